This design comes from an exercise in tuning for small area on the open sky130 flow, not from production work.
Where RTL was checked, it was by simulation tests only, not by an equivalence proof against the original.
The runs stand in the order in which they began. Some may have run side by side, so a run need not build on the results above it, and the first need not be the original design.
Not every run is shown, and edits may drop behaviour that the tests do not exercise.
The RTL of runs 3 to 6 was laid out without a check of its function.

<file path="flow/design.v">
module syncfifo_axis 
    #(
    parameter DATA_WIDTH      = 32,
	parameter FIFO_DEPTH      = 8                
    )(
	input  logic                            s_aclk,
	input  logic                            s_aresetn,
	input  logic [DATA_WIDTH-1:0]           s_axis_tdata,
	input  logic                            s_axis_tvalid,
	output logic                            s_axis_tready,
	output logic [DATA_WIDTH-1:0]           m_axis_tdata,
	output logic                            m_axis_tvalid,
	input  logic                            m_axis_tready
    );
    localparam int ADDR_WIDTH   = $clog2(FIFO_DEPTH);
    typedef logic [ADDR_WIDTH-1:0] addr_t;
    addr_t wraddr, rdaddr;
    addr_t nxtread, dblnext;
    logic write, read;
    logic pre_tvalid;
    logic [DATA_WIDTH-1:0] bram [FIFO_DEPTH];
    assign write = s_axis_tvalid & s_axis_tready;
    assign read  = pre_tvalid & (~m_axis_tvalid | m_axis_tready);
    assign dblnext = wraddr + 2'd2;
	assign nxtread = rdaddr + 1'd1;
    always_ff @(posedge s_aclk) begin
        if (~s_aresetn) begin
            s_axis_tready   <= '1;
            m_axis_tdata    <= '0;
            pre_tvalid      <= '0;
            m_axis_tvalid   <= '0;
            wraddr          <= '0;
            rdaddr          <= '0;
        end else begin
            if (!write && read) begin             
                s_axis_tready   <= '1;
                pre_tvalid      <= (nxtread != wraddr);
            end else if (write && !read) begin    
                s_axis_tready   <= (dblnext != rdaddr);
                pre_tvalid      <= '1;
            end else begin                        
                s_axis_tready   <= s_axis_tready;
                pre_tvalid      <= pre_tvalid;
            end
            if (write) begin
                wraddr          <= (wraddr + 1'b1);
                bram[wraddr]    <= s_axis_tdata;
            end
            if (read) begin
                rdaddr          <= (rdaddr + 1'b1);
                m_axis_tdata    <= bram[rdaddr];
            end
            m_axis_tvalid       <= pre_tvalid | (m_axis_tvalid & ~m_axis_tready);
        end
    end
endmodule
module uart #(
    parameter SYS_CLK     = 100,       
    parameter BAUDRATE    = 115200,    
    parameter FIFO_DEPTH  = 16,        
    parameter DBITS       = 8,         
    parameter PARITY    = "Odd",       
    parameter N_STOP_BITS = 1          
)(
    input   logic                               clk,
    input   logic                               rst_n,
    input   logic                               rx,
    output  logic                               tx,
    output  logic [DBITS-1:0]                   rx_axis_tdata,
    output  logic                               rx_axis_tvalid,
    input   logic                               rx_axis_tready,
    input   logic [DBITS-1:0]                   tx_axis_tdata,
    input   logic                               tx_axis_tvalid,
    output  logic                               tx_axis_tready,
    output  logic                               irq,
    output  logic [DBITS-1:0]                   debug_rx
);
    typedef logic [DBITS-1:0] data_t;
    localparam int BAUDRATE_SCALE_VALUE = (SYS_CLK * 1000000 + BAUDRATE - 1) / BAUDRATE;
    logic [$clog2(BAUDRATE_SCALE_VALUE)-1:0] rx_baud_scaler, tx_baud_scaler;
    logic rx_baud_scaler_rst, rx_baud_period_start, rx_baud_period_end;
    logic tx_baud_scaler_rst, tx_baud_period_start, tx_baud_period_end;
    localparam RX_IN_FILTER_SIZE = 32;
    logic [RX_IN_FILTER_SIZE-1:0] rx_in_filter;
    logic [$clog2(DBITS)-1:0] rx_dbits_cnt, tx_dbits_cnt;
    data_t rx_shift_rg, tx_shift_rg;
    logic [$clog2(N_STOP_BITS):0] rx_sbits_cnt, tx_sbits_cnt;
    logic rx_parity_ok;
    logic tx_parity_bit;
    data_t axis_rx_fifo_tdata, axis_tx_fifo_tdata;
    logic  axis_rx_fifo_tvalid, axis_rx_fifo_tready;
    logic  axis_tx_fifo_tvalid, axis_tx_fifo_tready;
    typedef enum {
        RS_IDLE,
        RS_START,
        RS_DATA,
        RS_PARITY,
        RS_STOP
    } rx_state_t;
    rx_state_t rx_state;
    typedef enum {
        TS_IDLE,
        TS_START,
        TS_DATA,
        TS_PARITY,
        TS_STOP
    } tx_state_t;
    tx_state_t tx_state;
    assign rx_baud_period_start    = (rx_baud_scaler == '0);
    assign rx_baud_period_end      = (rx_baud_scaler == BAUDRATE_SCALE_VALUE);
    assign rx_baud_scaler_rst      = (rx_state == RS_IDLE) & (rx_in_filter == '0);
    always_ff @(posedge clk) begin : rx_baudrate_generator
        if(!rst_n)
            rx_baud_scaler <= '0;
        else begin
            if(rx_baud_period_end || rx_baud_scaler_rst)
                rx_baud_scaler <= '0;
            else
                rx_baud_scaler <= rx_baud_scaler + 1'b1;
        end
    end
    assign tx_baud_period_start    = (tx_baud_scaler == '0);
    assign tx_baud_period_end      = (tx_baud_scaler == BAUDRATE_SCALE_VALUE);
    assign tx_baud_scaler_rst      = (tx_state == TS_IDLE) & (axis_tx_fifo_tvalid & axis_tx_fifo_tready);
    always_ff @(posedge clk) begin : tx_baudrate_generator
        if(!rst_n)
            tx_baud_scaler <= '0;
        else begin
            if(tx_baud_period_end || tx_baud_scaler_rst)
                tx_baud_scaler <= '0;
            else
                tx_baud_scaler <= tx_baud_scaler + 1'b1;
        end
    end
    always_ff @(posedge clk)
        rx_in_filter <= {rx_in_filter[RX_IN_FILTER_SIZE-2:0], rx};
    generate
        if(PARITY == "Odd") begin
            always_ff @(posedge clk) begin
                if(rx_baud_period_start && (rx_state == RS_PARITY))
                    rx_parity_ok <= (rx_in_filter == '0) ? ^rx_shift_rg : ~^rx_shift_rg;
            end
        end else if(PARITY == "Even") begin
            always_ff @(posedge clk) begin
                if(rx_baud_period_start && (rx_state == RS_PARITY))
                    rx_parity_ok <= (rx_in_filter == '0) ? ~^rx_shift_rg : ^rx_shift_rg;
            end
        end else begin
            assign rx_parity_ok = '0;
        end
    endgenerate
    always_ff @(posedge clk)
        if(!rst_n) begin
            rx_state        <= RS_IDLE;
            rx_dbits_cnt    <= '0;
            rx_sbits_cnt    <= '0;
        end else if (rx_baud_period_start)
            case(rx_state)
                RS_IDLE: begin
                    rx_dbits_cnt <= '0;
                    rx_sbits_cnt <= '0;
                    if(rx_in_filter == '0)  
                        rx_state <= RS_START;
                end
                RS_START: begin
                    rx_state <= RS_DATA;
                end
                RS_DATA: begin
                    rx_shift_rg     <= (rx_in_filter == '0) ? {1'b0, rx_shift_rg[DBITS-1:1]} : {1'b1, rx_shift_rg[DBITS-1:1]};
                    rx_dbits_cnt    <= rx_dbits_cnt + 1'b1;
                    if(rx_dbits_cnt == (DBITS - 1))
                        rx_state <= RS_PARITY;
                end
                RS_PARITY: begin
                    rx_state <= RS_STOP;
                end
                RS_STOP: begin
                    rx_sbits_cnt <= rx_sbits_cnt + 1'b1;
                    if(rx_sbits_cnt == (N_STOP_BITS - 1))
                        rx_state <= RS_IDLE;
                end
            endcase
    assign axis_rx_fifo_tdata  = rx_shift_rg;
    assign axis_rx_fifo_tvalid = rx_baud_period_start & (rx_state == RS_STOP) & (rx_sbits_cnt == (N_STOP_BITS - 1));
    syncfifo_axis #(.DATA_WIDTH(DBITS), .FIFO_DEPTH(FIFO_DEPTH))
        rx_fifo (.s_aclk(clk),           .s_aresetn(rst_n),
                 .s_axis_tdata(axis_rx_fifo_tdata), .s_axis_tvalid(axis_rx_fifo_tvalid), .s_axis_tready(axis_rx_fifo_tready),
                 .m_axis_tdata(rx_axis_tdata),      .m_axis_tvalid(rx_axis_tvalid),      .m_axis_tready(rx_axis_tready));
    generate
        if(PARITY == "Odd") begin
            always_ff @(posedge clk) begin
                if(tx_baud_period_start && (tx_state == TS_START))
                    tx_parity_bit <= ~^tx_shift_rg;
            end
        end else if(PARITY == "Even") begin
            always_ff @(posedge clk) begin
                if(tx_baud_period_start && (tx_state == TS_START))
                    tx_parity_bit <= ^tx_shift_rg;
            end
        end else begin
            assign tx_parity_bit = '0;
        end
    endgenerate
    always_ff @(posedge clk)
        if(!rst_n) begin
            tx_state            <= TS_IDLE;
            tx_dbits_cnt        <= '0;
            tx_sbits_cnt        <= '0;
            axis_tx_fifo_tready <= '0;
            tx                  <= '1;
        end else
            case(tx_state)
                TS_IDLE: begin
                    tx_dbits_cnt        <= '0;
                    tx_sbits_cnt        <= '0;
                    axis_tx_fifo_tready <= '1;
                    if(axis_tx_fifo_tready && axis_tx_fifo_tvalid) begin
                        tx_state            <= TS_START;
                        axis_tx_fifo_tready <= '0;
                        tx_shift_rg         <= axis_tx_fifo_tdata;
                    end
                end
                TS_START: begin
                    if(tx_baud_period_start) begin
                        tx_state    <= TS_DATA;
                        tx          <= '0;
                    end
                end
                TS_DATA: begin
                    if(tx_baud_period_start) begin
                        tx_shift_rg <= tx_shift_rg >> 1;
                        tx          <= tx_shift_rg[0];
                        tx_dbits_cnt <= tx_dbits_cnt + 1'b1;
                        if(tx_dbits_cnt == (DBITS - 1))
                            tx_state <= TS_PARITY;
                    end
                end
                TS_PARITY: begin
                    if(tx_baud_period_start) begin
                        tx_state    <= TS_STOP;
                        tx          <= tx_parity_bit;
                    end
                end
                TS_STOP: begin
                    if(tx_baud_period_start) begin
                        tx <= '1;
                        tx_sbits_cnt <= tx_sbits_cnt + 1'b1;
                        if(tx_sbits_cnt == (N_STOP_BITS))
                            tx_state <= TS_IDLE;
                    end
                end
            endcase
    syncfifo_axis #(.DATA_WIDTH(DBITS), .FIFO_DEPTH(FIFO_DEPTH))
        tx_fifo (.s_aclk(clk),      .s_aresetn(rst_n),
                 .s_axis_tdata(tx_axis_tdata),      .s_axis_tvalid(tx_axis_tvalid),      .s_axis_tready(tx_axis_tready),
                 .m_axis_tdata(axis_tx_fifo_tdata), .m_axis_tvalid(axis_tx_fifo_tvalid), .m_axis_tready(axis_tx_fifo_tready));
    assign irq  = tx_baud_period_start & (tx_state == TS_STOP) & (tx_sbits_cnt == (N_STOP_BITS));
    assign debug_rx = rx_shift_rg;
endmodule
</file>
<file path="flow/run.sh">
#!/bin/bash
# synth_recipe.tcl (not shown) runs the flow's synth.tcl, then flattens the netlist and writes it again
# the make line also repeats each setting of config.mk as NAME=value (left out here)
make -C /OpenROAD-flow-scripts/flow DESIGN_CONFIG=/design/flow/config.mk WORK_HOME=/design/flow/orfs CLKGATE_MAP_FILE= SYNTH_SCRIPT=/design/flow/synth_recipe.tcl finish
</file>
<file path="flow/config.mk">
export PLATFORM = sky130hd
export DESIGN_NAME = uart
export DESIGN_NICKNAME = uart
export VERILOG_FILES = /design/flow/design.v
export SDC_FILE = /design/flow/constraint.sdc
export NUM_CORES = 4
export LEC_CHECK = 0
export CAP_MARGIN = 20
export CORE_MARGIN = 2
export CORE_UTILIZATION = 40
export SLEW_MARGIN = 20
</file>
<file path="flow/constraint.sdc">
create_clock -name core_clock -period 10.0 [get_ports {clk}]
set_input_delay 2.0000 -clock core_clock [delete_from_list [all_inputs] [get_ports {clk}]]
set_output_delay 2.0000 -clock core_clock [all_outputs]
set_load 0.01 [all_outputs]
</file>
==> Flow_metrics.wiki, run 1 <==
{| class="wikitable"
! Metric !! Value
|-
| Routed Antenna Nets || 0
|-
| Worst min path class || register to register
|-
| Clock latency of the later-clocked register in the worst-skew pair || 550 ps
|-
| Setup repair after global routing missed its margin || no
|-
| Gate count after technology mapping || 915
|-
| Post-layout net count || 998
|-
| Via count of the first global-routing pass || 7,748
|-
| Number of placed instances, taps included || 1,384
|-
| Post-route clock period utilization || 0.462
|-
| Number of cells traversed by the worst hold path || 0
|-
| WP data arrival || 2620 ps
|-
| Setup TNS || 0 ps
|-
| Starting DRT DRC Count || 548
|-
| Total vias in the final route || 7,742
|-
| Data required time at the worst endpoint || 8000 ps
|-
| CTS tree || built
|-
| Core area || 0.0366 mm2
|-
| Post-layout utilization of the core || 0.466
|-
| Post-Synthesis Net Count || 954
|-
| Depth of the most critical reg-to-reg path || 6
|-
| Distinct cell type count of the synthesized netlist || 60
|-
| Die Y-Extent || 197 um
|-
| Worst reg2reg path startpoint || rx_baud_scaler[0]
|-
| Non-filler instance count after layout || 1,459
|-
| Flop-to-flop setup slack || 7280 ps
|-
| Slew headroom || 0.323
|-
| Global-route usage over all layers || 0.154
|-
| Pre-antenna DRT Iters || 5
|-
| Count of pins over their slew limit || 0
|-
| Post-detailed-routing wire length || 28,900 um
|-
| Register area share after synthesis || 0.693
|-
| Asr flop ratio synth || 0
|-
| Effective utilization at floorplan || 0.407
|-
| Worst-case clock buffer depth || 3
|-
| Fraction of final layout cells sized beyond drive strength 1 || 0.171
|-
| CTS Root Buffer Type || sky130_fd_sc_hd__clkbuf_16
|-
| Area of the mapped netlist || 0.0149 mm2
|-
| Final worst clock skew || 22.1 ps
|-
| Worst Tran Pin Value || 1010 ps
|-
| Die Width || 197 um
|-
| Number of I/O pins || 33
|-
| Total DRC errors in the routed layout || 0
|-
| First-pass GRT wire length || 45,100 um
|-
| Crit path setup slack, layout || 5380 ps
|-
| Number of max-capacitance violations reported || 0
|-
| Antenna violations before repair || 0
|-
| Gpl congestion || 0.753
|-
| Largest net degree at the start of global routing || 41
|-
| Post-Place Setup Slack || 5890 ps
|-
| Number of gates resized after CTS || 0
|-
| Setup repair bufs after CTS || 0
|-
| Count of buffers from port buffering || 32
|-
| Total of hold buffers inserted after clock tree synthesis || 0
|-
| Final Setup Violations || 0
|-
| Final HPWL DP || 18,400 um
|-
| Per-instance average area after synthesis || 16.3 um2
|-
| Path type of the worst setup path || register to output pin
|-
| Vias per std cell || 5.31
|-
| Post-DR wirelength/cell || 19.8 um
|-
| Total die area || 0.0388 mm2
|-
| Number of buffers created by CTS || 41
|-
| Fmax || 0.217 GHz
|-
| Number of synthesized register bits || 379
|-
| Synth-to-Final Area Change || 14.6%
|-
| Number of flops mapped to enable cells by yosys || 273
|-
| Global-route congestion overflow total || 0
|-
| Worst hold endpoint || rx_in_filter[8]
|-
| Outcome || no timing/DRC/antenna violations
|-
| Biggest fanout along the worst timing path || 6
|-
| Kind of start point of the critical path || register
|-
| Row count || 70
|-
| Crit. End Element || output pin
|-
| Total count of hold-check failures in the final report || 0
|-
| Ant. Diodes || 0
|-
| Most frequently used flop master after synthesis || sky130_fd_sc_hd__edfxtp_1
|-
| Clock Pin Slew Worst Setup and Hold Paths || 60 ps
|-
| Number of synthesis warnings || 2
|-
| Hold wc startpoint || rx_in_filter[7]
|-
| Clock sink count || 379
|-
| Clock period minus final worst setup slack || 4620 ps
|-
| H-tree levels || 2
|-
| Reg-to-Reg End || rx_fifo.bram[14][2]
|}
==> final cells by class <==
type                       instances  area (um2)
fill                            3167       19600
sequential                       379       10300
multi-input combinational        469        4280
clock buffer                      53        1100
tap                              468         586
timing repair buffer              43         398
clock inverter                    22         273
inverter                          25        93.8
==> per-stage QoR <==
stage	instance area (um2)	hold WS [ps]
global route	17100	345
floorplan	14900	331
finish	17100	335
global placement	15700	333
CTS	17100	339
detailed placement	15700	338
==> state kept, by name, indices dropped and copies added, names as in the netlist, 3 cells and up <==
signal                flops
rx_in_filter             32
rx_dbits_cnt              3
tx_state                  3
rx_baud_scaler           10
tx_fifo.m_axis_tdata      8
rx_fifo.rdaddr            4
rx_state                  3
tx_baud_scaler           10
tx_fifo.rdaddr            4
rx_fifo.m_axis_tdata      8
tx_shift_rg               8
rx_fifo.bram            128
tx_fifo.wraddr            4
rx_shift_rg               8
rx_fifo.wraddr            4
tx_dbits_cnt              3
tx_fifo.bram            128
==> worst max-delay path by stage <==
stage / startpoint / to
global route: tx_baud_scaler[8] / irq
CTS: tx_baud_scaler[8] / irq
floorplan: rst_n / tx_fifo.bram[12][0]
global placement: rst_n / rx_shift_rg[0]
detailed placement: rst_n / rx_fifo.bram[15][3]
finish: tx_baud_scaler[8] / irq
==> cells in the mapped netlist, types with 3 or more instances <==
| cell | n | area, um2 |
|---|---|---|
| sky130_fd_sc_hd__buf_2 | 16 | 80.1 |
| sky130_fd_sc_hd__nand4_1 | 14 | 87.6 |
| sky130_fd_sc_hd__mux2i_1 | 34 | 340 |
| sky130_fd_sc_hd__dfxtp_1 | 106 | 2120 |
| sky130_fd_sc_hd__mux2_2 | 7 | 78.8 |
| sky130_fd_sc_hd__buf_4 | 3 | 22.5 |
| sky130_fd_sc_hd__o21ai_0 | 7 | 35.0 |
| sky130_fd_sc_hd__xnor2_1 | 37 | 324 |
| sky130_fd_sc_hd__o21ai_1 | 3 | 15.0 |
| sky130_fd_sc_hd__buf_1 | 7 | 26.3 |
| sky130_fd_sc_hd__nor4_1 | 12 | 75.1 |
| sky130_fd_sc_hd__o22ai_1 | 4 | 25.0 |
| sky130_fd_sc_hd__a21oi_1 | 18 | 90.1 |
| sky130_fd_sc_hd__inv_1 | 24 | 90.1 |
| sky130_fd_sc_hd__clkbuf_1 | 15 | 56.3 |
| sky130_fd_sc_hd__nand2_1 | 32 | 120 |
| sky130_fd_sc_hd__ha_1 | 26 | 325 |
| sky130_fd_sc_hd__nand3b_1 | 6 | 45.0 |
| sky130_fd_sc_hd__xor2_1 | 14 | 123 |
| sky130_fd_sc_hd__mux4_2 | 64 | 1440 |
| sky130_fd_sc_hd__nor3_1 | 21 | 105 |
| sky130_fd_sc_hd__nor2_1 | 50 | 188 |
| sky130_fd_sc_hd__edfxtp_1 | 273 | 8200 |
| sky130_fd_sc_hd__o221ai_1 | 17 | 149 |
| sky130_fd_sc_hd__and3_1 | 14 | 87.6 |
| sky130_fd_sc_hd__nand2b_1 | 5 | 31.3 |
| sky130_fd_sc_hd__nand3_1 | 38 | 190 |
| sky130_fd_sc_hd__or3_1 | 7 | 43.8 |
==> critical path: stages (launching register included) <==
cell and delay, ps:
sky130_fd_sc_hd__dfxtp_1 350, sky130_fd_sc_hd__or4_4 560, sky130_fd_sc_hd__nor3_2 320, sky130_fd_sc_hd__nand2_1 100, sky130_fd_sc_hd__nor3_1 180, sky130_fd_sc_hd__clkdlybuf4s50_1 570
==> logic make-up after synthesis <==
logic type      synth area share
flops                      0.693
simple gates              0.0794
mux                        0.125
fa+ha+maj                 0.0218
buf+inv                   0.0195
xor+xnor                  0.0300
compound gates            0.0312
==> layer usage <==
layer	global-route usage	vias to the layer above	part of all wire
li1	-	3636	-
met1	0.216	3899	0.46
met2	0.241	167	0.47
met3	0.0354	40	0.049
met4	0.0412	0	0.019
met5	0	-	0
==> layout by cell type (no fill, tap or decap), drive strengths merged, types with 2 or more instances in the layout <==
cell type      synthesis  final
edfxtp               273    273
dfxtp                106    106
mux4                  64     64
clkbuf                15     53
nor2                  51     51
nand3                 39     39
xnor2                 37     37
mux2i                 34     34
nand2                 32     32
clkdlybuf4s50          0     31
inv                   24     27
ha                    26     26
nor3                  24     24
a21oi                 18     18
o221ai                17     17
and3                  15     15
nand4                 14     14
xor2                  14     14
nor4                  13     13
clkinv                 1     13
buf                   27     12
o21ai                 10     10
or3                    8      8
mux2                   7      7
nand3b                 6      6
bufinv                 0      6
nand2b                 5      5
o22ai                  4      4
o31ai                  4      4
or2                    2      2
a31oi                  2      2
a211oi                 2      2
or3b                   2      2
and2                   2      2
nor2b                  2      2
or4                    2      2
o31a                   2      2
Power of run 1 is not shown: the default activity estimate is doubtful for this run.
==> run 2: changes to the inputs <==
==> flow/design.v (replaced) <==
module syncfifo_axis
    #(
    parameter DATA_WIDTH      = 32,
    parameter FIFO_DEPTH      = 8                
    )(
    input  logic                            s_aclk,
    input  logic                            s_aresetn,
    input  logic [DATA_WIDTH-1:0]           s_axis_tdata,
    input  logic                            s_axis_tvalid,
    output logic                            s_axis_tready,
    output logic [DATA_WIDTH-1:0]           m_axis_tdata,
    output logic                            m_axis_tvalid,
    input  logic                            m_axis_tready
    );
    localparam int ADDR_WIDTH   = $clog2(FIFO_DEPTH);
    typedef logic [ADDR_WIDTH-1:0] addr_t;
    addr_t wraddr, hdaddr, hdnext;
    logic write, read, pending;
    logic [DATA_WIDTH-1:0] bram [FIFO_DEPTH];
    assign hdnext        = hdaddr + 1'b1;
    assign pending       = (wraddr != hdnext);
    assign s_axis_tready = (wraddr != hdaddr);
    assign write = s_axis_tvalid & s_axis_tready;
    assign read  = pending & (~m_axis_tvalid | m_axis_tready);
    assign m_axis_tdata = bram[hdaddr];
    always_ff @(posedge s_aclk)
        if (write)
            bram[wraddr] <= s_axis_tdata;
    always_ff @(posedge s_aclk) begin
        if (~s_aresetn) begin
            m_axis_tvalid   <= '0;
            wraddr          <= '0;
            hdaddr          <= '1;
        end else begin
            if (write)
                wraddr      <= wraddr + 1'b1;
            if (read)
                hdaddr      <= hdnext;
            m_axis_tvalid   <= pending | (m_axis_tvalid & ~m_axis_tready);
        end
    end
endmodule
module uart #(
    parameter SYS_CLK     = 100,       
    parameter BAUDRATE    = 115200,    
    parameter FIFO_DEPTH  = 16,        
    parameter DBITS       = 8,         
    parameter PARITY    = "Odd",       
    parameter N_STOP_BITS = 1          
)(
    input   logic                               clk,
    input   logic                               rst_n,
    input   logic                               rx,
    output  logic                               tx,
    output  logic [DBITS-1:0]                   rx_axis_tdata,
    output  logic                               rx_axis_tvalid,
    input   logic                               rx_axis_tready,
    input   logic [DBITS-1:0]                   tx_axis_tdata,
    input   logic                               tx_axis_tvalid,
    output  logic                               tx_axis_tready,
    output  logic                               irq,
    output  logic [DBITS-1:0]                   debug_rx
);
    localparam int BAUDRATE_SCALE_VALUE = (SYS_CLK * 1000000 + BAUDRATE - 1) / BAUDRATE;
    localparam int SW = $clog2(BAUDRATE_SCALE_VALUE);
    logic [4:0] rx_run;
    logic       rx_low;
    always_ff @(posedge clk) begin
        rx_run <= rx ? 5'd0 : rx_run + 1'b1;
        rx_low <= ~rx & (rx_low | (&rx_run));
    end
    logic [SW-1:0] rx_baud;
    logic [3:0]    rx_ph;
    logic [DBITS-1:0] rx_shift_rg;
    logic rx_start, rx_end, rx_idle, rx_wr, rx_fifo_ready;
    assign rx_start = (rx_baud == '0);
    assign rx_end   = (rx_baud == BAUDRATE_SCALE_VALUE);
    assign rx_idle  = (rx_ph == 4'd6);
    always_ff @(posedge clk)
        if (!rst_n || rx_end || (rx_idle && rx_low))
            rx_baud <= '0;
        else
            rx_baud <= rx_baud + 1'b1;
    always_ff @(posedge clk)
        if (!rst_n || (rx_start && rx_ph == 4'd1))
            rx_ph <= 4'd6;
        else if (rx_start && (!rx_idle || rx_low))
            rx_ph <= rx_ph + 1'b1;
    always_ff @(posedge clk)
        if (rx_start && rx_ph[3])
            rx_shift_rg <= {~rx_low, rx_shift_rg[DBITS-1:1]};
    assign rx_wr = rx_start & (rx_ph == 4'd1);
    syncfifo_axis #(.DATA_WIDTH(DBITS), .FIFO_DEPTH(FIFO_DEPTH))
        rx_fifo (.s_aclk(clk),           .s_aresetn(rst_n),
                 .s_axis_tdata(rx_shift_rg),   .s_axis_tvalid(rx_wr),          .s_axis_tready(rx_fifo_ready),
                 .m_axis_tdata(rx_axis_tdata), .m_axis_tvalid(rx_axis_tvalid), .m_axis_tready(rx_axis_tready));
    assign debug_rx = rx_shift_rg;
    logic [SW-1:0] tx_baud;
    logic [3:0]    tx_ph;
    logic [DBITS-1:0] tx_byte, tx_fifo_tdata;
    logic tx_fifo_tvalid, tx_fifo_tready, tx_par;
    logic tx_start, tx_end, tx_idle, tx_hs;
    assign tx_start       = (tx_baud == '0);
    assign tx_end         = (tx_baud == BAUDRATE_SCALE_VALUE);
    assign tx_idle        = (tx_ph[3:1] == 3'b010);
    assign tx_fifo_tready = (tx_ph == 4'd5);
    assign tx_hs          = tx_fifo_tready & tx_fifo_tvalid;
    always_ff @(posedge clk)
        if (!rst_n || tx_end || tx_idle)
            tx_baud <= '0;
        else
            tx_baud <= tx_baud + 1'b1;
    always_ff @(posedge clk)
        if (!rst_n || (tx_start && tx_ph == 4'd1))
            tx_ph <= 4'd4;
        else if (tx_idle ? (!tx_ph[0] || tx_fifo_tvalid) : tx_start)
            tx_ph <= tx_ph + 1'b1;
    always_ff @(posedge clk)
        if (tx_hs)
            tx_byte <= tx_fifo_tdata;
    always_ff @(posedge clk)
        if (tx_idle)
            tx_par <= 1'b1;
        else if (tx_start && tx_ph[3])
            tx_par <= tx_par ^ tx_byte[tx_ph[2:0]];
    always_comb
        if (tx_ph[3])              tx = tx_byte[tx_ph[2:0]];
        else if (tx_ph == 4'd0)    tx = tx_par;
        else                       tx = (tx_ph != 4'd7);
    assign irq = tx_start & (tx_ph == 4'd1);
    syncfifo_axis #(.DATA_WIDTH(DBITS), .FIFO_DEPTH(FIFO_DEPTH))
        tx_fifo (.s_aclk(clk),      .s_aresetn(rst_n),
                 .s_axis_tdata(tx_axis_tdata), .s_axis_tvalid(tx_axis_tvalid), .s_axis_tready(tx_axis_tready),
                 .m_axis_tdata(tx_fifo_tdata), .m_axis_tvalid(tx_fifo_tvalid), .m_axis_tready(tx_fifo_tready));
endmodule
==> run 2 against run 1 <==
Synthesized area down 8.2%. Non-clock buffer count down 1. Sequential share of layout area down 0.42 points. Global-route usage down 0.72 points. Utilization down 0.51 points. Critical endpoint is now rx_axis_tdata[2].
==> Flow_metrics.wiki, run 2 <==
{| class="wikitable"
! Metric !! Value
|-
| Outcome || no timing/DRC/antenna violations
|-
| Count of pins over their slew limit || 0
|-
| Global-route usage over all layers || 0.146
|-
| Leading post-synthesis cells by instance count || sky130_fd_sc_hd__edfxtp_1, sky130_fd_sc_hd__dfxtp_1, sky130_fd_sc_hd__nor2_1, sky130_fd_sc_hd__mux4_2, sky130_fd_sc_hd__mux4_1
|-
| Worst Tran Pin Value || 1060 ps
|-
| Clock Pin Slew Worst Setup and Hold Paths || 60 ps
|-
| Register area share after synthesis || 0.681
|-
| Die Width || 189 um
|-
| Fill cell count || 2,842
|-
| Setup TNS || 0 ps
|-
| Fmax || 0.203 GHz
|-
| Ant. Diodes || 0
|-
| Core area || 0.0336 mm2
|-
| Final Setup Violations || 0
|-
| Synth-to-Final Area Change || 13.4%
|-
| Number of flops mapped to enable cells by yosys || 272
|-
| Most used cells in the layout excluding fill and tap cells || sky130_fd_sc_hd__edfxtp_1, sky130_fd_sc_hd__nor2_1, sky130_fd_sc_hd__dfxtp_1
|-
| Slew headroom || 0.294
|-
| Fraction of final layout cells sized beyond drive strength 1 || 0.137
|-
| Reg-to-Reg End || tx_fifo.bram[7][5]
|-
| Post-Synthesis Net Count || 822
|-
| Starting DRT DRC Count || 512
|-
| Post-layout utilization of the core || 0.461
|-
| Post-Place Setup Slack || 5530 ps
|-
| Die Y-Extent || 189 um
|-
| End of the critical path || rx_axis_tdata[2]
|-
| Most frequently used flop master after synthesis || sky130_fd_sc_hd__edfxtp_1
|-
| Total die area || 0.0356 mm2
|-
| Largest area contributor in the synthesized netlist || sky130_fd_sc_hd__edfxtp_1
|-
| Kind of start point of the critical path || register
|-
| Total vias in the final route || 6,832
|-
| Area of the mapped netlist || 0.0137 mm2
|-
| Sequential standard cell area || 0.00931 mm2
|-
| Count leader, synth || sky130_fd_sc_hd__edfxtp_1
|-
| Final worst clock skew || 18.0 ps
|-
| Asr flop ratio synth || 0
|-
| Number of buffers created by CTS || 36
|-
| Number of I/O pins || 33
|-
| Worst reg2reg path startpoint || tx_fifo.hdaddr[3]
|-
| Worst-case clock buffer depth || 3
|-
| Post-layout net count || 865
|-
| Clock sink count || 329
|-
| H-tree levels || 2
|-
| Biggest fanout along the worst timing path || 32
|-
| Number of synthesis warnings || 2
|-
| Setup repair bufs after CTS || 0
|-
| Number of max-capacitance violations reported || 0
|-
| Gpl congestion || 0.729
|-
| Multi-input gate area in the final layout || 0.00407 mm2
|-
| Total DRC errors in the routed layout || 0
|-
| Antenna violations before repair || 0
|-
| Routed Antenna Nets || 0
|-
| Crit. End Element || output pin
|-
| Per-instance average area after synthesis || 17.4 um2
|-
| First-pass GRT wire length || 40,100 um
|-
| Final HPWL DP || 15,600 um
|-
| Count of buffers from port buffering || 32
|-
| Data required time at the worst endpoint || 8000 ps
|-
| Path type of the worst setup path || register to output pin
|-
| Total count of hold-check failures in the final report || 0
|-
| Row count || 67
|-
| Flop-to-flop setup slack || 7180 ps
|-
| Clock latency of the later-clocked register in the worst-skew pair || 510 ps
|-
| Total of hold buffers inserted after clock tree synthesis || 0
|-
| Global-route congestion overflow total || 0
|-
| CTS tree || built
|-
| Number of gates resized after CTS || 0
|-
| Setup repair after global routing missed its margin || no
|-
| Number of synthesized register bits || 329
|-
| Crit path setup slack, layout || 5070 ps
|-
| Registers with the highest flip-flop counts || rx_fifo.bram (128), tx_fifo.bram (128)
|-
| Pre-antenna DRT Iters || 4
|-
| Post-route clock period utilization || 0.493
|-
| Clock period minus final worst setup slack || 4930 ps
|-
| Via count of the first global-routing pass || 6,811
|-
| Post-detailed-routing wire length || 25,800 um
|-
| Yosys top cell area share || 0.598
|-
| Largest net degree at the start of global routing || 39
|-
| Effective utilization at floorplan || 0.406
|-
| Gate count after technology mapping || 785
|-
| Hold_ws || 459 ps
|-
| Post-DR wirelength/cell || 19.8 um
|-
| Depth of the most critical reg-to-reg path || 4
|-
| Vias per std cell || 5.25
|-
| Distinct cell type count of the synthesized netlist || 52
|-
| WP data arrival || 2930 ps
|-
| Worst min path class || register to register
|-
| Most common cell after layout, fill and taps aside || sky130_fd_sc_hd__edfxtp_1
|-
| Area contributors post-synth || sky130_fd_sc_hd__edfxtp_1, sky130_fd_sc_hd__mux4_2, sky130_fd_sc_hd__dfxtp_1, sky130_fd_sc_hd__mux4_1, sky130_fd_sc_hd__ha_1
|-
| CTS Root Buffer Type || sky130_fd_sc_hd__clkbuf_16
|}
[run 2: cell count changes after synthesis, moves of 13 or more]
cell                       change
sky130_fd_sc_hd__o221ai_1     -17
sky130_fd_sc_hd__mux2i_1      -27
sky130_fd_sc_hd__mux4_1       +27
sky130_fd_sc_hd__nand3_1      -14
sky130_fd_sc_hd__xnor2_1      -13
sky130_fd_sc_hd__dfxtp_1      -49
[run 2: worst min-delay path by stage]
stage / end / cells past startpoint / slack (ps) / startpoint
2_1_floorplan: rx_run[0] / 1 / 420 / rx_run[0]
3_3_place_gp: rx_run[0] / 1 / 430 / rx_run[0]
3_5_place_dp: rx_run[0] / 1 / 450 / rx_run[0]
4_1_cts: rx_run[0] / 1 / 460 / rx_run[0]
5_1_grt: rx_run[0] / 1 / 460 / rx_run[0]
6_report: rx_run[0] / 1 / 460 / rx_run[0]
[run 2: cell type report]
cell class,count,area share
sequential,329,0.601
timing repair buffer,42,0.0255
multi-input combinational,397,0.263
clock buffer,48,0.0624
tap,448,0.0362
inverter,22,0.00533
clock inverter,15,0.00703
[run 2: cells by family (layout without fill, tap and decap cells)]
kind of cell | count (synthesis) | count (layout) | share of synthesized area
AO/OA/AOI/OAI | 53 | 53 | 0.0268
XOR/XNOR | 38 | 38 | 0.0254
adder cells (fa/ha/maj) | 24 | 24 | 0.0220
buffers and inverters | 59 | 127 | 0.0209
flip-flops | 329 | 329 | 0.681
multiplexers | 89 | 89 | 0.147
AND/OR/NAND/NOR | 193 | 193 | 0.0767
[run 2: through the flow]
step,cells,instance area [um2]
after detailed placement,1238,14400
after CTS,1301,15500
after floorplan,785,13700
after global placement,1238,14400
final,1301,15500
after global routing,1301,15500
[run 2: layer usage]
metal  track usage  up-vias  share of wire
li1              -     3205              -
met1         0.211     3454           0.46
met2         0.229      133           0.47
met3        0.0291       40          0.049
met4        0.0364        0          0.018
met5             0        -              0
[run 2: worst max-delay path, stage by stage, from the launching register on]
cell                              delay, ps
sky130_fd_sc_hd__dfxtp_2                310
sky130_fd_sc_hd__buf_4                  510
sky130_fd_sc_hd__mux4_2                 580
sky130_fd_sc_hd__mux4_2                 510
sky130_fd_sc_hd__clkdlybuf4s50_1        510
Power of run 2 is not shown: the default activity estimate is doubtful for this run.
==> run 3: changes to the inputs <==
--- a/flow/design.v
+++ b/flow/design.v
@@ -13,29 +13,39 @@
     input  logic                            m_axis_tready
     );
     localparam int ADDR_WIDTH   = $clog2(FIFO_DEPTH);
-    typedef logic [ADDR_WIDTH-1:0] addr_t;
-    addr_t wraddr, hdaddr, hdnext;
+    logic [ADDR_WIDTH-1:0] cnt;
     logic write, read, pending;
     logic [DATA_WIDTH-1:0] bram [FIFO_DEPTH];
-    assign hdnext        = hdaddr + 1'b1;
-    assign pending       = (wraddr != hdnext);
-    assign s_axis_tready = (wraddr != hdaddr);
+    assign pending       = (cnt != '0);
+    assign s_axis_tready = (cnt != '1);
     assign write = s_axis_tvalid & s_axis_tready;
     assign read  = pending & (~m_axis_tvalid | m_axis_tready);
-    assign m_axis_tdata = bram[hdaddr];
+    logic [DATA_WIDTH-1:0] rdtree [ADDR_WIDTH+1][FIFO_DEPTH];
+    for (genvar k = 0; k <= ADDR_WIDTH; k++) begin : g_lvl
+        for (genvar j = 0; j < (FIFO_DEPTH >> k); j++) begin : g_node
+            if (k == 0) begin : g_leaf
+                assign rdtree[k][j] = bram[j];
+            end else begin : g_mux
+                assign rdtree[k][j] = cnt[k-1] ? rdtree[k-1][2*j+1] : rdtree[k-1][2*j];
+            end
+        end
+    end
+    assign m_axis_tdata = rdtree[ADDR_WIDTH][0];
     always_ff @(posedge s_aclk)
-        if (write)
-            bram[wraddr] <= s_axis_tdata;
+        if (write) begin
+            bram[0] <= s_axis_tdata;
+            for (int i = 1; i < FIFO_DEPTH; i++)
+                bram[i] <= bram[i-1];
+        end
     always_ff @(posedge s_aclk) begin
         if (~s_aresetn) begin
             m_axis_tvalid   <= '0;
-            wraddr          <= '0;
-            hdaddr          <= '1;
+            cnt             <= '0;
         end else begin
-            if (write)
-                wraddr      <= wraddr + 1'b1;
-            if (read)
-                hdaddr      <= hdnext;
+            if (write && !read)
+                cnt         <= cnt + 1'b1;
+            else if (read && !write)
+                cnt         <= cnt - 1'b1;
             m_axis_tvalid   <= pending | (m_axis_tvalid & ~m_axis_tready);
         end
     end
@@ -63,6 +73,7 @@
 );
     localparam int BAUDRATE_SCALE_VALUE = (SYS_CLK * 1000000 + BAUDRATE - 1) / BAUDRATE;
     localparam int SW = $clog2(BAUDRATE_SCALE_VALUE);
+    localparam logic [SW-1:0] BAUD_LAST = 10'b0110011001;
     logic [4:0] rx_run;
     logic       rx_low;
     always_ff @(posedge clk) begin
@@ -74,13 +85,13 @@
     logic [DBITS-1:0] rx_shift_rg;
     logic rx_start, rx_end, rx_idle, rx_wr, rx_fifo_ready;
     assign rx_start = (rx_baud == '0);
-    assign rx_end   = (rx_baud == BAUDRATE_SCALE_VALUE);
+    assign rx_end   = (rx_baud == BAUD_LAST);
     assign rx_idle  = (rx_ph == 4'd6);
     always_ff @(posedge clk)
         if (!rst_n || rx_end || (rx_idle && rx_low))
             rx_baud <= '0;
         else
-            rx_baud <= rx_baud + 1'b1;
+            rx_baud <= {rx_baud[SW-2:0], ~(rx_baud[9] ^ rx_baud[6])};
     always_ff @(posedge clk)
         if (!rst_n || (rx_start && rx_ph == 4'd1))
             rx_ph <= 4'd6;
@@ -101,7 +112,7 @@
     logic tx_fifo_tvalid, tx_fifo_tready, tx_par;
     logic tx_start, tx_end, tx_idle, tx_hs;
     assign tx_start       = (tx_baud == '0);
-    assign tx_end         = (tx_baud == BAUDRATE_SCALE_VALUE);
+    assign tx_end         = (tx_baud == BAUD_LAST);
     assign tx_idle        = (tx_ph[3:1] == 3'b010);
     assign tx_fifo_tready = (tx_ph == 4'd5);
     assign tx_hs          = tx_fifo_tready & tx_fifo_tvalid;
@@ -109,7 +120,7 @@
         if (!rst_n || tx_end || tx_idle)
             tx_baud <= '0;
         else
-            tx_baud <= tx_baud + 1'b1;
+            tx_baud <= {tx_baud[SW-2:0], ~(tx_baud[9] ^ tx_baud[6])};
     always_ff @(posedge clk)
         if (!rst_n || (tx_start && tx_ph == 4'd1))
             tx_ph <= 4'd4;
--- a/flow/config.mk
+++ b/flow/config.mk
@@ -8,4 +8,5 @@
 export CAP_MARGIN = 20
 export CORE_MARGIN = 2
 export CORE_UTILIZATION = 40
+export CTS_BUF_LIST = sky130_fd_sc_hd__clkbuf_4
 export SLEW_MARGIN = 20
==> run 3 against run 2 <==
Still clean on timing, DRC and antenna. Via count fell by 12%. Count of clock-buffer cells in the layout rose by 74. Wire length fell by 18%. Hold slack got worse by 37 ps. Die area fell by 9.9%. Non-clock buffer count fell by 2. Worst setup slack got worse by 290 ps. Utilization rose by 0.11 points. Register-to-register slack got worse by 900 ps. Synthesized cell count fell by 20%. Fmax fell by 5.6%. Largest cell class unchanged.
==> Flow_metrics.wiki, run 3 <==
{| class="wikitable"
! Metric !! Value
|-
| Non-filler instance count after layout || 1,173
|-
| Setup TNS || 0 ps
|-
| Dominant combinational cell family by area after synthesis || multiplexers
|-
| Most used cells in the layout excluding fill and tap cells || sky130_fd_sc_hd__edfxtp_1, sky130_fd_sc_hd__clkbuf_4, sky130_fd_sc_hd__mux4_2
|-
| Compound-cell area share of the yosys netlist || 0.0246
|-
| Area of the mapped netlist || 0.0123 mm2
|-
| Most frequently used flop master after synthesis || sky130_fd_sc_hd__edfxtp_1
|-
| Total count of hold-check failures in the final report || 0
|-
| Registers with the highest flip-flop counts || rx_fifo.bram (128), tx_fifo.bram (128)
|-
| Fmax || 0.192 GHz
|-
| CTS Root Buffer Type || sky130_fd_sc_hd__clkbuf_4
|-
| Clock Pin Slew Worst Setup and Hold Paths || 70 ps
|-
| Synth-to-Final Area Change || 14.5%
|-
| Via count of the first global-routing pass || 6,587
|-
| Global-route usage over all layers || 0.138
|-
| Fill cell count || 2,603
|-
| Post-layout utilization of the core || 0.462
|-
| Worst min path class || register to register
|-
| Slew headroom || 0.354
|-
| Final Setup Violations || 0
|-
| Yosys top cell area share || 0.665
|-
| Fraction of final layout cells sized beyond drive strength 1 || 0.286
|-
| Kind of start point of the critical path || register
|-
| Number of synthesized register bits || 317
|-
| Effective utilization at floorplan || 0.404
|-
| Post-route clock period utilization || 0.522
|-
| Row count || 64
|-
| Share of synthesized area spent on multiplexers || 0.148
|-
| Met3 layer wire length in the routed design || 910 um
|-
| Crit. End Element || output pin
|-
| Total of hold buffers inserted after clock tree synthesis || 0
|-
| Register area share after synthesis || 0.739
|-
| Number of placed instances, taps included || 1,032
|-
| Count of pins over their slew limit || 0
|-
| Worst-case clock buffer depth || 3
|-
| Leading post-synthesis cells by instance count || sky130_fd_sc_hd__edfxtp_1, sky130_fd_sc_hd__mux4_2, sky130_fd_sc_hd__dfxtp_1, sky130_fd_sc_hd__and2_1, sky130_fd_sc_hd__clkbuf_1
|-
| Total vias in the final route || 6,027
|-
| Total die area || 0.0321 mm2
|-
| Path type of the worst setup path || register to output pin
|-
| Reg-to-Reg End || rx_fifo.cnt[3]
|-
| Data required time at the worst endpoint || 8000 ps
|-
| Count leader, synth || sky130_fd_sc_hd__edfxtp_1
|-
| Share of the synthesized netlist area taken by xor and xnor gates || 0.00571
|-
| Area contributors post-synth || sky130_fd_sc_hd__edfxtp_1, sky130_fd_sc_hd__mux4_2, sky130_fd_sc_hd__dfxtp_1, sky130_fd_sc_hd__ha_1, sky130_fd_sc_hd__mux2i_1
|-
| Largest area contributor in the synthesized netlist || sky130_fd_sc_hd__edfxtp_1
|-
| DRT met1 WL || 9220 um
|-
| Worst reg2reg path startpoint || rx_baud[2]
|-
| Final worst clock skew || 30.2 ps
|-
| End of the critical path || rx_axis_tdata[1]
|-
| Depth of the most critical reg-to-reg path || 10
|-
| Worst Tran Pin Value || 969 ps
|-
| Number of I/O pins || 33
|-
| Core area || 0.0304 mm2
|-
| Clock period minus final worst setup slack || 5220 ps
|-
| Critical Path Start || rx_fifo.cnt[0]
|-
| Number of synthesis warnings || 4
|-
| Antenna violations before repair || 1
|-
| Post-Synthesis Net Count || 655
|-
| Count of buffers from port buffering || 32
|-
| Number of flops mapped to enable cells by yosys || 272
|-
| Per-instance average area after synthesis || 19.6 um2
|-
| Asr flop ratio synth || 0
|-
| WP data arrival || 3220 ps
|-
| H-tree levels || 3
|-
| Clock sink count || 317
|-
| CTS tree || built
|-
| Distinct cell type count of the synthesized netlist || 46
|-
| Vias per std cell || 5.14
|-
| Flop-to-flop setup slack || 6280 ps
|-
| Number of buffers created by CTS || 81
|-
| Setup repair bufs after CTS || 0
|-
| Starting DRT DRC Count || 479
|-
| Pre-antenna DRT Iters || 4
|-
| Total DRC errors in the routed layout || 0
|-
| Setup repair after global routing missed its margin || no
|-
| Die Width || 179 um
|-
| First-pass GRT wire length || 34,200 um
|-
| Post-detailed-routing wire length || 21,100 um
|-
| Synthesized-area fraction occupied by and/or/nand/nor cells || 0.0520
|-
| Final HPWL DP || 12,200 um
|-
| Adder-cell area share of the yosys netlist || 0.0175
|-
| Number of max-capacitance violations reported || 0
|-
| Number of gates resized after CTS || 0
|-
| Post-layout net count || 748
|-
| Gate count after technology mapping || 626
|-
| Biggest fanout along the worst timing path || 32
|-
| Most common cell after layout, fill and taps aside || sky130_fd_sc_hd__edfxtp_1
|-
| Gpl congestion || 0.753
|-
| Post-DR wirelength/cell || 18.0 um
|-
| Global-route congestion overflow total || 0
|-
| Routed Antenna Nets || 0
|-
| Highest metal layer with signal wires || met4
|-
| Largest net degree at the start of global routing || 95
|-
| Clock latency of the later-clocked register in the worst-skew pair || 690 ps
|-
| Outcome || no timing/DRC/antenna violations
|-
| Die Y-Extent || 179 um
|-
| Amount of wire on met2 after detailed routing || 10,400 um
|}
[run 3: cell types whose count changed after synthesis, sizes merged, moves of 14 or more]
cell | previous run | this run
xnor2 | 24 | 5
nor2 | 56 | 16
nand3 | 25 | 6
and3 | 17 | 3
and2 | 6 | 23
[run 3: layer usage]
layer  track usage  vias to the layer above
met1         0.174                     3087
li1              -                     2756
met5             0                        -
met4        0.0665                        0
met2         0.222                      134
met3        0.0367                       50
[run 3: cell families (layout without fill, tap and decap cells)]
kind of cell	count (synthesis)	count (layout)
XOR/XNOR	8	8
AND/OR/NAND/NOR	107	107
other	0	1
multiplexers	90	90
AO/OA/AOI/OAI	47	47
buffers and inverters	41	191
adder cells (fa/ha/maj)	16	16
flip-flops	317	317
[run 3: cell type report]
cell class / count / area [um2] / area share
Antenna cell: 1 / 2.50 / 0.000178
Clock inverter: 18 / 101 / 0.00721
Sequential cell: 317 / 9070 / 0.645
Inverter: 11 / 41.3 / 0.00294
Timing Repair Buffer: 40 / 384 / 0.0273
Clock buffer: 122 / 916 / 0.0651
Multi-Input combinational cell: 268 / 3050 / 0.217
Tap cell: 396 / 495 / 0.0352
[run 3: how the worst min path moves through the flow]
stage / depth (start not counted) / to / startpoint
final: 0 / rx_fifo.bram[2][6] / rx_fifo.bram[1][6]
after global routing: 0 / tx_fifo.bram[9][5] / tx_fifo.bram[8][5]
after CTS: 0 / rx_fifo.bram[2][6] / rx_fifo.bram[1][6]
after detailed placement: 0 / rx_fifo.bram[7][0] / rx_fifo.bram[6][0]
after global placement: 1 / rx_run[0] / rx_run[0]
after floorplan: 1 / rx_run[0] / rx_run[0]
[run 3: stage by stage]
step                      setup slack (ps)  instance area [um2]  hold WS [ps]
final                                 4780                14100           422
after global routing                  4530                14100           440
after CTS                             4650                14100           410
after detailed placement              5330                13000           431
after global placement                5440                13000           426
after floorplan                       3300                12300           416
[run 3: worst max-delay path, cell delays in order, from the launching register on]
cell and delay (ps):
sky130_fd_sc_hd__dfxtp_2 420, sky130_fd_sc_hd__buf_4 540, sky130_fd_sc_hd__mux4_2 570, sky130_fd_sc_hd__nor2b_1 140, sky130_fd_sc_hd__a211oi_1 250, sky130_fd_sc_hd__a21oi_1 80, sky130_fd_sc_hd__clkdlybuf4s50_1 530
Power of run 3 is not shown: the default activity estimate is doubtful for this run.
==> run 4: changes to the inputs <==
--- a/flow/config.mk
+++ b/flow/config.mk
@@ -7,6 +7,6 @@
 export LEC_CHECK = 0
 export CAP_MARGIN = 20
 export CORE_MARGIN = 2
-export CORE_UTILIZATION = 40
+export CORE_UTILIZATION = 65
 export CTS_BUF_LIST = sky130_fd_sc_hd__clkbuf_4
 export SLEW_MARGIN = 20
==> run 4 against run 3 <==
Still clean. Critical path depth unchanged. Sequential cell count is the same. Final area fell by 1.8%. Global-route usage grew 7.5 points. Register-to-register slack got worse by 180 ps. Via count shrank 1.1%. Die area down 38%. Hold slack improved by 6.4 ps. Synthesized area stayed put. Critical path type unchanged. Critical endpoint is now rx_axis_tdata[6]. Highest routed layer unchanged.
==> Flow_metrics.wiki, run 4 <==
{| class="wikitable"
! Metric !! Value
|-
| Outcome || no timing/DRC/antenna violations
|-
| Core area || 0.0186 mm2
|-
| Gate count after technology mapping || 626
|-
| Clock latency of the later-clocked register in the worst-skew pair || 670 ps
|-
| WP data arrival || 3330 ps
|-
| Number of gates resized after CTS || 0
|-
| Data required time at the worst endpoint || 8000 ps
|-
| H-tree levels || 3
|-
| Total count of hold-check failures in the final report || 0
|-
| Area contributors post-synth || sky130_fd_sc_hd__edfxtp_1, sky130_fd_sc_hd__mux4_2, sky130_fd_sc_hd__dfxtp_1, sky130_fd_sc_hd__ha_1, sky130_fd_sc_hd__mux2i_1
|-
| Setup repair after global routing missed its margin || no
|-
| Number of synthesized register bits || 317
|-
| Biggest fanout along the worst timing path || 23
|-
| Post-DR wirelength/cell || 19.9 um
|-
| Register area share after synthesis || 0.739
|-
| Post-detailed-routing wire length || 20,100 um
|-
| Total vias in the final route || 5,962
|-
| Adder-cell area share of the yosys netlist || 0.0175
|-
| Largest net degree at the start of global routing || 85
|-
| Count of pins over their slew limit || 0
|-
| Asr flop ratio synth || 0
|-
| Die Width || 141 um
|-
| Compound-cell area share of the yosys netlist || 0.0246
|-
| Most frequently used flop master after synthesis || sky130_fd_sc_hd__edfxtp_1
|-
| Multi-input gate area in the final layout || 0.00305 mm2
|-
| Worst Tran Pin Value || 1030 ps
|-
| Sequential standard cell area || 0.00907 mm2
|-
| Post-route clock period utilization || 0.533
|-
| Setup TNS || 0 ps
|-
| Registers with the highest flip-flop counts || rx_fifo.bram (128), tx_fifo.bram (128)
|-
| Number of flops mapped to enable cells by yosys || 272
|-
| Dominant combinational cell family by area after synthesis || multiplexers
|-
| Post-layout net count || 746
|-
| Total die area || 0.0200 mm2
|-
| Per-instance average area after synthesis || 19.6 um2
|-
| Final HPWL DP || 11,500 um
|-
| Count of buffers from port buffering || 32
|-
| Most used cells in the layout excluding fill and tap cells || sky130_fd_sc_hd__edfxtp_1, sky130_fd_sc_hd__clkbuf_4, sky130_fd_sc_hd__mux4_2
|-
| Share of synthesized area spent on multiplexers || 0.148
|-
| Starting DRT DRC Count || 485
|-
| Distinct cell type count of the synthesized netlist || 46
|-
| Leading post-synthesis cells by instance count || sky130_fd_sc_hd__edfxtp_1, sky130_fd_sc_hd__mux4_2, sky130_fd_sc_hd__dfxtp_1, sky130_fd_sc_hd__and2_1, sky130_fd_sc_hd__clkbuf_1
|-
| Number of max-capacitance violations reported || 0
|-
| Global-route congestion overflow total || 0
|-
| Final Setup Violations || 0
|-
| CTS tree || built
|-
| Worst-case clock buffer depth || 3
|-
| Antenna violations before repair || 1
|-
| Pre-antenna DRT Iters || 5
|-
| Gpl congestion || 0.726
|-
| Slew headroom || 0.313
|-
| Effective utilization at floorplan || 0.659
|-
| Clock Pin Slew Worst Setup and Hold Paths || 70 ps
|-
| Most common cell after layout, fill and taps aside || sky130_fd_sc_hd__edfxtp_1
|-
| Largest area contributor in the synthesized netlist || sky130_fd_sc_hd__edfxtp_1
|-
| Number of cells traversed by the worst hold path || 0
|-
| Number of buffers created by CTS || 78
|-
| Depth of the most critical reg-to-reg path || 10
|-
| Number of synthesis warnings || 4
|-
| CTS Root Buffer Type || sky130_fd_sc_hd__clkbuf_4
|-
| Total of hold buffers inserted after clock tree synthesis || 0
|-
| Post-Synthesis Net Count || 655
|-
| Yosys top cell area share || 0.665
|-
| Fraction of final layout cells sized beyond drive strength 1 || 0.268
|-
| Global-route usage over all layers || 0.213
|-
| Worst min path class || register to register
|-
| Clock period minus final worst setup slack || 5330 ps
|-
| First-pass GRT wire length || 32,900 um
|-
| Number of I/O pins || 33
|-
| Row count || 50
|-
| Synthesized-area fraction occupied by and/or/nand/nor cells || 0.0520
|-
| Final worst clock skew || 31.4 ps
|-
| Vias per std cell || 5.92
|-
| Crit. End Element || output pin
|-
| Count leader, synth || sky130_fd_sc_hd__edfxtp_1
|-
| Die Y-Extent || 141 um
|-
| Path type of the worst setup path || register to output pin
|-
| Synth-to-Final Area Change || 12.5%
|-
| Fill cell count || 1,129
|-
| Kind of start point of the critical path || register
|-
| Area of the mapped netlist || 0.0123 mm2
|-
| Via count of the first global-routing pass || 6,408
|-
| Routed Antenna Nets || 0
|-
| Clock sink count || 317
|-
| Fmax || 0.188 GHz
|-
| Setup repair bufs after CTS || 0
|-
| Share of the synthesized netlist area taken by xor and xnor gates || 0.00571
|-
| Total DRC errors in the routed layout || 0
|}
run 4: cell counts after synthesis:
Identical to the previous run, type by type.
run 4: cell families after synthesis:
logic type / after synthesis
compound gates: 47
xor+xnor: 8
fa+ha+maj: 16
buf+inv: 41
flops: 317
mux: 90
simple gates: 107
run 4: final cells by class:
type                            instances  area share
Sequential cell                       317       0.657
Multi-Input combinational cell        268       0.221
Clock buffer                          109      0.0592
Timing Repair Buffer                   41      0.0281
Tap cell                              234      0.0212
Clock inverter                         26      0.0110
Inverter                               11     0.00299
Antenna cell                            1    0.000181
run 4: per-layer routing:
metal	routed length, um	global-route usage	vias up
li1	-	-	2752
met1	8790	0.294	3026
met2	9980	0.334	149
met3	874	0.0503	35
met4	403	0.0879	0
met5	0	0	-
run 4: worst max-delay path, stage by stage (launching register included):
cell	delay (ps)
sky130_fd_sc_hd__dfxtp_2	620
sky130_fd_sc_hd__buf_4	490
sky130_fd_sc_hd__mux4_2	560
sky130_fd_sc_hd__nor2b_1	140
sky130_fd_sc_hd__a211oi_1	230
sky130_fd_sc_hd__a21oi_1	100
sky130_fd_sc_hd__clkdlybuf4s50_1	530
run 4: final timing paths:
| path | slack [ps] | startpoint | to |
|---|---|---|---|
| setup reg to reg | 6100 | rx_baud[2] | rx_fifo.cnt[3] |
| hold / removal | 430 | rx_fifo.bram[4][7] | rx_fifo.bram[5][7] |
| hold reg to reg | 430 | rx_fifo.bram[4][7] | rx_fifo.bram[5][7] |
| setup / recovery | 4670 | rx_fifo.cnt[0] | rx_axis_tdata[6] |
run 4: stage by stage:
| step | worst slack (ps) | utilization | hold slack [ps] | cells | instance area (um2) |
|---|---|---|---|---|---|
| after detailed placement | 5250 | 0.689 | 429 | 871 | 12800 |
| after CTS | 4530 | 0.741 | 413 | 1006 | 13800 |
| after global placement | 5280 | 0.689 | 424 | 871 | 12800 |
| after global routing | 4400 | 0.741 | 444 | 1007 | 13800 |
| final | 4670 | 0.741 | 429 | 1007 | 13800 |
| after floorplan | 3300 | - | 416 | 626 | 12300 |
Power of run 4 is not shown: the default activity estimate is doubtful for this run.
==> run 5: changes to the inputs <==
--- a/flow/config.mk
+++ b/flow/config.mk
@@ -8,5 +8,7 @@
 export CAP_MARGIN = 20
 export CORE_MARGIN = 2
 export CORE_UTILIZATION = 65
-export CTS_BUF_LIST = sky130_fd_sc_hd__clkbuf_4
+export CTS_BUF_LIST = sky130_fd_sc_hd__clkbuf_8
+export CTS_CLUSTER_DIAMETER = 50
+export CTS_CLUSTER_SIZE = 18
 export SLEW_MARGIN = 20
==> run 5 against run 4 <==
Non-clock buffer count is the same. Die area is the same. Critical endpoint unchanged. Still clean. Synthesized area is the same. Critical path depth is the same. Highest routed layer unchanged. Final cell count shrank 8.2%.
==> Flow_metrics.wiki, run 5 <==
{| class="wikitable"
! Metric !! Value
|-
| First-pass GRT wire length || 31,300 um
|-
| Worst reg2reg path startpoint || rx_baud[2]
|-
| Post-layout net count || 697
|-
| Total count of hold-check failures in the final report || 0
|-
| Met2 Usage GRT || 0.325
|-
| Synthesized-area fraction occupied by and/or/nand/nor cells || 0.0520
|-
| Crit. End Element || output pin
|-
| Global-route congestion overflow total || 0
|-
| Post-Synthesis Net Count || 655
|-
| Pre-antenna DRT Iters || 4
|-
| Post-route clock period utilization || 0.525
|-
| Worst hold endpoint || rx_fifo.bram[4][0]
|-
| Count of buffers from port buffering || 32
|-
| Path type of the worst setup path || register to output pin
|-
| Post-DR wirelength/cell || 20.7 um
|-
| Ant. Diodes || 0
|-
| Register area share after synthesis || 0.739
|-
| Most frequently used flop master after synthesis || sky130_fd_sc_hd__edfxtp_1
|-
| Gate count after technology mapping || 626
|-
| Area of the mapped netlist || 0.0123 mm2
|-
| Number of max-capacitance violations reported || 0
|-
| Final worst clock skew || 18.7 ps
|-
| Adder-cell area share of the yosys netlist || 0.0175
|-
| Row count || 50
|-
| Post-detailed-routing wire length || 19,100 um
|-
| Number of buffers created by CTS || 29
|-
| Fmax || 0.191 GHz
|-
| WP data arrival || 3250 ps
|-
| Reg-to-Reg End || rx_fifo.cnt[3]
|-
| Routed Antenna Nets || 0
|-
| Number of gates resized after CTS || 0
|-
| Number of I/O pins || 33
|-
| Count of pins over their slew limit || 0
|-
| Global-route usage over all layers || 0.199
|-
| Share of the synthesized netlist area taken by xor and xnor gates || 0.00571
|-
| Die Width || 141 um
|-
| Clock sink count || 317
|-
| GR peak layer || met2
|-
| Effective utilization at floorplan || 0.659
|-
| Gpl congestion || 0.726
|-
| Largest area contributor in the synthesized netlist || sky130_fd_sc_hd__edfxtp_1
|-
| Per-instance average area after synthesis || 19.6 um2
|-
| Dominant combinational cell family by area after synthesis || multiplexers
|-
| Data required time at the worst endpoint || 8000 ps
|-
| Slew headroom || 0.317
|-
| Compound-cell area share of the yosys netlist || 0.0246
|-
| Met3 global-route usage || 0.0260
|-
| Area contributors post-synth || sky130_fd_sc_hd__edfxtp_1, sky130_fd_sc_hd__mux4_2, sky130_fd_sc_hd__dfxtp_1, sky130_fd_sc_hd__ha_1, sky130_fd_sc_hd__mux2i_1
|-
| Number of flops mapped to enable cells by yosys || 272
|-
| Number of synthesized register bits || 317
|-
| Registers with the highest flip-flop counts || rx_fifo.bram (128), tx_fifo.bram (128)
|-
| Leading post-synthesis cells by instance count || sky130_fd_sc_hd__edfxtp_1, sky130_fd_sc_hd__mux4_2, sky130_fd_sc_hd__dfxtp_1, sky130_fd_sc_hd__and2_1, sky130_fd_sc_hd__clkbuf_1
|-
| Final Setup Violations || 0
|-
| Worst Tran Pin Value || 1020 ps
|-
| Clock Pin Slew Worst Setup and Hold Paths || 100 ps
|-
| Final HPWL DP || 11,500 um
|-
| Total of hold buffers inserted after clock tree synthesis || 0
|-
| Setup repair bufs after CTS || 0
|-
| Hold wc startpoint || rx_fifo.bram[3][0]
|-
| Outcome || no timing/DRC/antenna violations
|-
| Number of cells traversed by the worst hold path || 0
|-
| Depth of the most critical reg-to-reg path || 10
|-
| Fill cell count || 1,115
|-
| Clock period minus final worst setup slack || 5250 ps
|-
| Setup TNS || 0 ps
|-
| CTS Root Buffer Type || sky130_fd_sc_hd__clkbuf_8
|-
| Most used cells in the layout excluding fill and tap cells || sky130_fd_sc_hd__edfxtp_1, sky130_fd_sc_hd__mux4_2, sky130_fd_sc_hd__dfxtp_1
|-
| Largest net degree at the start of global routing || 85
|-
| Asr flop ratio synth || 0
|-
| Vias per std cell || 6.08
|-
| Worst min path class || register to register
|-
| Yosys top cell area share || 0.665
|-
| Flop-to-flop setup slack || 6100 ps
|-
| Met1 track demand over resource in global routing || 0.288
|-
| Die Y-Extent || 141 um
|-
| Setup repair after global routing missed its margin || no
|-
| Synth-to-Final Area Change || 10.1%
|-
| Number of synthesis warnings || 4
|-
| Total die area || 0.0200 mm2
|-
| Total DRC errors in the routed layout || 0
|-
| Most common cell after layout, fill and taps aside || sky130_fd_sc_hd__edfxtp_1
|-
| Fraction of final layout cells sized beyond drive strength 1 || 0.210
|-
| CTS tree || built
|-
| Antenna violations before repair || 0
|-
| Via count of the first global-routing pass || 5,937
|-
| Share of synthesized area spent on multiplexers || 0.148
|-
| Total vias in the final route || 5,620
|-
| Core area || 0.0186 mm2
|-
| Count leader, synth || sky130_fd_sc_hd__edfxtp_1
|-
| Worst-case clock buffer depth || 3
|-
| Clock latency of the later-clocked register in the worst-skew pair || 580 ps
|-
| Starting DRT DRC Count || 419
|-
| Distinct cell type count of the synthesized netlist || 46
|-
| Kind of start point of the critical path || register
|-
| H-tree levels || 1
|-
| Biggest fanout along the worst timing path || 23
|}
[run 5: cell count changes in the layout (fill, tap and decap cells not counted), sizes merged]
cell,before,now
clkbuf,109,31
clkinv,23,4
clkinvlp,0,6
diode,1,0
inv,12,21
[run 5: metal layers]
layer / part of all wire / wire length [um]
met1: 0.45 / 8580
met2: 0.49 / 9440
met3: 0.033 / 633
met4: 0.023 / 436
met5: 0 / 0
[run 5: worst max path at each step]
stage | from | slack (ps) | cells after the start | endpoint
final | rx_fifo.cnt[0] | 4750 | 6 | rx_axis_tdata[6]
after CTS | rx_fifo.cnt[0] | 4610 | 6 | rx_axis_tdata[6]
after global placement | rx_fifo.cnt[0] | 5280 | 6 | rx_axis_tdata[6]
after global routing | rx_fifo.cnt[0] | 4500 | 6 | rx_axis_tdata[6]
after floorplan | tx_axis_tvalid | 3300 | 8 | tx_fifo.cnt[3]
after detailed placement | rx_fifo.cnt[0] | 5250 | 6 | rx_axis_tdata[6]
[run 5: area by class of cell]
cell class                      count  area (um2)  share of cell area
Sequential cell                   317        9070               0.671
Multi-Input combinational cell    268        3050               0.225
Clock buffer                       31         427              0.0316
Timing Repair Buffer               41         388              0.0287
Tap cell                          234         293              0.0217
Clock inverter                     22         250              0.0185
Inverter                           11        41.3             0.00305
[run 5: cell families (layout without fill, tap and decap cells)]
kind of cell    count (synthesis)  after routing
buf+inv                        41            105
compound gates                 47             47
simple gates                  107            107
fa+ha+maj                      16             16
flops                         317            317
xor+xnor                        8              8
mux                            90             90
[run 5: worst max-delay path, cell delays in order, from the launching register on]
cell	delay (ps)
sky130_fd_sc_hd__dfxtp_2	630
sky130_fd_sc_hd__buf_4	490
sky130_fd_sc_hd__mux4_2	560
sky130_fd_sc_hd__nor2b_1	140
sky130_fd_sc_hd__a211oi_1	230
sky130_fd_sc_hd__a21oi_1	100
sky130_fd_sc_hd__clkdlybuf4s50_1	530
[run 5: stage by stage]
| step | area, um2 | hold slack [ps] | setup WS [ps] | instances | utilization |
|---|---|---|---|---|---|
| finish | 13500 | 436 | 4750 | 924 | 0.725 |
| global route | 13500 | 453 | 4500 | 924 | 0.725 |
| CTS | 13500 | 439 | 4610 | 924 | 0.725 |
| detailed placement | 12800 | 429 | 5250 | 871 | 0.689 |
| global placement | 12800 | 424 | 5280 | 871 | 0.689 |
| floorplan | 12300 | 416 | 3300 | 626 | - |
Power of run 5 is not shown: the default activity estimate is doubtful for this run.
==> run 6: changes to the inputs <==
--- a/flow/config.mk
+++ b/flow/config.mk
@@ -8,7 +8,7 @@
 export CAP_MARGIN = 20
 export CORE_MARGIN = 2
 export CORE_UTILIZATION = 65
-export CTS_BUF_LIST = sky130_fd_sc_hd__clkbuf_8
+export CTS_BUF_LIST = sky130_fd_sc_hd__clkbuf_16
 export CTS_CLUSTER_DIAMETER = 50
-export CTS_CLUSTER_SIZE = 18
+export CTS_CLUSTER_SIZE = 28
 export SLEW_MARGIN = 20
==> run 6 against run 5 <==
Wire length is 1.0% higher. Fmax up 0.63%. Synthesized area is the same. Utilization up 1.6 points. Sequential share of layout area down 1.4 points. Critical path depth stayed put. Worst setup slack gained 33 ps. Sequential cell count is the same. Global-route usage increased by 0.11 points. Final cell count fell by 0.11%. Final area increased by 2.1%. Count of clock-buffer cells in the layout fell by 3. Largest cell class unchanged.
==> Flow_metrics.wiki, run 6 <==
{| class="wikitable"
! Metric !! Value
|-
| Worst Tran Pin Value || 1030 ps
|-
| Setup TNS || 0 ps
|-
| Post-route clock period utilization || 0.522
|-
| Core area || 0.0186 mm2
|-
| Clock Pin Slew Worst Setup and Hold Paths || 80 ps
|-
| Data required time at the worst endpoint || 8000 ps
|-
| Most used cells in the layout excluding fill and tap cells || sky130_fd_sc_hd__edfxtp_1, sky130_fd_sc_hd__mux4_2, sky130_fd_sc_hd__dfxtp_1
|-
| Number of synthesis warnings || 4
|-
| Global-route usage over all layers || 0.200
|-
| Number of synthesized register bits || 317
|-
| Gate count after technology mapping || 626
|-
| Final HPWL DP || 11,500 um
|-
| Pre-antenna DRT Iters || 4
|-
| Total of hold buffers inserted after clock tree synthesis || 0
|-
| Largest area contributor in the synthesized netlist || sky130_fd_sc_hd__edfxtp_1
|-
| Yosys top cell area share || 0.665
|-
| Fmax || 0.192 GHz
|-
| Count of buffers from port buffering || 32
|-
| Crit. End Element || output pin
|-
| Asr flop ratio synth || 0
|-
| Post-Synthesis Net Count || 655
|-
| Setup repair after global routing missed its margin || no
|-
| Post-detailed-routing wire length || 19,300 um
|-
| Total die area || 0.0200 mm2
|-
| Vias per std cell || 6.20
|-
| Most common cell after layout, fill and taps aside || sky130_fd_sc_hd__edfxtp_1
|-
| Global-route congestion overflow total || 0
|-
| Post-DR wirelength/cell || 20.9 um
|-
| Leading post-synthesis cells by instance count || sky130_fd_sc_hd__edfxtp_1, sky130_fd_sc_hd__mux4_2, sky130_fd_sc_hd__dfxtp_1, sky130_fd_sc_hd__and2_1, sky130_fd_sc_hd__clkbuf_1
|-
| Register area share after synthesis || 0.739
|-
| Number of max-capacitance violations reported || 0
|-
| Depth of the most critical reg-to-reg path || 10
|-
| Worst min path class || register to register
|-
| Final Setup Violations || 0
|-
| Worst reg2reg path startpoint || rx_baud[2]
|-
| Kind of start point of the critical path || register
|-
| Number of placed instances, taps included || 871
|-
| Clock period minus final worst setup slack || 5220 ps
|-
| Count of pins over their slew limit || 0
|-
| Setup repair bufs after CTS || 0
|-
| Number of I/O pins || 33
|-
| Die Y-Extent || 141 um
|-
| Row count || 50
|-
| Effective utilization at floorplan || 0.659
|-
| Die Width || 141 um
|-
| Area of the mapped netlist || 0.0123 mm2
|-
| Number of flops mapped to enable cells by yosys || 272
|-
| Critical-path cell list || buf_4 -> mux4_2 -> nor2b_1 -> a211oi_1 -> a21oi_1 -> clkdlybuf4s50_1
|-
| Distinct cell type count of the synthesized netlist || 46
|-
| Hold wc startpoint || rx_fifo.bram[3][0]
|-
| Antenna violations before repair || 0
|-
| Total DRC errors in the routed layout || 0
|-
| Largest net degree at the start of global routing || 85
|-
| Synth-to-Final Area Change || 12.4%
|-
| Number of buffers created by CTS || 28
|-
| Total cell area at the placement stage || 0.0128 mm2
|-
| Outcome || no timing/DRC/antenna violations
|-
| Fill cell count || 1,101
|-
| Routed Antenna Nets || 0
|-
| Fraction of final layout cells sized beyond drive strength 1 || 0.209
|-
| Number of cells traversed by the worst hold path || 0
|-
| Largest stage delay, worst path || 620 ps
|-
| Ant. Diodes || 0
|-
| Non-filler instance count after layout || 923
|-
| Starting DRT DRC Count || 453
|-
| Clock latency of the later-clocked register in the worst-skew pair || 550 ps
|-
| CTS tree || built
|-
| Clock sink count || 317
|-
| Total count of hold-check failures in the final report || 0
|-
| WP data arrival || 3220 ps
|-
| Via count of the first global-routing pass || 5,934
|-
| Master of the slowest instance on the critical path || sky130_fd_sc_hd__dfxtp_2
|-
| Gpl congestion || 0.726
|-
| Slew headroom || 0.312
|-
| Area contributors post-synth || sky130_fd_sc_hd__edfxtp_1, sky130_fd_sc_hd__mux4_2, sky130_fd_sc_hd__dfxtp_1, sky130_fd_sc_hd__ha_1, sky130_fd_sc_hd__mux2i_1
|-
| Per-instance average area after synthesis || 19.6 um2
|-
| Non-Filler Cell Area, Final || 0.0138 mm2
|-
| First-pass GRT wire length || 31,500 um
|-
| H-tree levels || 1
|-
| Path type of the worst setup path || register to output pin
|-
| Number of gates resized after CTS || 0
|-
| Registers with the highest flip-flop counts || rx_fifo.bram (128), tx_fifo.bram (128)
|-
| Final worst clock skew || 15.9 ps
|-
| Worst-case clock buffer depth || 3
|-
| CTS Root Buffer Type || sky130_fd_sc_hd__clkbuf_16
|-
| Biggest fanout along the worst timing path || 23
|-
| Flop-to-flop setup slack || 6070 ps
|-
| Total vias in the final route || 5,725
|-
| Reg-to-Reg End || rx_fifo.cnt[3]
|-
| Most frequently used flop master after synthesis || sky130_fd_sc_hd__edfxtp_1
|-
| Worst hold endpoint || rx_fifo.bram[4][0]
|-
| Count leader, synth || sky130_fd_sc_hd__edfxtp_1
|-
| Post-layout net count || 696
|}
==> run 6: critical path, delay by kind of cell (launching register included) <==
kind / cells / cell delay [ps]
buffers and inverters: 2 / 1020
DFF: 1 / 620
AOI/OAI and AO/OA: 2 / 340
muxes: 1 / 560
and+or+nand+nor: 1 / 140
==> run 6: metrics by stage <==
| step | hold WS [ps] | worst slack (ps) | util |
|---|---|---|---|
| 2_1_floorplan | 416 | 3300 | - |
| 3_3_place_gp | 424 | 5280 | 0.689 |
| 3_5_place_dp | 429 | 5250 | 0.689 |
| 6_report | 438 | 4780 | 0.741 |
| 4_1_cts | 438 | 4650 | 0.741 |
| 5_1_grt | 446 | 4540 | 0.741 |
==> run 6: how the worst max path moves through the flow <==
stage                                   to      startpoint  depth (start not counted)  slack, ps
after floorplan             tx_fifo.cnt[3]  tx_axis_tvalid                          8       3300
after global placement    rx_axis_tdata[6]  rx_fifo.cnt[0]                          6       5280
after detailed placement  rx_axis_tdata[6]  rx_fifo.cnt[0]                          6       5250
after CTS                 rx_axis_tdata[6]  rx_fifo.cnt[0]                          6       4650
after global routing      rx_axis_tdata[6]  rx_fifo.cnt[0]                          6       4540
final                     rx_axis_tdata[6]  rx_fifo.cnt[0]                          6       4780
==> run 6: final cells by class <==
class                   count  area, um2  area share
clock buffers              28        701      0.0507
repair buffers             41        388      0.0281
clock inverters            24        265      0.0192
inverters                  11       41.3     0.00299
flip-flops and latches    317       9070       0.657
well taps                 234        293      0.0212
multi-input cells         268       3050       0.221
==> run 6: cells by family (layout without fill, tap and decap cells) <==
group | after synthesis | count (layout) | synth area share
DFF | 317 | 317 | 0.739
and+or+nand+nor | 107 | 107 | 0.0520
muxes | 90 | 90 | 0.148
AOI/OAI and AO/OA | 47 | 47 | 0.0246
buffers and inverters | 41 | 104 | 0.0139
adders and majority gates | 16 | 16 | 0.0175
xor gates and xnor gates | 8 | 8 | 0.00571
==> run 6: layer usage <==
layer,wire (um),track usage,up-vias
met2,9550,0.326,111
met1,8650,0.288,2982
met4,409,0.0616,0
met3,671,0.0287,29
met5,0,0,-
li1,-,-,2603
Power of run 6 is not shown: the default activity estimate is doubtful for this run.
==> run 7: changes to the inputs <==
--- a/flow/design.v
+++ b/flow/design.v
@@ -20,17 +20,11 @@
     assign s_axis_tready = (cnt != '1);
     assign write = s_axis_tvalid & s_axis_tready;
     assign read  = pending & (~m_axis_tvalid | m_axis_tready);
-    logic [DATA_WIDTH-1:0] rdtree [ADDR_WIDTH+1][FIFO_DEPTH];
-    for (genvar k = 0; k <= ADDR_WIDTH; k++) begin : g_lvl
-        for (genvar j = 0; j < (FIFO_DEPTH >> k); j++) begin : g_node
-            if (k == 0) begin : g_leaf
-                assign rdtree[k][j] = bram[j];
-            end else begin : g_mux
-                assign rdtree[k][j] = cnt[k-1] ? rdtree[k-1][2*j+1] : rdtree[k-1][2*j];
-            end
-        end
+    always_comb begin
+        m_axis_tdata = '0;
+        for (int i = 0; i < FIFO_DEPTH; i++)
+            m_axis_tdata = m_axis_tdata | (bram[i] & {DATA_WIDTH{cnt == i}});
     end
-    assign m_axis_tdata = rdtree[ADDR_WIDTH][0];
     always_ff @(posedge s_aclk)
         if (write) begin
             bram[0] <= s_axis_tdata;
@@ -73,7 +67,9 @@
 );
     localparam int BAUDRATE_SCALE_VALUE = (SYS_CLK * 1000000 + BAUDRATE - 1) / BAUDRATE;
     localparam int SW = $clog2(BAUDRATE_SCALE_VALUE);
-    localparam logic [SW-1:0] BAUD_LAST = 10'b0110011001;
+    localparam logic [SW-1:0] BAUD_MASK  = 10'b1010101010;
+    localparam logic [SW-1:0] BAUD_FIRST = BAUD_MASK;
+    localparam logic [SW-1:0] BAUD_LAST  = 10'b0110011001 ^ BAUD_MASK;
     logic [4:0] rx_run;
     logic       rx_low;
     always_ff @(posedge clk) begin
@@ -84,14 +80,14 @@
     logic [3:0]    rx_ph;
     logic [DBITS-1:0] rx_shift_rg;
     logic rx_start, rx_end, rx_idle, rx_wr, rx_fifo_ready;
-    assign rx_start = (rx_baud == '0);
+    assign rx_start = (rx_baud == BAUD_FIRST);
     assign rx_end   = (rx_baud == BAUD_LAST);
     assign rx_idle  = (rx_ph == 4'd6);
     always_ff @(posedge clk)
         if (!rst_n || rx_end || (rx_idle && rx_low))
-            rx_baud <= '0;
+            rx_baud <= BAUD_FIRST;
         else
-            rx_baud <= {rx_baud[SW-2:0], ~(rx_baud[9] ^ rx_baud[6])};
+            rx_baud <= {~rx_baud[SW-2:0], rx_baud[9] ^ rx_baud[6]};
     always_ff @(posedge clk)
         if (!rst_n || (rx_start && rx_ph == 4'd1))
             rx_ph <= 4'd6;
@@ -111,16 +107,16 @@
     logic [DBITS-1:0] tx_byte, tx_fifo_tdata;
     logic tx_fifo_tvalid, tx_fifo_tready, tx_par;
     logic tx_start, tx_end, tx_idle, tx_hs;
-    assign tx_start       = (tx_baud == '0);
+    assign tx_start       = (tx_baud == BAUD_FIRST);
     assign tx_end         = (tx_baud == BAUD_LAST);
     assign tx_idle        = (tx_ph[3:1] == 3'b010);
     assign tx_fifo_tready = (tx_ph == 4'd5);
     assign tx_hs          = tx_fifo_tready & tx_fifo_tvalid;
     always_ff @(posedge clk)
-        if (!rst_n || tx_end || tx_idle)
-            tx_baud <= '0;
+        if (tx_end || tx_idle)
+            tx_baud <= BAUD_FIRST;
         else
-            tx_baud <= {tx_baud[SW-2:0], ~(tx_baud[9] ^ tx_baud[6])};
+            tx_baud <= {~tx_baud[SW-2:0], tx_baud[9] ^ tx_baud[6]};
     always_ff @(posedge clk)
         if (!rst_n || (tx_start && tx_ph == 4'd1))
             tx_ph <= 4'd4;
==> flow/flow/run.sh (new file) <==
#!/bin/bash
# The standard layout (standard.sh) with two changes: the clock tree is built
# without dummy loads, and the port buffers use the smallest buffer cell.
export CTS_ARGS="-sink_clustering_enable -repair_clock_nets -dont_use_dummy_load -sink_clustering_size 18 -sink_clustering_max_diameter 50 -buf_list sky130_fd_sc_hd__clkbuf_8"
export BUFFER_PORTS_ARGS="-buffer_cell sky130_fd_sc_hd__buf_1"
bash standard.sh > standard.log 2>&1
==> flow/standard.sh (new file) <==
#!/bin/bash
# synth_recipe.tcl (not shown) runs the flow's synth.tcl, then flattens the netlist and writes it again
# the make line also repeats each setting of config.mk as NAME=value (left out here)
make -C /OpenROAD-flow-scripts/flow DESIGN_CONFIG=/design/flow/config.mk WORK_HOME=/design/flow/orfs CLKGATE_MAP_FILE= SYNTH_SCRIPT=/design/flow/synth_recipe.tcl "${@:-finish}"
--- a/flow/config.mk
+++ b/flow/config.mk
@@ -8,7 +8,7 @@
 export CAP_MARGIN = 20
 export CORE_MARGIN = 2
 export CORE_UTILIZATION = 65
-export CTS_BUF_LIST = sky130_fd_sc_hd__clkbuf_16
+export CTS_BUF_LIST = sky130_fd_sc_hd__clkbuf_8
 export CTS_CLUSTER_DIAMETER = 50
-export CTS_CLUSTER_SIZE = 28
+export CTS_CLUSTER_SIZE = 18
 export SLEW_MARGIN = 20
removed: flow/run.sh
==> run 7 against run 6 <==
Count of clock-buffer cells in the layout rose by 3. Critical endpoint is now rx_axis_tdata[5]. Still clean. Final cell count rose by 13%. Worst setup slack improved by 160 ps. Critical path depth did not move.
==> Flow_metrics.wiki, run 7 <==
{| class="wikitable"
! Metric !! Value
|-
| Outcome || no timing/DRC/antenna violations
|-
| Crit. End Element || output pin
|-
| Setup repair bufs after CTS || 0
|-
| First-pass GRT wire length || 35,400 um
|-
| Starting DRT DRC Count || 939
|-
| WP buf/inv || 2
|-
| Antenna violations before repair || 0
|-
| Post-layout net count || 846
|-
| Area contributors post-synth || sky130_fd_sc_hd__edfxtp_1, sky130_fd_sc_hd__dfxtp_1, sky130_fd_sc_hd__a22oi_1, sky130_fd_sc_hd__ha_1, sky130_fd_sc_hd__nand3_1
|-
| Largest net degree at the start of global routing || 92
|-
| Count of buffers from port buffering || 32
|-
| Largest area contributor in the synthesized netlist || sky130_fd_sc_hd__edfxtp_1
|-
| Vias per std cell || 6.63
|-
| Largest stage delay, worst path || 890 ps
|-
| Routed Antenna Nets || 0
|-
| Most common cell after layout, fill and taps aside || sky130_fd_sc_hd__edfxtp_1
|-
| Setup TNS || 0 ps
|-
| Area of the mapped netlist || 0.0122 mm2
|-
| Register area share after synthesis || 0.746
|-
| Worst-case clock buffer depth || 3
|-
| Per-instance average area after synthesis || 15.6 um2
|-
| Data required time at the worst endpoint || 8000 ps
|-
| Number of I/O pins || 33
|-
| Post-Synthesis Net Count || 815
|-
| Fmax || 0.198 GHz
|-
| Yosys top cell area share || 0.672
|-
| Count leader, synth || sky130_fd_sc_hd__edfxtp_1
|-
| Number of synthesized register bits || 317
|-
| Core area || 0.0185 mm2
|-
| Clock Pin Slew Worst Setup and Hold Paths || 70 ps
|-
| Post-detailed-routing wire length || 22,200 um
|-
| Path type of the worst setup path || register to output pin
|-
| Total count of hold-check failures in the final report || 0
|-
| Effective utilization at floorplan || 0.657
|-
| Synth-to-Final Area Change || 6.39%
|-
| Kind of start point of the critical path || register
|-
| Number of flops mapped to enable cells by yosys || 272
|-
| Master of the slowest instance on the critical path || sky130_fd_sc_hd__ha_1
|-
| Slew headroom || 0.278
|-
| Count of pins over their slew limit || 0
|-
| Post-DR wirelength/cell || 21.2 um
|-
| Final HPWL DP || 12,500 um
|-
| Pre-antenna DRT Iters || 6
|-
| Row count || 50
|-
| Final worst clock skew || 35.0 ps
|-
| Setup repair after global routing missed its margin || no
|-
| Number of buffers created by CTS || 31
|-
| Ant. Diodes || 0
|-
| Global-route congestion overflow total || 0
|-
| Biggest fanout along the worst timing path || 25
|-
| Total of hold buffers inserted after clock tree synthesis || 0
|-
| Fraction of final layout cells sized beyond drive strength 1 || 0.0814
|-
| CTS Root Buffer Type || sky130_fd_sc_hd__clkbuf_8
|-
| Clock latency of the later-clocked register in the worst-skew pair || 590 ps
|-
| Gpl congestion || 0.787
|-
| Final Setup Violations || 0
|-
| Critical-path cell list || inv_1 -> ha_1 -> a222oi_1 -> mux4_2 -> o21ai_0 -> buf_1
|-
| Number of max-capacitance violations reported || 0
|-
| Clock period minus final worst setup slack || 5060 ps
|-
| CTS tree || built
|-
| Via count of the first global-routing pass || 6,683
|-
| Clock sink count || 317
|-
| Total vias in the final route || 6,925
|-
| Number of gates resized after CTS || 0
|-
| Die Width || 141 um
|-
| Worst min path class || register to register
|-
| Leading post-synthesis cells by instance count || sky130_fd_sc_hd__edfxtp_1, sky130_fd_sc_hd__a22oi_1, sky130_fd_sc_hd__nand2_1, sky130_fd_sc_hd__dfxtp_1, sky130_fd_sc_hd__nand3_1
|-
| Gate family responsible for the most delay along the worst path || adder cells
|-
| Most used cells in the layout excluding fill and tap cells || sky130_fd_sc_hd__edfxtp_1, sky130_fd_sc_hd__a22oi_1, sky130_fd_sc_hd__nand2_1
|-
| Gate count after technology mapping || 782
|-
| Asr flop ratio synth || 0
|-
| Worst Tran Pin Value || 1080 ps
|-
| Total die area || 0.0198 mm2
|-
| H-tree levels || 1
|-
| Registers with the highest flip-flop counts || rx_fifo.bram (128), tx_fifo.bram (128)
|-
| Distinct cell type count of the synthesized netlist || 59
|-
| Number of synthesis warnings || 3
|-
| Global-route usage over all layers || 0.223
|-
| Die Y-Extent || 141 um
|-
| WP data arrival || 3060 ps
|-
| Total DRC errors in the routed layout || 0
|-
| Most frequently used flop master after synthesis || sky130_fd_sc_hd__edfxtp_1
|-
| Post-route clock period utilization || 0.506
|}
==> run 7: worst paths after layout <==
kind / depth (start not counted) / slack [ps] / to / from
min: 1 / 390 / tx_baud[3] / tx_baud[2]
min reg2reg: 1 / 390 / tx_baud[3] / tx_baud[2]
max reg2reg: 9 / 6940 / tx_fifo.cnt[3] / tx_fifo.cnt[0]
max: 6 / 4940 / rx_axis_tdata[5] / rx_fifo.cnt[0]
==> run 7: layout make-up <==
| class | count | area [um2] |
|---|---|---|
| Sequential cell | 317 | 9070 |
| Fill cell | 1235 | 5580 |
| Multi-Input combinational cell | 402 | 2870 |
| Clock buffer | 31 | 427 |
| Tap cell | 234 | 293 |
| Timing Repair Buffer | 45 | 221 |
| Inverter | 16 | 60.1 |
==> run 7: cells by family (layout without fill, tap and decap cells) <==
| family | after synthesis | count (layout) | synth area share |
|---|---|---|---|
| flip-flops | 317 | 317 | 0.746 |
| multiplexers | 24 | 24 | 0.0268 |
| XOR/XNOR | 10 | 10 | 0.00720 |
| AO/OA/AOI/OAI | 181 | 181 | 0.110 |
| AND/OR/NAND/NOR | 167 | 167 | 0.0698 |
| buffers and inverters | 63 | 92 | 0.0204 |
| adder cells (fa/ha/maj) | 20 | 20 | 0.0206 |
==> run 7: metal layers <==
layer | part of all wire | GRT usage | vias up
met5 | 0 | 0 | -
met4 | 0.021 | 0.0574 | 0
met3 | 0.070 | 0.0445 | 39
met2 | 0.45 | 0.334 | 271
met1 | 0.45 | 0.343 | 3475
li1 | - | - | 3140
==> run 7: stage by stage <==
stage / setup WS, ps / hold slack [ps] / util / std cells / area (um2)
finish: 4940 / 386 / 0.699 / 1045 / 12900
global route: 4810 / 408 / 0.699 / 1045 / 12900
CTS: 4920 / 385 / 0.698 / 1045 / 12900
detailed placement: 5550 / 370 / 0.675 / 1014 / 12500
global placement: 5670 / 359 / 0.675 / 1014 / 12500
floorplan: 2110 / 354 / - / 782 / 12200
Power of run 7 is not shown: the default activity estimate is doubtful for this run.
==> run 8: changes to the inputs <==
==> flow/flow/run.sh (replaced) <==
#!/bin/bash
# The standard layout (standard.sh) with two changes: the clock tree is built
# without dummy loads, and the port buffers use the smallest buffer cell.
export CTS_ARGS="-sink_clustering_enable -repair_clock_nets -dont_use_dummy_load -sink_clustering_size 32 -sink_clustering_max_diameter 70 -buf_list sky130_fd_sc_hd__clkbuf_16"
export BUFFER_PORTS_ARGS="-buffer_cell sky130_fd_sc_hd__buf_1"
bash standard.sh > standard.log 2>&1
==> run 8 against run 7 <==
Register-to-register slack gained 20 ps. Synthesized area is the same. Critical path type unchanged. Global-route usage shrank 0.38 points. Die area is the same. First-iteration DRC count shrank 3.7%. Count of clock-buffer cells in the layout shrank 15. Critical endpoint unchanged. Largest cell class unchanged. Fmax grew 1.2%. Non-clock buffer count is the same. Final area shrank 0.20%. Final cell count shrank 1.4%.
==> Flow_metrics.wiki, run 8 <==
{| class="wikitable"
! Metric !! Value
|-
| Post-DR wirelength/cell || 21.1 um
|-
| Starting DRT DRC Count || 904
|-
| Global-route congestion overflow total || 0
|-
| Final worst clock skew || 65.6 ps
|-
| Clock Pin Slew Worst Setup and Hold Paths || 110 ps
|-
| Die Y-Extent || 141 um
|-
| Crit. End Element || output pin
|-
| Number of max-capacitance violations reported || 0
|-
| Registers with the highest flip-flop counts || rx_fifo.bram (128), tx_fifo.bram (128)
|-
| Largest stage delay, worst path || 880 ps
|-
| Number of synthesis warnings || 3
|-
| WP data arrival || 3000 ps
|-
| Depth of the most critical reg-to-reg path || 9
|-
| Total die area || 0.0198 mm2
|-
| Per-instance average area after synthesis || 15.6 um2
|-
| Via count of the first global-routing pass || 6,531
|-
| Total count of hold-check failures in the final report || 0
|-
| Post-Place Setup Slack || 5550 ps
|-
| Non-Filler Cell Area, Final || 0.0129 mm2
|-
| Synth-to-Final Area Change || 6.17%
|-
| Ant. Diodes || 0
|-
| Total of hold buffers inserted after clock tree synthesis || 0
|-
| Number of placed instances, taps included || 1,014
|-
| Hold wc startpoint || tx_baud[2]
|-
| Worst Tran Pin Value || 1060 ps
|-
| Total cell area at the placement stage || 0.0125 mm2
|-
| Post-Synthesis Net Count || 815
|-
| Post-route clock period utilization || 0.500
|-
| Routed Antenna Nets || 0
|-
| Outcome || no timing/DRC/antenna violations
|-
| First-pass GRT wire length || 34,800 um
|-
| Number of gates resized after CTS || 0
|-
| Clock sink count || 317
|-
| Master of the slowest instance on the critical path || sky130_fd_sc_hd__ha_1
|-
| Register area share after synthesis || 0.746
|-
| Pre-antenna DRT Iters || 6
|-
| CTS tree || built
|-
| Antenna violations before repair || 0
|-
| Largest net degree at the start of global routing || 92
|-
| Data required time at the worst endpoint || 8000 ps
|-
| Reg-to-Reg End || tx_fifo.cnt[3]
|-
| Global-route usage over all layers || 0.219
|-
| Slew headroom || 0.295
|-
| Worst reg2reg path startpoint || tx_fifo.cnt[0]
|-
| Vias per std cell || 6.64
|-
| Worst-case clock buffer depth || 3
|-
| Final HPWL DP || 12,500 um
|-
| Total DRC errors in the routed layout || 0
|-
| Asr flop ratio synth || 0
|-
| Count leader, synth || sky130_fd_sc_hd__edfxtp_1
|-
| Number of flops mapped to enable cells by yosys || 272
|-
| Setup repair bufs after CTS || 0
|-
| Number of buffers created by CTS || 16
|-
| Die Width || 141 um
|-
| Gate count after technology mapping || 782
|-
| Most used cells in the layout excluding fill and tap cells || sky130_fd_sc_hd__edfxtp_1, sky130_fd_sc_hd__a22oi_1, sky130_fd_sc_hd__nand2_1
|-
| Area of the mapped netlist || 0.0122 mm2
|-
| Most frequently used flop master after synthesis || sky130_fd_sc_hd__edfxtp_1
|-
| Gate family responsible for the most delay along the worst path || adder cells
|-
| Number of I/O pins || 33
|-
| Worst min path class || register to register
|-
| Final Setup Violations || 0
|-
| Area contributors post-synth || sky130_fd_sc_hd__edfxtp_1, sky130_fd_sc_hd__dfxtp_1, sky130_fd_sc_hd__a22oi_1, sky130_fd_sc_hd__ha_1, sky130_fd_sc_hd__nand3_1
|-
| Yosys top cell area share || 0.672
|-
| Row count || 50
|-
| WP buf/inv || 2
|-
| Fraction of final layout cells sized beyond drive strength 1 || 0.0641
|-
| Number of synthesized register bits || 317
|-
| Count of pins over their slew limit || 0
|-
| Kind of start point of the critical path || register
|-
| Number of cells traversed by the worst hold path || 1
|-
| CTS Root Buffer Type || sky130_fd_sc_hd__clkbuf_16
|-
| Most common cell after layout, fill and taps aside || sky130_fd_sc_hd__edfxtp_1
|-
| Fmax || 0.200 GHz
|-
| Core area || 0.0185 mm2
|-
| Flop-to-flop setup slack || 6960 ps
|-
| Largest area contributor in the synthesized netlist || sky130_fd_sc_hd__edfxtp_1
|-
| Clock period minus final worst setup slack || 5000 ps
|-
| Count of buffers from port buffering || 32
|-
| Path type of the worst setup path || register to output pin
|-
| Worst hold endpoint || tx_baud[3]
|-
| Critical-path cell list || inv_1 -> ha_1 -> a22o_1 -> a221oi_1 -> mux4_2 -> o21ai_0 -> buf_1
|-
| Post-detailed-routing wire length || 21,800 um
|-
| Total vias in the final route || 6,839
|-
| Setup TNS || 0 ps
|-
| Non-filler instance count after layout || 1,030
|-
| H-tree levels || 1
|-
| Setup repair after global routing missed its margin || no
|-
| Leading post-synthesis cells by instance count || sky130_fd_sc_hd__edfxtp_1, sky130_fd_sc_hd__a22oi_1, sky130_fd_sc_hd__nand2_1, sky130_fd_sc_hd__dfxtp_1, sky130_fd_sc_hd__nand3_1
|-
| Distinct cell type count of the synthesized netlist || 59
|-
| Crit path setup slack, layout || 5000 ps
|-
| Effective utilization at floorplan || 0.657
|-
| Biggest fanout along the worst timing path || 25
|-
| Gpl congestion || 0.787
|-
| Clock latency of the later-clocked register in the worst-skew pair || 510 ps
|-
| Post-layout net count || 831
|}
[run 8: per-stage QoR]
stage | utilization | hold WS, ps
6_report | 0.697 | 383
5_1_grt | 0.697 | 404
4_1_cts | 0.697 | 383
3_5_place_dp | 0.675 | 370
3_3_place_gp | 0.675 | 359
2_1_floorplan | - | 354
[run 8: routing by layer]
layer | track usage | wire, um | up-vias
met5 | 0 | 0 | -
met3 | 0.0397 | 1470 | 30
li1 | - | - | 3112
met1 | 0.340 | 9880 | 3462
met2 | 0.332 | 10000 | 235
met4 | 0.0479 | 363 | 0
[run 8: worst max-delay path by stage]
stage	depth (start not counted)	endpoint	slack [ps]	start
after floorplan	7	rx_fifo.cnt[2]	2110	rx_fifo.cnt[0]
after global placement	7	rx_axis_tdata[5]	5670	rx_fifo.cnt[0]
after detailed placement	7	rx_axis_tdata[5]	5550	rx_fifo.cnt[0]
after CTS	7	rx_axis_tdata[5]	4980	rx_fifo.cnt[0]
after global routing	6	rx_axis_tdata[5]	4860	rx_fifo.cnt[0]
final	7	rx_axis_tdata[5]	5000	rx_fifo.cnt[0]
[run 8: cells by family after synthesis]
family                   Yosys count  share of synthesized area
adder cells (fa/ha/maj)           20                     0.0206
buffers and inverters             63                     0.0204
AND/OR/NAND/NOR                  167                     0.0698
multiplexers                      24                     0.0268
AO/OA/AOI/OAI                    181                      0.110
XOR/XNOR                          10                    0.00720
flip-flops                       317                      0.746
[run 8: layout make-up]
| cell class | instances | area (um2) |
|---|---|---|
| fillers | 1243 | 5610 |
| well taps | 234 | 293 |
| clock buffers | 16 | 400 |
| multi-input cells | 402 | 2870 |
| repair buffers | 45 | 221 |
| inverters | 16 | 60.1 |
| flip-flops and latches | 317 | 9070 |
Power of run 8 is not shown: the default activity estimate is doubtful for this run.
==> run 9: changes to the inputs <==
==> flow/flow/run.sh (replaced) <==
#!/bin/bash
# The standard layout (standard.sh) with these changes:
#  - synthesis maps the combinational logic with an area-oriented abc script
#    (flow/my_synth.tcl, flow/area.abc); registers are as in the standard synthesis;
#  - the clock tree is built without dummy loads;
#  - the port buffers use the smallest buffer cell.
# make's output is in standard.log; each step's log is under orfs/logs.
set -e
export MY_ABC_SCRIPT=$PWD/flow/area.abc
export CTS_ARGS="-sink_clustering_enable -repair_clock_nets -dont_use_dummy_load -sink_clustering_size 18 -sink_clustering_max_diameter 50 -buf_list sky130_fd_sc_hd__clkbuf_8"
export BUFFER_PORTS_ARGS="-buffer_cell sky130_fd_sc_hd__buf_1"
sed "s#SYNTH_SCRIPT=[^ ]*#SYNTH_SCRIPT=$PWD/flow/my_synth.tcl#" standard.sh > my_standard.sh
grep -q "SYNTH_SCRIPT=$PWD/flow/my_synth.tcl" my_standard.sh
bash my_standard.sh > standard.log 2>&1
==> flow/flow/area.abc (new file) <==
strash
dch
amap -F 20 -A 20
topo
==> flow/flow/my_synth.tcl (new file) <==
# synth_recipe.tcl (the standard synthesis) with one change: yosys's abc pass,
# which maps the combinational logic, runs the area-oriented script area.abc.
# Registers are mapped before abc, so they are the standard synthesis's.
proc synth {args} { yosys synth -nofsm -noshare {*}$args }
proc abc {args} {
  set i [lsearch -exact $args -script]
  if {$i >= 0} { lset args [expr {$i + 1}] $::env(MY_ABC_SCRIPT) }
  yosys abc {*}$args
}
source $::env(SCRIPTS_DIR)/synth.tcl
# left out here: clear keep_hierarchy, flatten, clean up, hide names made inside functions, write 1_2_yosys.v
==> run 9 against run 8 <==
Synthesized area is 4.4% lower. Sequential share of layout area is 2.6 points higher. Critical path depth is 9 higher. Fmax is 11% lower. Non-clock buffer count is 8 lower. Final cell count is 0.68% lower. Wire length is 7.9% lower. Critical path type unchanged. Worst setup slack worse by 590 ps. Synthesized cell count is 5.9% lower. Die area is 4.3% lower.
==> Flow_metrics.wiki, run 9 <==
{| class="wikitable"
! Metric !! Value
|-
| Outcome || no timing/DRC/antenna violations
|-
| Most used cells in the layout excluding fill and tap cells || sky130_fd_sc_hd__edfxtp_1, sky130_fd_sc_hd__clkinv_1, sky130_fd_sc_hd__nor2_1
|-
| Clock sink count || 317
|-
| Yosys top cell area share || 0.702
|-
| Synth-to-Final Area Change || 7.01%
|-
| Largest area contributor in the synthesized netlist || sky130_fd_sc_hd__edfxtp_1
|-
| Post-Synthesis Net Count || 769
|-
| Fill cell count || 1,142
|-
| Final Setup Violations || 0
|-
| Non-Filler Cell Area, Final || 0.0124 mm2
|-
| Flop-to-flop setup slack || 7020 ps
|-
| Row count || 48
|-
| Total DRC errors in the routed layout || 0
|-
| Fmax || 0.179 GHz
|-
| Total cell area at the placement stage || 0.0121 mm2
|-
| Worst reg2reg path startpoint || tx_fifo.cnt[0]
|-
| Effective utilization at floorplan || 0.668
|-
| Post-DR wirelength/cell || 19.6 um
|-
| Most common cell after layout, fill and taps aside || sky130_fd_sc_hd__edfxtp_1
|-
| Hold_ws || 408 ps
|-
| Clock latency of the later-clocked register in the worst-skew pair || 550 ps
|-
| Count leader, synth || sky130_fd_sc_hd__edfxtp_1
|-
| CTS tree || built
|-
| Area of the mapped netlist || 0.0116 mm2
|-
| Number of max-capacitance violations reported || 0
|-
| Setup TNS || 0 ps
|-
| Multi-input gate area in the final layout || 0.00232 mm2
|-
| Sequential standard cell area || 0.00907 mm2
|-
| Total die area || 0.0190 mm2
|-
| Slew headroom || 0.300
|-
| Largest net degree at the start of global routing || 89
|-
| WP buf/inv || 3
|-
| Most common cell on crit path || sky130_fd_sc_hd__nand2_1
|-
| Antenna violations before repair || 0
|-
| H-tree levels || 1
|-
| Gpl congestion || 0.817
|-
| Number of gates resized after CTS || 0
|-
| Count of buffers from port buffering || 32
|-
| Per-instance average area after synthesis || 15.8 um2
|-
| Asr flop ratio synth || 0
|-
| Global-route usage over all layers || 0.216
|-
| Gate family responsible for the most delay along the worst path || compound AO/OA/AOI/OAI gates
|-
| Number of synthesis warnings || 3
|-
| Total vias in the final route || 6,450
|-
| Number of buffers created by CTS || 25
|-
| Vias per std cell || 6.30
|-
| Biggest fanout along the worst timing path || 9
|-
| Setup repair bufs after CTS || 0
|-
| Die Y-Extent || 138 um
|-
| Number of placed instances, taps included || 997
|-
| Die Width || 138 um
|-
| Master of the slowest instance on the critical path || sky130_fd_sc_hd__dfxtp_1
|-
| Ant. Diodes || 0
|-
| Largest stage delay, worst path || 440 ps
|-
| Critical Path Start || rx_fifo.cnt[0]
|-
| Reg-to-Reg End || tx_byte[5]
|-
| Routed Antenna Nets || 0
|-
| Final HPWL DP || 13,600 um
|-
| Total count of hold-check failures in the final report || 0
|-
| Gate count after technology mapping || 736
|-
| Total of hold buffers inserted after clock tree synthesis || 0
|-
| Leading post-synthesis cells by instance count || sky130_fd_sc_hd__edfxtp_1, sky130_fd_sc_hd__clkinv_1, sky130_fd_sc_hd__nor2_1, sky130_fd_sc_hd__nand2_1, sky130_fd_sc_hd__a222oi_1
|-
| Post-detailed-routing wire length || 20,000 um
|-
| Area contributors post-synth || sky130_fd_sc_hd__edfxtp_1, sky130_fd_sc_hd__dfxtp_1, sky130_fd_sc_hd__a222oi_1, sky130_fd_sc_hd__clkinv_1, sky130_fd_sc_hd__nor2_1
|-
| Number of I/O pins || 33
|-
| Worst min path class || register to register
|-
| Data required time at the worst endpoint || 8000 ps
|-
| Registers with the highest flip-flop counts || rx_fifo.bram (128), tx_fifo.bram (128)
|-
| End of the critical path || rx_axis_tdata[5]
|-
| WP data arrival || 3590 ps
|-
| Worst Tran Pin Value || 1050 ps
|-
| Crit. End Element || output pin
|-
| Fraction of final layout cells sized beyond drive strength 1 || 0.0414
|-
| Setup repair after global routing missed its margin || no
|-
| Worst-case clock buffer depth || 3
|-
| Clock Pin Slew Worst Setup and Hold Paths || 100 ps
|-
| Non-filler instance count after layout || 1,023
|-
| First-pass GRT wire length || 31,700 um
|-
| Path type of the worst setup path || register to output pin
|-
| Clock period minus final worst setup slack || 5590 ps
|-
| Count of pins over their slew limit || 0
|-
| Core area || 0.0174 mm2
|-
| Post-route clock period utilization || 0.559
|-
| Number of synthesized register bits || 317
|-
| Starting DRT DRC Count || 783
|-
| Distinct cell type count of the synthesized netlist || 34
|-
| Kind of start point of the critical path || register
|-
| Post-layout net count || 833
|-
| Global-route congestion overflow total || 0
|-
| Pre-antenna DRT Iters || 7
|-
| Critical-path cell list || clkinv_1 -> ha_1 -> clkinv_1 -> nor2_1 -> a222oi_1 -> nand2_1 -> a221oi_1 -> nand2_1 -> a221oi_1 -> nand2_1 -> a221oi_1 -> o21ai_0 -> a21oi_1 -> nand2_1 -> a21o_1 -> buf_1
|-
| Most frequently used flop master after synthesis || sky130_fd_sc_hd__edfxtp_1
|-
| Number of flops mapped to enable cells by yosys || 272
|-
| Stages on the worst setup path || 16
|-
| CTS Root Buffer Type || sky130_fd_sc_hd__clkbuf_8
|-
| Depth of the most critical reg-to-reg path || 12
|-
| Final worst clock skew || 46.9 ps
|-
| Via count of the first global-routing pass || 6,075
|-
| Register area share after synthesis || 0.780
|}
[run 9: changes by cell type after synthesis, sizes merged, moves of 10 or more]
| cell | previous run | this run |
|---|---|---|
| o21ai | 24 | 9 |
| clkinv | 1 | 68 |
| a21oi | 24 | 10 |
| a22oi | 47 | 21 |
| nand3 | 39 | 17 |
| mux2i | 10 | 0 |
| buf | 15 | 0 |
| nand2 | 46 | 62 |
| a222oi | 19 | 48 |
| a22o | 10 | 0 |
| nor2 | 33 | 67 |
| clkbuf | 32 | 0 |
| inv | 15 | 0 |
| o221ai | 0 | 11 |
[run 9: layer usage]
metal | track usage | up-vias | share of wire
met5 | 0 | - | 0
met4 | 0.0448 | 0 | 0.016
met3 | 0.0346 | 28 | 0.065
met2 | 0.314 | 214 | 0.44
met1 | 0.352 | 3170 | 0.48
li1 | - | 3038 | -
[run 9: cell type report]
type | instances | share of cell area
sequential | 317 | 0.729
multi-input combinational | 351 | 0.187
clock buffer | 25 | 0.0276
tap | 225 | 0.0226
inverter | 68 | 0.0205
timing repair buffer | 37 | 0.0137
[run 9: logic make-up (layout without fill, tap and decap cells)]
| family | count (synthesis) | after routing | synth area share |
|---|---|---|---|
| adder cells (fa/ha/maj) | 20 | 20 | 0.0215 |
| buffers and inverters | 68 | 130 | 0.0219 |
| flip-flops | 317 | 317 | 0.780 |
| AO/OA/AOI/OAI | 142 | 142 | 0.101 |
| AND/OR/NAND/NOR | 189 | 189 | 0.0755 |
[run 9: worst min path at each step]
stage	from	end	cells past startpoint
floorplan	tx_baud[4]	tx_baud[5]	1
global placement	tx_baud[4]	tx_baud[5]	1
detailed placement	tx_baud[8]	tx_baud[9]	1
CTS	tx_fifo.bram[10][5]	tx_fifo.bram[11][5]	0
global route	rx_shift_rg[0]	rx_fifo.bram[0][0]	0
finish	tx_fifo.bram[11][2]	tx_fifo.bram[12][2]	0
[run 9: metrics by stage]
step	setup slack, ps	utilization
after CTS	4330	0.713
after global routing	3970	0.715
after detailed placement	4930	0.693
after floorplan	933	-
final	4410	0.715
after global placement	5070	0.693
Power of run 9 is not shown: the default activity estimate is doubtful for this run.
==> run 10: changes to the inputs <==
--- a/flow/design.v
+++ b/flow/design.v
@@ -20,10 +20,15 @@
     assign s_axis_tready = (cnt != '1);
     assign write = s_axis_tvalid & s_axis_tready;
     assign read  = pending & (~m_axis_tvalid | m_axis_tready);
+    logic [3:0] sel_lo, sel_hi;
     always_comb begin
+        for (int i = 0; i < 4; i++) begin
+            sel_lo[i] = (cnt[1:0] == i);
+            sel_hi[i] = (cnt[ADDR_WIDTH-1:2] == i);
+        end
         m_axis_tdata = '0;
         for (int i = 0; i < FIFO_DEPTH; i++)
-            m_axis_tdata = m_axis_tdata | (bram[i] & {DATA_WIDTH{cnt == i}});
+            m_axis_tdata = m_axis_tdata | (bram[i] & {DATA_WIDTH{sel_lo[i % 4] & sel_hi[i / 4]}});
     end
     always_ff @(posedge s_aclk)
         if (write) begin
--- a/flow/flow/run.sh
+++ b/flow/flow/run.sh
@@ -7,7 +7,7 @@
 # make's output is in standard.log; each step's log is under orfs/logs.
 set -e
 export MY_ABC_SCRIPT=$PWD/flow/area.abc
-export CTS_ARGS="-sink_clustering_enable -repair_clock_nets -dont_use_dummy_load -sink_clustering_size 18 -sink_clustering_max_diameter 50 -buf_list sky130_fd_sc_hd__clkbuf_8"
+export CTS_ARGS="-sink_clustering_enable -repair_clock_nets -dont_use_dummy_load -sink_clustering_size 22 -sink_clustering_max_diameter 45 -buf_list sky130_fd_sc_hd__clkbuf_8"
 export BUFFER_PORTS_ARGS="-buffer_cell sky130_fd_sc_hd__buf_1"
 sed "s#SYNTH_SCRIPT=[^ ]*#SYNTH_SCRIPT=$PWD/flow/my_synth.tcl#" standard.sh > my_standard.sh
 grep -q "SYNTH_SCRIPT=$PWD/flow/my_synth.tcl" my_standard.sh
==> run 10 against run 9 <==
Utilization is 0.56 points higher. Via count is 1.9% higher. Count of clock-buffer cells in the layout is 10 higher. Synthesized cell count is 0.27% higher. Synthesized area is 0.68% lower. Critical path depth is 1 lower. Global-route usage is 0.60 points higher. Register-to-register slack worse by 900 ps. Sequential cell count stayed put. Wire length is 3.2% higher. Sequential share of layout area is 0.31 points lower. Non-clock buffer count is 1 higher. Critical path type unchanged. Critical endpoint is now rx_axis_tdata[2]. Highest routed layer unchanged.
==> Flow_metrics.wiki, run 10 <==
{| class="wikitable"
! Metric !! Value
|-
| Yosys top cell area share || 0.707
|-
| Clock latency of the later-clocked register in the worst-skew pair || 530 ps
|-
| Gate count after technology mapping || 738
|-
| Total count of hold-check failures in the final report || 0
|-
| Master of the slowest instance on the critical path || sky130_fd_sc_hd__dfxtp_1
|-
| Worst min path class || register to register
|-
| Largest net degree at the start of global routing || 76
|-
| Antenna violations before repair || 0
|-
| Clock Pin Slew Worst Setup and Hold Paths || 80 ps
|-
| Setup repair bufs after CTS || 0
|-
| Setup repair after global routing missed its margin || no
|-
| Vias per std cell || 6.34
|-
| Post-Synthesis Net Count || 767
|-
| Clock sink count || 317
|-
| Most used cells in the layout excluding fill and tap cells || sky130_fd_sc_hd__edfxtp_1, sky130_fd_sc_hd__nand2_1, sky130_fd_sc_hd__nor2_1
|-
| Leading post-synthesis cells by instance count || sky130_fd_sc_hd__edfxtp_1, sky130_fd_sc_hd__nand2_1, sky130_fd_sc_hd__nor2_1, sky130_fd_sc_hd__clkinv_1, sky130_fd_sc_hd__dfxtp_1
|-
| Slew headroom || 0.384
|-
| Non-Filler Cell Area, Final || 0.0125 mm2
|-
| Asr flop ratio synth || 0
|-
| Total of hold buffers inserted after clock tree synthesis || 0
|-
| Data required time at the worst endpoint || 8000 ps
|-
| Synth-to-Final Area Change || 8.21%
|-
| Post-layout utilization of the core || 0.720
|-
| Number of buffers created by CTS || 35
|-
| Largest stage delay, worst path || 440 ps
|-
| H-tree levels || 2
|-
| Most common cell after layout, fill and taps aside || sky130_fd_sc_hd__edfxtp_1
|-
| Worst Tran Pin Value || 924 ps
|-
| Clock period minus final worst setup slack || 5430 ps
|-
| Path type of the worst setup path || register to output pin
|-
| Post-route clock period utilization || 0.543
|-
| Total DRC errors in the routed layout || 0
|-
| Per-instance average area after synthesis || 15.7 um2
|-
| Via count of the first global-routing pass || 6,360
|-
| Final worst clock skew || 41.9 ps
|-
| Starting DRT DRC Count || 1,015
|-
| Critical-path cell list || clkinv_1 -> nand2_1 -> nor2_1 -> a222oi_1 -> nand2_1 -> a221oi_1 -> nand2_1 -> a221oi_1 -> nand2_1 -> a221oi_1 -> nand2_1 -> a21oi_1 -> a21boi_0 -> nand2_1 -> buf_1
|-
| Kind of start point of the critical path || register
|-
| Outcome || no timing/DRC/antenna violations
|-
| Number of I/O pins || 33
|-
| Final HPWL DP || 13,900 um
|-
| Number of flops mapped to enable cells by yosys || 272
|-
| Gpl congestion || 0.876
|-
| First-pass GRT wire length || 32,300 um
|-
| Number of gates resized after CTS || 0
|-
| Registers with the highest flip-flop counts || rx_fifo.bram (128), tx_fifo.bram (128)
|-
| Die Width || 137 um
|-
| Number of synthesized register bits || 317
|-
| Global-route congestion overflow total || 0
|-
| Die Y-Extent || 137 um
|-
| Register area share after synthesis || 0.785
|-
| Count of pins over their slew limit || 0
|-
| Count of buffers from port buffering || 32
|-
| Final Setup Violations || 0
|-
| Count leader, synth || sky130_fd_sc_hd__edfxtp_1
|-
| Fraction of final layout cells sized beyond drive strength 1 || 0.0543
|-
| Total die area || 0.0189 mm2
|-
| Routed Antenna Nets || 0
|-
| Post-DR wirelength/cell || 20.0 um
|-
| WP data arrival || 3430 ps
|-
| Most frequently used flop master after synthesis || sky130_fd_sc_hd__edfxtp_1
|-
| Number of synthesis warnings || 3
|-
| Area contributors post-synth || sky130_fd_sc_hd__edfxtp_1, sky130_fd_sc_hd__dfxtp_1, sky130_fd_sc_hd__a222oi_1, sky130_fd_sc_hd__nand2_1, sky130_fd_sc_hd__nor2_1
|-
| Biggest fanout along the worst timing path || 9
|-
| Total cell area at the placement stage || 0.0120 mm2
|-
| Distinct cell type count of the synthesized netlist || 32
|-
| Post-layout net count || 842
|-
| Core area || 0.0174 mm2
|-
| Post-detailed-routing wire length || 20,700 um
|-
| Effective utilization at floorplan || 0.665
|-
| Fmax || 0.184 GHz
|-
| CTS Root Buffer Type || sky130_fd_sc_hd__clkbuf_8
|-
| Global-route usage over all layers || 0.222
|-
| Largest area contributor in the synthesized netlist || sky130_fd_sc_hd__edfxtp_1
|-
| Most common cell on crit path || sky130_fd_sc_hd__nand2_1
|-
| Setup TNS || 0 ps
|-
| Crit. End Element || output pin
|-
| Number of max-capacitance violations reported || 0
|-
| CTS tree || built
|-
| Ant. Diodes || 0
|-
| Pre-antenna DRT Iters || 8
|-
| Total vias in the final route || 6,571
|-
| Worst-case clock buffer depth || 3
|-
| Area of the mapped netlist || 0.0115 mm2
|-
| Row count || 48
|}
[run 10: layout make-up]
cell class / instances / area [um2]
tap: 225 / 282
clock buffer: 35 / 482
inverter: 47 / 176
timing repair buffer: 38 / 165
sequential: 317 / 9070
fill: 1121 / 4860
multi-input combinational: 374 / 2320
[run 10: worst paths after layout]
path | start | to | slack, ps | cells past startpoint
worst max-delay path | rx_fifo.cnt[0] | rx_axis_tdata[2] | 4570 | 15
worst min-delay path | rx_baud[5] | rx_baud[6] | 400 | 1
worst max register to register | rx_baud[8] | rx_fifo.cnt[3] | 6120 | 14
worst min register to register | rx_baud[5] | rx_baud[6] | 400 | 1
[run 10: through the flow]
| stage | setup slack (ps) | hold slack (ps) | instances |
|---|---|---|---|
| finish | 4570 | 397 | 1036 |
| global route | 4170 | 406 | 1036 |
| CTS | 4540 | 401 | 1036 |
| detailed placement | 5110 | 386 | 1001 |
| global placement | 5250 | 376 | 1001 |
| floorplan | 373 | 362 | 738 |
[run 10: cells by family (layout without fill, tap and decap cells)]
group	after synthesis	in the layout	share of synthesized area
DFF	317	317	0.785
and+or+nand+nor	208	208	0.0794
AOI/OAI and AO/OA	150	150	0.102
buffers and inverters	47	120	0.0153
adders and majority gates	16	16	0.0186
[run 10: metal layers]
metal / global-route usage / share of wire
met5: 0 / 0
met4: 0.0716 / 0.018
met3: 0.0504 / 0.073
met1: 0.331 / 0.46
met2: 0.331 / 0.45
[run 10: worst max-delay path: cells and delay by family (launching register included)]
kind / cells / cell delay [ps]
AOI/OAI and AO/OA: 6 / 1410
DFF: 1 / 440
and+or+nand+nor: 7 / 790
buffers and inverters: 2 / 290
Power of run 10 is not shown: the default activity estimate is doubtful for this run.
==> run 11: changes to the inputs <==
--- a/flow/flow/run.sh
+++ b/flow/flow/run.sh
@@ -7,7 +7,7 @@
 # make's output is in standard.log; each step's log is under orfs/logs.
 set -e
 export MY_ABC_SCRIPT=$PWD/flow/area.abc
-export CTS_ARGS="-sink_clustering_enable -repair_clock_nets -dont_use_dummy_load -sink_clustering_size 22 -sink_clustering_max_diameter 45 -buf_list sky130_fd_sc_hd__clkbuf_8"
+export CTS_ARGS="-sink_clustering_enable -repair_clock_nets -dont_use_dummy_load -sink_clustering_size 20 -sink_clustering_max_diameter 60 -buf_list sky130_fd_sc_hd__clkbuf_8"
 export BUFFER_PORTS_ARGS="-buffer_cell sky130_fd_sc_hd__buf_1"
 sed "s#SYNTH_SCRIPT=[^ ]*#SYNTH_SCRIPT=$PWD/flow/my_synth.tcl#" standard.sh > my_standard.sh
 grep -q "SYNTH_SCRIPT=$PWD/flow/my_synth.tcl" my_standard.sh
==> run 11 against run 10 <==
Synthesized area unchanged. Hold slack better by 11 ps. Critical path depth unchanged. Global-route usage down 0.56 points. Fmax barely moved. Register-to-register slack got worse by 20 ps. Highest routed layer unchanged.
==> Flow_metrics.wiki, run 11 <==
{| class="wikitable"
! Metric !! Value
|-
| Multi-input gate area in the final layout || 0.00232 mm2
|-
| Area of the mapped netlist || 0.0115 mm2
|-
| Reg-to-Reg End || rx_fifo.cnt[3]
|-
| Outcome || no timing/DRC/antenna violations
|-
| Pre-antenna DRT Iters || 9
|-
| Gpl congestion || 0.876
|-
| Largest area contributor in the synthesized netlist || sky130_fd_sc_hd__edfxtp_1
|-
| Clock latency of the later-clocked register in the worst-skew pair || 520 ps
|-
| Final Setup Violations || 0
|-
| Number of flops mapped to enable cells by yosys || 272
|-
| Core area || 0.0174 mm2
|-
| Post-detailed-routing wire length || 20,200 um
|-
| Hold wc startpoint || tx_baud[4]
|-
| Master of the slowest instance on the critical path || sky130_fd_sc_hd__dfxtp_1
|-
| Clock Pin Slew Worst Setup and Hold Paths || 110 ps
|-
| Setup repair after global routing missed its margin || no
|-
| Path type of the worst setup path || register to output pin
|-
| Most frequently used flop master after synthesis || sky130_fd_sc_hd__edfxtp_1
|-
| Fraction of final layout cells sized beyond drive strength 1 || 0.0364
|-
| Most common cell after layout, fill and taps aside || sky130_fd_sc_hd__edfxtp_1
|-
| Largest stage delay, worst path || 460 ps
|-
| Worst-case clock buffer depth || 3
|-
| Clock sink count || 317
|-
| Antenna violations before repair || 0
|-
| Die Width || 137 um
|-
| Registers with the highest flip-flop counts || rx_fifo.bram (128), tx_fifo.bram (128)
|-
| Final worst clock skew || 41.7 ps
|-
| Hold_ws || 408 ps
|-
| Effective utilization at floorplan || 0.665
|-
| Crit. End Element || output pin
|-
| H-tree levels || 1
|-
| Most used cells in the layout excluding fill and tap cells || sky130_fd_sc_hd__edfxtp_1, sky130_fd_sc_hd__nand2_1, sky130_fd_sc_hd__nor2_1
|-
| Fmax || 0.184 GHz
|-
| Total vias in the final route || 6,449
|-
| Die Y-Extent || 137 um
|-
| First-pass GRT wire length || 31,700 um
|-
| Non-Filler Cell Area, Final || 0.0123 mm2
|-
| Gate count after technology mapping || 738
|-
| Stages on the worst setup path || 15
|-
| Number of synthesis warnings || 3
|-
| Kind of start point of the critical path || register
|-
| Global-route congestion overflow total || 0
|-
| Number of I/O pins || 33
|-
| Total DRC errors in the routed layout || 0
|-
| Number of max-capacitance violations reported || 0
|-
| Worst hold endpoint || tx_baud[5]
|-
| Distinct cell type count of the synthesized netlist || 32
|-
| Biggest fanout along the worst timing path || 9
|-
| Flop-to-flop setup slack || 6100 ps
|-
| Starting DRT DRC Count || 877
|-
| Post-Synthesis Net Count || 767
|-
| Post-DR wirelength/cell || 19.8 um
|-
| Leading post-synthesis cells by instance count || sky130_fd_sc_hd__edfxtp_1, sky130_fd_sc_hd__nand2_1, sky130_fd_sc_hd__nor2_1, sky130_fd_sc_hd__clkinv_1, sky130_fd_sc_hd__dfxtp_1
|-
| Number of buffers created by CTS || 20
|-
| Worst min path class || register to register
|-
| Critical-path cell list || clkinv_1 -> nand2_1 -> nor2_1 -> a222oi_1 -> nand2_1 -> a221oi_1 -> nand2_1 -> a221oi_1 -> nand2_1 -> a221oi_1 -> nand2_1 -> a21oi_1 -> nand2_1 -> a21o_1 -> buf_1
|-
| Number of cells traversed by the worst hold path || 1
|-
| Fill cell count || 1,145
|-
| Data required time at the worst endpoint || 8000 ps
|-
| Ant. Diodes || 0
|-
| Via count of the first global-routing pass || 6,203
|-
| Slew headroom || 0.393
|-
| Worst reg2reg path startpoint || rx_baud[8]
|-
| Row count || 48
|-
| Total cell area at the placement stage || 0.0120 mm2
|-
| Gate family responsible for the most delay along the worst path || compound AO/OA/AOI/OAI gates
|-
| Number of synthesized register bits || 317
|-
| Total of hold buffers inserted after clock tree synthesis || 0
|-
| Count of buffers from port buffering || 32
|-
| Most common cell on crit path || sky130_fd_sc_hd__nand2_1
|-
| Vias per std cell || 6.32
|-
| Asr flop ratio synth || 0
|-
| Yosys top cell area share || 0.707
|-
| Total die area || 0.0189 mm2
|-
| Number of gates resized after CTS || 0
|-
| Register area share after synthesis || 0.785
|-
| Per-instance average area after synthesis || 15.7 um2
|-
| Final HPWL DP || 13,900 um
|-
| Setup TNS || 0 ps
|-
| Synth-to-Final Area Change || 6.42%
|-
| WP buf/inv || 2
|-
| Depth of the most critical reg-to-reg path || 14
|-
| Post-layout net count || 827
|-
| Count of pins over their slew limit || 0
|-
| Count leader, synth || sky130_fd_sc_hd__edfxtp_1
|-
| Sequential standard cell area || 0.00907 mm2
|-
| Total count of hold-check failures in the final report || 0
|-
| Routed Antenna Nets || 0
|-
| Area contributors post-synth || sky130_fd_sc_hd__edfxtp_1, sky130_fd_sc_hd__dfxtp_1, sky130_fd_sc_hd__a222oi_1, sky130_fd_sc_hd__nand2_1, sky130_fd_sc_hd__nor2_1
|-
| Worst Tran Pin Value || 911 ps
|-
| Post-route clock period utilization || 0.543
|-
| CTS tree || built
|-
| Clock period minus final worst setup slack || 5430 ps
|-
| Post-layout utilization of the core || 0.708
|-
| Largest net degree at the start of global routing || 76
|-
| Global-route usage over all layers || 0.217
|-
| WP data arrival || 3430 ps
|-
| Setup repair bufs after CTS || 0
|-
| CTS Root Buffer Type || sky130_fd_sc_hd__clkbuf_8
|}
==> run 11: worst max-delay path by stage <==
stage	start	to
floorplan	tx_axis_tvalid	tx_fifo.cnt[3]
global placement	rx_fifo.cnt[0]	rx_axis_tdata[2]
detailed placement	rx_fifo.cnt[0]	rx_axis_tdata[2]
CTS	rx_fifo.cnt[0]	rx_axis_tdata[2]
global route	rx_fifo.cnt[0]	rx_axis_tdata[3]
finish	rx_fifo.cnt[0]	rx_axis_tdata[3]
==> run 11: cell type report <==
type,count,area share
sequential,317,0.738
multi-input combinational,374,0.189
inverter,47,0.0144
tap,225,0.0229
timing repair buffer,38,0.0134
clock buffer,20,0.0224
==> run 11: worst reg2reg max path: cells and delay by family (launching register included) <==
kind            cells  cell delay [ps]
compound gates      6              850
flops               1              340
buf+inv             2              750
simple gates        4             1270
fa+ha+maj           2              640
==> run 11: cell families after synthesis <==
kind of cell | count (synthesis) | share of synthesized area
AOI/OAI and AO/OA | 150 | 0.102
buffers and inverters | 47 | 0.0153
DFF | 317 | 0.785
adders and majority gates | 16 | 0.0186
and+or+nand+nor | 208 | 0.0794
==> run 11: stage by stage <==
step / setup slack (ps) / std cells
4_1_cts: 4510 / 1021
2_1_floorplan: 373 / 738
5_1_grt: 4130 / 1021
3_3_place_gp: 5250 / 1001
6_report: 4570 / 1021
3_5_place_dp: 5110 / 1001
==> run 11: routing by layer <==
metal,global-route usage,vias up,wire (um)
li1,-,3011,-
met1,0.332,3173,9410
met2,0.331,241,9230
met3,0.0375,24,1320
met4,0.0504,0,257
met5,0,-,0
Power of run 11 is not shown: the default activity estimate is doubtful for this run.
==> run 12: changes to the inputs <==
--- a/flow/config.mk
+++ b/flow/config.mk
@@ -7,7 +7,7 @@
 export LEC_CHECK = 0
 export CAP_MARGIN = 20
 export CORE_MARGIN = 2
-export CORE_UTILIZATION = 65
+export CORE_UTILIZATION = 75
 export CTS_BUF_LIST = sky130_fd_sc_hd__clkbuf_8
 export CTS_CLUSTER_DIAMETER = 50
 export CTS_CLUSTER_SIZE = 18
==> run 12 against run 11 <==
Still clean on timing, DRC and antenna. Final area decreased by 0.59%. Via count grew 2.2%. Utilization rose by 9.9 points. Wire length increased by 2.0%. Fmax down 1.8%. Count of clock-buffer cells in the layout is 1 lower. Sequential share of layout area rose by 0.44 points. Die area is 13% lower. Global-route usage rose by 4.1 points. Critical endpoint is now rx_axis_tdata[2]. Largest cell class unchanged.
==> Flow_metrics.wiki, run 12 <==
{| class="wikitable"
! Metric !! Value
|-
| Number of placed instances, taps included || 963
|-
| Leading post-synthesis cells by instance count || sky130_fd_sc_hd__edfxtp_1, sky130_fd_sc_hd__nand2_1, sky130_fd_sc_hd__nor2_1, sky130_fd_sc_hd__clkinv_1, sky130_fd_sc_hd__dfxtp_1
|-
| Row count || 45
|-
| Post-Synthesis Net Count || 767
|-
| Critical Path Start || rx_fifo.cnt[0]
|-
| Global-route usage over all layers || 0.258
|-
| Fraction of final layout cells sized beyond drive strength 1 || 0.0327
|-
| End of the critical path || rx_axis_tdata[2]
|-
| Number of synthesis warnings || 3
|-
| Number of gates resized after CTS || 0
|-
| Clock latency of the later-clocked register in the worst-skew pair || 530 ps
|-
| CTS Root Buffer Type || sky130_fd_sc_hd__clkbuf_8
|-
| Outcome || no timing/DRC/antenna violations
|-
| Clock sink count || 317
|-
| Depth of the most critical reg-to-reg path || 14
|-
| Worst-case clock buffer depth || 3
|-
| Distinct cell type count of the synthesized netlist || 32
|-
| First-pass GRT wire length || 33,000 um
|-
| Final Setup Violations || 0
|-
| Pre-antenna DRT Iters || 8
|-
| Worst Tran Pin Value || 1010 ps
|-
| Kind of start point of the critical path || register
|-
| Per-instance average area after synthesis || 15.7 um2
|-
| Worst reg2reg path startpoint || rx_baud[8]
|-
| Gpl congestion || 0.888
|-
| Count leader, synth || sky130_fd_sc_hd__edfxtp_1
|-
| Number of synthesized register bits || 317
|-
| Area contributors post-synth || sky130_fd_sc_hd__edfxtp_1, sky130_fd_sc_hd__dfxtp_1, sky130_fd_sc_hd__a222oi_1, sky130_fd_sc_hd__nand2_1, sky130_fd_sc_hd__nor2_1
|-
| Worst min path class || register to register
|-
| Synth-to-Final Area Change || 5.80%
|-
| Total vias in the final route || 6,591
|-
| Total of hold buffers inserted after clock tree synthesis || 0
|-
| Number of I/O pins || 33
|-
| Slew headroom || 0.327
|-
| Largest net degree at the start of global routing || 81
|-
| Total die area || 0.0164 mm2
|-
| Effective utilization at floorplan || 0.763
|-
| Non-Filler Cell Area, Final || 0.0122 mm2
|-
| Most frequently used flop master after synthesis || sky130_fd_sc_hd__edfxtp_1
|-
| Starting DRT DRC Count || 930
|-
| Path type of the worst setup path || register to output pin
|-
| Register area share after synthesis || 0.785
|-
| Number of buffers created by CTS || 19
|-
| Registers with the highest flip-flop counts || rx_fifo.bram (128), tx_fifo.bram (128)
|-
| Fmax || 0.181 GHz
|-
| Final worst clock skew || 28.7 ps
|-
| Clock Pin Slew Worst Setup and Hold Paths || 110 ps
|-
| WP data arrival || 3530 ps
|-
| Hold_ws || 399 ps
|-
| Antenna violations before repair || 0
|-
| Die Width || 128 um
|-
| Total DRC errors in the routed layout || 0
|-
| Crit. End Element || output pin
|-
| Post-DR wirelength/cell || 21.0 um
|-
| CTS tree || built
|-
| Most common cell after layout, fill and taps aside || sky130_fd_sc_hd__edfxtp_1
|-
| Routed Antenna Nets || 0
|-
| Number of flops mapped to enable cells by yosys || 272
|-
| Number of max-capacitance violations reported || 0
|-
| Setup repair after global routing missed its margin || no
|-
| Post-layout net count || 825
|-
| Non-filler instance count after layout || 982
|-
| Yosys top cell area share || 0.707
|-
| Area of the mapped netlist || 0.0115 mm2
|-
| Asr flop ratio synth || 0
|-
| Vias per std cell || 6.71
|-
| Post-detailed-routing wire length || 20,600 um
|-
| Global-route congestion overflow total || 0
|-
| Core area || 0.0151 mm2
|-
| Gate count after technology mapping || 738
|-
| Final HPWL DP || 14,100 um
|-
| Count of pins over their slew limit || 0
|-
| Total cell area at the placement stage || 0.0120 mm2
|-
| Data required time at the worst endpoint || 8000 ps
|-
| Setup TNS || 0 ps
|-
| Reg-to-Reg End || rx_fifo.cnt[3]
|-
| Largest area contributor in the synthesized netlist || sky130_fd_sc_hd__edfxtp_1
|-
| Via count of the first global-routing pass || 6,498
|-
| Die Y-Extent || 128 um
|-
| Post-route clock period utilization || 0.553
|-
| Total count of hold-check failures in the final report || 0
|-
| Flop-to-flop setup slack || 6240 ps
|-
| Clock period minus final worst setup slack || 5530 ps
|-
| Count of buffers from port buffering || 32
|-
| Setup repair bufs after CTS || 0
|-
| H-tree levels || 1
|-
| Ant. Diodes || 0
|-
| Most used cells in the layout excluding fill and tap cells || sky130_fd_sc_hd__edfxtp_1, sky130_fd_sc_hd__nand2_1, sky130_fd_sc_hd__nor2_1
|-
| Biggest fanout along the worst timing path || 9
|}
-- run 12: cell counts after synthesis --
Identical to the previous run, type by type.
-- run 12: cell type report --
cell class / count / area (um2)
sequential: 317 / 9070
tap: 188 / 235
inverter: 47 / 176
fill: 803 / 2930
multi-input combinational: 374 / 2320
timing repair buffer: 37 / 158
clock buffer: 19 / 262
-- run 12: worst min path at each step --
| stage | from | to | depth (start not counted) |
|---|---|---|---|
| floorplan | rx_baud[4] | rx_baud[5] | 1 |
| global placement | tx_baud[4] | tx_baud[5] | 1 |
| detailed placement | tx_baud[4] | tx_baud[5] | 1 |
| CTS | rx_baud[0] | rx_baud[1] | 1 |
| global route | rx_baud[0] | rx_baud[1] | 1 |
| finish | rx_baud[0] | rx_baud[1] | 1 |
-- run 12: worst max-delay path, cell delays in order, from the launching register on --
cell and delay, ps:
sky130_fd_sc_hd__dfxtp_1 470, sky130_fd_sc_hd__clkinv_1 160, sky130_fd_sc_hd__nand2_1 150, sky130_fd_sc_hd__nor2_1 160, sky130_fd_sc_hd__a222oi_1 370, sky130_fd_sc_hd__nand2_1 120
sky130_fd_sc_hd__a221oi_1 230, sky130_fd_sc_hd__nand2_1 100, sky130_fd_sc_hd__a221oi_1 240, sky130_fd_sc_hd__nand2_1 100, sky130_fd_sc_hd__a221oi_1 230, sky130_fd_sc_hd__nand2_1 90
sky130_fd_sc_hd__a21oi_1 130, sky130_fd_sc_hd__a21boi_0 240, sky130_fd_sc_hd__nand2_1 100, sky130_fd_sc_hd__buf_1 130
-- run 12: cells by family after synthesis --
family,count (synthesis),share of synthesized area
fa+ha+maj,16,0.0186
buf+inv,47,0.0153
flops,317,0.785
simple gates,208,0.0794
compound gates,150,0.102
-- run 12: metal layers --
layer,global-route usage,share of wire
met1,0.392,0.43
met2,0.411,0.48
met3,0.0371,0.079
met4,0.0575,0.012
met5,0,0
-- run 12: metrics by stage --
step	utilization	setup slack [ps]
6_report	0.807	4470
4_1_cts	0.807	4470
5_1_grt	0.807	4100
3_3_place_gp	0.790	5250
3_5_place_dp	0.790	5050
2_1_floorplan	-	373
Power of run 12 is not shown: the default activity estimate is doubtful for this run.
==> run 13: changes to the inputs <==
==> flow/flow/area.abc (replaced) <==
strash
dch
amap -F 20 -A 20
strash
dch
amap -F 20 -A 20
topo
==> run 13 against run 12 <==
Critical path type unchanged. Critical endpoint is now rx_axis_tdata[4]. First-iteration DRC count increased by 18%. Count of clock-buffer cells in the layout unchanged. Hold slack improved by 6.1 ps. Non-clock buffer count up 4. Global-route usage rose by 2.3 points. Largest cell class unchanged. Critical path depth fell by 8. Fmax is 16% higher. Sequential cell count stayed put. Clock skew up 21 ps.
==> Flow_metrics.wiki, run 13 <==
{| class="wikitable"
! Metric !! Value
|-
| Most common cell after layout, fill and taps aside || sky130_fd_sc_hd__edfxtp_1
|-
| Largest net degree at the start of global routing || 80
|-
| Per-instance average area after synthesis || 16.6 um2
|-
| Final HPWL DP || 14,600 um
|-
| Setup repair bufs after CTS || 0
|-
| Slew headroom || 0.316
|-
| Crit. End Element || output pin
|-
| Post-layout net count || 781
|-
| Number of flops mapped to enable cells by yosys || 272
|-
| Area contributors post-synth || sky130_fd_sc_hd__edfxtp_1, sky130_fd_sc_hd__dfxtp_1, sky130_fd_sc_hd__a222oi_1, sky130_fd_sc_hd__nor2_1, sky130_fd_sc_hd__a22oi_1
|-
| Post-Place Setup Slack || 5400 ps
|-
| Post-layout utilization of the core || 0.806
|-
| Starting DRT DRC Count || 1,095
|-
| Number of buffers created by CTS || 19
|-
| Clock sink count || 317
|-
| Count of buffers from port buffering || 32
|-
| Via count of the first global-routing pass || 6,462
|-
| First-pass GRT wire length || 34,800 um
|-
| Synth-to-Final Area Change || 6.12%
|-
| Worst-case clock buffer depth || 3
|-
| Die Width || 127 um
|-
| Number of max-capacitance violations reported || 0
|-
| Most frequently used flop master after synthesis || sky130_fd_sc_hd__edfxtp_1
|-
| Total vias in the final route || 6,649
|-
| Leading post-synthesis cells by instance count || sky130_fd_sc_hd__edfxtp_1, sky130_fd_sc_hd__nor2_1, sky130_fd_sc_hd__a222oi_1, sky130_fd_sc_hd__nand2_1, sky130_fd_sc_hd__dfxtp_1
|-
| Pre-antenna DRT Iters || 7
|-
| Biggest fanout along the worst timing path || 9
|-
| Largest stage delay, worst path || 780 ps
|-
| Flop-to-flop setup slack || 6570 ps
|-
| Total die area || 0.0162 mm2
|-
| Number of synthesis warnings || 3
|-
| Setup repair after global routing missed its margin || no
|-
| Area of the mapped netlist || 0.0114 mm2
|-
| Largest area contributor in the synthesized netlist || sky130_fd_sc_hd__edfxtp_1
|-
| Count of pins over their slew limit || 0
|-
| Master of the slowest instance on the critical path || sky130_fd_sc_hd__nor2_1
|-
| Post-Synthesis Net Count || 719
|-
| Fmax || 0.209 GHz
|-
| H-tree levels || 1
|-
| End of the critical path || rx_axis_tdata[4]
|-
| Number of I/O pins || 33
|-
| Sequential standard cell area || 0.00907 mm2
|-
| Critical Path Start || rx_fifo.cnt[0]
|-
| Register area share after synthesis || 0.794
|-
| Number of cells traversed by the worst hold path || 1
|-
| Die Y-Extent || 127 um
|-
| Count leader, synth || sky130_fd_sc_hd__edfxtp_1
|-
| Reg-to-Reg End || rx_fifo.cnt[3]
|-
| Post-route clock period utilization || 0.478
|-
| Effective utilization at floorplan || 0.760
|-
| Fill cell count || 776
|-
| Asr flop ratio synth || 0
|-
| WP data arrival || 2780 ps
|-
| Total count of hold-check failures in the final report || 0
|-
| Critical-path cell list || nand2_1 -> nor2_1 -> a222oi_1 -> nand4_1 -> a221oi_1 -> nand3_1 -> buf_1
|-
| Depth of the most critical reg-to-reg path || 14
|-
| Number of synthesized register bits || 317
|-
| Multi-input gate area in the final layout || 0.00222 mm2
|-
| Post-detailed-routing wire length || 22,300 um
|-
| Clock latency of the later-clocked register in the worst-skew pair || 550 ps
|-
| Path type of the worst setup path || register to output pin
|-
| Outcome || no timing/DRC/antenna violations
|-
| Fraction of final layout cells sized beyond drive strength 1 || 0.0400
|-
| Core area || 0.0150 mm2
|-
| Post-DR wirelength/cell || 23.8 um
|-
| Antenna violations before repair || 0
|-
| Distinct cell type count of the synthesized netlist || 37
|-
| Hold_ws || 405 ps
|-
| Data required time at the worst endpoint || 8000 ps
|-
| CTS tree || built
|-
| Clock Pin Slew Worst Setup and Hold Paths || 120 ps
|-
| Final Setup Violations || 0
|-
| Crit path setup slack, layout || 5220 ps
|-
| Worst reg2reg path startpoint || rx_fifo.cnt[0]
|-
| Gate count after technology mapping || 690
|-
| Worst min path class || register to register
|-
| Routed Antenna Nets || 0
|-
| Number of gates resized after CTS || 0
|-
| Final worst clock skew || 49.5 ps
|-
| Clock period minus final worst setup slack || 4780 ps
|-
| Gpl congestion || 0.847
|-
| Global-route congestion overflow total || 0
|-
| Setup TNS || 0 ps
|-
| Yosys top cell area share || 0.715
|-
| Ant. Diodes || 0
|-
| Registers with the highest flip-flop counts || rx_fifo.bram (128), tx_fifo.bram (128)
|-
| Vias per std cell || 7.09
|-
| Most used cells in the layout excluding fill and tap cells || sky130_fd_sc_hd__edfxtp_1, sky130_fd_sc_hd__nor2_1, sky130_fd_sc_hd__a222oi_1
|-
| Worst Tran Pin Value || 1020 ps
|-
| CTS Root Buffer Type || sky130_fd_sc_hd__clkbuf_8
|-
| Total DRC errors in the routed layout || 0
|-
| Total of hold buffers inserted after clock tree synthesis || 0
|-
| Row count || 45
|-
| Global-route usage over all layers || 0.281
|-
| Kind of start point of the critical path || register
|}
==> run 13: kinds of logic (layout without fill, tap and decap cells) <==
logic type / after synthesis / in the layout / synth area share
buffers and inverters: 40 / 100 / 0.0131
AO/OA/AOI/OAI: 147 / 147 / 0.105
AND/OR/NAND/NOR: 170 / 170 / 0.0691
flip-flops: 317 / 317 / 0.794
adder cells (fa/ha/maj): 16 / 16 / 0.0188
==> run 13: routing by layer <==
| metal | GRT usage | routed length [um] |
|---|---|---|
| met1 | 0.423 | 9360 |
| met4 | 0.0692 | 464 |
| met3 | 0.0544 | 2080 |
| met2 | 0.438 | 10400 |
| met5 | 0 | 0 |
==> run 13: cell type report <==
| cell class | instances | area share |
|---|---|---|
| Inverter | 40 | 0.0124 |
| Timing Repair Buffer | 41 | 0.0155 |
| Sequential cell | 317 | 0.748 |
| Clock buffer | 19 | 0.0216 |
| Multi-Input combinational cell | 333 | 0.183 |
| Tap cell | 188 | 0.0194 |
==> run 13: critical path, delay by kind of cell (launching register included) <==
kind / cells / cell delay (ps)
DFF: 1 / 470
and+or+nand+nor: 4 / 1240
AOI/OAI and AO/OA: 2 / 350
buffers and inverters: 1 / 150
==> run 13: per-stage QoR <==
stage | instances | cell area, um2
after CTS | 938 | 12100
after floorplan | 690 | 11400
final | 938 | 12100
after global placement | 919 | 11900
after global routing | 938 | 12100
after detailed placement | 919 | 11900
==> run 13: worst min-delay path by stage <==
stage | endpoint | start
floorplan | rx_baud[5] | rx_baud[4]
global placement | rx_baud[5] | rx_baud[4]
detailed placement | tx_baud[3] | tx_baud[2]
CTS | tx_baud[3] | tx_baud[2]
global route | tx_baud[3] | tx_baud[2]
finish | tx_baud[3] | tx_baud[2]
Power of run 13 is not shown: the default activity estimate is doubtful for this run.
==> run 14: changes to the inputs <==
--- a/flow/flow/run.sh
+++ b/flow/flow/run.sh
@@ -7,7 +7,7 @@
 # make's output is in standard.log; each step's log is under orfs/logs.
 set -e
 export MY_ABC_SCRIPT=$PWD/flow/area.abc
-export CTS_ARGS="-sink_clustering_enable -repair_clock_nets -dont_use_dummy_load -sink_clustering_size 20 -sink_clustering_max_diameter 60 -buf_list sky130_fd_sc_hd__clkbuf_8"
+export CTS_ARGS="-sink_clustering_enable -repair_clock_nets -dont_use_dummy_load -sink_clustering_size 11 -sink_clustering_max_diameter 45 -buf_list sky130_fd_sc_hd__clkbuf_4"
 export BUFFER_PORTS_ARGS="-buffer_cell sky130_fd_sc_hd__buf_1"
 sed "s#SYNTH_SCRIPT=[^ ]*#SYNTH_SCRIPT=$PWD/flow/my_synth.tcl#" standard.sh > my_standard.sh
 grep -q "SYNTH_SCRIPT=$PWD/flow/my_synth.tcl" my_standard.sh
==> run 14 against run 13 <==
Non-clock buffer count is the same. Clock skew grew 8.7 ps. First-iteration DRC count grew 12%. Die area is the same. Worst setup slack lost 120 ps. Register-to-register slack gained 30 ps. Synthesized cell count is the same. Sequential share of layout area is essentially flat.
==> Flow_metrics.wiki, run 14 <==
{| class="wikitable"
! Metric !! Value
|-
| Post-route clock period utilization || 0.490
|-
| Total DRC errors in the routed layout || 0
|-
| Distinct cell type count of the synthesized netlist || 37
|-
| Via count of the first global-routing pass || 6,642
|-
| Largest stage delay, worst path || 810 ps
|-
| Largest area contributor in the synthesized netlist || sky130_fd_sc_hd__edfxtp_1
|-
| Total count of hold-check failures in the final report || 0
|-
| Vias per std cell || 7.00
|-
| Number of gates resized after CTS || 0
|-
| Per-instance average area after synthesis || 16.6 um2
|-
| Largest net degree at the start of global routing || 80
|-
| Post-layout utilization of the core || 0.807
|-
| Area contributors post-synth || sky130_fd_sc_hd__edfxtp_1, sky130_fd_sc_hd__dfxtp_1, sky130_fd_sc_hd__a222oi_1, sky130_fd_sc_hd__nor2_1, sky130_fd_sc_hd__a22oi_1
|-
| Biggest fanout along the worst timing path || 9
|-
| Number of placed instances, taps included || 919
|-
| Fraction of final layout cells sized beyond drive strength 1 || 0.0601
|-
| Antenna violations before repair || 1
|-
| Effective utilization at floorplan || 0.760
|-
| Count leader, synth || sky130_fd_sc_hd__edfxtp_1
|-
| Die Width || 127 um
|-
| Number of synthesis warnings || 3
|-
| Number of buffers created by CTS || 35
|-
| Number of synthesized register bits || 317
|-
| Non-filler instance count after layout || 955
|-
| Registers with the highest flip-flop counts || rx_fifo.bram (128), tx_fifo.bram (128)
|-
| Hold_ws || 405 ps
|-
| Final Setup Violations || 0
|-
| Count of buffers from port buffering || 32
|-
| Total vias in the final route || 6,688
|-
| Critical-path cell list || nand2_1 -> nor2_1 -> a222oi_1 -> nand4_1 -> a221oi_1 -> nand3_1 -> buf_1
|-
| Setup TNS || 0 ps
|-
| Yosys top cell area share || 0.715
|-
| CTS tree || built
|-
| Path type of the worst setup path || register to output pin
|-
| Outcome || no timing/DRC/antenna violations
|-
| Register area share after synthesis || 0.794
|-
| Gate count after technology mapping || 690
|-
| WP data arrival || 2900 ps
|-
| Starting DRT DRC Count || 1,228
|-
| Kind of start point of the critical path || register
|-
| Row count || 45
|-
| Clock period minus final worst setup slack || 4900 ps
|-
| Asr flop ratio synth || 0
|-
| Setup repair bufs after CTS || 0
|-
| Core area || 0.0150 mm2
|-
| Data required time at the worst endpoint || 8000 ps
|-
| Final worst clock skew || 58.3 ps
|-
| Total of hold buffers inserted after clock tree synthesis || 0
|-
| Routed Antenna Nets || 0
|-
| Global-route usage over all layers || 0.288
|-
| Worst min path class || register to register
|-
| Number of flops mapped to enable cells by yosys || 272
|-
| Master of the slowest instance on the critical path || sky130_fd_sc_hd__nor2_1
|-
| Clock latency of the later-clocked register in the worst-skew pair || 660 ps
|-
| Global-route congestion overflow total || 0
|-
| Area of the mapped netlist || 0.0114 mm2
|-
| Count of pins over their slew limit || 0
|-
| Post-detailed-routing wire length || 22,600 um
|-
| Setup repair after global routing missed its margin || no
|-
| Final HPWL DP || 14,600 um
|-
| Most common cell after layout, fill and taps aside || sky130_fd_sc_hd__edfxtp_1
|-
| Gpl congestion || 0.847
|-
| H-tree levels || 2
|-
| Crit. End Element || output pin
|-
| Total die area || 0.0162 mm2
|-
| Leading post-synthesis cells by instance count || sky130_fd_sc_hd__edfxtp_1, sky130_fd_sc_hd__nor2_1, sky130_fd_sc_hd__a222oi_1, sky130_fd_sc_hd__nand2_1, sky130_fd_sc_hd__dfxtp_1
|-
| Fmax || 0.204 GHz
|-
| Pre-antenna DRT Iters || 8
|-
| Die Y-Extent || 127 um
|-
| Clock Pin Slew Worst Setup and Hold Paths || 110 ps
|-
| CTS Root Buffer Type || sky130_fd_sc_hd__clkbuf_4
|-
| Worst Tran Pin Value || 1020 ps
|-
| Clock sink count || 317
|-
| Post-layout net count || 797
|-
| Number of max-capacitance violations reported || 0
|-
| Worst-case clock buffer depth || 3
|-
| Most used cells in the layout excluding fill and tap cells || sky130_fd_sc_hd__edfxtp_1, sky130_fd_sc_hd__nor2_1, sky130_fd_sc_hd__a222oi_1
|-
| First-pass GRT wire length || 35,300 um
|-
| Post-DR wirelength/cell || 23.6 um
|-
| Most frequently used flop master after synthesis || sky130_fd_sc_hd__edfxtp_1
|-
| Slew headroom || 0.316
|-
| Synth-to-Final Area Change || 6.16%
|-
| Post-Synthesis Net Count || 719
|-
| Number of I/O pins || 33
|}
run 14: metrics by stage:
stage	area, um2	setup slack, ps
global placement	11900	5670
CTS	12100	5110
global route	12100	4860
detailed placement	11900	5400
floorplan	11400	268
finish	12100	5100
run 14: worst paths after layout:
check / start / to / slack (ps) / cells past startpoint
worst min register to register: rx_baud[4] / rx_baud[5] / 410 / 1
worst max-delay path: rx_fifo.cnt[0] / rx_axis_tdata[4] / 5100 / 7
worst min-delay path: rx_baud[4] / rx_baud[5] / 410 / 1
worst max register to register: rx_fifo.cnt[1] / rx_fifo.cnt[3] / 6600 / 14
run 14: cells by family (layout without fill, tap and decap cells):
group / count (synthesis) / in the layout / share of synthesized area
DFF: 317 / 317 / 0.794
and+or+nand+nor: 170 / 170 / 0.0691
buffers and inverters: 40 / 116 / 0.0131
adders and majority gates: 16 / 16 / 0.0188
AOI/OAI and AO/OA: 147 / 147 / 0.105
other: 0 / 1 / 0
run 14: per-layer routing:
metal | GRT usage | wire (um)
met1 | 0.426 | 9100
met3 | 0.0724 | 2600
met2 | 0.436 | 10400
met5 | 0 | 0
met4 | 0.0924 | 465
run 14: final cells by class:
class / instances / area (um2)
antenna: 1 / 2.50
timing repair buffer: 41 / 188
tap: 188 / 235
sequential: 317 / 9070
multi-input combinational: 333 / 2220
inverter: 40 / 150
clock buffer: 35 / 263
fill: 794 / 2910
run 14: worst max-delay path, delay by kind of cell (launching register included):
kind | cells | cell delay (ps)
compound gates | 2 | 350
buf+inv | 1 | 150
flops | 1 | 480
simple gates | 4 | 1270
Power of run 14 is not shown: the default activity estimate is doubtful for this run.
==> run 15: changes to the inputs <==
--- a/flow/design.v
+++ b/flow/design.v
@@ -75,47 +75,60 @@
     localparam logic [SW-1:0] BAUD_MASK  = 10'b1010101010;
     localparam logic [SW-1:0] BAUD_FIRST = BAUD_MASK;
     localparam logic [SW-1:0] BAUD_LAST  = 10'b0110011001 ^ BAUD_MASK;
+    function automatic logic [2:0] ph_next(input logic [2:0] ph);
+        ph_next = {ph[1:0], ph[2] ^ (ph[1] | ~ph[0])};
+    endfunction
+    localparam logic [4:0] RUN_MASK  = 5'b01010;
+    localparam logic [4:0] RUN_LAST  = 5'b10000 ^ RUN_MASK;
     logic [4:0] rx_run;
     logic       rx_low;
     always_ff @(posedge clk) begin
-        rx_run <= rx ? 5'd0 : rx_run + 1'b1;
-        rx_low <= ~rx & (rx_low | (&rx_run));
+        if (rx)
+            rx_run <= RUN_MASK;
+        else
+            rx_run <= {~rx_run[3:0], rx_run[4] ^ rx_run[2] ^ (rx_run[3:0] == 4'b1010)};
+        rx_low <= ~rx & (rx_low | (rx_run == RUN_LAST));
     end
     logic [SW-1:0] rx_baud;
-    logic [3:0]    rx_ph;
+    logic [2:0]    rx_ph;
+    logic          rx_dat;
     logic [DBITS-1:0] rx_shift_rg;
     logic rx_start, rx_end, rx_idle, rx_wr, rx_fifo_ready;
     assign rx_start = (rx_baud == BAUD_FIRST);
     assign rx_end   = (rx_baud == BAUD_LAST);
-    assign rx_idle  = (rx_ph == 4'd6);
+    assign rx_idle  = !rx_dat && (rx_ph == 3'b000);
     always_ff @(posedge clk)
         if (!rst_n || rx_end || (rx_idle && rx_low))
             rx_baud <= BAUD_FIRST;
         else
             rx_baud <= {~rx_baud[SW-2:0], rx_baud[9] ^ rx_baud[6]};
     always_ff @(posedge clk)
-        if (!rst_n || (rx_start && rx_ph == 4'd1))
-            rx_ph <= 4'd6;
-        else if (rx_start && (!rx_idle || rx_low))
-            rx_ph <= rx_ph + 1'b1;
+        if (!rst_n || rx_wr) begin
+            rx_dat <= 1'b0;
+            rx_ph  <= 3'b000;
+        end else if (rx_start && (!rx_idle || rx_low)) begin
+            rx_dat <= rx_dat ^ (rx_ph == 3'b001);
+            rx_ph  <= ph_next(rx_ph);
+        end
     always_ff @(posedge clk)
-        if (rx_start && rx_ph[3])
+        if (rx_start && rx_dat)
             rx_shift_rg <= {~rx_low, rx_shift_rg[DBITS-1:1]};
-    assign rx_wr = rx_start & (rx_ph == 4'd1);
+    assign rx_wr = rx_start & !rx_dat & (rx_ph == 3'b101);
     syncfifo_axis #(.DATA_WIDTH(DBITS), .FIFO_DEPTH(FIFO_DEPTH))
         rx_fifo (.s_aclk(clk),           .s_aresetn(rst_n),
                  .s_axis_tdata(rx_shift_rg),   .s_axis_tvalid(rx_wr),          .s_axis_tready(rx_fifo_ready),
                  .m_axis_tdata(rx_axis_tdata), .m_axis_tvalid(rx_axis_tvalid), .m_axis_tready(rx_axis_tready));
     assign debug_rx = rx_shift_rg;
     logic [SW-1:0] tx_baud;
-    logic [3:0]    tx_ph;
+    logic [2:0]    tx_ph;
+    logic          tx_dat, tx_bit;
     logic [DBITS-1:0] tx_byte, tx_fifo_tdata;
     logic tx_fifo_tvalid, tx_fifo_tready, tx_par;
     logic tx_start, tx_end, tx_idle, tx_hs;
     assign tx_start       = (tx_baud == BAUD_FIRST);
     assign tx_end         = (tx_baud == BAUD_LAST);
-    assign tx_idle        = (tx_ph[3:1] == 3'b010);
-    assign tx_fifo_tready = (tx_ph == 4'd5);
+    assign tx_idle        = !tx_dat && (tx_ph[2:1] == 2'b00);
+    assign tx_fifo_tready = !tx_dat && (tx_ph == 3'b001);
     assign tx_hs          = tx_fifo_tready & tx_fifo_tvalid;
     always_ff @(posedge clk)
         if (tx_end || tx_idle)
@@ -123,23 +136,28 @@
         else
             tx_baud <= {~tx_baud[SW-2:0], tx_baud[9] ^ tx_baud[6]};
     always_ff @(posedge clk)
-        if (!rst_n || (tx_start && tx_ph == 4'd1))
-            tx_ph <= 4'd4;
-        else if (tx_idle ? (!tx_ph[0] || tx_fifo_tvalid) : tx_start)
-            tx_ph <= tx_ph + 1'b1;
+        if (!rst_n || irq) begin
+            tx_dat <= 1'b0;
+            tx_ph  <= 3'b000;
+        end else if (tx_idle ? (!tx_ph[0] || tx_fifo_tvalid) : tx_start) begin
+            tx_dat <= tx_dat ^ (tx_ph == 3'b101);
+            tx_ph  <= ph_next(tx_ph);
+        end
     always_ff @(posedge clk)
-        if (tx_hs)
-            tx_byte <= tx_fifo_tdata;
+        if (tx_fifo_tready)
+            tx_byte <= {tx_fifo_tdata[1], tx_fifo_tdata[2], tx_fifo_tdata[7], tx_fifo_tdata[3],
+                        tx_fifo_tdata[0], tx_fifo_tdata[6], tx_fifo_tdata[5], tx_fifo_tdata[4]};
+    assign tx_bit = tx_byte[tx_ph];
     always_ff @(posedge clk)
         if (tx_idle)
             tx_par <= 1'b1;
-        else if (tx_start && tx_ph[3])
-            tx_par <= tx_par ^ tx_byte[tx_ph[2:0]];
+        else if (tx_start && tx_dat)
+            tx_par <= tx_par ^ tx_bit;
     always_comb
-        if (tx_ph[3])              tx = tx_byte[tx_ph[2:0]];
-        else if (tx_ph == 4'd0)    tx = tx_par;
-        else                       tx = (tx_ph != 4'd7);
-    assign irq = tx_start & (tx_ph == 4'd1);
+        if (tx_dat)                 tx = tx_bit;
+        else if (tx_ph == 3'b011)   tx = tx_par;
+        else                        tx = (tx_ph != 3'b101);
+    assign irq = tx_start & !tx_dat & (tx_ph == 3'b111);
     syncfifo_axis #(.DATA_WIDTH(DBITS), .FIFO_DEPTH(FIFO_DEPTH))
         tx_fifo (.s_aclk(clk),      .s_aresetn(rst_n),
                  .s_axis_tdata(tx_axis_tdata), .s_axis_tvalid(tx_axis_tvalid), .s_axis_tready(tx_axis_tready),
--- a/flow/flow/run.sh
+++ b/flow/flow/run.sh
@@ -7,7 +7,7 @@
 # make's output is in standard.log; each step's log is under orfs/logs.
 set -e
 export MY_ABC_SCRIPT=$PWD/flow/area.abc
-export CTS_ARGS="-sink_clustering_enable -repair_clock_nets -dont_use_dummy_load -sink_clustering_size 11 -sink_clustering_max_diameter 45 -buf_list sky130_fd_sc_hd__clkbuf_4"
+export CTS_ARGS="-sink_clustering_enable -repair_clock_nets -dont_use_dummy_load -sink_clustering_size 20 -sink_clustering_max_diameter 60 -buf_list sky130_fd_sc_hd__clkbuf_8"
 export BUFFER_PORTS_ARGS="-buffer_cell sky130_fd_sc_hd__buf_1"
 sed "s#SYNTH_SCRIPT=[^ ]*#SYNTH_SCRIPT=$PWD/flow/my_synth.tcl#" standard.sh > my_standard.sh
 grep -q "SYNTH_SCRIPT=$PWD/flow/my_synth.tcl" my_standard.sh
==> run 15 against run 14 <==
Sequential cell count unchanged. Clock skew down 21 ps. Wire length down 4.7%. Via count down 1.3%. Count of clock-buffer cells in the layout down 16. Final area down 0.44%. First-iteration DRC count down 22%. Synthesized cell count up 2.2%. Worst setup slack worse by 110 ps. Non-clock buffer count down 5. Critical path type unchanged.
==> Flow_metrics.wiki, run 15 <==
{| class="wikitable"
! Metric !! Value
|-
| Number of max-capacitance violations reported || 0
|-
| Count of pins over their slew limit || 0
|-
| Number of flops mapped to enable cells by yosys || 272
|-
| Crit. End Element || output pin
|-
| Most used cells in the layout excluding fill and tap cells || sky130_fd_sc_hd__edfxtp_1, sky130_fd_sc_hd__nor2_1, sky130_fd_sc_hd__nand2_1
|-
| Number of synthesized register bits || 317
|-
| Pre-antenna DRT Iters || 8
|-
| WP data arrival || 3010 ps
|-
| Gate count after technology mapping || 705
|-
| Post-detailed-routing wire length || 21,500 um
|-
| Met2 Usage GRT || 0.416
|-
| Clock latency of the later-clocked register in the worst-skew pair || 550 ps
|-
| Worst Tran Pin Value || 1090 ps
|-
| Most common cell after layout, fill and taps aside || sky130_fd_sc_hd__edfxtp_1
|-
| Register area share after synthesis || 0.795
|-
| CTS Root Buffer Type || sky130_fd_sc_hd__clkbuf_8
|-
| Hold wc startpoint || rx_baud[4]
|-
| Post-layout net count || 787
|-
| Post-DR wirelength/cell || 22.7 um
|-
| Gpl congestion || 0.851
|-
| Worst reg2reg path startpoint || rx_fifo.cnt[0]
|-
| Biggest fanout along the worst timing path || 8
|-
| Die Y-Extent || 127 um
|-
| Number of synthesis warnings || 3
|-
| Largest stage delay, worst path || 480 ps
|-
| Ant. Diodes || 0
|-
| Per-instance average area after synthesis || 16.2 um2
|-
| CTS tree || built
|-
| Path type of the worst setup path || register to output pin
|-
| Area of the mapped netlist || 0.0114 mm2
|-
| Final Setup Violations || 0
|-
| Largest net degree at the start of global routing || 102
|-
| Count of buffers from port buffering || 32
|-
| Outcome || no timing/DRC/antenna violations
|-
| Number of I/O pins || 33
|-
| Fraction of final layout cells sized beyond drive strength 1 || 0.0342
|-
| Met1 track demand over resource in global routing || 0.410
|-
| Global-route congestion overflow total || 0
|-
| Setup TNS || 0 ps
|-
| Yosys top cell area share || 0.716
|-
| Master of the slowest instance on the critical path || sky130_fd_sc_hd__dfxtp_1
|-
| Total vias in the final route || 6,603
|-
| Starting DRT DRC Count || 954
|-
| Critical-path cell list || clkinv_1 -> nand2_1 -> nor2_1 -> a222oi_1 -> o21ai_0 -> a221o_1 -> a221oi_1 -> nand4_1 -> buf_1
|-
| Total DRC errors in the routed layout || 0
|-
| Setup repair after global routing missed its margin || no
|-
| Multi-input gate area in the final layout || 0.00222 mm2
|-
| Crit path setup slack, layout || 4990 ps
|-
| Total die area || 0.0162 mm2
|-
| Number of buffers created by CTS || 19
|-
| Data required time at the worst endpoint || 8000 ps
|-
| Area contributors post-synth || sky130_fd_sc_hd__edfxtp_1, sky130_fd_sc_hd__dfxtp_1, sky130_fd_sc_hd__a222oi_1, sky130_fd_sc_hd__a22oi_1, sky130_fd_sc_hd__nor2_1
|-
| Final HPWL DP || 14,100 um
|-
| Fmax || 0.200 GHz
|-
| GR peak layer || met2
|-
| Count leader, synth || sky130_fd_sc_hd__edfxtp_1
|-
| Total cell area at the placement stage || 0.0118 mm2
|-
| Synth-to-Final Area Change || 5.88%
|-
| Largest area contributor in the synthesized netlist || sky130_fd_sc_hd__edfxtp_1
|-
| Total count of hold-check failures in the final report || 0
|-
| H-tree levels || 1
|-
| Post-Synthesis Net Count || 730
|-
| Vias per std cell || 6.97
|-
| Worst-case clock buffer depth || 3
|-
| Slew headroom || 0.272
|-
| Final worst clock skew || 36.8 ps
|-
| Reg-to-Reg End || rx_fifo.cnt[3]
|-
| Most frequently used flop master after synthesis || sky130_fd_sc_hd__edfxtp_1
|-
| Via count of the first global-routing pass || 6,303
|-
| Clock Pin Slew Worst Setup and Hold Paths || 110 ps
|-
| Kind of start point of the critical path || register
|-
| Non-Filler Cell Area, Final || 0.0121 mm2
|-
| Row count || 45
|-
| Core area || 0.0150 mm2
|-
| Routed Antenna Nets || 0
|-
| Met3 global-route usage || 0.0473
|-
| Total of hold buffers inserted after clock tree synthesis || 0
|-
| Number of cells traversed by the worst hold path || 1
|-
| Sequential standard cell area || 0.00907 mm2
|-
| Die Width || 127 um
|-
| Worst hold endpoint || rx_baud[5]
|-
| Distinct cell type count of the synthesized netlist || 34
|-
| Global-route usage over all layers || 0.269
|-
| Registers with the highest flip-flop counts || rx_fifo.bram (128), tx_fifo.bram (128)
|-
| Post-route clock period utilization || 0.501
|-
| Fill cell count || 829
|-
| Post-Place Setup Slack || 5440 ps
|-
| First-pass GRT wire length || 33,500 um
|-
| Antenna violations before repair || 1
|-
| Depth of the most critical reg-to-reg path || 12
|-
| Effective utilization at floorplan || 0.759
|-
| Setup repair bufs after CTS || 0
|-
| Worst min path class || register to register
|-
| Flop-to-flop setup slack || 6230 ps
|-
| Asr flop ratio synth || 0
|-
| Number of gates resized after CTS || 0
|-
| Hold_ws || 401 ps
|-
| Leading post-synthesis cells by instance count || sky130_fd_sc_hd__edfxtp_1, sky130_fd_sc_hd__nor2_1, sky130_fd_sc_hd__nand2_1, sky130_fd_sc_hd__a22oi_1, sky130_fd_sc_hd__dfxtp_1
|-
| Clock period minus final worst setup slack || 5010 ps
|-
| Clock sink count || 317
|}
run 15: cell type report:
| cell class | instances | area share |
|---|---|---|
| clock buffers | 19 | 0.0217 |
| inverters | 36 | 0.0112 |
| multi-input cells | 352 | 0.184 |
| flip-flops and latches | 317 | 0.751 |
| well taps | 188 | 0.0195 |
| repair buffers | 36 | 0.0127 |
run 15: kinds of logic (layout without fill, tap and decap cells):
kind of cell,Yosys count,in the layout,share of synthesized area
AND/OR/NAND/NOR,186,186,0.0726
buffers and inverters,36,91,0.0118
AO/OA/AOI/OAI,154,154,0.106
flip-flops,317,317,0.795
adder cells (fa/ha/maj),12,12,0.0145
run 15: how the worst max path moves through the flow:
| stage | startpoint | endpoint | cells past startpoint |
|---|---|---|---|
| 5_1_grt | rx_fifo.cnt[0] | rx_axis_tdata[4] | 9 |
| 4_1_cts | rx_fifo.cnt[0] | rx_axis_tdata[4] | 9 |
| 2_1_floorplan | tx_axis_tvalid | tx_fifo.cnt[3] | 10 |
| 3_5_place_dp | tx_axis_tvalid | tx_fifo.cnt[3] | 12 |
| 6_report | rx_fifo.cnt[0] | rx_axis_tdata[4] | 9 |
| 3_3_place_gp | tx_axis_tvalid | tx_fifo.cnt[3] | 12 |
run 15: critical path: cells and delay by family, from the launching register on:
family / cells / cell delay, ps
AO/OA/AOI/OAI: 4 / 1220
buffers and inverters: 2 / 320
flip-flops: 1 / 480
AND/OR/NAND/NOR: 3 / 480
run 15: layer usage:
layer,wire [um],vias up
met1,9170,3268
met5,13,-
li1,-,2925
met2,9920,368
met4,454,2
met3,1950,40
run 15: stage by stage:
step,instances,util
2_1_floorplan,705,-
3_3_place_gp,929,0.785
3_5_place_dp,929,0.785
4_1_cts,948,0.803
5_1_grt,948,0.803
6_report,948,0.803
Power of run 15 is not shown: the default activity estimate is doubtful for this run.
==> run 16: changes to the inputs <==
--- a/flow/design.v
+++ b/flow/design.v
@@ -14,17 +14,20 @@
     );
     localparam int ADDR_WIDTH   = $clog2(FIFO_DEPTH);
     logic [ADDR_WIDTH-1:0] cnt;
+    logic [1:0] cnt_lo, cnt_hi;
     logic write, read, pending;
+    assign cnt_lo = cnt[1:0];
+    assign cnt_hi = cnt[3:2];
     logic [DATA_WIDTH-1:0] bram [FIFO_DEPTH];
-    assign pending       = (cnt != '0);
-    assign s_axis_tready = (cnt != '1);
+    assign pending       = (cnt != 4'b0000);       
+    assign s_axis_tready = (cnt != 4'b1010);       
     assign write = s_axis_tvalid & s_axis_tready;
     assign read  = pending & (~m_axis_tvalid | m_axis_tready);
     logic [3:0] sel_lo, sel_hi;
     always_comb begin
         for (int i = 0; i < 4; i++) begin
-            sel_lo[i] = (cnt[1:0] == i);
-            sel_hi[i] = (cnt[ADDR_WIDTH-1:2] == i);
+            sel_lo[i] = (cnt_lo == (i ^ (i >> 1)));
+            sel_hi[i] = (cnt_hi == (i ^ (i >> 1)));
         end
         m_axis_tdata = '0;
         for (int i = 0; i < FIFO_DEPTH; i++)
@@ -41,10 +44,15 @@
             m_axis_tvalid   <= '0;
             cnt             <= '0;
         end else begin
-            if (write && !read)
-                cnt         <= cnt + 1'b1;
-            else if (read && !write)
-                cnt         <= cnt - 1'b1;
+            if (write && !read) begin
+                cnt[1:0]    <= {cnt_lo[0], ~cnt_lo[1]};
+                if (cnt_lo == 2'b10)
+                    cnt[3:2] <= {cnt_hi[0], ~cnt_hi[1]};
+            end else if (read && !write) begin
+                cnt[1:0]    <= {~cnt_lo[0], cnt_lo[1]};
+                if (cnt_lo == 2'b00)
+                    cnt[3:2] <= {~cnt_hi[0], cnt_hi[1]};
+            end
             m_axis_tvalid   <= pending | (m_axis_tvalid & ~m_axis_tready);
         end
     end
==> run 16 against run 15 <==
Via count rose by 0.56%. First-iteration DRC count grew 14%. Final area is 0.44% lower. Die area shrank 0.49%. Fmax fell by 1.8%. Sequential cell count stayed put. Clock skew decreased by 11 ps. Still clean.
==> Flow_metrics.wiki, run 16 <==
{| class="wikitable"
! Metric !! Value
|-
| Outcome || no timing/DRC/antenna violations
|-
| CTS Root Buffer Type || sky130_fd_sc_hd__clkbuf_8
|-
| Number of synthesis warnings || 3
|-
| Starting DRT DRC Count || 1,085
|-
| Gate count after technology mapping || 708
|-
| Clock sink count || 317
|-
| Count leader, synth || sky130_fd_sc_hd__edfxtp_1
|-
| Post-Synthesis Net Count || 727
|-
| Clock latency of the later-clocked register in the worst-skew pair || 530 ps
|-
| Die Y-Extent || 127 um
|-
| Per-instance average area after synthesis || 16.0 um2
|-
| Largest net degree at the start of global routing || 66
|-
| Data required time at the worst endpoint || 8000 ps
|-
| Area contributors post-synth || sky130_fd_sc_hd__edfxtp_1, sky130_fd_sc_hd__dfxtp_1, sky130_fd_sc_hd__a222oi_1, sky130_fd_sc_hd__nand2_1, sky130_fd_sc_hd__nor2_1
|-
| Fmax || 0.196 GHz
|-
| Worst Tran Pin Value || 1030 ps
|-
| Met3 global-route usage || 0.0532
|-
| Number of synthesized register bits || 317
|-
| Clock Pin Slew Worst Setup and Hold Paths || 120 ps
|-
| Number of gates resized after CTS || 0
|-
| Kind of start point of the critical path || register
|-
| First-pass GRT wire length || 33,800 um
|-
| Leading post-synthesis cells by instance count || sky130_fd_sc_hd__edfxtp_1, sky130_fd_sc_hd__nand2_1, sky130_fd_sc_hd__nor2_1, sky130_fd_sc_hd__dfxtp_1
|-
| Final HPWL DP || 14,300 um
|-
| Slew headroom || 0.312
|-
| Yosys top cell area share || 0.720
|-
| Total die area || 0.0161 mm2
|-
| Post-DR wirelength/cell || 22.9 um
|-
| Number of max-capacitance violations reported || 0
|-
| Most frequently used flop master after synthesis || sky130_fd_sc_hd__edfxtp_1
|-
| Met1 track demand over resource in global routing || 0.417
|-
| Pre-antenna DRT Iters || 6
|-
| Worst min path class || register to register
|-
| Register area share after synthesis || 0.799
|-
| Number of flops mapped to enable cells by yosys || 272
|-
| Total of hold buffers inserted after clock tree synthesis || 0
|-
| Area of the mapped netlist || 0.0113 mm2
|-
| GR peak layer || met2
|-
| Setup TNS || 0 ps
|-
| Core area || 0.0146 mm2
|-
| CTS tree || built
|-
| Antenna violations before repair || 0
|-
| H-tree levels || 1
|-
| Largest area contributor in the synthesized netlist || sky130_fd_sc_hd__edfxtp_1
|-
| Total cell area at the placement stage || 0.0118 mm2
|-
| Gpl congestion || 0.880
|-
| Worst-case clock buffer depth || 3
|-
| Biggest fanout along the worst timing path || 9
|-
| Most used cells in the layout excluding fill and tap cells || sky130_fd_sc_hd__edfxtp_1, sky130_fd_sc_hd__nand2_1, sky130_fd_sc_hd__nor2_1
|-
| Clock period minus final worst setup slack || 5100 ps
|-
| Routed Antenna Nets || 0
|-
| Setup repair after global routing missed its margin || no
|-
| Post-route clock period utilization || 0.510
|-
| Count of pins over their slew limit || 0
|-
| Final worst clock skew || 25.6 ps
|-
| Post-layout net count || 786
|-
| Most common cell after layout, fill and taps aside || sky130_fd_sc_hd__edfxtp_1
|-
| Met2 Usage GRT || 0.418
|-
| Number of I/O pins || 33
|-
| Post-detailed-routing wire length || 21,700 um
|-
| WP data arrival || 3100 ps
|-
| Ant. Diodes || 0
|-
| Distinct cell type count of the synthesized netlist || 32
|-
| Total DRC errors in the routed layout || 0
|-
| Non-Filler Cell Area, Final || 0.0120 mm2
|-
| Die Width || 127 um
|-
| Total vias in the final route || 6,640
|-
| Global-route usage over all layers || 0.272
|-
| Via count of the first global-routing pass || 6,326
|-
| Vias per std cell || 7.00
|-
| Global-route congestion overflow total || 0
|-
| Final Setup Violations || 0
|-
| Row count || 44
|-
| Count of buffers from port buffering || 32
|-
| Crit. End Element || output pin
|-
| Synth-to-Final Area Change || 5.95%
|-
| Total count of hold-check failures in the final report || 0
|-
| Path type of the worst setup path || register to output pin
|-
| Registers with the highest flip-flop counts || rx_fifo.bram (128), tx_fifo.bram (128)
|-
| Fraction of final layout cells sized beyond drive strength 1 || 0.0353
|-
| Asr flop ratio synth || 0
|-
| Number of buffers created by CTS || 19
|-
| Setup repair bufs after CTS || 0
|-
| Effective utilization at floorplan || 0.775
|}
## run 16: cells by family after synthesis
family / after synthesis / share of synthesized area
adder cells (fa/ha/maj): 6 / 0.00662
AND/OR/NAND/NOR: 195 / 0.0774
flip-flops: 317 / 0.799
AO/OA/AOI/OAI: 146 / 0.102
buffers and inverters: 44 / 0.0146
## run 16: critical path, stage by stage (launching register included)
cell                       delay, ps
sky130_fd_sc_hd__dfxtp_1         450
sky130_fd_sc_hd__clkinv_1        170
sky130_fd_sc_hd__nand2_1         150
sky130_fd_sc_hd__nor2_1          160
sky130_fd_sc_hd__a222oi_1        440
sky130_fd_sc_hd__clkinv_1        130
sky130_fd_sc_hd__a221oi_1        280
sky130_fd_sc_hd__nand4_1         190
sky130_fd_sc_hd__a21oi_1         160
sky130_fd_sc_hd__nand2_1          70
sky130_fd_sc_hd__a221o_1         250
sky130_fd_sc_hd__buf_1           130
## run 16: final timing paths
| kind | from | endpoint | slack [ps] | depth (start not counted) |
|---|---|---|---|---|
| setup / recovery | rx_fifo.cnt[0] | rx_axis_tdata[3] | 4900 | 11 |
| hold / removal | rx_run[0] | rx_run[1] | 400 | 1 |
| setup reg to reg | tx_ph[0] | tx_fifo.cnt[3] | 6770 | 12 |
| hold reg to reg | rx_run[0] | rx_run[1] | 400 | 1 |
## run 16: cell type report
type,count,area [um2]
inverter,44,165
fill,756,2620
clock buffer,19,262
sequential,317,9070
tap,184,230
timing repair buffer,38,165
multi-input combinational,347,2130
## run 16: per-stage QoR
| step | util | cells | hold slack, ps | worst slack (ps) |
|---|---|---|---|---|
| after floorplan | - | 708 | 358 | 744 |
| after global placement | 0.803 | 930 | 364 | 5710 |
| after detailed placement | 0.803 | 930 | 376 | 5550 |
| after CTS | 0.821 | 949 | 400 | 4910 |
| after global routing | 0.821 | 949 | 424 | 4670 |
| final | 0.821 | 949 | 397 | 4900 |
## run 16: per-layer routing
layer,vias up,share of wire
met5,-,0
li1,2950,-
met4,0,0.021
met2,418,0.46
met1,3231,0.41
met3,41,0.11
Power of run 16 is not shown: the default activity estimate is doubtful for this run.
==> run 17: changes to the inputs <==
--- a/flow/design.v
+++ b/flow/design.v
@@ -81,8 +81,8 @@
     localparam int BAUDRATE_SCALE_VALUE = (SYS_CLK * 1000000 + BAUDRATE - 1) / BAUDRATE;
     localparam int SW = $clog2(BAUDRATE_SCALE_VALUE);
     localparam logic [SW-1:0] BAUD_MASK  = 10'b1010101010;
-    localparam logic [SW-1:0] BAUD_FIRST = BAUD_MASK;
-    localparam logic [SW-1:0] BAUD_LAST  = 10'b0110011001 ^ BAUD_MASK;
+    localparam logic [SW-1:0] BAUD_FIRST = 10'd509 ^ BAUD_MASK;
+    localparam logic [SW-1:0] BAUD_LAST  = 10'd511 ^ BAUD_MASK;
     function automatic logic [2:0] ph_next(input logic [2:0] ph);
         ph_next = {ph[1:0], ph[2] ^ (ph[1] | ~ph[0])};
     endfunction
==> run 17 against run 16 <==
Utilization about the same. Wire length is 4.0% higher. Sequential cell count is the same. Critical path type unchanged. Critical endpoint is now rx_axis_tdata[1]. Largest cell class unchanged.
==> Flow_metrics.wiki, run 17 <==
{| class="wikitable"
! Metric !! Value
|-
| Clock period minus final worst setup slack || 5290 ps
|-
| Leading post-synthesis cells by instance count || sky130_fd_sc_hd__edfxtp_1, sky130_fd_sc_hd__nand2_1, sky130_fd_sc_hd__nor2_1, sky130_fd_sc_hd__clkinv_1, sky130_fd_sc_hd__a222oi_1
|-
| WP data arrival || 3290 ps
|-
| Antenna violations before repair || 0
|-
| Gate family responsible for the most delay along the worst path || compound AO/OA/AOI/OAI gates
|-
| Slew headroom || 0.333
|-
| Total die area || 0.0161 mm2
|-
| Total count of hold-check failures in the final report || 0
|-
| Fmax || 0.189 GHz
|-
| Fraction of final layout cells sized beyond drive strength 1 || 0.0383
|-
| Worst reg2reg path startpoint || rx_baud[6]
|-
| Asr flop ratio synth || 0
|-
| Critical Path Start || rx_fifo.cnt[0]
|-
| Post-layout utilization of the core || 0.821
|-
| Gate count after technology mapping || 698
|-
| Post-detailed-routing wire length || 22,600 um
|-
| Non-filler instance count after layout || 941
|-
| Total DRC errors in the routed layout || 0
|-
| Worst min path class || register to register
|-
| Setup TNS || 0 ps
|-
| Number of I/O pins || 33
|-
| Final HPWL DP || 14,900 um
|-
| Die Width || 127 um
|-
| Gpl congestion || 0.866
|-
| Kind of start point of the critical path || register
|-
| Number of gates resized after CTS || 0
|-
| Via count of the first global-routing pass || 6,424
|-
| Per-instance average area after synthesis || 16.2 um2
|-
| Crit. End Element || output pin
|-
| Largest area contributor in the synthesized netlist || sky130_fd_sc_hd__edfxtp_1
|-
| Setup repair after global routing missed its margin || no
|-
| Largest net degree at the start of global routing || 85
|-
| First-pass GRT wire length || 34,900 um
|-
| Number of synthesis warnings || 3
|-
| Registers with the highest flip-flop counts || rx_fifo.bram (128), tx_fifo.bram (128)
|-
| Row count || 44
|-
| Area contributors post-synth || sky130_fd_sc_hd__edfxtp_1, sky130_fd_sc_hd__dfxtp_1, sky130_fd_sc_hd__a222oi_1, sky130_fd_sc_hd__nand2_1, sky130_fd_sc_hd__a22oi_1
|-
| Core area || 0.0146 mm2
|-
| Post-DR wirelength/cell || 24.0 um
|-
| Number of placed instances, taps included || 922
|-
| H-tree levels || 1
|-
| Clock latency of the later-clocked register in the worst-skew pair || 540 ps
|-
| Final worst clock skew || 24.5 ps
|-
| Data required time at the worst endpoint || 8000 ps
|-
| Number of flops mapped to enable cells by yosys || 272
|-
| Effective utilization at floorplan || 0.773
|-
| Starting DRT DRC Count || 1,251
|-
| Number of buffers created by CTS || 19
|-
| Flop-to-flop setup slack || 6700 ps
|-
| Ant. Diodes || 0
|-
| Outcome || no timing/DRC/antenna violations
|-
| Count of pins over their slew limit || 0
|-
| Count of buffers from port buffering || 32
|-
| Global-route congestion overflow total || 0
|-
| CTS Root Buffer Type || sky130_fd_sc_hd__clkbuf_8
|-
| Hold_ws || 395 ps
|-
| Most common cell after layout, fill and taps aside || sky130_fd_sc_hd__edfxtp_1
|-
| Clock sink count || 317
|-
| Distinct cell type count of the synthesized netlist || 32
|-
| Path type of the worst setup path || register to output pin
|-
| Number of max-capacitance violations reported || 0
|-
| Most used cells in the layout excluding fill and tap cells || sky130_fd_sc_hd__edfxtp_1, sky130_fd_sc_hd__nand2_1, sky130_fd_sc_hd__nor2_1
|-
| Master of the slowest instance on the critical path || sky130_fd_sc_hd__a222oi_1
|-
| Register area share after synthesis || 0.801
|-
| Largest stage delay, worst path || 470 ps
|-
| Die Y-Extent || 127 um
|-
| Clock Pin Slew Worst Setup and Hold Paths || 110 ps
|-
| Pre-antenna DRT Iters || 8
|-
| Routed Antenna Nets || 0
|-
| Worst Tran Pin Value || 1000 ps
|-
| Vias per std cell || 7.10
|-
| CTS tree || built
|-
| Total of hold buffers inserted after clock tree synthesis || 0
|-
| Setup repair bufs after CTS || 0
|-
| Hold wc startpoint || tx_baud[0]
|-
| WP buf/inv || 3
|-
| Total vias in the final route || 6,681
|-
| Synth-to-Final Area Change || 6.10%
|-
| Post-route clock period utilization || 0.529
|-
| Biggest fanout along the worst timing path || 9
|-
| Most frequently used flop master after synthesis || sky130_fd_sc_hd__edfxtp_1
|-
| Critical-path cell list || clkinv_1 -> nand2_1 -> nor2_1 -> a222oi_1 -> clkinv_1 -> a221oi_1 -> nand4_1 -> a21oi_1 -> nand2_1 -> a221o_1 -> buf_1
|-
| Area of the mapped netlist || 0.0113 mm2
|-
| Count leader, synth || sky130_fd_sc_hd__edfxtp_1
|-
| Number of synthesized register bits || 317
|-
| Post-Synthesis Net Count || 717
|-
| Worst-case clock buffer depth || 3
|-
| Post-layout net count || 778
|-
| Final Setup Violations || 0
|-
| Global-route usage over all layers || 0.282
|-
| Yosys top cell area share || 0.721
|}
run 17: cell count changes in the layout (fill, tap and decap cells not counted), sizes merged, moves of 4 or more:
cell	change
clkinv	+6
a21oi	-4
or2	-6
nand3	-11
nor2	-6
nand4b	+5
run 17: cell type report:
type	count	area [um2]
clock buffers	19	262
fillers	730	2630
inverters	50	188
multi-input cells	331	2090
flip-flops and latches	317	9070
well taps	184	230
repair buffers	40	180
run 17: logic make-up (layout without fill, tap and decap cells):
logic type / Yosys count / after routing / synth area share
DFF: 317 / 317 / 0.801
and+or+nand+nor: 177 / 177 / 0.0716
AOI/OAI and AO/OA: 148 / 148 / 0.105
buffers and inverters: 50 / 109 / 0.0166
adders and majority gates: 6 / 6 / 0.00663
run 17: final timing paths:
kind / endpoint / cells after the start
setup / recovery: rx_axis_tdata[1] / 11
hold / removal: tx_baud[1] / 1
setup reg to reg: rx_fifo.bram[15][3] / 7
hold reg to reg: tx_baud[1] / 1
run 17: layer usage:
layer / track usage / vias up / share of wire
met4: 0.0659 / 0 / 0.023
met3: 0.0515 / 61 / 0.11
met1: 0.438 / 3236 / 0.41
li1: - / 2919 / -
met2: 0.432 / 465 / 0.46
met5: 0 / - / 0
run 17: stage by stage:
step / setup slack, ps / cell area (um2)
2_1_floorplan: 744 / 11300
3_3_place_gp: 5750 / 11700
3_5_place_dp: 5330 / 11800
4_1_cts: 4740 / 12000
5_1_grt: 4520 / 12000
6_report: 4710 / 12000
Power of run 17 is not shown: the default activity estimate is doubtful for this run.
==> run 18: changes to the inputs <==
--- a/flow/flow/run.sh
+++ b/flow/flow/run.sh
@@ -7,7 +7,7 @@
 # make's output is in standard.log; each step's log is under orfs/logs.
 set -e
 export MY_ABC_SCRIPT=$PWD/flow/area.abc
-export CTS_ARGS="-sink_clustering_enable -repair_clock_nets -dont_use_dummy_load -sink_clustering_size 20 -sink_clustering_max_diameter 60 -buf_list sky130_fd_sc_hd__clkbuf_8"
+export CTS_ARGS="-sink_clustering_enable -repair_clock_nets -dont_use_dummy_load -sink_clustering_size 18 -sink_clustering_max_diameter 60 -buf_list sky130_fd_sc_hd__clkbuf_8"
 export BUFFER_PORTS_ARGS="-buffer_cell sky130_fd_sc_hd__buf_1"
 sed "s#SYNTH_SCRIPT=[^ ]*#SYNTH_SCRIPT=$PWD/flow/my_synth.tcl#" standard.sh > my_standard.sh
 grep -q "SYNTH_SCRIPT=$PWD/flow/my_synth.tcl" my_standard.sh
==> run 18 against run 17 <==
First-iteration DRC count increased by 1.4%. Wire length decreased by 1.2%. Fmax decreased by 0.49%. Critical path depth unchanged. Critical endpoint unchanged. Highest routed layer unchanged.
==> Flow_metrics.wiki, run 18 <==
{| class="wikitable"
! Metric !! Value
|-
| Outcome || no timing/DRC/antenna violations
|-
| Asr flop ratio synth || 0
|-
| Number of synthesis warnings || 3
|-
| Met3 layer wire length in the routed design || 2510 um
|-
| Post-detailed-routing wire length || 22,300 um
|-
| Register area share after synthesis || 0.801
|-
| Post-layout utilization of the core || 0.823
|-
| Clock sink count || 317
|-
| Setup repair after global routing missed its margin || no
|-
| Largest net degree at the start of global routing || 85
|-
| Kind of start point of the critical path || register
|-
| Via count of the first global-routing pass || 6,421
|-
| Total die area || 0.0161 mm2
|-
| Routed Antenna Nets || 0
|-
| Count of pins over their slew limit || 0
|-
| Post-Synthesis Net Count || 717
|-
| Synth-to-Final Area Change || 6.34%
|-
| Gate count after technology mapping || 698
|-
| Core area || 0.0146 mm2
|-
| Non-filler instance count after layout || 943
|-
| Effective utilization at floorplan || 0.773
|-
| Post-DR wirelength/cell || 23.7 um
|-
| First-pass GRT wire length || 34,800 um
|-
| Crit. End Element || output pin
|-
| Yosys top cell area share || 0.721
|-
| Pre-antenna DRT Iters || 6
|-
| Number of placed instances, taps included || 922
|-
| Row count || 44
|-
| Worst Tran Pin Value || 996 ps
|-
| Setup TNS || 0 ps
|-
| Total DRC errors in the routed layout || 0
|-
| Clock Pin Slew Worst Setup and Hold Paths || 110 ps
|-
| Number of buffers created by CTS || 21
|-
| Fmax || 0.188 GHz
|-
| Area contributors post-synth || sky130_fd_sc_hd__edfxtp_1, sky130_fd_sc_hd__dfxtp_1, sky130_fd_sc_hd__a222oi_1, sky130_fd_sc_hd__nand2_1, sky130_fd_sc_hd__a22oi_1
|-
| Final HPWL DP || 14,900 um
|-
| Number of max-capacitance violations reported || 0
|-
| Largest stage delay, worst path || 460 ps
|-
| Largest area contributor in the synthesized netlist || sky130_fd_sc_hd__edfxtp_1
|-
| Most frequently used flop master after synthesis || sky130_fd_sc_hd__edfxtp_1
|-
| H-tree levels || 1
|-
| Most used cells in the layout excluding fill and tap cells || sky130_fd_sc_hd__edfxtp_1, sky130_fd_sc_hd__nand2_1, sky130_fd_sc_hd__nor2_1
|-
| Data required time at the worst endpoint || 8000 ps
|-
| Clock period minus final worst setup slack || 5320 ps
|-
| Number of gates resized after CTS || 0
|-
| Final worst clock skew || 35.6 ps
|-
| Clock latency of the later-clocked register in the worst-skew pair || 540 ps
|-
| Die Y-Extent || 127 um
|-
| Die Width || 127 um
|-
| Highest metal layer with signal wires || met4
|-
| Amount of wire on met2 after detailed routing || 10,300 um
|-
| Count of buffers from port buffering || 32
|-
| Number of I/O pins || 33
|-
| CTS tree || built
|-
| Gpl congestion || 0.866
|-
| Master of the slowest instance on the critical path || sky130_fd_sc_hd__a222oi_1
|-
| Setup repair bufs after CTS || 0
|-
| Leading post-synthesis cells by instance count || sky130_fd_sc_hd__edfxtp_1, sky130_fd_sc_hd__nand2_1, sky130_fd_sc_hd__nor2_1, sky130_fd_sc_hd__clkinv_1, sky130_fd_sc_hd__a222oi_1
|-
| Worst min path class || register to register
|-
| Registers with the highest flip-flop counts || rx_fifo.bram (128), tx_fifo.bram (128)
|-
| Distinct cell type count of the synthesized netlist || 32
|-
| Critical-path cell list || clkinv_1 -> nand2_1 -> nor2_1 -> a222oi_1 -> clkinv_1 -> a221oi_1 -> nand4_1 -> a21oi_1 -> nand2_1 -> a221o_1 -> buf_1
|-
| Global-route congestion overflow total || 0
|-
| Global-route usage over all layers || 0.281
|-
| WP data arrival || 3320 ps
|-
| Per-instance average area after synthesis || 16.2 um2
|-
| Number of synthesized register bits || 317
|-
| Antenna violations before repair || 0
|-
| Total of hold buffers inserted after clock tree synthesis || 0
|-
| Total count of hold-check failures in the final report || 0
|-
| Post-layout net count || 780
|-
| Most common cell after layout, fill and taps aside || sky130_fd_sc_hd__edfxtp_1
|-
| Vias per std cell || 7.09
|-
| Number of flops mapped to enable cells by yosys || 272
|-
| Count leader, synth || sky130_fd_sc_hd__edfxtp_1
|-
| Slew headroom || 0.336
|-
| Area of the mapped netlist || 0.0113 mm2
|-
| Total vias in the final route || 6,684
|-
| Ant. Diodes || 0
|-
| Fraction of final layout cells sized beyond drive strength 1 || 0.0408
|-
| DRT met1 WL || 8980 um
|-
| CTS Root Buffer Type || sky130_fd_sc_hd__clkbuf_8
|-
| Starting DRT DRC Count || 1,269
|-
| Final Setup Violations || 0
|-
| Post-route clock period utilization || 0.532
|-
| Biggest fanout along the worst timing path || 9
|-
| Worst-case clock buffer depth || 3
|-
| Path type of the worst setup path || register to output pin
|}
run 18: critical path, delay by kind of cell (launching register included):
| kind | cells | cell delay [ps] |
|---|---|---|
| flops | 1 | 440 |
| buf+inv | 3 | 480 |
| compound gates | 4 | 1200 |
| simple gates | 4 | 640 |
run 18: final timing paths:
check,cells after the start,from,slack [ps],end
worst max-delay path,11,rx_fifo.cnt[0],4680,rx_axis_tdata[1]
worst min-delay path,1,rx_baud[0],390,rx_baud[1]
worst min register to register,1,rx_baud[0],390,rx_baud[1]
worst max register to register,7,rx_baud[6],6850,rx_fifo.bram[0][6]
run 18: final cells by class:
class                   count  area [um2]
repair buffers             40         180
inverters                  50         188
clock buffers              21         289
multi-input cells         331        2090
fillers                   720        2600
flip-flops and latches    317        9070
well taps                 184         230
run 18: metrics by stage:
step | hold WS (ps) | setup slack, ps | area, um2
floorplan | 358 | 744 | 11300
global placement | 364 | 5750 | 11700
detailed placement | 374 | 5330 | 11800
CTS | 381 | 4730 | 12000
global route | 411 | 4510 | 12000
finish | 387 | 4680 | 12000
run 18: routing by layer:
layer,track usage,vias up
met5,0,-
met4,0.0685,0
met3,0.0506,57
met2,0.429,453
met1,0.436,3241
li1,-,2933
run 18: logic make-up after synthesis:
group	count (synthesis)	synth area share
flip-flops	317	0.801
AND/OR/NAND/NOR	177	0.0716
AO/OA/AOI/OAI	148	0.105
buffers and inverters	50	0.0166
adder cells (fa/ha/maj)	6	0.00663
Power of run 18 is not shown: the default activity estimate is doubtful for this run.
==> run 19: changes to the inputs <==
==> flow/flow/area.abc (replaced) <==
strash
dch
amap -F 20 -A 20
strash
dch
amap -F 20 -A 20
strash
dch
amap -F 20 -A 20
strash
dch
amap -F 20 -A 20
strash
dch
amap -F 20 -A 20
topo
==> run 19 against run 18 <==
Still clean on timing, DRC and antenna. Sequential share of layout area is 0.76 points higher. Die area is 0.80% lower. Fmax is 11% higher. Register-to-register slack worse by 170 ps. Clock skew is 22 ps higher.
==> Flow_metrics.wiki, run 19 <==
{| class="wikitable"
! Metric !! Value
|-
| Post-route clock period utilization || 0.478
|-
| Most common cell after layout, fill and taps aside || sky130_fd_sc_hd__edfxtp_1
|-
| Clock Pin Slew Worst Setup and Hold Paths || 110 ps
|-
| Kind of start point of the critical path || register
|-
| Registers with the highest flip-flop counts || rx_fifo.bram (128), tx_fifo.bram (128)
|-
| Crit. End Element || output pin
|-
| Gate count after technology mapping || 676
|-
| Total of hold buffers inserted after clock tree synthesis || 0
|-
| Worst Tran Pin Value || 1050 ps
|-
| CTS Root Buffer Type || sky130_fd_sc_hd__clkbuf_8
|-
| Non-Filler Cell Area, Final || 0.0119 mm2
|-
| Global-route usage over all layers || 0.288
|-
| Largest stage delay, worst path || 400 ps
|-
| First-pass GRT wire length || 35,400 um
|-
| Post-Synthesis Net Count || 695
|-
| Setup TNS || 0 ps
|-
| Total vias in the final route || 6,646
|-
| Gpl congestion || 0.845
|-
| Hold_ws || 386 ps
|-
| Effective utilization at floorplan || 0.770
|-
| Number of synthesized register bits || 317
|-
| Number of buffers created by CTS || 21
|-
| Most used cells in the layout excluding fill and tap cells || sky130_fd_sc_hd__edfxtp_1, sky130_fd_sc_hd__nand2_1, sky130_fd_sc_hd__nor2_1
|-
| Clock sink count || 317
|-
| WP data arrival || 2780 ps
|-
| Row count || 44
|-
| Die Width || 126 um
|-
| Core area || 0.0146 mm2
|-
| Asr flop ratio synth || 0
|-
| Distinct cell type count of the synthesized netlist || 29
|-
| Ant. Diodes || 0
|-
| Setup repair bufs after CTS || 0
|-
| Number of synthesis warnings || 3
|-
| Leading post-synthesis cells by instance count || sky130_fd_sc_hd__edfxtp_1, sky130_fd_sc_hd__nand2_1, sky130_fd_sc_hd__nor2_1, sky130_fd_sc_hd__a222oi_1, sky130_fd_sc_hd__dfxtp_1
|-
| Post-detailed-routing wire length || 22,900 um
|-
| Post-DR wirelength/cell || 25.0 um
|-
| Worst-case clock buffer depth || 3
|-
| Post-layout net count || 755
|-
| Number of flops mapped to enable cells by yosys || 272
|-
| CTS tree || built
|-
| Pre-antenna DRT Iters || 8
|-
| Slew headroom || 0.294
|-
| Fmax || 0.209 GHz
|-
| Routed Antenna Nets || 0
|-
| Area of the mapped netlist || 0.0112 mm2
|-
| Setup repair after global routing missed its margin || no
|-
| Synth-to-Final Area Change || 6.16%
|-
| Total DRC errors in the routed layout || 0
|-
| H-tree levels || 1
|-
| Count leader, synth || sky130_fd_sc_hd__edfxtp_1
|-
| Post-layout utilization of the core || 0.817
|-
| Die Y-Extent || 126 um
|-
| Area contributors post-synth || sky130_fd_sc_hd__edfxtp_1, sky130_fd_sc_hd__dfxtp_1, sky130_fd_sc_hd__a222oi_1, sky130_fd_sc_hd__a22oi_1, sky130_fd_sc_hd__nand2_1
|-
| Total count of hold-check failures in the final report || 0
|-
| Total die area || 0.0160 mm2
|-
| Path type of the worst setup path || register to output pin
|-
| Vias per std cell || 7.24
|-
| Number of I/O pins || 33
|-
| Outcome || no timing/DRC/antenna violations
|-
| Total cell area at the placement stage || 0.0116 mm2
|-
| Number of gates resized after CTS || 0
|-
| Biggest fanout along the worst timing path || 8
|-
| Most frequently used flop master after synthesis || sky130_fd_sc_hd__edfxtp_1
|-
| Master of the slowest instance on the critical path || sky130_fd_sc_hd__dfxtp_1
|-
| Final Setup Violations || 0
|-
| Register area share after synthesis || 0.807
|-
| Final HPWL DP || 14,800 um
|-
| Critical-path cell list || clkinv_1 -> nand2_1 -> nor2_1 -> a222oi_1 -> nand3_1 -> a21oi_1 -> nand4_1 -> a221o_1 -> buf_1
|-
| Final worst clock skew || 57.7 ps
|-
| Yosys top cell area share || 0.727
|-
| Count of pins over their slew limit || 0
|-
| Global-route congestion overflow total || 0
|-
| Antenna violations before repair || 0
|-
| Via count of the first global-routing pass || 6,471
|-
| Number of max-capacitance violations reported || 0
|-
| Per-instance average area after synthesis || 16.6 um2
|-
| Clock period minus final worst setup slack || 4780 ps
|-
| Fill cell count || 732
|-
| Count of buffers from port buffering || 32
|-
| Largest area contributor in the synthesized netlist || sky130_fd_sc_hd__edfxtp_1
|-
| Fraction of final layout cells sized beyond drive strength 1 || 0.0381
|-
| Data required time at the worst endpoint || 8000 ps
|-
| Clock latency of the later-clocked register in the worst-skew pair || 560 ps
|-
| Largest net degree at the start of global routing || 83
|-
| Starting DRT DRC Count || 1,158
|-
| Worst min path class || register to register
|}
## run 19: cell count changes after synthesis, sizes merged, moves of 5 or more
cell	before	now
a221oi	14	8
a222oi	46	52
nand4b	9	4
nand2	66	56
nand3	9	17
clkinv	50	38
## run 19: critical path, delay by kind of cell, from the launching register on
kind / cells / cell delay (ps)
DFF: 1 / 400
and+or+nand+nor: 4 / 640
buffers and inverters: 2 / 300
AOI/OAI and AO/OA: 3 / 880
## run 19: layout make-up
type	instances	area (um2)	area share
tap	184	230	0.0193
sequential	317	9070	0.760
inverter	38	143	0.0120
clock buffer	21	289	0.0242
multi-input combinational	321	2040	0.171
timing repair buffer	37	158	0.0132
## run 19: logic make-up after synthesis
kind of cell | synth area share
AO/OA/AOI/OAI | 0.109
adder cells (fa/ha/maj) | 0.00668
AND/OR/NAND/NOR | 0.0645
flip-flops | 0.807
buffers and inverters | 0.0127
## run 19: stage by stage
step | cells | setup WS [ps]
after global routing | 918 | 5050
after floorplan | 676 | 744
after global placement | 897 | 6010
after CTS | 918 | 5260
after detailed placement | 897 | 5880
final | 918 | 5220
## run 19: worst paths after layout
path,from,endpoint,slack (ps),depth (start not counted)
min reg2reg,rx_baud[3],rx_baud[4],390,1
max reg2reg,tx_ph[0],tx_fifo.cnt[3],6680,12
min,rx_baud[3],rx_baud[4],390,1
max,rx_fifo.cnt[3],rx_axis_tdata[3],5220,9
## run 19: metal layers
layer / track usage / wire (um) / vias to the layer above
met1: 0.435 / 9030 / 3238
met3: 0.0725 / 2770 / 59
li1: - / - / 2862
met2: 0.432 / 10600 / 487
met5: 0 / 0 / -
met4: 0.0808 / 554 / 0
Power of run 19 is not shown: the default activity estimate is doubtful for this run.

==> separate check: timing with driven ports <==
In the flow no input, the clock included, has a driving cell. The finished layouts below were timed again as built, in two steps. Step 1: set_driving_cell puts a clkbuf_16 on clk and a buf_2 on each other input, an assumption about the parent block. Step 2 adds t to the input delays and takes it off the output delays; t is the mean of the earliest and latest rising clock arrival at the registers after step 1. Input paths then give back, and output paths get back, about the clock's delay inside the block. Slacks: no drivers / after step 1 / after step 2; pairs: no drivers / after step 1.
run | t (ns) | setup WS [ns] | hold slack, ns | worst data-port slew with drivers (ns) | cell pins on the clock port's net
run 1 | 0.591 | 5.384 / 5.331 / 5.887 | 0.335 / 0.335 / 0.335 | 0.04 | 1
run 2 | 0.550 | 5.070 / 5.021 / 5.571 | 0.459 / 0.459 / 0.459 | 0.06 | 1
run 3 | 0.710 | 4.780 / 4.738 / 5.321 | 0.422 / 0.422 / 0.422 | 0.04 | 1
run 4 | 0.694 | 4.669 / 4.629 / 5.323 | 0.429 / 0.429 / 0.429 | 0.04 | 1
run 5 | 0.609 | 4.751 / 4.711 / 5.320 | 0.436 / 0.436 / 0.436 | 0.04 | 1
run 6 | 0.590 | 4.784 / 4.736 / 5.326 | 0.438 / 0.438 / 0.438 | 0.04 | 1
run 7 | 0.613 | 4.942 / 4.900 / 5.513 | 0.386 / 0.386 / 0.386 | 0.03 | 1
run 8 | 0.526 | 5.003 / 4.956 / 5.482 | 0.383 / 0.383 / 0.383 | 0.04 | 1
run 9 | 0.571 | 4.409 / 4.367 / 4.938 | 0.408 / 0.408 / 0.408 | 0.03 | 1
run 10 | 0.548 | 4.566 / 4.526 / 5.074 | 0.397 / 0.397 / 0.397 | 0.03 | 1
run 11 | 0.543 | 4.570 / 4.530 / 5.074 | 0.408 / 0.408 / 0.408 | 0.03 | 1
run 12 | 0.555 | 4.470 / 4.430 / 4.985 | 0.399 / 0.399 / 0.399 | 0.04 | 1
run 13 | 0.570 | 5.220 / 5.179 / 5.431 | 0.405 / 0.405 / 0.405 | 0.04 | 1
run 14 | 0.667 | 5.100 / 5.061 / 5.395 | 0.405 / 0.405 / 0.405 | 0.04 | 1
run 15 | 0.569 | 4.990 / 4.952 / 5.380 | 0.401 / 0.401 / 0.401 | 0.04 | 1
run 16 | 0.553 | 4.899 / 4.861 / 5.414 | 0.397 / 0.397 / 0.397 | 0.03 | 1
run 17 | 0.566 | 4.710 / 4.669 / 5.235 | 0.395 / 0.395 / 0.395 | 0.03 | 1
run 18 | 0.565 | 4.684 / 4.643 / 5.208 | 0.387 / 0.387 / 0.387 | 0.03 | 1
run 19 | 0.572 | 5.215 / 5.177 / 5.749 | 0.386 / 0.386 / 0.386 | 0.03 | 1
After both steps setup and hold are still met in every run listed.
